From an optimization exercise on the open Yosys and OpenROAD flow, aimed at small area; shortcuts taken in it are not production practice.
Function was checked by simulation only, so behaviour that the tests miss may differ from the original.
Runs are listed by start time; runs that overlapped did not see each other's results, and the first one shown may already differ from the original design.
Some runs may be left out. An edit can pass the tests and still lose a function that they never use.
Power and IR drop assume default switching activity.

File: flow/design.v
`timescale 10ns/1ns
module Syntacore_simple
#(parameter   MSTR_NUM     = 2,
              SLV_NUM      = 4,
              DATA_WDTH    = 32,
              ADDR_WDTH    = 32,
              IDL_NUM      = 5
)
(
   input                                                  i_clk,
   input                                                  rst,
   input          [(MSTR_NUM - 1)                  : 0]   i_m_s_req,
   input          [(MSTR_NUM * ADDR_WDTH - 1)      : 0]   i_m_s_addr,
   input          [(MSTR_NUM - 1)                  : 0]   i_m_s_cmd,
   input          [(MSTR_NUM * DATA_WDTH - 1)      : 0]   i_m_s_wdata,
   input          [(SLV_NUM - 1)                   : 0]   i_s_m_ack,
   input          [(SLV_NUM * DATA_WDTH - 1)       : 0]   i_s_m_rdata,
   output   reg   [(SLV_NUM - 1)                   : 0]   o_m_s_req,
   output   reg   [(SLV_NUM * ADDR_WDTH - 1)       : 0]   o_m_s_addr,
   output   reg   [(SLV_NUM - 1)                   : 0]   o_m_s_cmd,
   output   reg   [(SLV_NUM * DATA_WDTH - 1)       : 0]   o_m_s_wdata,
   output   reg   [(MSTR_NUM - 1)                  : 0]   o_s_m_ack,
   output   reg   [(MSTR_NUM * DATA_WDTH - 1)      : 0]   o_s_m_rdata
);
reg   [(MSTR_NUM - 1)        : 0]   r_msk_seq          [(SLV_NUM - 1)  : 0];            
reg   [($clog2(MSTR_NUM + 1) - 1) : 0]   rw_slv_mstr_addr   [(SLV_NUM - 1)  : 0];            
reg   [($clog2(MSTR_NUM + 1) - 1) : 0]   r_slv_mstr_addr    [(SLV_NUM - 1)  : 0];            
reg   [(MSTR_NUM - 1)        : 0]   rw_slv_dec_in      [(SLV_NUM - 1)  : 0];            
reg   [($clog2(IDL_NUM) - 1)       : 0]   r_idle_cnt         [(SLV_NUM - 1)  : 0];            
reg   [(ADDR_WDTH - 1)       : 0]   r_m_cb_addr        [(MSTR_NUM - 1) : 0];            
reg   [(DATA_WDTH - 1)       : 0]   r_m_cb_wdata       [(MSTR_NUM - 1) : 0];            
reg   [(DATA_WDTH - 1)       : 0]   r_s_cb_rdata       [(SLV_NUM - 1)  : 0];            
reg   [(ADDR_WDTH - 1)       : 0]   r_cb_s_addr        [(SLV_NUM - 1)  : 0];            
reg   [(DATA_WDTH - 1)       : 0]   r_cb_s_wdata       [(SLV_NUM - 1)  : 0];            
reg   [(DATA_WDTH - 1)       : 0]   r_cb_m_rdata       [(MSTR_NUM - 1) : 0];            
reg   [2                     : 0]   r_s_m_ack_re       [(MSTR_NUM - 1) : 0];            
genvar slv_num;
genvar mstr_num;  
generate
   for(mstr_num = 0; mstr_num < MSTR_NUM; mstr_num = mstr_num + 1)
      begin: mstr_bus_loop
         always @*
            begin
               r_m_cb_addr  [mstr_num]   =   i_m_s_addr  [((mstr_num + 1) * ADDR_WDTH - 1) -: ADDR_WDTH];
               r_m_cb_wdata [mstr_num]   =   i_m_s_wdata [((mstr_num + 1) * DATA_WDTH - 1) -: DATA_WDTH];
               o_s_m_rdata  [((mstr_num + 1) * DATA_WDTH - 1) -: DATA_WDTH] = r_cb_m_rdata[mstr_num];
            end
      end
endgenerate 
generate
   for(slv_num = 0; slv_num < SLV_NUM; slv_num = slv_num + 1)
      begin: slv_bus_loop
         always @*
            begin
               r_s_cb_rdata[slv_num] = i_s_m_rdata[((slv_num + 1) * DATA_WDTH - 1) -: DATA_WDTH];
               o_m_s_addr  [((slv_num + 1) * ADDR_WDTH - 1) -: ADDR_WDTH]   =  r_cb_s_addr  [slv_num];
               o_m_s_wdata [((slv_num + 1) * DATA_WDTH - 1) -: DATA_WDTH]   =  r_cb_s_wdata [slv_num];
            end
      end
endgenerate 
generate
   for(slv_num = 0; slv_num < SLV_NUM; slv_num = slv_num + 1)
      begin: slv_trans_loop
         for(mstr_num = 0; mstr_num < MSTR_NUM; mstr_num = mstr_num + 1)
            begin: mstr_loop
               always @*
                  begin
                     rw_slv_dec_in[slv_num][mstr_num] = (i_m_s_req[mstr_num] & (r_m_cb_addr[mstr_num][(ADDR_WDTH - 1) -: $clog2(SLV_NUM)] == slv_num) 
                                                        & r_msk_seq[slv_num][mstr_num]);
                  end
            end
            always @*
               begin
                  casez(rw_slv_dec_in[slv_num])
                     2'b?1:   rw_slv_mstr_addr[slv_num] = 2'b01;
                     2'b10:   rw_slv_mstr_addr[slv_num] = 2'b10;
                     default: rw_slv_mstr_addr[slv_num] = 2'b00;
                  endcase
               end
            always @(posedge i_clk)
               begin
                  if(rst | (r_idle_cnt[slv_num] == IDL_NUM))
                     r_msk_seq[slv_num] <= 2'b11;
                  else if((r_slv_mstr_addr[slv_num] == 2'b01) & (o_s_m_ack[r_slv_mstr_addr[slv_num] - 1]))
                     r_msk_seq[slv_num] <= 2'b10;
                  else if((r_slv_mstr_addr[slv_num] == 2'b10) & (o_s_m_ack[r_slv_mstr_addr[slv_num] - 1]))
                     r_msk_seq[slv_num] <= 2'b01;
                  else
                     r_msk_seq[slv_num] <= r_msk_seq[slv_num];
               end
				always @(posedge i_clk)
					begin
                  if(rst | (r_idle_cnt[slv_num] == IDL_NUM) | rw_slv_dec_in[slv_num])
                     r_idle_cnt[slv_num] <= 0;
						else
							r_idle_cnt[slv_num] <= r_idle_cnt[slv_num] + 1;
					end
            always @(posedge i_clk)
               begin
                  if(rst | (r_s_m_ack_re[r_slv_mstr_addr[slv_num] - 1][2] & rw_slv_dec_in[slv_num] == 0))
                     r_slv_mstr_addr[slv_num] <= 0;
                  else if(rw_slv_dec_in[slv_num] != 0)	
                     r_slv_mstr_addr[slv_num] <= rw_slv_mstr_addr[slv_num];
                  else
                     r_slv_mstr_addr[slv_num] <= r_slv_mstr_addr[slv_num];
               end
            always @(posedge i_clk)
               begin
                  if(rst | !rw_slv_mstr_addr[slv_num] | !rw_slv_dec_in[slv_num][rw_slv_mstr_addr[slv_num] - 1] | o_s_m_ack[rw_slv_mstr_addr[slv_num] - 1])
                     begin
                        o_m_s_req    [slv_num]   <= 0;
                        r_cb_s_addr  [slv_num]   <= 0;
                        o_m_s_cmd    [slv_num]   <= 0;
                        r_cb_s_wdata [slv_num]   <= 0;
                     end
                  else
                     begin
                        o_m_s_req    [slv_num]   <= rw_slv_dec_in [slv_num][rw_slv_mstr_addr[slv_num] - 1];
                        r_cb_s_addr  [slv_num]   <= r_m_cb_addr   [rw_slv_mstr_addr[slv_num] - 1];
                        o_m_s_cmd    [slv_num]   <= i_m_s_cmd     [rw_slv_mstr_addr[slv_num] - 1];
                        r_cb_s_wdata [slv_num]   <= r_m_cb_wdata  [rw_slv_mstr_addr[slv_num] - 1];
                     end
               end
      end
endgenerate
generate
   for(mstr_num = 0; mstr_num < MSTR_NUM; mstr_num = mstr_num + 1)
      begin: mstr_gen_loop
         always @*
            begin
               if((r_slv_mstr_addr[r_m_cb_addr[mstr_num][(ADDR_WDTH - 1) -: $clog2(SLV_NUM)]] - 1) == mstr_num)
                  o_s_m_ack[mstr_num]  = i_s_m_ack[r_m_cb_addr[mstr_num][(ADDR_WDTH - 1) -: $clog2(SLV_NUM)]];
               else
                  o_s_m_ack[mstr_num]  = 0;
            end
         always @*
            begin
					if(rst | !r_s_m_ack_re[mstr_num][2] | i_m_s_cmd[mstr_num])
						r_cb_m_rdata[mstr_num] = 0;
               else
                  r_cb_m_rdata[mstr_num] = r_s_cb_rdata[r_m_cb_addr[mstr_num][(ADDR_WDTH - 1) -: $clog2(SLV_NUM)]];
            end 
         always @(posedge i_clk)
            begin
               r_s_m_ack_re[mstr_num][0] <= o_s_m_ack[mstr_num];
               r_s_m_ack_re[mstr_num][1] <= r_s_m_ack_re[mstr_num][0];
            end
         always @*
            begin
               r_s_m_ack_re[mstr_num][2] = ~r_s_m_ack_re[mstr_num][1] & r_s_m_ack_re[mstr_num][0];  
            end
      end
endgenerate 
endmodule
File: flow/run.sh
#!/bin/bash
# synth_recipe.tcl (not shown) runs the flow's synth.tcl, then flattens the netlist and writes it again
# the make line also repeats each setting of config.mk as NAME=value (left out here)
make -C /OpenROAD-flow-scripts/flow DESIGN_CONFIG=/design/flow/config.mk WORK_HOME=/design/flow/orfs CLKGATE_MAP_FILE= SYNTH_SCRIPT=/design/flow/synth_recipe.tcl finish
File: flow/config.mk
export PLATFORM = sky130hd
export DESIGN_NAME = Syntacore_simple
export DESIGN_NICKNAME = Syntacore_simple
export VERILOG_FILES = /design/flow/design.v
export SDC_FILE = /design/flow/constraint.sdc
export NUM_CORES = 4
export LEC_CHECK = 0
export CAP_MARGIN = 20
export CORE_AREA = 5 5 215 215
export DIE_AREA = 0 0 220 220
export SLEW_MARGIN = 20
File: flow/constraint.sdc
create_clock -name core_clock -period 5.0 [get_ports {i_clk}]
set_input_delay 1.0000 -clock core_clock [delete_from_list [all_inputs] [get_ports {i_clk}]]
set_output_delay 1.0000 -clock core_clock [all_outputs]
set_load 0.01 [all_outputs]
==> summary.txt, run 1 <==
Status - timing/DRC/antenna clean
Min Hold Slack - 356 ps
Post_cts resized - 0
Initial antenna violation count - 7
Most common cell after layout, fill and taps aside - clkdlybuf4s50_1
Mean Syn Cell Area - 11.2 µm²
Row count - 77
Final Cycle Share - 82.5%
Antenna viol nets, final - 0
Crit. End Element - output pin
Fmax - 0.242 GHz
Number of port buffers - 595
Crit-path cells - buf_2 > buf_12 > mux4_2 > and3_1 > clkdlybuf4s50_1
Max Clock Skew - 17.9 ps
Top-area cell type share of the netlist area - 47.9%
Critical Path AT - 3130 ps
Final hold viol count - 0
Layout area overhead - 61.0%
Total track usage - 20.9%
Average wire per standard cell - 23.6 µm
Flops & latches, synth - 296
Vias in the first global route - 12000
Slowest stage delay, CP - 610 ps
TritonCTS Sinks - 296
Clock Root Buffer - clkbuf_16
Yosys warnings - 13
Nets - 1942
Hold depth - 0
FF-to-FF setup slack - 2390 ps
Hold path start - r_s_m_ack_re[0][0]
Cts hold-fix bufs - 0
Top post-synthesis cells by area - dfxtp_1, mux4_2, o22ai_1
Min Tclk post-route - 4130 ps
Slowest CP cell - buf_2
Vias - 11700
CTS Buffer Depth - 3
Setup TNS - 0 ps
First-pass GRT wire length - 77300 µm
Fill count - 4167
Initial Util - 28.1%
Lkg Pwr - 7.02 nW
Core Region - 43900 µm²
Top Ports - 596
Max Cap Viol - 0
Hold WC Path Type - reg -> reg
CTS tree - done
GPL Wtd Cong - 0.866
Largest net degree at the start of global routing - 110
Maximum VDD drop - 0.184 mV
Power density cells - 298 nW/µm²
Maximum fanout count along the critical path - 25
Hold EP - r_s_m_ack_re[0][1]
Cells after DPL - 2211
1st-iter DRT viols - 796
Post-synthesis sequential area ratio - 47.9%
# DRC - 0
RSZ-0062 raised after global routing - false
Slew headroom - 29.0%
CTS Buf Count - 35
Die area - 48400 µm²
Most frequent cells in the layout - clkdlybuf4s50_1, dfxtp_1, o22ai_1
Die height - 220 µm
Final cell count without fillers - 2278
Layout cells sized above 1 - 13.1%
Synth Instances - 1100
Yosys top cell by area - dfxtp_1
Cell count of the worst reg-to-reg path - 7
CP Class - in -> out
Data required time at the worst endpoint - 4000 ps
Max-slew violations - 0
Pre-antenna DRT Iters - 7
Synth Cell Area - 12400 µm²
Reg2Reg Launch Point - r_slv_mstr_addr[1][1]
Routed wire length - 53700 µm
CTS H-tree lvls - 2
Worst-Skew Late Latency - 530 ps
Via/cell ratio - 5.12
Worst-path clk slew - 60 ps
Reg-to-reg endpoint - r_cb_s_addr[1][13]
Setup crit start kind - input port
Placed wire-length estimate - 38000 µm
Grt ovf - 0
Final Setup Violations - 0
Count of cell types in the netlist - 48
Worst slew pin tran - 1060 ps
Setup Fix Bufs, Post-CTS - 0
Die X - 220 µm
## registers in the layout, summed over array words and instances, names as in the netlist
register	flops
r_cb_s_addr	128
o_m_s_req	4
r_s_m_ack_re	4
r_slv_mstr_addr	8
r_cb_s_wdata	128
r_msk_seq	8
r_idle_cnt	12
o_m_s_cmd	4
## cells in the mapped netlist (all sizes together)
| cell | count |
|---|---|
| xnor2 | 4 |
| a21o | 6 |
| and3b | 1 |
| nand4b | 3 |
| and4b | 2 |
| conb | 1 |
| mux4 | 64 |
| nor2b | 35 |
| clkbuf | 34 |
| ha | 20 |
| o22ai | 246 |
| and3 | 35 |
| inv | 18 |
| and4 | 2 |
| nand2 | 22 |
| nand4 | 10 |
| dfxtp | 296 |
| nor3b | 6 |
| and4bb | 1 |
| nand3 | 11 |
| o21ai | 5 |
| o21bai | 1 |
| a211o | 5 |
| a211oi | 12 |
| nor2 | 30 |
| nor4 | 3 |
| nand2b | 124 |
| nand3b | 2 |
| or3 | 1 |
| a31oi | 6 |
| buf | 66 |
| a41oi | 1 |
| a22oi | 3 |
| o41ai | 1 |
| mux2i | 1 |
| a21oi | 22 |
## area by class of cell
class	instances	area, µm²	share of cell area [%]
antenna	5	12.5	0.0629
clock buffer	50	1010	5.09
clock inverter	12	136	0.685
inverter	18	67.6	0.339
multi-input combinational	689	5840	29.4
sequential	296	5930	29.8
tap	592	741	3.72
timing repair buffer	616	6170	31.0
## kinds of logic after synthesis
family                     count (synthesis)  synth area share, %
AOI/OAI and AO/OA                        308                 18.8
xor gates and xnor gates                   4                0.283
and+or+nand+nor                          288                 14.1
DFF                                      296                 47.9
adders and majority gates                 20                 2.02
muxes                                     65                 11.7
buffers and inverters                    118                 5.05
other                                      1               0.0303
## per-stage QoR
stage	total power, mW	area, µm²	setup slack (ps)	util, %
CTS	6.00	19900	815	45.3
global placement	3.43	18700	810	42.7
floorplan	2.94	12400	1770	-
finish	5.92	19900	873	45.3
detailed placement	3.44	18700	820	42.7
global route	6.17	19900	752	45.3
## worst max path at each step
stage | startpoint | to | cells after the start
final | i_m_s_addr[63] | o_s_m_rdata[46] | 5
after global routing | i_m_s_addr[63] | o_s_m_rdata[46] | 5
after floorplan | i_m_s_addr[63] | o_s_m_rdata[33] | 4
after global placement | i_m_s_addr[63] | o_s_m_rdata[46] | 5
after CTS | i_m_s_addr[63] | o_s_m_rdata[46] | 5
after detailed placement | i_m_s_addr[63] | o_s_m_rdata[46] | 5
## worst max-delay path, delay by kind of cell
family / cells / cell delay, ps
buffers and inverters: 3 / 1430
muxes: 1 / 500
and+or+nand+nor: 1 / 190
## per-layer routing
metal | global-route usage, % | wire length (µm) | vias to the layer above
met5 | 0 | 20 | -
met3 | 5.73 | 4610 | 112
met4 | 8.15 | 2060 | 2
li1 | - | - | 5252
met1 | 25.5 | 21200 | 5744
met2 | 35.0 | 25900 | 557
## power breakdown
group	leakage [nW]	internal (mW)	total, mW	switching [mW]
clock network	0.556	1.52	2.53	1.01
registers	2.41	2.44	2.47	0.0312
logic	4.06	0.500	0.916	0.416
total	7.02	4.46	5.92	1.46
==> inputs of run 2 (changes only) <==
==> flow/design.v (replaced) <==
`timescale 10ns/1ns
module Syntacore_simple
#(parameter   MSTR_NUM     = 2,
              SLV_NUM      = 4,
              DATA_WDTH    = 32,
              ADDR_WDTH    = 32,
              IDL_NUM      = 5
)
(
   input                                                  i_clk,
   input                                                  rst,
   input          [(MSTR_NUM - 1)                  : 0]   i_m_s_req,
   input          [(MSTR_NUM * ADDR_WDTH - 1)      : 0]   i_m_s_addr,
   input          [(MSTR_NUM - 1)                  : 0]   i_m_s_cmd,
   input          [(MSTR_NUM * DATA_WDTH - 1)      : 0]   i_m_s_wdata,
   input          [(SLV_NUM - 1)                   : 0]   i_s_m_ack,
   input          [(SLV_NUM * DATA_WDTH - 1)       : 0]   i_s_m_rdata,
   output   reg   [(SLV_NUM - 1)                   : 0]   o_m_s_req,
   output   reg   [(SLV_NUM * ADDR_WDTH - 1)       : 0]   o_m_s_addr,
   output   reg   [(SLV_NUM - 1)                   : 0]   o_m_s_cmd,
   output   reg   [(SLV_NUM * DATA_WDTH - 1)       : 0]   o_m_s_wdata,
   output   reg   [(MSTR_NUM - 1)                  : 0]   o_s_m_ack,
   output   reg   [(MSTR_NUM * DATA_WDTH - 1)      : 0]   o_s_m_rdata
);
localparam SW = $clog2(SLV_NUM);
localparam IW = $clog2(IDL_NUM);
wire [SW-1:0] sel0 = i_m_s_addr[ADDR_WDTH-1 -: SW];
wire [SW-1:0] sel1 = i_m_s_addr[2*ADDR_WDTH-1 -: SW];
reg  [1:0]    msk   [0:SLV_NUM-1];    
reg  [1:0]    own   [0:SLV_NUM-1];    
reg  [IW-1:0] idle  [0:SLV_NUM-1];    
reg  [1:0]    dec   [0:SLV_NUM-1];    
reg  [1:0]    ack_d1, ack_d2;         
wire [1:0]    ack_post = ack_d1 & ~ack_d2;
always @* begin
   o_s_m_ack[0] = i_s_m_ack[sel0] & own[sel0][0];
   o_s_m_ack[1] = i_s_m_ack[sel1] & own[sel1][1];
   o_s_m_rdata[DATA_WDTH-1:0]           = i_s_m_rdata[sel0*DATA_WDTH +: DATA_WDTH];
   o_s_m_rdata[2*DATA_WDTH-1:DATA_WDTH] = i_s_m_rdata[sel1*DATA_WDTH +: DATA_WDTH];
end
always @(posedge i_clk) begin
   ack_d1 <= o_s_m_ack;
   ack_d2 <= ack_d1;
end
genvar s;
generate
   for (s = 0; s < SLV_NUM; s = s + 1) begin: slv
      always @* begin
         dec[s][0] = i_m_s_req[0] & (sel0 == s) & msk[s][0];
         dec[s][1] = i_m_s_req[1] & (sel1 == s) & msk[s][1];
         o_m_s_addr [s*ADDR_WDTH +: ADDR_WDTH] = ({ADDR_WDTH{own[s][0]}} & i_m_s_addr [0 +: ADDR_WDTH])
                                               | ({ADDR_WDTH{own[s][1]}} & i_m_s_addr [ADDR_WDTH +: ADDR_WDTH]);
         o_m_s_wdata[s*DATA_WDTH +: DATA_WDTH] = ({DATA_WDTH{own[s][0]}} & i_m_s_wdata[0 +: DATA_WDTH])
                                               | ({DATA_WDTH{own[s][1]}} & i_m_s_wdata[DATA_WDTH +: DATA_WDTH]);
         o_m_s_cmd[s] = (own[s][0] & i_m_s_cmd[0]) | (own[s][1] & i_m_s_cmd[1]);
      end
      always @(posedge i_clk) begin
         if (rst | (idle[s] == IDL_NUM))
            msk[s] <= 2'b11;
         else if (own[s][0] & o_s_m_ack[0])
            msk[s] <= 2'b10;
         else if (own[s][1] & o_s_m_ack[1])
            msk[s] <= 2'b01;
         if (rst | (idle[s] == IDL_NUM) | (dec[s] != 0))
            idle[s] <= 0;
         else
            idle[s] <= idle[s] + 1'b1;
         if (rst | (dec[s] == 0 & |(own[s] & ack_post)))
            own[s] <= 2'b00;
         else if (dec[s][0])
            own[s] <= 2'b01;
         else if (dec[s][1])
            own[s] <= 2'b10;
         o_m_s_req[s] <= ~rst & (dec[s][0] ? ~o_s_m_ack[0] : dec[s][1] & ~o_s_m_ack[1]);
      end
   end
endgenerate
endmodule
==> run 2 against run 1 <==
  * First-iteration DRC count decreased by 27%
  * Final cell count decreased by 25%
  * Sequential power decreased by 87%
  * Total power decreased by 70%
  * Largest power group is now combinational logic
  * Die area unchanged
  * Sequential cell count decreased by 260
  * Clock-buffer cell count decreased by 43
  * Critical path depth unchanged
  * Via count decreased by 31%
  * Non-clock buffer count decreased by 3
==> summary.txt, run 2 <==
Status - timing/DRC/antenna clean (unchanged)
Final hold viol count - 0 (unchanged)
Layout cells sized above 1 - 9.86% (was 13.1%)
Metal3 WL - 3120 µm (was 4610 µm)
Layout area overhead - 118% (was 61.0%)
Max-slew violations - 0 (unchanged)
Dpl ws - 1170 ps (was 820 ps)
Largest Register - idle
Die X - 220 µm (unchanged)
Psw - 0.595 mW (was 1.46 mW)
Top-count cell post-synth - a22o_1 (was dfxtp_1)
Slowest stage delay, CP - 560 ps (was 610 ps)
Total track usage - 14.0% (was 20.9%)
Sw frac - 33.6% (was 24.6%)
Number of port buffers - 595 (unchanged)
Antenna viol nets, final - 0 (unchanged)
Routed wire length - 38600 µm (was 53700 µm)
Max FFs per register - 12
M1 WL - 15400 µm (was 21200 µm)
Core Region - 43900 µm² (unchanged)
Hold WC Path Type - reg -> reg (unchanged)
Lkg Pwr - 4.33 nW (was 7.02 nW)
Crit. End Element - output pin (unchanged)
Max Cap Viol - 0 (unchanged)
CTS tree - done (unchanged)
Crit-path cells - clkdlybuf4s50_1 > nand2_1 > mux4_2 > clkinv_4 > clkdlybuf4s50_1 (was buf_2 > buf_12 > mux4_2 > and3_1 > clkdlybuf4s50_1)
Cts hold-fix bufs - 0 (unchanged)
CTS H-tree lvls - 2 (unchanged)
Most common cell after layout, fill and taps aside - clkdlybuf4s50_1 (unchanged)
Synth Instances - 572 (was 1100)
Post_cts resized - 0 (unchanged)
Clk pwr share - 17.7% (was 42.8%)
Average wire per standard cell - 22.7 µm (was 23.6 µm)
Final Cycle Share - 76.9% (was 82.5%)
Initial antenna violation count - 7 (unchanged)
Mean Syn Cell Area - 9.93 µm² (was 11.2 µm²)
Met2 wire length - 19200 µm (was 25900 µm)
CP Class - in -> out (unchanged)
Fin util - 28.1% (was 45.3%)
Vias in the first global route - 7753 (was 12000)
Placed wire-length estimate - 30400 µm (was 38000 µm)
Initial Util - 12.9% (was 28.1%)
Asr flop ratio synth - 0% (unchanged)
Setup Fix Bufs, Post-CTS - 0 (unchanged)
Worst-Skew Late Latency - 270 ps (was 530 ps)
Most frequent cells in the layout - clkdlybuf4s50_1, a22o_1, mux4_2 (was clkdlybuf4s50_1, dfxtp_1, o22ai_1)
Fill count - 4703 (was 4167)
Pre-antenna DRT Iters - 5 (was 7)
Slowest CP cell - mux4_2 (was buf_2)
Row count - 77 (unchanged)
Slew headroom - 35.7% (was 29.0%)
Maximum VDD drop - 0.217 mV (was 0.184 mV)
Combinational share of power - 63.8% (was 15.5%)
Max Clock Skew - 4.47 ps (was 17.9 ps)
Worst-path clk slew - 50 ps (was 60 ps)
Cells after DPL - 1691 (was 2211)
Final cell count without fillers - 1702 (was 2278)
Count of cell types in the netlist - 40 (was 48)
First-pass GRT wire length - 52500 µm (was 77300 µm)
Max Used Layer - met5 (unchanged)
Final worst-path setup slack - 1160 ps (was 873 ps)
Vias - 8009 (was 11700)
Yosys top cell by area - a22o_1 (was dfxtp_1)
Worst slew pin tran - 964 ps (was 1060 ps)
Number of flops mapped to enable cells by yosys - 0 (unchanged)
Setup crit start kind - input port (unchanged)
Most used cell, CP - clkdlybuf4s50_1
Critical Path AT - 2840 ps (was 3130 ps)
1st-iter DRT viols - 584 (was 796)
RSZ-0062 raised after global routing - false (unchanged)
List of most frequent post-synthesis cells - a22o_1, mux4_2, clkbuf_1 (was dfxtp_1, o22ai_1, nand2b_1)
Flops & latches, synth - 36 (was 296)
Fmax - 0.260 GHz (was 0.242 GHz)
TritonCTS Sinks - 36 (was 296)
Yosys warnings - 5 (was 13)
CTS Buffer Depth - 2 (was 3)
Maximum fanout count along the critical path - 8 (was 25)
DP Area - 12200 µm² (was 18700 µm²)
Clock Root Buffer - clkbuf_16 (unchanged)
Top post-synthesis cells by area - a22o_1, mux4_2, dfxtp_1 (was dfxtp_1, mux4_2, o22ai_1)
Setup TNS - 0 ps (unchanged)
Top-area cell type share of the netlist area - 40.1% (was 47.9%)
Largest net degree at the start of global routing - 71 (was 110)
Nets - 1380 (was 1942)
Data required time at the worst endpoint - 4000 ps (about the same)
Die area - 48400 µm² (unchanged)
Post-synthesis sequential area ratio - 12.7% (was 47.9%)
Top Ports - 596 (unchanged)
Power density cells - 143 nW/µm² (was 298 nW/µm²)
Ys flop type - dfxtp_1 (unchanged)
Synth Cell Area - 5680 µm² (was 12400 µm²)
Grt ovf - 0 (unchanged)
Seq pwr share - 18.4% (was 41.8%)
Final Cell Area - 12400 µm² (was 19900 µm²)
Cell Int Power - 1.17 mW (was 4.46 mW)
Largest registers - idle (12), msk (8), own (8) (was r_cb_s_addr (128), r_cb_s_wdata (128), r_idle_cnt (12))
Final Setup Violations - 0 (unchanged)
GPL Wtd Cong - 0.949 (was 0.866)
CTS Buf Count - 5 (was 35)
Min Tclk post-route - 3840 ps (was 4130 ps)
Via/cell ratio - 4.71 (was 5.12)
Die height - 220 µm (unchanged)
# DRC - 0 (unchanged)
run 2: changes by cell type after synthesis, sizes merged, moves of 14 or more:
cell,previous run,this run
a22o,0,260
dfxtp,296,36
o22ai,246,0
nand2b,124,1
and3,35,1
nor2b,35,4
buf,66,37
nor2,30,12
clkbuf,34,49
nand2,22,8
run 2: path summary, 6_finish.rpt:
check	cells past startpoint	startpoint	slack, ps	to
worst min-delay path	0	ack_d1[1]	340	ack_d2[1]
worst min register to register	0	ack_d1[1]	340	ack_d2[1]
worst max register to register	5	own[2][1]	2920	msk[0][1]
worst max-delay path	5	i_s_m_ack[0]	1160	o_s_m_ack[1]
run 2: power groups by stage:
| stage | Sequential [mW] | Combinational (mW) | Clock (mW) |
|---|---|---|---|
| detailed placement | 0.332 | 1.13 | 0 |
| global placement | 0.332 | 1.12 | 0 |
| CTS | 0.326 | 1.13 | 0.324 |
| floorplan | 0.315 | 0.430 | 0 |
| global route | 0.328 | 1.19 | 0.337 |
| finish | 0.326 | 1.13 | 0.314 |
run 2: kinds of logic after synthesis:
kind of cell    count (synthesis)  share of synthesized area (%)
buf+inv                        98                           7.58
flops                          36                           12.7
mux                            67                           26.4
compound gates                297                           45.0
xor+xnor                        4                          0.617
fa+ha+maj                       8                           1.76
simple gates                   62                           5.95
run 2: final cells by class:
class | instances | area (µm²) | area share [%]
tap | 592 | 741 | 5.99
sequential | 36 | 731 | 5.91
antenna | 4 | 10.0 | 0.0810
inverter | 12 | 50.0 | 0.405
clock buffer | 7 | 153 | 1.24
multi-input combinational | 438 | 4530 | 36.6
timing repair buffer | 613 | 6150 | 49.7
run 2: critical path, delay by kind of cell:
family | cells | cell delay (ps)
buffers and inverters | 3 | 1210
muxes | 1 | 560
and+or+nand+nor | 1 | 80
run 2: stage by stage:
step / hold slack [ps] / power, mW
after floorplan: 324 / 0.746
after global placement: 326 / 1.45
after detailed placement: 329 / 1.46
after CTS: 341 / 1.78
after global routing: 351 / 1.85
final: 339 / 1.77
run 2: routing by layer:
layer | global-route usage [%] | vias to the layer above
met4 | 3.08 | 8
li1 | - | 3522
met5 | 0 | -
met2 | 24.4 | 411
met1 | 17.5 | 4014
met3 | 3.19 | 54
==> inputs of run 3 (changes only) <==
==> flow/flow/run.sh (new file) <==
#!/bin/bash
# Standard ORFS layout, except that the port buffers that global placement
# inserts use the smallest buffer (buf_1) instead of the tool's default pick.
set -euo pipefail
cd "$(dirname "$0")/.."
export BUFFER_PORTS_ARGS="-buffer_cell sky130_fd_sc_hd__buf_1"
bash standard.sh > flow_standard.log 2>&1
==> flow/standard.sh (new file) <==
#!/bin/bash
# synth_recipe.tcl (not shown) runs the flow's synth.tcl, then flattens the netlist and writes it again
# the make line also repeats each setting of config.mk as NAME=value (left out here)
make -C /OpenROAD-flow-scripts/flow DESIGN_CONFIG=/design/flow/config.mk WORK_HOME=/design/flow/orfs CLKGATE_MAP_FILE= SYNTH_SCRIPT=/design/flow/synth_recipe.tcl "${@:-finish}"
removed: flow/run.sh
==> run 3 against run 2 <==
  * Synthesized cell count unchanged
  * Register-to-register slack improved by 180 ps
  * Design area decreased by 30%
  * Total power decreased by 18%
  * Largest cell class is now multi-input combinational cells
  * Largest power group unchanged
==> summary.txt, run 3 <==
Fmax - 0.278 GHz (was 0.260 GHz)
Worst-Skew Late Latency - 280 ps (was 270 ps)
Worst-path clk slew - 50 ps (about the same)
Critical Path AT - 2600 ps (was 2840 ps)
Crit. End Element - output pin (unchanged)
Placed wire-length estimate - 28100 µm (was 30400 µm)
TritonCTS Sinks - 36 (unchanged)
Vias - 8347 (was 8009)
Setup Fix Bufs, Post-CTS - 0 (unchanged)
Top-area cell type share of the netlist area - 40.1% (unchanged)
Min Tclk post-route - 3600 ps (was 3840 ps)
DP Area - 8450 µm² (was 12200 µm²)
Largest registers - idle (12), msk (8), own (8) (unchanged)
Flops & latches, synth - 36 (unchanged)
Initial antenna violation count - 5 (was 7)
Max FFs per register - 12 (unchanged)
CTS Buffer Depth - 2 (unchanged)
Lkg Pwr - 2.82 nW (was 4.33 nW)
Pre-antenna DRT Iters - 6 (was 5)
Mean Syn Cell Area - 9.93 µm² (unchanged)
Post_cts resized - 0 (unchanged)
Routed wire length - 36000 µm (was 38600 µm)
Maximum fanout count along the critical path - 18 (was 8)
Top Ports - 596 (unchanged)
Antenna viol nets, final - 0 (unchanged)
Power density cells - 168 nW/µm² (was 143 nW/µm²)
Die X - 220 µm (unchanged)
Top post-synthesis cells by area - a22o_1, mux4_2, dfxtp_1 (unchanged)
Count of cell types in the netlist - 40 (unchanged)
CTS Buf Count - 5 (unchanged)
Die height - 220 µm (unchanged)
Slew headroom - 36.3% (was 35.7%)
Number of port buffers - 595 (unchanged)
Vias in the first global route - 7588 (was 7753)
Setup crit start kind - input port (unchanged)
Nets - 1379 (was 1380)
Total track usage - 12.7% (was 14.0%)
Max-slew violations - 0 (unchanged)
Clock Root Buffer - clkbuf_16 (unchanged)
Crit-path cells - buf_2 > buf_4 > mux4_2 > buf_1 (was clkdlybuf4s50_1 > nand2_1 > mux4_2 > clkinv_4 > clkdlybuf4s50_1)
CTS H-tree lvls - 2 (unchanged)
Initial Util - 12.9% (unchanged)
Yosys top cell by area - a22o_1 (unchanged)
1st-iter DRT viols - 788 (was 584)
Yosys warnings - 5 (unchanged)
Worst slew pin tran - 956 ps (was 964 ps)
Layout area overhead - 52.1% (was 118%)
Synth Cell Area - 5680 µm² (unchanged)
Maximum VDD drop - 0.242 mV (was 0.217 mV)
RSZ-0062 raised after global routing - false (unchanged)
CP Class - in -> out (unchanged)
Most frequent cells in the layout - buf_1, a22o_1, mux4_2 (was clkdlybuf4s50_1, a22o_1, mux4_2)
Status - timing/DRC/antenna clean (unchanged)
Max Cap Viol - 0 (unchanged)
Synth Instances - 572 (unchanged)
Post-synthesis sequential area ratio - 12.7% (unchanged)
Data required time at the worst endpoint - 4000 ps (about the same)
Slowest CP cell - mux4_2 (unchanged)
Ys flop type - dfxtp_1 (unchanged)
Slowest stage delay, CP - 550 ps (was 560 ps)
Number of flops mapped to enable cells by yosys - 0 (unchanged)
Setup TNS - 0 ps (unchanged)
Die area - 48400 µm² (unchanged)
Final Setup Violations - 0 (unchanged)
Final hold viol count - 0 (unchanged)
Average wire per standard cell - 21.1 µm (was 22.7 µm)
Top-count cell post-synth - a22o_1 (unchanged)
Core Region - 43900 µm² (unchanged)
Grt ovf - 0 (unchanged)
First-pass GRT wire length - 47800 µm (was 52500 µm)
GPL Wtd Cong - 0.994 (was 0.949)
Min Hold Slack - 345 ps (was 339 ps)
Fin util - 19.7% (was 28.1%)
Asr flop ratio synth - 0% (unchanged)
Max Clock Skew - 3.47 ps (was 4.47 ps)
Layout cells sized above 1 - 9.86% (unchanged)
Final Cell Area - 8630 µm² (was 12400 µm²)
Cts hold-fix bufs - 0 (unchanged)
List of most frequent post-synthesis cells - a22o_1, mux4_2, clkbuf_1 (unchanged)
Hold WC Path Type - reg -> reg (unchanged)
Final Cycle Share - 72.0% (was 76.9%)
Largest Register - idle (unchanged)
# DRC - 0 (unchanged)
CTS tree - done (unchanged)
Largest net degree at the start of global routing - 71 (unchanged)
Most common cell after layout, fill and taps aside - buf_1 (was clkdlybuf4s50_1)
Row count - 77 (unchanged)
Via/cell ratio - 4.90 (was 4.71)
[run 3: changes by cell type in the layout (fill, tap and decap cells not counted), sizes merged]
cell           previous run  this run
diode                     4         6
bufinv                    0         1
buf                      22       609
clkbuf                    7         8
clkinvlp                  0         1
clkinv                    1         2
clkdlybuf4s50           591         0
[run 3: worst paths after layout]
| kind | start | to | slack [ps] | cells after the start |
|---|---|---|---|---|
| worst max register to register | own[3][1] | msk[0][1] | 3100 | 5 |
| worst min-delay path | ack_d1[1] | ack_d2[1] | 350 | 0 |
| worst max-delay path | i_m_s_addr[62] | o_s_m_rdata[57] | 1400 | 4 |
| worst min register to register | ack_d1[1] | ack_d2[1] | 350 | 0 |
[run 3: final cells by class]
| class | count | area (µm²) |
|---|---|---|
| inverters | 12 | 50.0 |
| flip-flops and latches | 36 | 731 |
| diodes | 6 | 15.0 |
| clock inverters | 3 | 42.5 |
| clock buffers | 5 | 125 |
| multi-input cells | 438 | 4530 |
| repair buffers | 612 | 2400 |
| well taps | 592 | 741 |
| fillers | 4964 | 35300 |
[run 3: layer usage]
metal / part of all wire [%] / up-vias / global-route usage [%]
met1: 41 / 4165 / 16.5
met5: 0 / - / 1.46
met3: 8.3 / 69 / 2.28
met2: 49 / 577 / 21.7
met4: 2.0 / 0 / 3.00
li1: - / 3536 / -
[run 3: through the flow]
stage | worst slack (ps) | power, mW | std cells
3_5_place_dp | 1360 | 1.09 | 1690
4_1_cts | 1370 | 1.44 | 1698
2_1_floorplan | 1950 | 0.746 | 572
6_report | 1400 | 1.45 | 1704
3_3_place_gp | 1380 | 1.08 | 1690
5_1_grt | 1300 | 1.52 | 1703
[run 3: critical path: cells and delay by family]
family	cells	cell delay, ps
buffers and inverters	3	1030
multiplexers	1	550
[run 3: kinds of logic after synthesis]
family / count (synthesis) / share of synthesized area [%]
fa+ha+maj: 8 / 1.76
compound gates: 297 / 45.0
mux: 67 / 26.4
flops: 36 / 12.7
buf+inv: 98 / 7.58
xor+xnor: 4 / 0.617
simple gates: 62 / 5.95
[run 3: power breakdown]
group          switching, mW  internal [mW]
sequential            0.0197          0.303
clock                  0.116          0.234
combinational          0.462          0.311
total                  0.598          0.848
==> inputs of run 4 (changes only) <==
--- a/flow/design.v
+++ b/flow/design.v
@@ -31,12 +31,20 @@
 reg  [IW-1:0] idle  [0:SLV_NUM-1];    
 reg  [1:0]    dec   [0:SLV_NUM-1];    
 reg  [1:0]    ack_d1, ack_d2;         
+function [DATA_WDTH-1:0] rmux(input [4*DATA_WDTH-1:0] d, input [1:0] sel);
+   reg [3:0] n;
+   begin
+      n = ~(4'b0001 << sel);
+      rmux = ~(~((d[0 +: DATA_WDTH] | {DATA_WDTH{n[0]}}) & (d[DATA_WDTH +: DATA_WDTH] | {DATA_WDTH{n[1]}}))
+             | ~((d[2*DATA_WDTH +: DATA_WDTH] | {DATA_WDTH{n[2]}}) & (d[3*DATA_WDTH +: DATA_WDTH] | {DATA_WDTH{n[3]}})));
+   end
+endfunction
 wire [1:0]    ack_post = ack_d1 & ~ack_d2;
 always @* begin
    o_s_m_ack[0] = i_s_m_ack[sel0] & own[sel0][0];
    o_s_m_ack[1] = i_s_m_ack[sel1] & own[sel1][1];
-   o_s_m_rdata[DATA_WDTH-1:0]           = i_s_m_rdata[sel0*DATA_WDTH +: DATA_WDTH];
-   o_s_m_rdata[2*DATA_WDTH-1:DATA_WDTH] = i_s_m_rdata[sel1*DATA_WDTH +: DATA_WDTH];
+   o_s_m_rdata[DATA_WDTH-1:0]           = rmux(i_s_m_rdata, sel0);
+   o_s_m_rdata[2*DATA_WDTH-1:DATA_WDTH] = rmux(i_s_m_rdata, sel1);
 end
 always @(posedge i_clk) begin
    ack_d1 <= o_s_m_ack;
--- a/flow/config.mk
+++ b/flow/config.mk
@@ -5,7 +5,9 @@
 export SDC_FILE = /design/flow/constraint.sdc
 export NUM_CORES = 4
 export LEC_CHECK = 0
+export ABC_AREA = 1
 export CAP_MARGIN = 20
 export CORE_AREA = 5 5 215 215
+export CTS_BUF_LIST = sky130_fd_sc_hd__clkbuf_2 sky130_fd_sc_hd__clkbuf_4
 export DIE_AREA = 0 0 220 220
 export SLEW_MARGIN = 20
==> run 4 against run 3 <==
  * Worst setup slack worse by 470 ps
  * Clock power down 57%
  * Total power down 8.3%
  * Global-route usage up 3.5 points
  * Design area down 4.7%
  * Via count up 17%
  * Critical endpoint is now o_s_m_rdata[58]
==> summary.txt, run 4 <==
Crit. End Element - output pin (unchanged)
Layout area overhead - 51.7% (was 52.1%)
Sw frac - 52.7% (was 41.4%)
Largest Register - idle (unchanged)
Nets - 1703 (was 1379)
Top Ports - 596 (unchanged)
Die height - 220 µm (unchanged)
Ys flop type - dfxtp_1 (unchanged)
# DRC - 0 (unchanged)
1st-iter DRT viols - 892 (was 788)
RSZ-0062 raised after global routing - false (unchanged)
Min Tclk post-route - 4070 ps (was 3600 ps)
Final cell count without fillers - 2022 (was 1704)
Lkg Pwr - 3.31 nW (was 2.82 nW)
Fill count - 5171 (was 4964)
Grt ovf - 0 (unchanged)
Top post-synthesis cells by area - o22ai_1, inv_1, dfxtp_1 (was a22o_1, mux4_2, dfxtp_1)
Top-count cell post-synth - o22ai_1 (was a22o_1)
Initial Util - 12.3% (was 12.9%)
Initial antenna violation count - 6 (was 5)
Cts hold-fix bufs - 0 (unchanged)
CP Class - in -> out (unchanged)
Setup crit start kind - input port (unchanged)
Vias - 9798 (was 8347)
ANT cells - 0 (was 6)
Cells after DPL - 2014 (was 1690)
Data required time at the worst endpoint - 4000 ps (about the same)
Total track usage - 16.2% (was 12.7%)
Worst-Skew Late Latency - 330 ps (was 280 ps)
DP Area - 8170 µm² (was 8450 µm²)
Synth Instances - 890 (was 572)
Max Clock Skew - 13.7 ps (was 3.47 ps)
CTS Buf Count - 5 (unchanged)
Final Setup Violations - 0 (unchanged)
Post_cts resized - 0 (unchanged)
CTS tree - done (unchanged)
Average wire per standard cell - 22.2 µm (was 21.1 µm)
Cell Int Power - 0.628 mW (was 0.848 mW)
Setup TNS - 0 ps (unchanged)
CTS Buffer Depth - 2 (unchanged)
Via/cell ratio - 4.85 (was 4.90)
Min Hold Slack - 423 ps (was 345 ps)
Maximum VDD drop - 0.0758 mV (was 0.242 mV)
Mean Syn Cell Area - 6.09 µm² (was 9.93 µm²)
Clock Root Buffer - clkbuf_4 (was clkbuf_16)
Worst slew pin tran - 937 ps (was 956 ps)
Placed wire-length estimate - 35900 µm (was 28100 µm)
Core Region - 43900 µm² (unchanged)
Largest registers - idle (12), msk (8), own (8) (unchanged)
Routed wire length - 44800 µm (was 36000 µm)
Asr flop ratio synth - 0% (unchanged)
Seq pwr share - 23.8% (was 22.3%)
Layout cells sized above 1 - 4.06% (was 9.86%)
Fin util - 18.7% (was 19.7%)
Synth Cell Area - 5420 µm² (was 5680 µm²)
Combinational share of power - 64.8% (was 53.5%)
Number of port buffers - 595 (unchanged)
CTS H-tree lvls - 2 (unchanged)
Final Cell Area - 8230 µm² (was 8630 µm²)
Clk pwr share - 11.4% (was 24.2%)
Status - timing/DRC/antenna clean (unchanged)
Yosys top cell by area - o22ai_1 (was a22o_1)
Yosys warnings - 5 (unchanged)
Psw - 0.699 mW (was 0.598 mW)
Pre-antenna DRT Iters - 5 (was 6)
Row count - 77 (unchanged)
Flops & latches, synth - 36 (unchanged)
Vias in the first global route - 8704 (was 7588)
Final hold viol count - 0 (unchanged)
Top-area cell type share of the netlist area - 38.8% (was 40.1%)
Slew headroom - 37.6% (was 36.3%)
Max-slew violations - 0 (unchanged)
Die area - 48400 µm² (unchanged)
First-pass GRT wire length - 59200 µm (was 47800 µm)
Largest net degree at the start of global routing - 63 (was 71)
Hold WC Path Type - reg -> reg (unchanged)
Final Cycle Share - 81.5% (was 72.0%)
Max Cap Viol - 0 (unchanged)
Critical Path AT - 3070 ps (was 2600 ps)
Area of the multi-input gates - 3550 µm² (was 4530 µm²)
Antenna viol nets, final - 0 (unchanged)
Number of flops mapped to enable cells by yosys - 0 (unchanged)
Worst-path clk slew - 110 ps (was 50 ps)
List of most frequent post-synthesis cells - o22ai_1, inv_1, nand2_1 (was a22o_1, mux4_2, clkbuf_1)
Most common cell after layout, fill and taps aside - buf_1 (unchanged)
Most frequent cells in the layout - buf_1, o22ai_1, inv_1 (was buf_1, a22o_1, mux4_2)
Register area - 721 µm² (was 731 µm²)
Die X - 220 µm (unchanged)
Setup Fix Bufs, Post-CTS - 0 (unchanged)
Power density cells - 161 nW/µm² (was 168 nW/µm²)
Fmax - 0.245 GHz (was 0.278 GHz)
Count of cell types in the netlist - 31 (was 40)
Max FFs per register - 12 (unchanged)
Post-synthesis sequential area ratio - 13.3% (was 12.7%)
Maximum fanout count along the critical path - 34 (was 18)
TritonCTS Sinks - 36 (unchanged)
GPL Wtd Cong - 0.876 (was 0.994)
==> run 4: power by group through the flow <==
stage	registers, mW	logic, mW	clock network, mW
finish	0.315	0.860	0.151
global route	0.317	0.923	0.171
CTS	0.315	0.856	0.157
detailed placement	0.322	0.852	0
global placement	0.322	0.852	0
floorplan	0.319	0.464	0
==> run 4: worst paths after layout <==
kind | startpoint | end | slack [ps] | cells past startpoint
setup / recovery | i_m_s_addr[62] | o_s_m_rdata[58] | 930 | 7
hold / removal | ack_d1[0] | ack_d2[0] | 420 | 0
setup reg to reg | own[0][1] | own[0][1] | 3370 | 5
hold reg to reg | ack_d1[0] | ack_d2[0] | 420 | 0
==> run 4: per-layer routing <==
metal	GRT usage [%]	vias up	wire [µm]	part of all wire [%]
li1	-	4383	-	-
met1	20.3	4471	17300	39
met2	28.2	819	21600	48
met3	3.48	115	4570	10
met4	4.16	10	1250	2.8
met5	0	-	66	0.15
==> run 4: area by class of cell <==
class	instances	share of cell area (%)
Timing Repair Buffer	608	28.6
Clock buffer	6	0.548
Tap cell	592	9.00
Inverter	213	9.81
Multi-Input combinational cell	565	43.1
Clock inverter	2	0.137
Sequential cell	36	8.76
==> run 4: through the flow <==
stage / total power [mW] / worst slack (ps)
floorplan: 0.782 / 2050
global placement: 1.17 / 851
detailed placement: 1.17 / 762
CTS: 1.33 / 757
global route: 1.41 / 770
finish: 1.33 / 926
==> run 4: cells by family (layout without fill, tap and decap cells) <==
logic type	count (synthesis)	after routing	synth area share, %
flip-flops	36	36	13.3
AO/OA/AOI/OAI	405	405	49.7
buffers and inverters	289	829	21.3
adder cells (fa/ha/maj)	8	8	1.85
AND/OR/NAND/NOR	148	148	13.2
XOR/XNOR	4	4	0.646
==> run 4: worst max-delay path, cell delays in order <==
cell	delay (ps)
buf_1	170
buf_4	250
inv_2	90
nand2_2	600
o22ai_1	140
a221oi_1	520
buf_1	250
==> inputs of run 5 (changes only) <==
==> flow/design.v (replaced) <==
`timescale 10ns/1ns
module Syntacore_simple
#(parameter   MSTR_NUM     = 2,
              SLV_NUM      = 4,
              DATA_WDTH    = 32,
              ADDR_WDTH    = 32,
              IDL_NUM      = 5
)
(
   input                                                  i_clk,
   input                                                  rst,
   input          [(MSTR_NUM - 1)                  : 0]   i_m_s_req,
   input          [(MSTR_NUM * ADDR_WDTH - 1)      : 0]   i_m_s_addr,
   input          [(MSTR_NUM - 1)                  : 0]   i_m_s_cmd,
   input          [(MSTR_NUM * DATA_WDTH - 1)      : 0]   i_m_s_wdata,
   input          [(SLV_NUM - 1)                   : 0]   i_s_m_ack,
   input          [(SLV_NUM * DATA_WDTH - 1)       : 0]   i_s_m_rdata,
   output   reg   [(SLV_NUM - 1)                   : 0]   o_m_s_req,
   output   reg   [(SLV_NUM * ADDR_WDTH - 1)       : 0]   o_m_s_addr,
   output   reg   [(SLV_NUM - 1)                   : 0]   o_m_s_cmd,
   output   reg   [(SLV_NUM * DATA_WDTH - 1)       : 0]   o_m_s_wdata,
   output   reg   [(MSTR_NUM - 1)                  : 0]   o_s_m_ack,
   output   reg   [(MSTR_NUM * DATA_WDTH - 1)      : 0]   o_s_m_rdata
);
localparam SW = $clog2(SLV_NUM);
localparam IW = $clog2(IDL_NUM);
wire [SW-1:0] sel0 = i_m_s_addr[ADDR_WDTH-1 -: SW];
wire [SW-1:0] sel1 = i_m_s_addr[2*ADDR_WDTH-1 -: SW];
reg  [1:0]         msk   [0:SLV_NUM-1];    
reg  [IW-1:0]      idle  [0:SLV_NUM-1];    
reg  [1:0]         dec   [0:SLV_NUM-1];    
reg  [SLV_NUM-1:0] own1;                   
function [DATA_WDTH-1:0] rmux(input [4*DATA_WDTH-1:0] d, input [1:0] sel);
   reg [3:0] n;
   begin
      n = ~(4'b0001 << sel);
      rmux = ~(~((d[0 +: DATA_WDTH] | {DATA_WDTH{n[0]}}) & (d[DATA_WDTH +: DATA_WDTH] | {DATA_WDTH{n[1]}}))
             | ~((d[2*DATA_WDTH +: DATA_WDTH] | {DATA_WDTH{n[2]}}) & (d[3*DATA_WDTH +: DATA_WDTH] | {DATA_WDTH{n[3]}})));
   end
endfunction
always @* begin
   o_s_m_ack[0] = i_s_m_ack[sel0] & ~own1[sel0];
   o_s_m_ack[1] = i_s_m_ack[sel1] &  own1[sel1];
   o_s_m_rdata[DATA_WDTH-1:0]           = rmux(i_s_m_rdata, sel0);
   o_s_m_rdata[2*DATA_WDTH-1:DATA_WDTH] = rmux(i_s_m_rdata, sel1);
end
genvar s;
generate
   for (s = 0; s < SLV_NUM; s = s + 1) begin: slv
      always @* begin
         dec[s][0] = i_m_s_req[0] & (sel0 == s) & msk[s][0];
         dec[s][1] = i_m_s_req[1] & (sel1 == s) & msk[s][1];
         o_m_s_addr [s*ADDR_WDTH +: ADDR_WDTH] = own1[s] ? i_m_s_addr [ADDR_WDTH +: ADDR_WDTH] : i_m_s_addr [0 +: ADDR_WDTH];
         o_m_s_wdata[s*DATA_WDTH +: DATA_WDTH] = own1[s] ? i_m_s_wdata[DATA_WDTH +: DATA_WDTH] : i_m_s_wdata[0 +: DATA_WDTH];
         o_m_s_cmd[s] = own1[s] ? i_m_s_cmd[1] : i_m_s_cmd[0];
      end
      always @(posedge i_clk) begin
         if (rst | (idle[s] == IDL_NUM))
            msk[s] <= 2'b11;
         else if (i_s_m_ack[s])
            msk[s] <= {~own1[s], own1[s]};
         if (rst | (idle[s] == IDL_NUM) | (dec[s] != 0))
            idle[s] <= 0;
         else
            idle[s] <= idle[s] + 1'b1;
         own1[s] <= ~dec[s][0];
         o_m_s_req[s] <= (dec[s] != 0) & ~(i_s_m_ack[s] & (own1[s] == ~dec[s][0]));
      end
   end
endgenerate
endmodule
--- a/flow/config.mk
+++ b/flow/config.mk
@@ -7,7 +7,7 @@
 export LEC_CHECK = 0
 export ABC_AREA = 1
 export CAP_MARGIN = 20
-export CORE_AREA = 5 5 215 215
-export CTS_BUF_LIST = sky130_fd_sc_hd__clkbuf_2 sky130_fd_sc_hd__clkbuf_4
-export DIE_AREA = 0 0 220 220
+export CORE_AREA = 5 5 135 135
+export CTS_BUF_LIST = sky130_fd_sc_hd__clkbuf_4 sky130_fd_sc_hd__clkbuf_8
+export DIE_AREA = 0 0 140 140
 export SLEW_MARGIN = 20
==> run 5 against run 4 <==
  * The flow now stops in I/O pin placement
  * Synthesized cell count increased by 28%
  * Area after synthesis is 1.6% higher
==> summary.txt, run 5 <==
Top-count cell post-synth - nand2_1 (was o22ai_1)
Post-synthesis simple-gate area fraction - 34.1% (was 13.2%)
Top-area cell type share of the netlist area - 29.4% (was 38.8%)
Row count - 47 (was 77)
Die X - 140 µm (was 220 µm)
Ys flop type - dfxtp_1 (unchanged)
Yosys warnings - 4 (was 5)
Stop err - [ERROR PPL-0024] Number of IO pins (596) exceeds maximum number of available positions (498). Increase the die perimeter from 560.00um to 810.56um.
List of most frequent post-synthesis cells - nand2_1, o21ai_0, inv_1 (was o22ai_1, inv_1, nand2_1)
Asr flop ratio synth - 0% (unchanged)
Initial Util - 33.2% (was 12.3%)
Synthesized-area fraction occupied by adder cells - 1.82% (was 1.85%)
Number of flops mapped to enable cells by yosys - 0 (unchanged)
Largest family of logic cells by synthesized area - compound AO/OA/AOI/OAI gates (unchanged)
Exit stage - I/O pin placement
Post-synthesis xor/xnor area fraction - 0.636% (was 0.646%)
Mean Syn Cell Area - 4.84 µm² (was 6.09 µm²)
Complex-gate fraction of the synthesized area - 37.2% (was 49.7%)
Synth Instances - 1138 (was 890)
Status - aborted with a tool error (was timing/DRC/antenna clean)
Yosys top cell by area - o21ai_0 (was o22ai_1)
Flops & latches, synth - 28 (was 36)
Post-synthesis sequential area ratio - 10.2% (was 13.3%)
Count of cell types in the netlist - 19 (was 31)
Top post-synthesis cells by area - o21ai_0, nand2_1, dfxtp_1 (was o22ai_1, inv_1, dfxtp_1)
Mux share of post-synthesis cell area - 0% (unchanged)
Synth Cell Area - 5510 µm² (was 5420 µm²)
Die height - 140 µm (was 220 µm)
-- run 5: cell types whose count changed after synthesis, sizes merged, moves of 8 or more --
cell / previous run / this run
o21ai: 4 / 324
nand2: 67 / 374
o22ai: 336 / 64
inv: 213 / 133
nor2: 44 / 97
a221oi: 50 / 0
buf: 39 / 57
nand3: 29 / 13
clkbuf: 37 / 25
dfxtp: 36 / 28
-- run 5: cell families after synthesis --
logic type	Yosys count
AND/OR/NAND/NOR	490
AO/OA/AOI/OAI	393
buffers and inverters	215
flip-flops	28
adder cells (fa/ha/maj)	8
XOR/XNOR	4
==> inputs of run 6 (changes only) <==
==> flow/flow/run.sh (replaced) <==
#!/bin/bash
# Standard ORFS layout with two changes:
#  * after the standard synthesis, the combinational logic of the netlist is
#    mapped again by ABC with an area-oriented script (remap.ys); the
#    flip-flops are kept as they are (same instances, names and cells);
#  * the port buffers that global placement inserts use buf_1.
# Each tool's output goes to a log file of its own in this folder.
set -euo pipefail
cd "$(dirname "$0")/.."
W=$PWD
R=$W/orfs/results/$FLOW_PLATFORM/Syntacore_simple/base
LIB=$FLOW_HOME/platforms/$FLOW_PLATFORM/lib/sky130_fd_sc_hd__tt_025C_1v80.lib
export BUFFER_PORTS_ARGS="-buffer_cell sky130_fd_sc_hd__buf_1"

bash standard.sh "$R/1_2_yosys.v" > log_1_synth.log 2>&1
cp "$R/1_2_yosys.v" "$W/synth_standard.v"

# cells ABC must not use: the platform's don't-use cells
DONT=$(grep -o 'cell *( *"\?sky130_fd_sc_hd__\(lpflow\|probe\)[a-z0-9_]*' "$LIB" | sed 's/.*"\?\(sky130[a-z0-9_]*\)/-dont_use \1/' | tr '\n' ' ')
sed -e "s#@LIB@#$LIB#g" -e "s#@IN@#$W/synth_standard.v#" -e "s#@OUT@#$W/synth_remap.v#" \
    -e "s#@SCRIPT@#$W/flow/remap.abc#" -e "s#@DONT@#$DONT#" flow/remap.ys > remap_run.ys
YOSYS=yosys
[[ -x $FLOW_HOME/../tools/install/yosys/bin/yosys ]] && YOSYS=$FLOW_HOME/../tools/install/yosys/bin/yosys
$YOSYS -l log_2_remap.log -q remap_run.ys > /dev/null 2>&1
cp "$W/synth_remap.v" "$R/1_2_yosys.v"

bash standard.sh > log_3_layout.log 2>&1
==> flow/flow/remap.abc (new file) <==
strash
dch
amap
topo
==> flow/flow/remap.ys (new file) <==
# Re-map the combinational cells of the standard synthesis netlist.
read_liberty -ignore_miss_func @LIB@
read_verilog @IN@
hierarchy -top Syntacore_simple
# flip-flops and tie cells stay as they are
blackbox sky130_fd_sc_hd__dfxtp_1 sky130_fd_sc_hd__dfxtp_2 sky130_fd_sc_hd__dfxtp_4 sky130_fd_sc_hd__conb_1
flatten
opt_clean -purge
abc -liberty @LIB@ -script @SCRIPT@ @DONT@
opt_clean -purge
stat -liberty @LIB@
write_verilog -noattr -noexpr -nohex -nodec @OUT@
==> run 6 against run 5 <==
  * The run again fails in I/O pin placement
  * Synthesized cell count decreased by 34%
  * Area after synthesis shrank 21%
==> summary.txt, run 6 <==
Status - aborted with a tool error (unchanged)
Exit stage - I/O pin placement (unchanged)
Stop err - [ERROR PPL-0024] Number of IO pins (596) exceeds maximum number of available positions (498). Increase the die perimeter from 560.00um to 810.56um. (unchanged)
Yosys warnings - 4 (unchanged)
Synth Instances - 754 (was 1138)
Die X - 140 µm (unchanged)
Row count - 47 (unchanged)
Die height - 140 µm (unchanged)
Initial Util - 26.1% (was 33.2%)
Synth Cell Area - 4330 µm² (was 5510 µm²)
Mean Syn Cell Area - 5.75 µm² (was 4.84 µm²)
==> inputs of run 7 (changes only) <==
==> flow/flow/run.sh (replaced) <==
#!/bin/bash
# Standard ORFS layout, except that the port buffers that global placement
# inserts use the smallest buffer (buf_1) instead of the tool's default pick.
set -euo pipefail
cd "$(dirname "$0")/.."
export BUFFER_PORTS_ARGS="-buffer_cell sky130_fd_sc_hd__buf_1"
bash standard.sh > flow_standard.log 2>&1
--- a/flow/config.mk
+++ b/flow/config.mk
@@ -7,7 +7,7 @@
 export LEC_CHECK = 0
 export ABC_AREA = 1
 export CAP_MARGIN = 20
-export CORE_AREA = 5 5 135 135
-export CTS_BUF_LIST = sky130_fd_sc_hd__clkbuf_4 sky130_fd_sc_hd__clkbuf_8
-export DIE_AREA = 0 0 140 140
+export CORE_AREA = 5 5 215 215
+export CTS_BUF_LIST = sky130_fd_sc_hd__clkbuf_8
+export DIE_AREA = 0 0 220 220
 export SLEW_MARGIN = 20
removed: flow/flow/remap.abc
removed: flow/flow/remap.ys
==> run 7 against run 6 <==
  * Now clean on timing, DRC and antenna
  * Area after synthesis up 27%
  * Synthesized cell count up 51%
==> summary.txt, run 7 <==
Fmax - 0.266 GHz
Buffers & Inverters on Critical Path - 4
FF-to-FF setup slack - 3340 ps
Final Cell Area - 8290 µm²
Synth Instances - 1138 (was 754)
Largest net degree at the start of global routing - 103
Max Cap Viol - 0
Top post-synthesis cells by area - o21ai_0, nand2_1, dfxtp_1
Nets - 1945
CP delay by family, top - buffers and inverters
GRT met2 Usage - 26.0%
Maximum VDD drop - 0.0967 mV
Area of the multi-input gates - 4060 µm²
CP Class - in -> out
GPL Wtd Cong - 1.03
Critical Path AT - 2750 ps
Final Setup Violations - 0
Vias - 9889
Crit-path cells - buf_1 > inv_1 > nand2_1 > buf_4 > o21ai_0 > nor2_1 > buf_1
Most frequent cells in the layout - buf_1, nand2_1, o21ai_0
Min Hold Slack - 460 ps
Status - timing/DRC/antenna clean (was aborted with a tool error)
Average wire per standard cell - 17.9 µm
Row count - 77 (was 47)
Hold WC Path Type - reg -> reg
Top Ports - 596
Total track usage - 14.8%
Setup TNS - 0 ps
RSZ-0062 raised after global routing - false
Ys flop type - dfxtp_1
Maximum fanout count along the critical path - 27
CTS Buf Count - 3
Most common cell after layout, fill and taps aside - buf_1
Layout cells sized above 1 - 1.56%
Most used cell, CP - buf_1
GR Layer Usage met3 - 3.26%
Die X - 220 µm (was 140 µm)
1st-iter DRT viols - 871
Final worst-path setup slack - 1250 ps
Top-area cell type share of the netlist area - 29.4%
Mean Syn Cell Area - 4.84 µm² (was 5.75 µm²)
Asr flop ratio synth - 0%
Number of flops mapped to enable cells by yosys - 0
Max Clock Skew - 4.31 ps
Yosys top cell by area - o21ai_0
Post-synthesis sequential area ratio - 10.2%
TritonCTS Sinks - 28
Hold EP - idle[0][0]
Min Tclk post-route - 3750 ps
Pwr Total - 1.21 mW
Die height - 220 µm (was 140 µm)
Antenna viol nets, final - 0
Count of cell types in the netlist - 19
Worst slew pin tran - 1080 ps
CTS Buffer Depth - 2
Crit. End Element - output pin
GRT Max-Usage Layer - met2
Max-slew violations - 0
First-pass GRT wire length - 54200 µm
Post_cts resized - 0
Max FFs per register - 12
DP Area - 8240 µm²
Register area - 576 µm²
# DRC - 0
Die area - 48400 µm²
Power density cells - 146 nW/µm²
Setup Fix Bufs, Post-CTS - 0
Via/cell ratio - 4.36
Cts hold-fix bufs - 0
Hold path start - idle[0][0]
Grt ovf - 0
Final hold viol count - 0
Hold depth - 1
Reg-to-reg endpoint - o_m_s_req[2]
Largest registers - idle (12), msk (8)
Data required time at the worst endpoint - 4000 ps
CTS H-tree lvls - 1
Slowest CP cell - nand2_1
Number of port buffers - 595
Setup crit start kind - input port
Largest Register - idle
Pre-antenna DRT Iters - 6
Slowest stage delay, CP - 690 ps
Final Cycle Share - 75.1%
Lkg Pwr - 3.69 nW
Placed wire-length estimate - 34300 µm
Core Region - 43900 µm²
Cell count of the worst reg-to-reg path - 4
Worst-Skew Late Latency - 270 ps
Layout area overhead - 50.5%
Met1 Resource Use GR - 17.7%
List of most frequent post-synthesis cells - nand2_1, o21ai_0, inv_1
Top-count cell post-synth - nand2_1
Yosys warnings - 4 (unchanged)
Routed wire length - 40600 µm
Flops & latches, synth - 28
Fill count - 5200
Initial antenna violation count - 7
CTS tree - done
Worst-path clk slew - 90 ps
Clock Root Buffer - clkbuf_8
Synth Cell Area - 5510 µm² (was 4330 µm²)
Reg2Reg Launch Point - own1[2]
Dpl ws - 1270 ps
Vias in the first global route - 8362
Slew headroom - 27.7%
Initial Util - 12.5% (was 26.1%)
==> run 7: cell families (layout without fill, tap and decap cells) <==
group | count (synthesis) | after routing | synth area share (%)
AND/OR/NAND/NOR | 490 | 490 | 34.1
buffers and inverters | 215 | 747 | 16.1
XOR/XNOR | 4 | 4 | 0.636
other | 0 | 4 | 0
AO/OA/AOI/OAI | 393 | 393 | 37.2
flip-flops | 28 | 28 | 10.2
adder cells (fa/ha/maj) | 8 | 8 | 1.82
==> run 7: area by class of cell <==
cell class | instances | area share [%]
flip-flops and latches | 28 | 6.94
inverters | 133 | 6.02
clock inverters | 1 | 0.0453
diodes | 4 | 0.121
multi-input cells | 895 | 49.0
well taps | 592 | 8.93
repair buffers | 610 | 28.4
clock buffers | 3 | 0.498
==> run 7: through the flow <==
step | std cells | util (%)
6_report | 2266 | 18.9
3_5_place_dp | 2258 | 18.8
4_1_cts | 2262 | 18.9
5_1_grt | 2265 | 18.9
3_3_place_gp | 2258 | 18.8
2_1_floorplan | 1138 | -
==> run 7: report_power, final <==
group	switching [mW]	total (mW)	leakage, nW	internal (mW)
sequential	0.0372	0.275	0.231	0.238
clock	0.0677	0.123	0.0269	0.0550
combinational	0.558	0.815	3.43	0.257
==> run 7: worst reg2reg max path: stages, from the launching register on <==
cell and delay [ps]:
dfxtp_4 1010, nor2_1 210, nand3_1 140, nand2_1 60
nor2_1 170
==> run 7: metal layers <==
layer | vias up | share of wire, %
met3 | 89 | 11
met2 | 660 | 48
met5 | - | 0.084
li1 | 4772 | -
met4 | 6 | 3.8
met1 | 4362 | 37
==> run 7: worst max path at each step <==
stage | cells after the start | start | to | slack (ps)
3_5_place_dp | 7 | i_m_s_addr[31] | o_s_m_rdata[8] | 1270
3_3_place_gp | 7 | i_m_s_addr[63] | o_s_m_rdata[63] | 1300
6_report | 7 | i_m_s_addr[31] | o_s_m_rdata[8] | 1250
4_1_cts | 7 | i_m_s_addr[31] | o_s_m_rdata[8] | 1270
2_1_floorplan | 6 | i_m_s_addr[31] | o_s_m_rdata[10] | 2220
5_1_grt | 7 | i_m_s_addr[31] | o_s_m_rdata[8] | 1130
==> inputs of run 8 (changes only) <==
==> flow/flow/run.sh (replaced) <==
#!/bin/bash
# Standard ORFS layout with two changes:
#  * after the standard synthesis, the combinational logic of the netlist is
#    mapped again by ABC with an area-oriented script (remap.ys); the
#    flip-flops are kept as they are (same instances, names and cells);
#  * the port buffers that global placement inserts use buf_1.
# Each tool's output goes to a log file of its own in this folder.
set -euo pipefail
cd "$(dirname "$0")/.."
W=$PWD
R=$W/orfs/results/$FLOW_PLATFORM/Syntacore_simple/base
LIB=$FLOW_HOME/platforms/$FLOW_PLATFORM/lib/sky130_fd_sc_hd__tt_025C_1v80.lib
export BUFFER_PORTS_ARGS="-buffer_cell sky130_fd_sc_hd__buf_1"

bash standard.sh "$R/1_2_yosys.v" > log_1_synth.log 2>&1
cp "$R/1_2_yosys.v" "$W/synth_standard.v"

# cells ABC must not use: the platform's don't-use cells
DONT=$(grep -o 'cell *( *"\?sky130_fd_sc_hd__\(lpflow\|probe\)[a-z0-9_]*' "$LIB" | sed 's/.*"\?\(sky130[a-z0-9_]*\)/-dont_use \1/' | tr '\n' ' ')
sed -e "s#@LIB@#$LIB#g" -e "s#@IN@#$W/synth_standard.v#" -e "s#@OUT@#$W/synth_remap.v#" \
    -e "s#@SCRIPT@#$W/flow/remap.abc#" -e "s#@DONT@#$DONT#" flow/remap.ys > remap_run.ys
YOSYS=yosys
[[ -x $FLOW_HOME/../tools/install/yosys/bin/yosys ]] && YOSYS=$FLOW_HOME/../tools/install/yosys/bin/yosys
$YOSYS -l log_2_remap.log -q remap_run.ys > /dev/null 2>&1
cp "$W/synth_remap.v" "$R/1_2_yosys.v"

bash standard.sh > log_3_layout.log 2>&1
==> flow/flow/remap.abc (new file) <==
strash
dch
amap
topo
==> flow/flow/remap.ys (new file) <==
# Re-map the combinational cells of the standard synthesis netlist.
read_liberty -ignore_miss_func @LIB@
read_verilog @IN@
hierarchy -top Syntacore_simple
# flip-flops and tie cells stay as they are
blackbox sky130_fd_sc_hd__dfxtp_1 sky130_fd_sc_hd__dfxtp_2 sky130_fd_sc_hd__dfxtp_4 sky130_fd_sc_hd__conb_1
flatten
opt_clean -purge
abc -liberty @LIB@ -script @SCRIPT@ @DONT@
opt_clean -purge
stat -liberty @LIB@
write_verilog -noattr -noexpr -nohex -nodec @OUT@
==> run 8 against run 7 <==
  * Still clean on timing, DRC and antenna
  * Total power grew 8.4%
  * Clock power up 45%
  * Register-to-register slack got worse by 280 ps
  * Area after synthesis down 21%
  * Global-route usage increased by 1.8 points
  * Sequential power is 8.4% lower
  * Clock skew is 1.7 ps higher
  * Die area unchanged
  * Sequential cell count unchanged
  * Clock-buffer cell count unchanged
  * Critical endpoint is now o_s_m_rdata[36]
==> summary.txt, run 8 <==
Slew headroom - 31.9% (was 27.7%)
Data required time at the worst endpoint - 4000 ps (about the same)
CTS Buf Count - 3 (unchanged)
Hold EP - msk[1][0] (was idle[0][0])
Row count - 77 (unchanged)
Psw - 0.687 mW (was 0.663 mW)
Synth Instances - 754 (was 1138)
Nets - 1639 (was 1945)
Hold depth - 2 (was 1)
Most common cell after layout, fill and taps aside - buf_1 (unchanged)
Final Setup Violations - 0 (unchanged)
Crit-path cells - buf_1 > clkinv_1 > nor2_1 > clkinv_1 > buf_4 > o22ai_1 > nor2_1 > buf_1 (was buf_1 > inv_1 > nand2_1 > buf_4 > o21ai_0 > nor2_1 > buf_1)
Pwr Total - 1.31 mW (was 1.21 mW)
Worst-path clk slew - 90 ps (about the same)
Power density cells - 174 nW/µm² (was 146 nW/µm²)
M1 WL - 16700 µm (was 15200 µm)
Routed wire length - 45400 µm (was 40600 µm)
Grt ovf - 0 (unchanged)
FF-to-FF setup slack - 3060 ps (was 3340 ps)
Setup crit start kind - input port (unchanged)
Max Used Layer - met5 (unchanged)
Initial Util - 9.87% (was 12.5%)
Largest net degree at the start of global routing - 67 (was 103)
Largest registers - idle (12), msk (8) (unchanged)
Cell count of the worst reg-to-reg path - 3 (was 4)
Antenna viol nets, final - 0 (unchanged)
Placed wire-length estimate - 37600 µm (was 34300 µm)
TritonCTS Sinks - 28 (unchanged)
First-pass GRT wire length - 59300 µm (was 54200 µm)
Reg-to-reg endpoint - o_m_s_req[1] (was o_m_s_req[2])
Area of the multi-input gates - 3180 µm² (was 4060 µm²)
Vias - 9448 (was 9889)
Post_cts resized - 0 (unchanged)
Slowest stage delay, CP - 620 ps (was 690 ps)
Most frequent cells in the layout - buf_1, o22ai_1, clkinv_1 (was buf_1, nand2_1, o21ai_0)
CTS tree - done (unchanged)
Lkg Pwr - 2.18 nW (was 3.69 nW)
Worst slew pin tran - 1020 ps (was 1080 ps)
Final Cycle Share - 81.4% (was 75.1%)
Reg2Reg Launch Point - own1[1] (was own1[2])
Max-slew violations - 0 (unchanged)
Initial antenna violation count - 20 (was 7)
Maximum VDD drop - 0.131 mV (was 0.0967 mV)
Hold WC Path Type - reg -> reg (unchanged)
Layout area overhead - 74.3% (was 50.5%)
Min Tclk post-route - 4070 ps (was 3750 ps)
Via/cell ratio - 4.79 (was 4.36)
CTS H-tree lvls - 1 (unchanged)
Average wire per standard cell - 23.0 µm (was 17.9 µm)
Metal3 WL - 5060 µm (was 4370 µm)
Clock Root Buffer - clkbuf_8 (unchanged)
Buffers & Inverters on Critical Path - 5 (was 4)
Number of port buffers - 595 (unchanged)
Core Region - 43900 µm² (unchanged)
Setup Fix Bufs, Post-CTS - 0 (unchanged)
Dpl ws - 993 ps (was 1270 ps)
Pre-antenna DRT Iters - 5 (was 6)
Final worst-path setup slack - 932 ps (was 1250 ps)
Cell Int Power - 0.628 mW (was 0.550 mW)
RSZ-0062 raised after global routing - false (unchanged)
Worst-Skew Late Latency - 270 ps (about the same)
Cts hold-fix bufs - 0 (unchanged)
# DRC - 0 (unchanged)
Clk pwr share - 13.6% (was 10.1%)
Top Ports - 596 (unchanged)
Maximum fanout count along the critical path - 21 (was 27)
Vias in the first global route - 8205 (was 8362)
Synth Cell Area - 4330 µm² (was 5510 µm²)
CP delay by family, top - buffers and inverters (unchanged)
Crit. End Element - output pin (unchanged)
Die area - 48400 µm² (unchanged)
Total track usage - 16.6% (was 14.8%)
Status - timing/DRC/antenna clean (unchanged)
Yosys warnings - 4 (unchanged)
Max Clock Skew - 6.01 ps (was 4.31 ps)
Mean Syn Cell Area - 5.75 µm² (was 4.84 µm²)
Fill count - 5239 (was 5200)
1st-iter DRT viols - 909 (was 871)
Hold path start - msk[1][0] (was idle[0][0])
Layout cells sized above 1 - 2.26% (was 1.56%)
Final hold viol count - 0 (unchanged)
Fmax - 0.246 GHz (was 0.266 GHz)
Max Cap Viol - 0 (unchanged)
Largest Register - idle (unchanged)
CTS Buffer Depth - 2 (unchanged)
Max FFs per register - 12 (unchanged)
Setup TNS - 0 ps (unchanged)
CP Class - in -> out (unchanged)
Seq pwr share - 19.2% (was 22.7%)
Met2 wire length - 22200 µm (was 19400 µm)
Critical Path AT - 3070 ps (was 2750 ps)
Die X - 220 µm (unchanged)
Combinational share of power - 67.3% (was 67.2%)
GPL Wtd Cong - 0.955 (was 1.03)
Die height - 220 µm (unchanged)
Slowest CP cell - clkinv_1 (was nand2_1)
Sw frac - 52.2% (was 54.7%)
Register area - 576 µm² (unchanged)
[run 8: changes by cell type in the layout (fill, tap and decap cells not counted), sizes merged, moves of 8 or more]
cell	previous run	this run
nand2	374	9
o21ai	324	7
o22ai	64	355
clkinv	0	153
inv	134	4
nor3	0	44
nor2	97	126
nand3	13	0
ha	8	0
[run 8: area by class of cell]
class	instances	share of cell area (%)
Tap cell	592	9.80
Sequential cell	28	7.62
Clock buffer	3	0.547
Antenna cell	7	0.232
Timing Repair Buffer	614	31.5
Clock inverter	1	0.397
Inverter	157	7.80
Multi-Input combinational cell	569	42.1
[run 8: worst reg2reg max path: stages (launching register included)]
cell	delay (ps)
dfxtp_4	510
inv_2	640
nor2_1	250
o32ai_1	430
[run 8: power by group through the flow]
stage                     combinational, mW  sequential, mW  clock (mW)
final                                 0.885           0.252       0.178
after global routing                  0.945           0.254       0.194
after CTS                             0.884           0.252       0.183
after detailed placement              0.881           0.257           0
after global placement                0.883           0.257           0
after floorplan                       0.426           0.267           0
[run 8: routing by layer]
metal | up-vias | global-route usage (%)
li1 | 4205 | -
met1 | 4390 | 19.5
met2 | 737 | 30.0
met3 | 94 | 4.41
met4 | 22 | 3.85
met5 | - | 0
[run 8: worst max path at each step]
| stage | end | slack (ps) | start | cells past startpoint |
|---|---|---|---|---|
| 6_report | o_s_m_rdata[36] | 930 | i_m_s_addr[63] | 8 |
| 5_1_grt | o_s_m_rdata[63] | 790 | i_m_s_addr[63] | 8 |
| 4_1_cts | o_s_m_rdata[2] | 990 | i_m_s_addr[30] | 7 |
| 3_5_place_dp | o_s_m_rdata[2] | 990 | i_m_s_addr[30] | 7 |
| 3_3_place_gp | o_s_m_rdata[2] | 1040 | i_m_s_addr[30] | 7 |
| 2_1_floorplan | o_s_m_ack[1] | 350 | own1[0] | 4 |
[run 8: stage by stage]
stage / utilization [%] / cell area, µm² / instances / hold slack (ps)
3_5_place_dp: 17.0 / 7470 / 1960 / 442
3_3_place_gp: 17.0 / 7470 / 1960 / 438
4_1_cts: 17.2 / 7540 / 1964 / 461
6_report: 17.2 / 7550 / 1971 / 457
2_1_floorplan: - / 4330 / 754 / 422
5_1_grt: 17.2 / 7550 / 1968 / 482
==> inputs of run 9 (changes only) <==
--- a/flow/design.v
+++ b/flow/design.v
@@ -23,11 +23,11 @@
    output   reg   [(MSTR_NUM * DATA_WDTH - 1)      : 0]   o_s_m_rdata
 );
 localparam SW = $clog2(SLV_NUM);
-localparam IW = $clog2(IDL_NUM);
 wire [SW-1:0] sel0 = i_m_s_addr[ADDR_WDTH-1 -: SW];
 wire [SW-1:0] sel1 = i_m_s_addr[2*ADDR_WDTH-1 -: SW];
 reg  [1:0]         msk   [0:SLV_NUM-1];    
-reg  [IW-1:0]      idle  [0:SLV_NUM-1];    
+reg  [2:0]         idle  [0:SLV_NUM-1];    
+reg  [SLV_NUM-1:0] idle5;                  
 reg  [1:0]         dec   [0:SLV_NUM-1];    
 reg  [SLV_NUM-1:0] own1;                   
 function [DATA_WDTH-1:0] rmux(input [4*DATA_WDTH-1:0] d, input [1:0] sel);
@@ -48,6 +48,7 @@
 generate
    for (s = 0; s < SLV_NUM; s = s + 1) begin: slv
       always @* begin
+         idle5[s]  = idle[s][2] & ~idle[s][1];
          dec[s][0] = i_m_s_req[0] & (sel0 == s) & msk[s][0];
          dec[s][1] = i_m_s_req[1] & (sel1 == s) & msk[s][1];
          o_m_s_addr [s*ADDR_WDTH +: ADDR_WDTH] = own1[s] ? i_m_s_addr [ADDR_WDTH +: ADDR_WDTH] : i_m_s_addr [0 +: ADDR_WDTH];
@@ -55,14 +56,14 @@
          o_m_s_cmd[s] = own1[s] ? i_m_s_cmd[1] : i_m_s_cmd[0];
       end
       always @(posedge i_clk) begin
-         if (rst | (idle[s] == IDL_NUM))
+         if (rst | idle5[s])
             msk[s] <= 2'b11;
          else if (i_s_m_ack[s])
             msk[s] <= {~own1[s], own1[s]};
-         if (rst | (idle[s] == IDL_NUM) | (dec[s] != 0))
-            idle[s] <= 0;
+         if (rst | idle5[s] | (dec[s] != 0))
+            idle[s] <= 3'b000;
          else
-            idle[s] <= idle[s] + 1'b1;
+            idle[s] <= {idle[s][1:0], ~idle[s][2]};
          own1[s] <= ~dec[s][0];
          o_m_s_req[s] <= (dec[s] != 0) & ~(i_s_m_ack[s] & (own1[s] == ~dec[s][0]));
       end
--- a/flow/config.mk
+++ b/flow/config.mk
@@ -6,8 +6,8 @@
 export NUM_CORES = 4
 export LEC_CHECK = 0
 export ABC_AREA = 1
-export CAP_MARGIN = 20
+export CAP_MARGIN = 5
 export CORE_AREA = 5 5 215 215
 export CTS_BUF_LIST = sky130_fd_sc_hd__clkbuf_8
 export DIE_AREA = 0 0 220 220
-export SLEW_MARGIN = 20
+export SLEW_MARGIN = 5
==> run 9 against run 8 <==
  * Largest power group unchanged
  * First-iteration DRC count is 2.2% lower
  * Non-clock buffer count is 4 higher
  * Critical path type unchanged
  * Final cell count hardly changed
  * Highest routed layer unchanged
  * Design area hardly changed
  * Die area stayed put
  * Sequential power hardly changed
==> summary.txt, run 9 <==
Status - timing/DRC/antenna clean (unchanged)
Largest registers - idle (12), msk (8) (unchanged)
Routed wire length - 45600 µm (was 45400 µm)
Final Cycle Share - 79.2% (was 81.4%)
Nets - 1640 (was 1639)
GPL Wtd Cong - 0.914 (was 0.955)
RSZ-0062 raised after global routing - false (unchanged)
Most frequent cells in the layout - buf_1, o22ai_1, clkinv_1 (unchanged)
Cell count of the worst reg-to-reg path - 5 (was 3)
Top Ports - 596 (unchanged)
Mean Syn Cell Area - 5.72 µm² (was 5.75 µm²)
Critical Path AT - 2960 ps (was 3070 ps)
CTS Buffer Depth - 2 (unchanged)
CTS tree - done (unchanged)
Hold path start - idle[0][1] (was msk[1][0])
Final Setup Violations - 0 (unchanged)
1st-iter DRT viols - 889 (was 909)
Fill count - 5254 (was 5239)
Most common cell after layout, fill and taps aside - buf_1 (unchanged)
Cell Int Power - 0.630 mW (was 0.628 mW)
Grt ovf - 0 (unchanged)
Clk pwr share - 13.6% (about the same)
Fmax - 0.252 GHz (was 0.246 GHz)
Max Cap Viol - 0 (unchanged)
Lkg Pwr - 2.24 nW (was 2.18 nW)
Max FFs per register - 12 (unchanged)
Combinational share of power - 67.3% (about the same)
Die X - 220 µm (unchanged)
GR Layer Usage met3 - 5.92% (was 4.41%)
Die height - 220 µm (unchanged)
Setup crit start kind - input port (unchanged)
Met1 Resource Use GR - 18.8% (was 19.5%)
Psw - 0.679 mW (was 0.687 mW)
GRT Max-Usage Layer - met2 (unchanged)
Core Region - 43900 µm² (unchanged)
Via/cell ratio - 4.81 (was 4.79)
GRT met2 Usage - 28.5% (was 30.0%)
# DRC - 0 (unchanged)
Crit. End Element - output pin (unchanged)
Placed wire-length estimate - 37600 µm (about the same)
CTS H-tree lvls - 1 (unchanged)
Initial Util - 9.78% (was 9.87%)
Initial antenna violation count - 16 (was 20)
Min Tclk post-route - 3960 ps (was 4070 ps)
Seq pwr share - 19.1% (was 19.2%)
Hold WC Path Type - reg -> reg (unchanged)
Reg-to-reg endpoint - o_m_s_req[0] (was o_m_s_req[1])
Hold depth - 2 (unchanged)
Synth Cell Area - 4300 µm² (was 4330 µm²)
TritonCTS Sinks - 28 (unchanged)
Power density cells - 173 nW/µm² (was 174 nW/µm²)
Setup TNS - 0 ps (unchanged)
Fin util - 17.2% (about the same)
First-pass GRT wire length - 59000 µm (was 59300 µm)
Cts hold-fix bufs - 0 (unchanged)
Crit path launch - i_m_s_addr[63] (unchanged)
Largest Register - idle (unchanged)
Post_cts resized - 0 (unchanged)
Largest net degree at the start of global routing - 63 (was 67)
Pre-antenna DRT Iters - 5 (unchanged)
Worst-Skew Late Latency - 280 ps (was 270 ps)
Maximum VDD drop - 0.160 mV (was 0.131 mV)
Data required time at the worst endpoint - 4000 ps (about the same)
Setup Fix Bufs, Post-CTS - 0 (unchanged)
Yosys warnings - 4 (unchanged)
FF-to-FF setup slack - 3150 ps (was 3060 ps)
Synth Instances - 751 (was 754)
Worst slew pin tran - 894 ps (was 1020 ps)
Maximum fanout count along the critical path - 18 (was 21)
Number of port buffers - 595 (unchanged)
Die area - 48400 µm² (unchanged)
Vias in the first global route - 8377 (was 8205)
CTS Buf Count - 3 (unchanged)
Min Hold Slack - 422 ps (was 457 ps)
Reg2Reg Launch Point - own1[0] (was own1[1])
Average wire per standard cell - 23.1 µm (was 23.0 µm)
Hold EP - idle[0][2] (was msk[1][0])
Final hold viol count - 0 (unchanged)
Max-slew violations - 0 (unchanged)
Layout area overhead - 75.7% (was 74.3%)
Clock Root Buffer - clkbuf_8 (unchanged)
Antenna viol nets, final - 0 (unchanged)
Row count - 77 (unchanged)
Layout cells sized above 1 - 2.55% (was 2.26%)
Sw frac - 51.9% (was 52.2%)
Vias - 9494 (was 9448)
Worst-path clk slew - 100 ps (was 90 ps)
CP Class - in -> out (unchanged)
Slew headroom - 40.3% (was 31.9%)
Max Clock Skew - 5.24 ps (was 6.01 ps)
Total track usage - 16.6% (about the same)
==> run 9: metrics by stage <==
stage	total power, mW	cells	worst slack, ps	area (µm²)
2_1_floorplan	0.693	751	378	4300
3_3_place_gp	1.13	1961	1170	7460
3_5_place_dp	1.13	1961	1120	7460
4_1_cts	1.31	1965	1120	7540
5_1_grt	1.38	1970	895	7550
6_report	1.31	1972	1040	7550
==> run 9: critical path, stage by stage <==
cell	delay, ps
buf_1	140
clkinv_1	190
nand2_1	620
buf_4	360
o22ai_1	100
nor3_1	320
buf_1	210
==> run 9: worst max-delay path by stage <==
stage	end	cells after the start
after floorplan	o_s_m_ack[1]	4
after global placement	o_s_m_rdata[53]	7
after detailed placement	o_s_m_rdata[53]	7
after CTS	o_s_m_rdata[53]	7
after global routing	o_s_m_rdata[53]	7
final	o_s_m_rdata[43]	7
==> run 9: area by class of cell <==
type / count / area, µm² / area share (%)
repair buffers: 618 / 2410 / 31.9
multi-input cells: 562 / 3130 / 41.5
clock buffers: 3 / 41.3 / 0.547
flip-flops and latches: 28 / 576 / 7.62
diodes: 7 / 17.5 / 0.232
inverters: 161 / 609 / 8.07
clock inverters: 1 / 30.0 / 0.398
well taps: 592 / 741 / 9.81
==> run 9: power groups by stage <==
stage / clock, mW / combinational, mW / sequential, mW
after floorplan: 0 / 0.429 / 0.264
after global placement: 0 / 0.875 / 0.254
after detailed placement: 0 / 0.872 / 0.255
after CTS: 0.183 / 0.876 / 0.250
after global routing: 0.189 / 0.943 / 0.251
final: 0.178 / 0.881 / 0.250
==> run 9: metal layers <==
layer  routed length, µm  up-vias
met1               16400     4411
met3                5770      116
li1                    -     4178
met4                1970       12
met2               21400      777
met5                  77        -
==> inputs of run 10 (changes only) <==
--- a/flow/flow/run.sh
+++ b/flow/flow/run.sh
@@ -4,6 +4,7 @@
 #    mapped again by ABC with an area-oriented script (remap.ys); the
 #    flip-flops are kept as they are (same instances, names and cells);
 #  * the port buffers that global placement inserts use buf_1.
+#  * IO pins may sit one routing track apart (PLACE_PINS_ARGS).
 # Each tool's output goes to a log file of its own in this folder.
 set -euo pipefail
 cd "$(dirname "$0")/.."
@@ -11,6 +12,8 @@
 R=$W/orfs/results/$FLOW_PLATFORM/Syntacore_simple/base
 LIB=$FLOW_HOME/platforms/$FLOW_PLATFORM/lib/sky130_fd_sc_hd__tt_025C_1v80.lib
 export BUFFER_PORTS_ARGS="-buffer_cell sky130_fd_sc_hd__buf_1"
+# pins one routing track apart, so that they fit on a smaller die
+export PLACE_PINS_ARGS="-min_distance 1 -min_distance_in_tracks"
 
 bash standard.sh "$R/1_2_yosys.v" > log_1_synth.log 2>&1
 cp "$R/1_2_yosys.v" "$W/synth_standard.v"
--- a/flow/config.mk
+++ b/flow/config.mk
@@ -7,7 +7,7 @@
 export LEC_CHECK = 0
 export ABC_AREA = 1
 export CAP_MARGIN = 5
-export CORE_AREA = 5 5 215 215
+export CORE_AREA = 5 5 145 145
 export CTS_BUF_LIST = sky130_fd_sc_hd__clkbuf_8
-export DIE_AREA = 0 0 220 220
+export DIE_AREA = 0 0 150 150
 export SLEW_MARGIN = 5
==> run 10 against run 9 <==
  * Register-to-register slack better by 240 ps
  * Global-route usage up 7.5 points
  * Worst setup slack better by 300 ps
  * First-iteration DRC count down 20%
  * Non-clock buffer count down 6
  * Critical path depth unchanged
  * Via count down 2.9%
  * Clock-buffer cell count unchanged
  * Largest power group unchanged
  * Highest routed layer unchanged
==> summary.txt, run 10 <==
Clock Root Buffer - clkbuf_8 (unchanged)
Cell count of the worst reg-to-reg path - 5 (unchanged)
Final Setup Violations - 0 (unchanged)
Maximum fanout count along the critical path - 27 (was 18)
# DRC - 0 (unchanged)
Most frequent cells in the layout - buf_1, o22ai_1, clkinv_1 (unchanged)
Crit. End Element - output pin (unchanged)
Cts hold-fix bufs - 0 (unchanged)
Final Cell Area - 7080 µm² (was 7550 µm²)
Final Cycle Share - 73.2% (was 79.2%)
Initial Util - 22.2% (was 9.78%)
Sw frac - 49.6% (was 51.9%)
Metal3 WL - 4920 µm (was 5770 µm)
Pwr Total - 1.25 mW (was 1.31 mW)
Max-slew violations - 0 (unchanged)
Maximum VDD drop - 0.104 mV (was 0.160 mV)
Total track usage - 24.1% (was 16.6%)
Nets - 1634 (was 1640)
Top Ports - 596 (unchanged)
Hold depth - 2 (unchanged)
Number of port buffers - 595 (unchanged)
Core Region - 19400 µm² (was 43900 µm²)
Final worst-path setup slack - 1340 ps (was 1040 ps)
TritonCTS Sinks - 28 (unchanged)
CP Class - in -> out (unchanged)
Max FFs per register - 12 (unchanged)
Largest Register - idle (unchanged)
Die area - 22500 µm² (was 48400 µm²)
M1 WL - 11100 µm (was 16400 µm)
Post_cts resized - 0 (unchanged)
Most common cell after layout, fill and taps aside - buf_1 (unchanged)
Via/cell ratio - 5.65 (was 4.81)
Min Tclk post-route - 3660 ps (was 3960 ps)
Max Used Layer - met5 (unchanged)
Seq pwr share - 19.4% (was 19.1%)
Slew headroom - 35.2% (was 40.3%)
Worst-Skew Late Latency - 270 ps (was 280 ps)
Lkg Pwr - 2.21 nW (was 2.24 nW)
Setup crit start kind - input port (unchanged)
Row count - 51 (was 77)
ANT cells - 0 (was 7)
Vias - 9223 (was 9494)
1st-iter DRT viols - 714 (was 889)
Status - timing/DRC/antenna clean (unchanged)
Setup Fix Bufs, Post-CTS - 0 (unchanged)
Initial antenna violation count - 1 (was 16)
DP Area - 7010 µm² (was 7460 µm²)
Antenna viol nets, final - 0 (unchanged)
Worst-path clk slew - 100 ps (about the same)
CTS Buf Count - 3 (unchanged)
Critical Path AT - 2660 ps (was 2960 ps)
Fin util - 36.5% (was 17.2%)
Placed wire-length estimate - 23700 µm (was 37600 µm)
Combinational share of power - 66.6% (was 67.3%)
Largest registers - idle (12), msk (8) (unchanged)
Max Clock Skew - 9.48 ps (was 5.24 ps)
CTS tree - done (unchanged)
RSZ-0062 raised after global routing - false (unchanged)
Min Hold Slack - 423 ps (was 422 ps)
CTS Buffer Depth - 2 (unchanged)
Die height - 150 µm (was 220 µm)
Cells after DPL - 1628 (was 1961)
Worst slew pin tran - 973 ps (was 894 ps)
Synth Instances - 751 (unchanged)
Max Cap Viol - 0 (unchanged)
Dpl ws - 1410 ps (was 1120 ps)
Pre-antenna DRT Iters - 26 (was 5)
Vias in the first global route - 8357 (was 8377)
Layout cells sized above 1 - 2.12% (was 2.55%)
Cell Int Power - 0.630 mW (about the same)
Setup TNS - 0 ps (unchanged)
Die X - 150 µm (was 220 µm)
Average wire per standard cell - 19.1 µm (was 23.1 µm)
Met2 wire length - 13600 µm (was 21400 µm)
Psw - 0.620 mW (was 0.679 mW)
Final cell count without fillers - 1632 (was 1972)
Final hold viol count - 0 (unchanged)
Synth Cell Area - 4300 µm² (unchanged)
Clk pwr share - 14.0% (was 13.6%)
Power density cells - 177 nW/µm² (was 173 nW/µm²)
CTS H-tree lvls - 1 (unchanged)
Hold WC Path Type - reg -> reg (unchanged)
Data required time at the worst endpoint - 4000 ps (about the same)
First-pass GRT wire length - 44400 µm (was 59000 µm)
Grt ovf - 0 (unchanged)
Yosys warnings - 4 (unchanged)
Mean Syn Cell Area - 5.72 µm² (unchanged)
Routed wire length - 31200 µm (was 45600 µm)
Largest net degree at the start of global routing - 68 (was 63)
Fmax - 0.273 GHz (was 0.252 GHz)
Layout area overhead - 64.7% (was 75.7%)
GPL Wtd Cong - 1.06 (was 0.914)
[run 10: per-layer routing]
layer,vias up,GRT usage (%)
met5,-,0
met4,2,10.6
met3,137,8.75
met2,843,40.3
met1,4078,27.5
li1,4163,-
[run 10: area by class of cell]
| class | count | area, µm² |
|---|---|---|
| Clock buffer | 3 | 41.3 |
| Multi-Input combinational cell | 562 | 3130 |
| Timing Repair Buffer | 612 | 2370 |
| Tap cell | 265 | 332 |
| Fill cell | 2174 | 12300 |
| Sequential cell | 28 | 566 |
| Inverter | 161 | 604 |
| Clock inverter | 1 | 30.0 |
[run 10: power by group through the flow]
| stage | registers, mW | logic [mW] | clock network [mW] |
|---|---|---|---|
| CTS | 0.243 | 0.811 | 0.176 |
| detailed placement | 0.248 | 0.807 | 0 |
| global placement | 0.247 | 0.811 | 0 |
| global route | 0.244 | 0.886 | 0.190 |
| floorplan | 0.264 | 0.429 | 0 |
| finish | 0.243 | 0.833 | 0.175 |
[run 10: final timing paths]
check / slack, ps / from / end
setup / recovery: 1340 / i_m_s_addr[63] / o_s_m_rdata[50]
hold / removal: 420 / idle[1][1] / idle[1][2]
setup reg to reg: 3390 / own1[0] / o_m_s_req[0]
hold reg to reg: 420 / idle[1][1] / idle[1][2]
[run 10: worst max-delay path, cell delays in order]
cell,delay (ps)
buf_1,160
clkinv_1,200
nand2_1,330
buf_4,390
o22ai_1,120
nor3_1,240
buf_1,200
==> inputs of run 11 (changes only) <==
--- a/flow/design.v
+++ b/flow/design.v
@@ -25,9 +25,11 @@
 localparam SW = $clog2(SLV_NUM);
 wire [SW-1:0] sel0 = i_m_s_addr[ADDR_WDTH-1 -: SW];
 wire [SW-1:0] sel1 = i_m_s_addr[2*ADDR_WDTH-1 -: SW];
+reg  [2:0]         cnt   [0:SLV_NUM-1];
+reg  [SLV_NUM-1:0] one0;                   
+reg  [SLV_NUM-1:0] open;                   
+reg  [SLV_NUM-1:0] idle5;                  
 reg  [1:0]         msk   [0:SLV_NUM-1];    
-reg  [2:0]         idle  [0:SLV_NUM-1];    
-reg  [SLV_NUM-1:0] idle5;                  
 reg  [1:0]         dec   [0:SLV_NUM-1];    
 reg  [SLV_NUM-1:0] own1;                   
 function [DATA_WDTH-1:0] rmux(input [4*DATA_WDTH-1:0] d, input [1:0] sel);
@@ -48,7 +50,9 @@
 generate
    for (s = 0; s < SLV_NUM; s = s + 1) begin: slv
       always @* begin
-         idle5[s]  = idle[s][2] & ~idle[s][1];
+         open[s]   = ~cnt[s][2] & cnt[s][1] & ~cnt[s][0];
+         idle5[s]  = cnt[s][2] & ~cnt[s][1];
+         msk[s]    = {open[s] | ~one0[s], open[s] | one0[s]};
          dec[s][0] = i_m_s_req[0] & (sel0 == s) & msk[s][0];
          dec[s][1] = i_m_s_req[1] & (sel1 == s) & msk[s][1];
          o_m_s_addr [s*ADDR_WDTH +: ADDR_WDTH] = own1[s] ? i_m_s_addr [ADDR_WDTH +: ADDR_WDTH] : i_m_s_addr [0 +: ADDR_WDTH];
@@ -57,13 +61,11 @@
       end
       always @(posedge i_clk) begin
          if (rst | idle5[s])
-            msk[s] <= 2'b11;
-         else if (i_s_m_ack[s])
-            msk[s] <= {~own1[s], own1[s]};
-         if (rst | idle5[s] | (dec[s] != 0))
-            idle[s] <= 3'b000;
-         else
-            idle[s] <= {idle[s][1:0], ~idle[s][2]};
+            cnt[s] <= 3'b010;
+         else if (i_s_m_ack[s] | ~open[s])
+            cnt[s] <= (dec[s] != 0) ? 3'b000 : (open[s] ? 3'b001 : {cnt[s][1:0], ~cnt[s][2]});
+         if (i_s_m_ack[s])
+            one0[s] <= own1[s];
          own1[s] <= ~dec[s][0];
          o_m_s_req[s] <= (dec[s] != 0) & ~(i_s_m_ack[s] & (own1[s] == ~dec[s][0]));
       end
--- a/flow/flow/run.sh
+++ b/flow/flow/run.sh
@@ -3,8 +3,9 @@
 #  * after the standard synthesis, the combinational logic of the netlist is
 #    mapped again by ABC with an area-oriented script (remap.ys); the
 #    flip-flops are kept as they are (same instances, names and cells);
-#  * the port buffers that global placement inserts use buf_1.
-#  * IO pins may sit one routing track apart (PLACE_PINS_ARGS).
+#  * the port buffers that global placement inserts use buf_1;
+#  * clock tree synthesis adds no dummy loads (CTS_ARGS, otherwise ORFS's
+#    own arguments).
 # Each tool's output goes to a log file of its own in this folder.
 set -euo pipefail
 cd "$(dirname "$0")/.."
@@ -12,8 +13,7 @@
 R=$W/orfs/results/$FLOW_PLATFORM/Syntacore_simple/base
 LIB=$FLOW_HOME/platforms/$FLOW_PLATFORM/lib/sky130_fd_sc_hd__tt_025C_1v80.lib
 export BUFFER_PORTS_ARGS="-buffer_cell sky130_fd_sc_hd__buf_1"
-# pins one routing track apart, so that they fit on a smaller die
-export PLACE_PINS_ARGS="-min_distance 1 -min_distance_in_tracks"
+export CTS_ARGS="-sink_clustering_enable -repair_clock_nets -buf_list sky130_fd_sc_hd__clkbuf_8 -dont_use_dummy_load"
 
 bash standard.sh "$R/1_2_yosys.v" > log_1_synth.log 2>&1
 cp "$R/1_2_yosys.v" "$W/synth_standard.v"
--- a/flow/config.mk
+++ b/flow/config.mk
@@ -7,7 +7,7 @@
 export LEC_CHECK = 0
 export ABC_AREA = 1
 export CAP_MARGIN = 5
-export CORE_AREA = 5 5 145 145
+export CORE_AREA = 5 5 215 215
 export CTS_BUF_LIST = sky130_fd_sc_hd__clkbuf_8
-export DIE_AREA = 0 0 150 150
+export DIE_AREA = 0 0 220 220
 export SLEW_MARGIN = 5
==> run 11 against run 10 <==
  * The run now fails in netlist read-in after synthesis
==> summary.txt, run 11 <==
Exit stage - netlist read-in after synthesis
Status - aborted with a tool error (was timing/DRC/antenna clean)
Yosys warnings - 4 (unchanged)
Stop err - [ERROR ORD-2013] instance _0854_.A_reg LEF master $_DFF_P_ not found.
==> inputs of run 12 (changes only) <==
--- a/flow/flow/run.sh
+++ b/flow/flow/run.sh
@@ -24,7 +24,15 @@
     -e "s#@SCRIPT@#$W/flow/remap.abc#" -e "s#@DONT@#$DONT#" flow/remap.ys > remap_run.ys
 YOSYS=yosys
 [[ -x $FLOW_HOME/../tools/install/yosys/bin/yosys ]] && YOSYS=$FLOW_HOME/../tools/install/yosys/bin/yosys
-$YOSYS -l log_2_remap.log -q remap_run.ys > /dev/null 2>&1
-cp "$W/synth_remap.v" "$R/1_2_yosys.v"
+$YOSYS -l log_2_remap.log -q remap_run.ys > /dev/null 2>&1 || true
+# use the re-mapped netlist only if it keeps every register of the standard
+# synthesis: the same instance names in the same cells
+regs() { grep -o 'sky130_fd_sc_hd__[a-z0-9]*d[fl][a-z0-9_]* *[^ (]*' "$1" | tr -s ' ' | sort; }
+if [[ -s $W/synth_remap.v ]] && cmp -s <(regs "$W/synth_standard.v") <(regs "$W/synth_remap.v"); then
+  cp "$W/synth_remap.v" "$R/1_2_yosys.v"
+  echo "using the re-mapped netlist" > log_2_remap_choice.log
+else
+  echo "registers differ; using the standard netlist" > log_2_remap_choice.log
+fi
 
 bash standard.sh > log_3_layout.log 2>&1
--- a/flow/flow/remap.ys
+++ b/flow/flow/remap.ys
@@ -3,7 +3,7 @@
 read_verilog @IN@
 hierarchy -top Syntacore_simple
 # flip-flops and tie cells stay as they are
-blackbox sky130_fd_sc_hd__dfxtp_1 sky130_fd_sc_hd__dfxtp_2 sky130_fd_sc_hd__dfxtp_4 sky130_fd_sc_hd__conb_1
+blackbox sky130_fd_sc_hd__*df* sky130_fd_sc_hd__*dl* sky130_fd_sc_hd__conb_1
 flatten
 opt_clean -purge
 abc -liberty @LIB@ -script @SCRIPT@ @DONT@
==> run 12 against run 11 <==
  * The run now finishes clean
==> summary.txt, run 12 <==
Core Region - 43900 µm²
Final Cycle Share - 81.4%
Min Tclk post-route - 4070 ps
Top Ports - 596
Crit-path cells - buf_1 > clkinv_1 > nor2_1 > clkinv_1 > buf_4 > o22ai_1 > nor2_1 > buf_1
Reg-to-reg endpoint - o_m_s_req[2]
Die area - 48400 µm²
Pre-antenna DRT Iters - 9
1st-iter DRT viols - 870
Slew headroom - 30.4%
Setup crit start kind - input port
Layout cells sized above 1 - 2.64%
Die height - 220 µm
Max Clock Skew - 10.1 ps
Hold path start - cnt[3][1]
DP Area - 7440 µm²
Cell count of the worst reg-to-reg path - 4
Via/cell ratio - 4.80
CTS Buf Count - 3
Final worst-path setup slack - 931 ps
Lkg Pwr - 2.13 nW
Largest Register - cnt
Cts hold-fix bufs - 0
Clock Root Buffer - clkbuf_8
Yosys warnings - 4 (unchanged)
Power density cells - 171 nW/µm²
Data required time at the worst endpoint - 4000 ps
Final Cell Area - 7500 µm²
Worst-path clk slew - 70 ps
FF-to-FF setup slack - 2750 ps
Average wire per standard cell - 23.7 µm
CTS Buffer Depth - 2
Mean Syn Cell Area - 5.72 µm²
Vias in the first global route - 8641
Min Hold Slack - 442 ps
Synth Instances - 742
Setup Fix Bufs, Post-CTS - 0
Critical Path AT - 3070 ps
Max FFs per register - 12
Hold depth - 2
Worst slew pin tran - 1040 ps
RSZ-0062 raised after global routing - false
Layout area overhead - 76.7%
Slowest CP cell - o22ai_1
Fmax - 0.246 GHz
Row count - 77
Hold WC Path Type - reg -> reg
First-pass GRT wire length - 61100 µm
Largest net degree at the start of global routing - 57
Maximum fanout count along the critical path - 32
CTS H-tree lvls - 1
Final hold viol count - 0
Final Setup Violations - 0
GPL Wtd Cong - 0.939
Reg2Reg Launch Point - own1[2]
Total track usage - 17.2%
Vias - 9451
Synth Cell Area - 4250 µm²
Max Cap Viol - 0
Nets - 1633
Max-slew violations - 0
CTS tree - done
Routed wire length - 46600 µm
Hold EP - cnt[3][2]
Maximum VDD drop - 0.0809 mV
Crit. End Element - output pin
Dpl ws - 923 ps
Placed wire-length estimate - 38600 µm
Number of port buffers - 595
Post_cts resized - 0
Setup TNS - 0 ps
Antenna viol nets, final - 0
CP delay by family, top - buffers and inverters
Die X - 220 µm
Buffers & Inverters on Critical Path - 5
Slowest stage delay, CP - 550 ps
Initial antenna violation count - 13
Pwr Total - 1.29 mW
Grt ovf - 0
Worst-Skew Late Latency - 260 ps
# DRC - 0
Initial Util - 9.67%
CP Class - in -> out
Most frequent cells in the layout - buf_1, o22ai_1, clkinv_1
TritonCTS Sinks - 24
Most common cell after layout, fill and taps aside - buf_1
Status - timing/DRC/antenna clean (was aborted with a tool error)
-- run 12: tightest hold or removal path: cells and delay by family, from the launching register on --
kind                   cells  cell delay, ps
DFF                        1             300
buffers and inverters      1              60
and+or+nand+nor            1              50
-- run 12: how the worst max path moves through the flow --
stage / start / end / slack, ps / depth (start not counted)
after floorplan: own1[0] / o_m_s_addr[31] / 450 / 2
after global placement: i_m_s_addr[62] / o_s_m_rdata[45] / 910 / 8
after detailed placement: i_m_s_addr[62] / o_s_m_rdata[45] / 920 / 8
after CTS: i_m_s_addr[62] / o_s_m_rdata[45] / 920 / 8
after global routing: i_m_s_addr[62] / o_s_m_rdata[45] / 840 / 8
final: i_m_s_addr[62] / o_s_m_rdata[45] / 930 / 8
-- run 12: layout make-up --
type / instances / area [µm²]
sequential: 24 / 536
clock buffer: 3 / 41.3
timing repair buffer: 620 / 2430
multi-input combinational: 560 / 3130
tap: 592 / 741
antenna: 10 / 25.0
inverter: 158 / 594
fill: 5242 / 36400
-- run 12: report_power, final --
| group | internal, mW | total (mW) | leakage (nW) | switching [mW] |
|---|---|---|---|---|
| registers | 0.218 | 0.244 | 0.197 | 0.0259 |
| logic | 0.300 | 0.930 | 1.91 | 0.630 |
| clock network | 0.0538 | 0.111 | 0.0216 | 0.0572 |
-- run 12: routing by layer --
metal	up-vias	part of all wire [%]	global-route usage, %
li1	4179	-	-
met1	4399	37	19.9
met2	764	47	30.1
met3	109	10	4.14
met4	0	5.3	7.18
met5	-	0	0
-- run 12: stage by stage --
step,util (%),std cells
CTS,17.0,1957
detailed placement,16.9,1954
global placement,16.9,1954
finish,17.1,1967
floorplan,-,742
global route,17.1,1965
==> inputs of run 13 (changes only) <==
==> flow/flow/remap.abc (replaced) <==
strash
dch
amap -F 3 -A 5
topo
--- a/flow/flow/remap.ys
+++ b/flow/flow/remap.ys
@@ -4,9 +4,17 @@
 hierarchy -top Syntacore_simple
 # flip-flops and tie cells stay as they are
 blackbox sky130_fd_sc_hd__*df* sky130_fd_sc_hd__*dl* sky130_fd_sc_hd__conb_1
+# so do the read-data selects where the standard synthesis already made them
+# as two OR-AND-inverts and a NOR per bit
+cd Syntacore_simple
+select -set rdn w:o_s_m_rdata %ci1 t:sky130_fd_sc_hd__nor2_1 %i
+select -set rdo @rdn %ci2 t:sky130_fd_sc_hd__o22ai_1 %i
+setattr -set keep_hierarchy 1 @rdn @rdo
+cd
 flatten
 opt_clean -purge
 abc -liberty @LIB@ -script @SCRIPT@ @DONT@
 opt_clean -purge
 stat -liberty @LIB@
+blackbox sky130_fd_sc_hd__*
 write_verilog -noattr -noexpr -nohex -nodec @OUT@
==> run 13 against run 12 <==
  * Critical path type unchanged
  * Sequential cell count is the same
  * Area after synthesis shrank 3.2%
  * Critical endpoint unchanged
  * Non-clock buffer count shrank 4
  * Global-route usage shrank 4.0 points
  * Design area shrank 2.5%
  * Total power shrank 4.9%
==> summary.txt, run 13 <==
Final Setup Violations - 0 (unchanged)
Initial Util - 9.36% (was 9.67%)
Max Cap Viol - 0 (unchanged)
Cell count of the worst reg-to-reg path - 8 (was 4)
Final Cycle Share - 81.3% (was 81.4%)
FF-to-FF setup slack - 3280 ps (was 2750 ps)
Cell Int Power - 0.569 mW (was 0.572 mW)
Seq pwr share - 19.1% (was 19.0%)
Slowest CP cell - nand2_1 (was o22ai_1)
Die height - 220 µm (unchanged)
Grt ovf - 0 (unchanged)
Slowest stage delay, CP - 740 ps (was 550 ps)
Setup TNS - 0 ps (unchanged)
Lkg Pwr - 1.99 nW (was 2.13 nW)
Status - timing/DRC/antenna clean (unchanged)
Hold path start - cnt[1][2] (was cnt[3][1])
RSZ-0062 raised after global routing - false (unchanged)
CTS H-tree lvls - 1 (unchanged)
Cts hold-fix bufs - 0 (unchanged)
Vias in the first global route - 7517 (was 8641)
Sw frac - 53.5% (was 55.5%)
Combinational share of power - 71.7% (was 72.4%)
Max-slew violations - 0 (unchanged)
CTS Buf Count - 3 (unchanged)
Data required time at the worst endpoint - 4000 ps (about the same)
Final hold viol count - 0 (unchanged)
Psw - 0.653 mW (was 0.713 mW)
Reg-to-reg endpoint - cnt[3][1] (was o_m_s_req[2])
1st-iter DRT viols - 1075 (was 870)
Worst-path clk slew - 80 ps (was 70 ps)
Top Ports - 596 (unchanged)
Crit-path cells - buf_1 > buf_4 > clkinv_1 > nand2_1 > buf_4 > o22ai_1 > nor2_1 > buf_1 (was buf_1 > clkinv_1 > nor2_1 > clkinv_1 > buf_4 > o22ai_1 > nor2_1 > buf_1)
Synth Cell Area - 4110 µm² (was 4250 µm²)
Power density cells - 167 nW/µm² (was 171 nW/µm²)
Min Tclk post-route - 4060 ps (was 4070 ps)
Slew headroom - 30.9% (was 30.4%)
Largest Register - cnt (unchanged)
Maximum VDD drop - 0.131 mV (was 0.0809 mV)
Number of port buffers - 595 (unchanged)
# DRC - 0 (unchanged)
CTS Buffer Depth - 2 (unchanged)
GPL Wtd Cong - 0.972 (was 0.939)
Crit. End Element - output pin (unchanged)
Most common cell after layout, fill and taps aside - buf_1 (unchanged)
Layout cells sized above 1 - 2.45% (was 2.64%)
CTS tree - done (unchanged)
Layout area overhead - 78.1% (was 76.7%)
Average wire per standard cell - 19.9 µm (was 23.7 µm)
Pre-antenna DRT Iters - 5 (was 9)
Synth Instances - 689 (was 742)
Setup Fix Bufs, Post-CTS - 0 (unchanged)
Core Region - 43900 µm² (unchanged)
Area of the multi-input gates - 3020 µm² (was 3130 µm²)
Maximum fanout count along the critical path - 21 (was 32)
Placed wire-length estimate - 30700 µm (was 38600 µm)
Hold EP - cnt[1][0] (was cnt[3][2])
Die X - 220 µm (unchanged)
Nets - 1576 (was 1633)
Max Clock Skew - 1.01 ps (was 10.1 ps)
Routed wire length - 38000 µm (was 46600 µm)
Register area - 526 µm² (was 536 µm²)
Fmax - 0.246 GHz (about the same)
Antenna viol nets, final - 0 (unchanged)
Hold depth - 1 (was 2)
Initial antenna violation count - 20 (was 13)
Fin util - 16.7% (was 17.1%)
Most frequent cells in the layout - buf_1, o22ai_1, clkinv_1 (unchanged)
Post_cts resized - 0 (unchanged)
Vias - 9203 (was 9451)
Total track usage - 13.2% (was 17.2%)
TritonCTS Sinks - 24 (unchanged)
Setup crit start kind - input port (unchanged)
First-pass GRT wire length - 48800 µm (was 61100 µm)
Worst-Skew Late Latency - 260 ps (about the same)
Largest net degree at the start of global routing - 68 (was 57)
Hold WC Path Type - reg -> reg (unchanged)
Max FFs per register - 12 (unchanged)
CP Class - in -> out (unchanged)
Worst slew pin tran - 1040 ps (about the same)
Fill count - 5158 (was 5242)
Via/cell ratio - 4.83 (was 4.80)
Clk pwr share - 9.2% (was 8.6%)
Row count - 77 (unchanged)
Yosys warnings - 4 (unchanged)
Die area - 48400 µm² (unchanged)
Mean Syn Cell Area - 5.97 µm² (was 5.72 µm²)
Reg2Reg Launch Point - cnt[3][1] (was own1[2])
Clock Root Buffer - clkbuf_8 (unchanged)
Critical Path AT - 3060 ps (was 3070 ps)
## run 13: worst max path at each step
stage	start	to	slack, ps
2_1_floorplan	own1[3]	o_s_m_ack[1]	400
3_3_place_gp	i_m_s_addr[62]	o_s_m_rdata[45]	1050
3_5_place_dp	i_m_s_addr[62]	o_s_m_rdata[45]	960
4_1_cts	i_m_s_addr[62]	o_s_m_rdata[45]	950
5_1_grt	i_m_s_addr[62]	o_s_m_rdata[45]	820
6_report	i_m_s_addr[62]	o_s_m_rdata[45]	940
## run 13: cell type report
cell class,instances,share of cell area (%)
clock buffers,3,0.564
repair buffers,616,32.8
well taps,592,10.1
diodes,7,0.239
multi-input cells,512,41.2
inverters,153,7.85
flip-flops and latches,24,7.18
## run 13: power by group through the flow
stage / registers (mW) / logic, mW / clock network (mW)
after floorplan: 0.252 / 0.448 / 0
after global placement: 0.238 / 0.862 / 0
after detailed placement: 0.238 / 0.861 / 0
after CTS: 0.234 / 0.865 / 0.114
after global routing: 0.237 / 0.940 / 0.124
final: 0.234 / 0.876 / 0.112
## run 13: routing by layer
metal  wire, µm  GRT usage, %  vias to the layer above
met2      18200          22.7                      829
li1           -             -                     4074
met3       5320          5.54                       93
met4        676          2.39                        6
met5         41             0                        -
met1      13800          15.5                     4201
## run 13: critical path, delay by kind of cell
| kind | cells | cell delay, ps |
|---|---|---|
| AOI/OAI and AO/OA | 1 | 90 |
| buffers and inverters | 5 | 1040 |
| and+or+nand+nor | 2 | 920 |
## run 13: metrics by stage
step	instance area [µm²]	worst slack (ps)	power, mW	instances	hold slack (ps)
detailed placement	7260	956	1.10	1897	445
global placement	7260	1050	1.10	1897	437
global route	7310	821	1.30	1902	480
finish	7320	937	1.22	1907	454
floorplan	4110	400	0.700	689	422
CTS	7300	946	1.21	1900	454
==> inputs of run 14 (changes only) <==
--- a/flow/flow/run.sh
+++ b/flow/flow/run.sh
@@ -1,10 +1,11 @@
 #!/bin/bash
-# Standard ORFS layout with two changes:
+# Standard ORFS layout with these changes:
 #  * after the standard synthesis, the combinational logic of the netlist is
 #    mapped again by ABC with an area-oriented script (remap.ys); the
 #    flip-flops are kept as they are (same instances, names and cells);
 #  * the port buffers that global placement inserts use buf_1;
-#  * clock tree synthesis adds no dummy loads (CTS_ARGS, otherwise ORFS's
+#  * clock tree synthesis adds no dummy loads and puts all registers in one
+#    sink cluster (CTS_ARGS, otherwise ORFS's
 #    own arguments).
 # Each tool's output goes to a log file of its own in this folder.
 set -euo pipefail
@@ -13,7 +14,7 @@
 R=$W/orfs/results/$FLOW_PLATFORM/Syntacore_simple/base
 LIB=$FLOW_HOME/platforms/$FLOW_PLATFORM/lib/sky130_fd_sc_hd__tt_025C_1v80.lib
 export BUFFER_PORTS_ARGS="-buffer_cell sky130_fd_sc_hd__buf_1"
-export CTS_ARGS="-sink_clustering_enable -repair_clock_nets -buf_list sky130_fd_sc_hd__clkbuf_8 -dont_use_dummy_load"
+export CTS_ARGS="-sink_clustering_enable -sink_clustering_size 30 -sink_clustering_max_diameter 400 -repair_clock_nets -buf_list sky130_fd_sc_hd__clkbuf_8 -dont_use_dummy_load"
 
 bash standard.sh "$R/1_2_yosys.v" > log_1_synth.log 2>&1
 cp "$R/1_2_yosys.v" "$W/synth_standard.v"
==> run 14 against run 13 <==
  * Combinational power barely moved
  * Largest power group unchanged
  * Critical path depth is the same
  * Sequential share of layout area unchanged
  * Critical endpoint unchanged
  * Register-to-register slack is essentially flat
  * Wire length stayed put
  * First-iteration DRC count stayed put
  * Global-route usage stayed put
  * Design area unchanged
  * Via count unchanged
  * Total power unchanged
  * Non-clock buffer count unchanged
  * Die area unchanged
==> summary.txt, run 14 <==
FF-to-FF setup slack - 3280 ps (about the same)
Reg2Reg Launch Point - cnt[3][1] (unchanged)
Row count - 77 (unchanged)
1st-iter DRT viols - 1075 (unchanged)
Status - timing/DRC/antenna clean (unchanged)
Die height - 220 µm (unchanged)
Hold EP - cnt[1][0] (unchanged)
Initial Util - 9.36% (unchanged)
Final Cell Area - 7320 µm² (unchanged)
Yosys warnings - 4 (unchanged)
Number of port buffers - 595 (unchanged)
Hold WC Path Type - reg -> reg (unchanged)
Routed wire length - 38000 µm (unchanged)
Final cell count without fillers - 1907 (unchanged)
Average wire per standard cell - 19.9 µm (unchanged)
Crit-path cells - buf_1 > buf_4 > clkinv_1 > nand2_1 > buf_4 > o22ai_1 > nor2_1 > buf_1 (unchanged)
DP Area - 7260 µm² (unchanged)
Initial antenna violation count - 20 (unchanged)
Antenna viol nets, final - 0 (unchanged)
Cells after DPL - 1897 (unchanged)
Layout cells sized above 1 - 2.45% (unchanged)
Grt ovf - 0 (unchanged)
Largest net degree at the start of global routing - 68 (unchanged)
Max Cap Viol - 0 (unchanged)
CP Class - in -> out (unchanged)
Clock Root Buffer - clkbuf_8 (unchanged)
Layout area overhead - 78.1% (unchanged)
Core Region - 43900 µm² (unchanged)
Hold path start - cnt[1][2] (unchanged)
Die area - 48400 µm² (unchanged)
Final Setup Violations - 0 (unchanged)
Top Ports - 596 (unchanged)
Die X - 220 µm (unchanged)
Fin util - 16.7% (unchanged)
Max FFs per register - 12 (unchanged)
Largest Register - cnt (unchanged)
Nets - 1576 (unchanged)
Post_cts resized - 0 (unchanged)
Worst-path clk slew - 80 ps (about the same)
GPL Wtd Cong - 0.972 (unchanged)
Vias in the first global route - 7517 (unchanged)
Power density cells - 167 nW/µm² (unchanged)
Hold depth - 1 (unchanged)
Maximum VDD drop - 0.131 mV (unchanged)
CTS Buf Count - 3 (unchanged)
Cell count of the worst reg-to-reg path - 8 (unchanged)
Maximum fanout count along the critical path - 21 (unchanged)
CP delay by family, top - buffers and inverters (unchanged)
Crit. End Element - output pin (unchanged)
Setup crit start kind - input port (unchanged)
Synth Instances - 689 (unchanged)
Slowest stage delay, CP - 740 ps (about the same)
Setup Fix Bufs, Post-CTS - 0 (unchanged)
Most common cell after layout, fill and taps aside - buf_1 (unchanged)
Worst-Skew Late Latency - 260 ps (about the same)
Slew headroom - 30.9% (unchanged)
Max Clock Skew - 1.01 ps (unchanged)
Most frequent cells in the layout - buf_1, o22ai_1, clkinv_1 (unchanged)
Via/cell ratio - 4.83 (unchanged)
First-pass GRT wire length - 48800 µm (unchanged)
Worst slew pin tran - 1040 ps (unchanged)
Max-slew violations - 0 (unchanged)
Reg-to-reg endpoint - cnt[3][1] (unchanged)
Cts hold-fix bufs - 0 (unchanged)
Pre-antenna DRT Iters - 5 (unchanged)
RSZ-0062 raised after global routing - false (unchanged)
Critical Path AT - 3060 ps (about the same)
Lkg Pwr - 1.99 nW (unchanged)
Vias - 9203 (unchanged)
# DRC - 0 (unchanged)
Synth Cell Area - 4110 µm² (unchanged)
Final worst-path setup slack - 937 ps (unchanged)
Final hold viol count - 0 (unchanged)
Final Cycle Share - 81.3% (unchanged)
Total track usage - 13.2% (unchanged)
Dpl ws - 956 ps (unchanged)
Min Tclk post-route - 4060 ps (unchanged)
Critical path depth in cells - 8 (unchanged)
TritonCTS Sinks - 24 (unchanged)
CTS H-tree lvls - 1 (unchanged)
Mean Syn Cell Area - 5.97 µm² (unchanged)
Buffers & Inverters on Critical Path - 5 (unchanged)
Setup TNS - 0 ps (unchanged)
Data required time at the worst endpoint - 4000 ps (about the same)
Placed wire-length estimate - 30700 µm (unchanged)
CTS Buffer Depth - 2 (unchanged)
Slowest CP cell - nand2_1 (unchanged)
CTS tree - done (unchanged)
Fmax - 0.246 GHz (unchanged)
run 14: how the worst max path moves through the flow:
stage / from / endpoint / slack, ps
after floorplan: own1[3] / o_s_m_ack[1] / 400
after detailed placement: i_m_s_addr[62] / o_s_m_rdata[45] / 960
final: i_m_s_addr[62] / o_s_m_rdata[45] / 940
after global placement: i_m_s_addr[62] / o_s_m_rdata[45] / 1050
after CTS: i_m_s_addr[62] / o_s_m_rdata[45] / 950
after global routing: i_m_s_addr[62] / o_s_m_rdata[45] / 820
run 14: final cells by class:
type / count / area, µm²
antenna: 7 / 17.5
clock buffer: 3 / 41.3
fill: 5158 / 36600
inverter: 153 / 574
multi-input combinational: 512 / 3020
sequential: 24 / 526
tap: 592 / 741
timing repair buffer: 616 / 2400
run 14: routing by layer:
| metal | vias to the layer above | routed length (µm) | global-route usage, % |
|---|---|---|---|
| met5 | - | 41 | 0 |
| met4 | 6 | 676 | 2.39 |
| met3 | 93 | 5320 | 5.54 |
| met2 | 829 | 18200 | 22.7 |
| met1 | 4201 | 13800 | 15.5 |
| li1 | 4074 | - | - |
run 14: power breakdown:
part | switching, mW | internal, mW
clock network | 0.0584 | 0.0538
logic | 0.581 | 0.295
registers | 0.0134 | 0.220
total | 0.653 | 0.569
run 14: through the flow:
step / hold slack, ps / total power, mW
finish: 454 / 1.22
global route: 480 / 1.30
CTS: 454 / 1.21
detailed placement: 445 / 1.10
global placement: 437 / 1.10
floorplan: 422 / 0.700
==> inputs of run 15 (changes only) <==
--- a/flow/design.v
+++ b/flow/design.v
@@ -56,6 +56,7 @@
          dec[s][0] = i_m_s_req[0] & (sel0 == s) & msk[s][0];
          dec[s][1] = i_m_s_req[1] & (sel1 == s) & msk[s][1];
          o_m_s_addr [s*ADDR_WDTH +: ADDR_WDTH] = own1[s] ? i_m_s_addr [ADDR_WDTH +: ADDR_WDTH] : i_m_s_addr [0 +: ADDR_WDTH];
+         o_m_s_addr [s*ADDR_WDTH + ADDR_WDTH-1 -: SW] = s;
          o_m_s_wdata[s*DATA_WDTH +: DATA_WDTH] = own1[s] ? i_m_s_wdata[DATA_WDTH +: DATA_WDTH] : i_m_s_wdata[0 +: DATA_WDTH];
          o_m_s_cmd[s] = own1[s] ? i_m_s_cmd[1] : i_m_s_cmd[0];
       end
--- a/flow/flow/run.sh
+++ b/flow/flow/run.sh
@@ -4,8 +4,7 @@
 #    mapped again by ABC with an area-oriented script (remap.ys); the
 #    flip-flops are kept as they are (same instances, names and cells);
 #  * the port buffers that global placement inserts use buf_1;
-#  * clock tree synthesis adds no dummy loads and puts all registers in one
-#    sink cluster (CTS_ARGS, otherwise ORFS's
+#  * clock tree synthesis adds no dummy loads (CTS_ARGS, otherwise ORFS's
 #    own arguments).
 # Each tool's output goes to a log file of its own in this folder.
 set -euo pipefail
@@ -14,7 +13,7 @@
 R=$W/orfs/results/$FLOW_PLATFORM/Syntacore_simple/base
 LIB=$FLOW_HOME/platforms/$FLOW_PLATFORM/lib/sky130_fd_sc_hd__tt_025C_1v80.lib
 export BUFFER_PORTS_ARGS="-buffer_cell sky130_fd_sc_hd__buf_1"
-export CTS_ARGS="-sink_clustering_enable -sink_clustering_size 30 -sink_clustering_max_diameter 400 -repair_clock_nets -buf_list sky130_fd_sc_hd__clkbuf_8 -dont_use_dummy_load"
+export CTS_ARGS="-sink_clustering_enable -repair_clock_nets -buf_list sky130_fd_sc_hd__clkbuf_8 -dont_use_dummy_load"
 
 bash standard.sh "$R/1_2_yosys.v" > log_1_synth.log 2>&1
 cp "$R/1_2_yosys.v" "$W/synth_standard.v"
==> run 15 against run 14 <==
  * Die area is the same
  * Combinational power shrank 0.5%
  * Sequential share of layout area grew 0.057 points
  * Core utilization shrank 0.13 points
  * Sequential power is essentially flat
  * Area after synthesis shrank 0.73%
  * Clock-buffer cell count is the same
  * Design area shrank 0.79%
  * Largest power group unchanged
==> summary.txt, run 15 <==
Layout cells sized above 1 - 2.39% (was 2.45%)
Die X - 220 µm (unchanged)
Top Ports - 596 (unchanged)
Most common cell after layout, fill and taps aside - buf_1 (unchanged)
GRT met2 Usage - 24.6% (was 22.7%)
Fin util - 16.5% (was 16.7%)
Die area - 48400 µm² (unchanged)
Initial Util - 9.29% (was 9.36%)
Clock Root Buffer - clkbuf_8 (unchanged)
Nets - 1567 (was 1576)
1st-iter DRT viols - 724 (was 1075)
Slowest CP cell - clkinv_1 (was nand2_1)
Power density cells - 168 nW/µm² (was 167 nW/µm²)
Average wire per standard cell - 20.7 µm (was 19.9 µm)
Fmax - 0.274 GHz (was 0.246 GHz)
TritonCTS Sinks - 24 (unchanged)
Yosys warnings - 4 (unchanged)
Pre-antenna DRT Iters - 5 (unchanged)
Worst slew pin tran - 893 ps (was 1040 ps)
Buffers & Inverters on Critical Path - 5 (unchanged)
Pwr Total - 1.22 mW (about the same)
DP Area - 7200 µm² (was 7260 µm²)
Die height - 220 µm (unchanged)
Cells after DPL - 1888 (was 1897)
Max FFs per register - 12 (unchanged)
CTS Buffer Depth - 2 (unchanged)
Grt ovf - 0 (unchanged)
Critical Path AT - 2650 ps (was 3060 ps)
Largest net degree at the start of global routing - 67 (was 68)
Synth Cell Area - 4080 µm² (was 4110 µm²)
FF-to-FF setup slack - 3330 ps (was 3280 ps)
Worst-Skew Late Latency - 270 ps (was 260 ps)
GR Layer Usage met3 - 2.16% (was 5.54%)
Max Clock Skew - 8.58 ps (was 1.01 ps)
Synth Instances - 683 (was 689)
Layout area overhead - 78.0% (was 78.1%)
Fill count - 5176 (was 5158)
RSZ-0062 raised after global routing - false (unchanged)
Most frequent cells in the layout - buf_1, o22ai_1, clkinv_1 (unchanged)
Core Region - 43900 µm² (unchanged)
Slew headroom - 40.5% (was 30.9%)
Vias in the first global route - 7575 (was 7517)
CP delay by family, top - buffers and inverters (unchanged)
Crit. End Element - output pin (unchanged)
Slowest stage delay, CP - 460 ps (was 740 ps)
Maximum VDD drop - 0.0930 mV (was 0.131 mV)
CTS tree - done (unchanged)
Lkg Pwr - 1.98 nW (was 1.99 nW)
Setup crit start kind - input port (unchanged)
GRT Max-Usage Layer - met2 (unchanged)
Antenna viol nets, final - 0 (unchanged)
Max Cap Viol - 0 (unchanged)
Total track usage - 13.8% (was 13.2%)
Hold WC Path Type - reg -> reg (unchanged)
Row count - 77 (unchanged)
Max-slew violations - 0 (unchanged)
GPL Wtd Cong - 0.919 (was 0.972)
Data required time at the worst endpoint - 4000 ps (about the same)
Routed wire length - 39300 µm (was 38000 µm)
Maximum fanout count along the critical path - 19 (was 21)
Min Tclk post-route - 3650 ps (was 4060 ps)
Number of port buffers - 587 (was 595)
Initial antenna violation count - 16 (was 20)
Worst-path clk slew - 90 ps (was 80 ps)
CTS H-tree lvls - 1 (unchanged)
Cts hold-fix bufs - 0 (unchanged)
CP Class - in -> out (unchanged)
Mean Syn Cell Area - 5.97 µm² (about the same)
Crit-path cells - buf_1 > clkinv_1 > nor2_1 > clkinv_1 > buf_4 > o22ai_1 > nor2_1 > buf_1 (was buf_1 > buf_4 > clkinv_1 > nand2_1 > buf_4 > o22ai_1 > nor2_1 > buf_1)
Final Setup Violations - 0 (unchanged)
Post_cts resized - 0 (unchanged)
Final Cycle Share - 73.0% (was 81.3%)
Placed wire-length estimate - 32900 µm (was 30700 µm)
# DRC - 0 (unchanged)
Setup Fix Bufs, Post-CTS - 0 (unchanged)
CTS Buf Count - 3 (unchanged)
Vias - 9120 (was 9203)
Status - timing/DRC/antenna clean (unchanged)
Final hold viol count - 0 (unchanged)
Via/cell ratio - 4.81 (was 4.83)
Largest Register - cnt (unchanged)
First-pass GRT wire length - 51100 µm (was 48800 µm)
Final Cell Area - 7260 µm² (was 7320 µm²)
Met1 Resource Use GR - 16.4% (was 15.5%)
Final cell count without fillers - 1898 (was 1907)
Setup TNS - 0 ps (unchanged)
run 15: worst paths after layout:
check,cells past startpoint,from,endpoint
worst max-delay path,8,i_m_s_addr[31],o_s_m_rdata[28]
worst min-delay path,1,cnt[3][2],cnt[3][0]
worst max register to register,6,cnt[0][1],cnt[0][1]
worst min register to register,1,cnt[3][2],cnt[3][0]
run 15: power by group:
part	total [mW]	internal (mW)	switching, mW	leakage (nW)
clock	0.114	0.0539	0.0600	0.0216
combinational	0.872	0.291	0.581	1.77
sequential	0.234	0.220	0.0138	0.196
total	1.22	0.565	0.655	1.98
run 15: final cells by class:
cell class	count	area (µm²)	share of cell area, %
diodes	7	17.5	0.241
clock buffers	3	41.3	0.569
inverters	156	586	8.06
multi-input cells	509	3000	41.3
flip-flops and latches	24	526	7.24
well taps	592	741	10.2
repair buffers	607	2350	32.4
run 15: routing by layer:
metal	share of wire, %	vias to the layer above	wire, µm
met4	4.7	0	1860
met2	49	814	19300
met1	36	4148	14300
li1	-	4025	-
met5	0	-	0
met3	10	133	3920
run 15: per-stage QoR:
step	setup slack (ps)	hold WS, ps
floorplan	525	422
global placement	1350	434
detailed placement	1350	436
CTS	1350	449
global route	1210	472
finish	1350	447
==> inputs of run 16 (changes only) <==
--- a/flow/flow/run.sh
+++ b/flow/flow/run.sh
@@ -4,6 +4,8 @@
 #    mapped again by ABC with an area-oriented script (remap.ys); the
 #    flip-flops are kept as they are (same instances, names and cells);
 #  * the port buffers that global placement inserts use buf_1;
+#  * IO pins may sit one routing track apart (PLACE_PINS_ARGS), so that they
+#    fit on a smaller die;
 #  * clock tree synthesis adds no dummy loads (CTS_ARGS, otherwise ORFS's
 #    own arguments).
 # Each tool's output goes to a log file of its own in this folder.
@@ -13,6 +15,7 @@
 R=$W/orfs/results/$FLOW_PLATFORM/Syntacore_simple/base
 LIB=$FLOW_HOME/platforms/$FLOW_PLATFORM/lib/sky130_fd_sc_hd__tt_025C_1v80.lib
 export BUFFER_PORTS_ARGS="-buffer_cell sky130_fd_sc_hd__buf_1"
+export PLACE_PINS_ARGS="-min_distance 1 -min_distance_in_tracks"
 export CTS_ARGS="-sink_clustering_enable -repair_clock_nets -buf_list sky130_fd_sc_hd__clkbuf_8 -dont_use_dummy_load"
 
 bash standard.sh "$R/1_2_yosys.v" > log_1_synth.log 2>&1
--- a/flow/config.mk
+++ b/flow/config.mk
@@ -7,7 +7,7 @@
 export LEC_CHECK = 0
 export ABC_AREA = 1
 export CAP_MARGIN = 5
-export CORE_AREA = 5 5 215 215
+export CORE_AREA = 5 5 145 145
 export CTS_BUF_LIST = sky130_fd_sc_hd__clkbuf_8
-export DIE_AREA = 0 0 220 220
+export DIE_AREA = 0 0 150 150
 export SLEW_MARGIN = 5
==> run 16 against run 15 <==
  * Still clean on timing, DRC and antenna
  * Area after synthesis unchanged
  * Critical path depth is 1 lower
  * Worst setup slack lost 82 ps
  * Via count decreased by 2.6%
  * Register-to-register slack gained 20 ps
  * Wire length down 26%
  * Sequential share of layout area is 0.47 points higher
  * First-iteration DRC count shrank 6.2%
  * Sequential cell count unchanged
  * Hold slack improved by 3.8 ps
  * Sequential power barely moved
  * Die area is 54% lower
  * Critical path type unchanged
==> summary.txt, run 16 <==
Maximum VDD drop - 0.104 mV (was 0.0930 mV)
CP Class - in -> out (unchanged)
Layout cells sized above 1 - 2.16% (was 2.39%)
Clock Root Buffer - clkbuf_8 (unchanged)
Average wire per standard cell - 18.5 µm (was 20.7 µm)
Top Ports - 596 (unchanged)
Worst-path clk slew - 70 ps (was 90 ps)
Synth Instances - 683 (unchanged)
Die X - 150 µm (was 220 µm)
Min Tclk post-route - 3730 ps (was 3650 ps)
Setup crit start kind - input port (unchanged)
Final hold viol count - 0 (unchanged)
First-pass GRT wire length - 42000 µm (was 51100 µm)
Max FFs per register - 12 (unchanged)
Slowest CP cell - clkinv_1 (unchanged)
Core Region - 19400 µm² (was 43900 µm²)
Power density cells - 173 nW/µm² (was 168 nW/µm²)
Cells after DPL - 1558 (was 1888)
Final Setup Violations - 0 (unchanged)
Placed wire-length estimate - 21900 µm (was 32900 µm)
Max Clock Skew - 17.1 ps (was 8.58 ps)
CTS Buffer Depth - 2 (unchanged)
Grt ovf - 0 (unchanged)
Worst slew pin tran - 1180 ps (was 893 ps)
TritonCTS Sinks - 24 (unchanged)
Most frequent cells in the layout - buf_1, o22ai_1, clkinv_1 (unchanged)
Row count - 51 (was 77)
Max Cap Viol - 0 (unchanged)
Vias - 8886 (was 9120)
Routed wire length - 28900 µm (was 39300 µm)
Setup TNS - 0 ps (unchanged)
Post_cts resized - 0 (unchanged)
Max-slew violations - 0 (unchanged)
Critical Path AT - 2730 ps (was 2650 ps)
Total track usage - 22.5% (was 13.8%)
Antenna viol nets, final - 0 (unchanged)
Yosys warnings - 4 (unchanged)
Pre-antenna DRT Iters - 23 (was 5)
Met2 wire length - 12800 µm (was 19300 µm)
Metal3 WL - 4500 µm (was 3920 µm)
Data required time at the worst endpoint - 4000 ps (about the same)
Largest Register - cnt (unchanged)
Slew headroom - 21.3% (was 40.5%)
Crit-path cells - buf_1 > nor2_1 > clkinv_1 > buf_4 > o22ai_1 > nor2_1 > buf_1 (was buf_1 > clkinv_1 > nor2_1 > clkinv_1 > buf_4 > o22ai_1 > nor2_1 > buf_1)
Crit. End Element - output pin (unchanged)
Lkg Pwr - 1.97 nW (was 1.98 nW)
Vias in the first global route - 8048 (was 7575)
Fmax - 0.268 GHz (was 0.274 GHz)
Most common cell after layout, fill and taps aside - buf_1 (unchanged)
Largest net degree at the start of global routing - 66 (was 67)
Synth Cell Area - 4080 µm² (unchanged)
Die height - 150 µm (was 220 µm)
Slowest stage delay, CP - 650 ps (was 460 ps)
Number of port buffers - 587 (unchanged)
Initial Util - 21.0% (was 9.29%)
Via/cell ratio - 5.69 (was 4.81)
Cts hold-fix bufs - 0 (unchanged)
Die area - 22500 µm² (was 48400 µm²)
1st-iter DRT viols - 679 (was 724)
Hold WC Path Type - reg -> reg (unchanged)
Final cell count without fillers - 1562 (was 1898)
Layout area overhead - 67.0% (was 78.0%)
Fill count - 2142 (was 5176)
Setup Fix Bufs, Post-CTS - 0 (unchanged)
Worst-Skew Late Latency - 260 ps (was 270 ps)
CTS H-tree lvls - 1 (unchanged)
Final Cycle Share - 74.7% (was 73.0%)
Nets - 1564 (was 1567)
CTS tree - done (unchanged)
GPL Wtd Cong - 1.03 (was 0.919)
Status - timing/DRC/antenna clean (unchanged)
Mean Syn Cell Area - 5.97 µm² (unchanged)
RSZ-0062 raised after global routing - false (unchanged)
# DRC - 0 (unchanged)
M1 WL - 10200 µm (was 14300 µm)
Max Used Layer - met4 (unchanged)
CTS Buf Count - 3 (unchanged)
Maximum fanout count along the critical path - 24 (was 19)
Initial antenna violation count - 1 (was 16)
-- run 16: changes by cell type in the layout (fill, tap and decap cells not counted) --
cell | previous run | this run
buf_4 | 20 | 17
diode_2 | 7 | 1
-- run 16: critical path, delay by kind of cell --
family          cells  cell delay, ps
compound gates      1             120
buf+inv             4            1340
simple gates        2             270
-- run 16: cell type report --
class	count	area (µm²)	area share, %
Inverter	156	586	8.59
Multi-Input combinational cell	509	3000	44.0
Tap cell	265	332	4.87
Antenna cell	1	2.50	0.0367
Sequential cell	24	526	7.71
Clock buffer	3	41.3	0.606
Timing Repair Buffer	604	2330	34.2
-- run 16: worst paths after layout --
kind / start / end / slack [ps] / depth (start not counted)
worst max-delay path: i_m_s_addr[31] / o_s_m_rdata[26] / 1270 / 7
worst min-delay path: cnt[1][2] / cnt[1][0] / 450 / 1
worst max register to register: cnt[1][1] / o_m_s_req[1] / 3350 / 6
worst min register to register: cnt[1][2] / cnt[1][0] / 450 / 1
-- run 16: routing by layer --
layer,GRT usage (%),vias up
li1,-,3999
met1,24.8,3972
met2,38.3,776
met3,8.24,139
met4,10.5,0
met5,0.455,-
-- run 16: power by group --
part           switching [mW]  internal, mW
sequential             0.0109         0.220
clock                  0.0564        0.0537
combinational           0.550         0.290
total                   0.617         0.564
-- run 16: per-stage QoR --
step | hold WS (ps) | area (µm²) | utilization [%] | power [mW] | worst slack (ps)
after floorplan | 422 | 4100 | - | 0.697 | 525
after global placement | 434 | 6770 | 34.9 | 1.06 | 1350
after detailed placement | 440 | 6770 | 34.9 | 1.05 | 1310
after CTS | 453 | 6810 | 35.1 | 1.17 | 1300
after global routing | 479 | 6810 | 35.1 | 1.26 | 1150
final | 451 | 6810 | 35.1 | 1.18 | 1270
==> inputs of run 17 (changes only) <==
--- a/flow/flow/run.sh
+++ b/flow/flow/run.sh
@@ -4,8 +4,6 @@
 #    mapped again by ABC with an area-oriented script (remap.ys); the
 #    flip-flops are kept as they are (same instances, names and cells);
 #  * the port buffers that global placement inserts use buf_1;
-#  * IO pins may sit one routing track apart (PLACE_PINS_ARGS), so that they
-#    fit on a smaller die;
 #  * clock tree synthesis adds no dummy loads (CTS_ARGS, otherwise ORFS's
 #    own arguments).
 # Each tool's output goes to a log file of its own in this folder.
@@ -15,7 +13,6 @@
 R=$W/orfs/results/$FLOW_PLATFORM/Syntacore_simple/base
 LIB=$FLOW_HOME/platforms/$FLOW_PLATFORM/lib/sky130_fd_sc_hd__tt_025C_1v80.lib
 export BUFFER_PORTS_ARGS="-buffer_cell sky130_fd_sc_hd__buf_1"
-export PLACE_PINS_ARGS="-min_distance 1 -min_distance_in_tracks"
 export CTS_ARGS="-sink_clustering_enable -repair_clock_nets -buf_list sky130_fd_sc_hd__clkbuf_8 -dont_use_dummy_load"
 
 bash standard.sh "$R/1_2_yosys.v" > log_1_synth.log 2>&1
--- a/flow/config.mk
+++ b/flow/config.mk
@@ -7,7 +7,8 @@
 export LEC_CHECK = 0
 export ABC_AREA = 1
 export CAP_MARGIN = 5
-export CORE_AREA = 5 5 145 145
+export CORE_AREA = 5 5 215 215
 export CTS_BUF_LIST = sky130_fd_sc_hd__clkbuf_8
-export DIE_AREA = 0 0 150 150
+export DIE_AREA = 0 0 220 220
+export GPL_TIMING_DRIVEN = 0
 export SLEW_MARGIN = 5
==> run 17 against run 16 <==
  * Fmax decreased by 12%
  * Worst setup slack got worse by 490 ps
  * Hold slack got worse by 0.71 ps
  * Register-to-register slack got worse by 840 ps
  * Non-clock buffer count decreased by 11
  * Sequential cell count unchanged
  * First-iteration DRC count increased by 24%
  * Critical endpoint is now o_s_m_ack[0]
==> summary.txt, run 17 <==
Vias - 9023 (was 8886)
Worst-path clk slew - 70 ps (about the same)
Maximum fanout count along the critical path - 34 (was 24)
Mean Syn Cell Area - 5.97 µm² (unchanged)
Setup TNS - 0 ps (unchanged)
Crit. End Element - output pin (unchanged)
Number of port buffers - 587 (unchanged)
Min Tclk post-route - 4220 ps (was 3730 ps)
Cells after DPL - 1874 (was 1558)
Grt ovf - 0 (unchanged)
Psw - 0.657 mW (was 0.617 mW)
Slew headroom - 24.1% (was 21.3%)
Final cell count without fillers - 1886 (was 1562)
Vias in the first global route - 7459 (was 8048)
CTS Buf Count - 3 (unchanged)
Slowest stage delay, CP - 880 ps (was 650 ps)
Die X - 220 µm (was 150 µm)
Worst slew pin tran - 1130 ps (was 1180 ps)
Slowest CP cell - clkinv_1 (unchanged)
Seq pwr share - 21.0% (was 19.6%)
Top Ports - 596 (unchanged)
Buffers & Inverters on Critical Path - 4 (unchanged)
Initial antenna violation count - 20 (was 1)
Min Hold Slack - 450 ps (was 451 ps)
Max Cap Viol - 0 (unchanged)
CTS tree - done (unchanged)
Setup Fix Bufs, Post-CTS - 0 (unchanged)
Die area - 48400 µm² (was 22500 µm²)
Sw frac - 53.8% (was 52.3%)
Layout area overhead - 77.9% (was 67.0%)
Yosys warnings - 4 (unchanged)
Antenna viol nets, final - 0 (unchanged)
Max-slew violations - 0 (unchanged)
CP delay by family, top - buffers and inverters (unchanged)
Via/cell ratio - 4.78 (was 5.69)
Synth Cell Area - 4080 µm² (unchanged)
Average wire per standard cell - 20.2 µm (was 18.5 µm)
Layout cells sized above 1 - 1.56% (was 2.16%)
Final Setup Violations - 0 (unchanged)
CTS Buffer Depth - 2 (unchanged)
Maximum VDD drop - 0.0844 mV (was 0.104 mV)
# DRC - 0 (unchanged)
Placed wire-length estimate - 31900 µm (was 21900 µm)
Final hold viol count - 0 (unchanged)
Cts hold-fix bufs - 0 (unchanged)
RSZ-0062 raised after global routing - false (unchanged)
Clk pwr share - 9.1% (was 9.3%)
Initial Util - 9.29% (was 21.0%)
Synth Instances - 683 (unchanged)
Nets - 1553 (was 1564)
Lkg Pwr - 1.94 nW (was 1.97 nW)
Crit-path cells - buf_1 > clkinv_1 > nor2_1 > clkinv_1 > o22ai_1 > o221a_1 > buf_1 (was buf_1 > nor2_1 > clkinv_1 > buf_4 > o22ai_1 > nor2_1 > buf_1)
Routed wire length - 38100 µm (was 28900 µm)
Combinational share of power - 70.0% (was 71.1%)
Status - timing/DRC/antenna clean (unchanged)
FF-to-FF setup slack - 2510 ps (was 3350 ps)
CP Class - in -> out (unchanged)
CTS H-tree lvls - 1 (unchanged)
Post_cts resized - 0 (unchanged)
Most frequent cells in the layout - buf_1, o22ai_1, clkinv_1 (unchanged)
Total track usage - 13.4% (was 22.5%)
Fmax - 0.237 GHz (was 0.268 GHz)
TritonCTS Sinks - 24 (unchanged)
First-pass GRT wire length - 49300 µm (was 42000 µm)
Max FFs per register - 12 (unchanged)
Most common cell after layout, fill and taps aside - buf_1 (unchanged)
Fin util - 16.5% (was 35.1%)
GPL Wtd Cong - 0.820 (was 1.03)
Largest net degree at the start of global routing - 67 (was 66)
1st-iter DRT viols - 840 (was 679)
Max Clock Skew - 3.85 ps (was 17.1 ps)
Setup crit start kind - input port (unchanged)
Critical Path AT - 3220 ps (was 2730 ps)
Row count - 77 (was 51)
Pwr Total - 1.22 mW (was 1.18 mW)
Largest Register - cnt (unchanged)
Final Cycle Share - 84.4% (was 74.7%)
Die height - 220 µm (was 150 µm)
Power density cells - 168 nW/µm² (was 173 nW/µm²)
Cell Int Power - 0.563 mW (was 0.564 mW)
Clock Root Buffer - clkbuf_8 (unchanged)
Core Region - 43900 µm² (was 19400 µm²)
Pre-antenna DRT Iters - 6 (was 23)
Data required time at the worst endpoint - 4000 ps (about the same)
Worst-Skew Late Latency - 260 ps (about the same)
Hold WC Path Type - reg -> reg (unchanged)
[run 17: layer usage]
layer | track usage (%) | wire, µm | vias up
met1 | 16.0 | 14100 | 4170
li1 | - | - | 3994
met3 | 1.72 | 3520 | 102
met4 | 5.55 | 1520 | 2
met2 | 24.0 | 18900 | 755
met5 | 0 | 20 | -
[run 17: area by class of cell]
type                            count  area (µm²)
Antenna cell                        9        22.5
Clock buffer                        3        41.3
Fill cell                        5231       36700
Inverter                          156         591
Multi-Input combinational cell    509        3000
Sequential cell                    24         536
Tap cell                          592         741
Timing Repair Buffer              593        2330
[run 17: worst paths after layout]
| path | startpoint | endpoint | cells past startpoint |
|---|---|---|---|
| max | i_m_s_addr[30] | o_s_m_ack[0] | 7 |
| min | cnt[3][2] | cnt[3][0] | 1 |
| max reg2reg | own1[3] | o_m_s_req[3] | 4 |
| min reg2reg | cnt[3][2] | cnt[3][0] | 1 |
[run 17: power groups by stage]
stage                     clock, mW  combinational, mW  sequential (mW)
after detailed placement          0              0.842            0.260
after CTS                     0.114              0.844            0.256
after floorplan                   0              0.445            0.252
final                         0.110              0.854            0.256
after global placement            0              0.829            0.266
after global routing          0.123              0.917            0.261
[run 17: metrics by stage]
stage	setup slack (ps)	cell area [µm²]
floorplan	525	4100
global placement	-2280	7050
detailed placement	824	7190
CTS	818	7230
global route	561	7260
finish	780	7260
[run 17: worst reg2reg max path, cell delays in order, from the launching register on]
cell	delay, ps
dfxtp_4	840
clkinv_2	870
buf_12	400
a21oi_1	180
o22ai_1	80
==> inputs of run 18 (changes only) <==
--- a/flow/flow/run.sh
+++ b/flow/flow/run.sh
@@ -4,6 +4,8 @@
 #    mapped again by ABC with an area-oriented script (remap.ys); the
 #    flip-flops are kept as they are (same instances, names and cells);
 #  * the port buffers that global placement inserts use buf_1;
+#  * IO pins may sit one routing track apart (PLACE_PINS_ARGS), so that they
+#    fit on a smaller die;
 #  * clock tree synthesis adds no dummy loads (CTS_ARGS, otherwise ORFS's
 #    own arguments).
 # Each tool's output goes to a log file of its own in this folder.
@@ -13,6 +15,7 @@
 R=$W/orfs/results/$FLOW_PLATFORM/Syntacore_simple/base
 LIB=$FLOW_HOME/platforms/$FLOW_PLATFORM/lib/sky130_fd_sc_hd__tt_025C_1v80.lib
 export BUFFER_PORTS_ARGS="-buffer_cell sky130_fd_sc_hd__buf_1"
+export PLACE_PINS_ARGS="-min_distance 1 -min_distance_in_tracks"
 export CTS_ARGS="-sink_clustering_enable -repair_clock_nets -buf_list sky130_fd_sc_hd__clkbuf_8 -dont_use_dummy_load"
 
 bash standard.sh "$R/1_2_yosys.v" > log_1_synth.log 2>&1
--- a/flow/config.mk
+++ b/flow/config.mk
@@ -7,8 +7,8 @@
 export LEC_CHECK = 0
 export ABC_AREA = 1
 export CAP_MARGIN = 5
-export CORE_AREA = 5 5 215 215
+export CORE_AREA = 5 5 145 145
 export CTS_BUF_LIST = sky130_fd_sc_hd__clkbuf_8
-export DIE_AREA = 0 0 220 220
+export DIE_AREA = 0 0 150 150
 export GPL_TIMING_DRIVEN = 0
 export SLEW_MARGIN = 5
==> run 18 against run 17 <==
  * Still clean on timing, DRC and antenna
  * Fmax down 2.3%
  * Die area down 54%
  * Final cell count down 18%
  * Combinational power down 4.1%
  * Largest cell class unchanged
  * Largest power group unchanged
==> summary.txt, run 18 <==
Slew headroom - 11.2% (was 24.1%)
Largest Register - cnt (unchanged)
Worst-path clk slew - 70 ps (about the same)
Maximum VDD drop - 0.106 mV (was 0.0844 mV)
CTS Buf Count - 3 (unchanged)
Placed wire-length estimate - 21600 µm (was 31900 µm)
Synth Instances - 683 (unchanged)
Grt ovf - 0 (unchanged)
Core Region - 19400 µm² (was 43900 µm²)
Min Tclk post-route - 4320 ps (was 4220 ps)
Hold WC Path Type - reg -> reg (unchanged)
Power density cells - 173 nW/µm² (was 168 nW/µm²)
Die height - 150 µm (was 220 µm)
Antenna viol nets, final - 0 (unchanged)
Top Ports - 596 (unchanged)
Crit. End Element - output pin (unchanged)
CP Class - in -> out (unchanged)
Setup crit start kind - input port (unchanged)
Total track usage - 21.9% (was 13.4%)
Die X - 150 µm (was 220 µm)
Initial antenna violation count - 0 (was 20)
RSZ-0062 raised after global routing - false (unchanged)
CTS tree - done (unchanged)
Max Cap Viol - 0 (unchanged)
Final Setup Violations - 0 (unchanged)
Row count - 51 (was 77)
Worst-Skew Late Latency - 270 ps (was 260 ps)
DP Area - 6830 µm² (was 7190 µm²)
Pre-antenna DRT Iters - 24 (was 6)
Vias - 8822 (was 9023)
Initial Util - 21.0% (was 9.29%)
Largest net degree at the start of global routing - 67 (unchanged)
Final hold viol count - 0 (unchanged)
Slowest stage delay, CP - 890 ps (was 880 ps)
GPL Wtd Cong - 0.947 (was 0.820)
Vias in the first global route - 8032 (was 7459)
First-pass GRT wire length - 41100 µm (was 49300 µm)
Routed wire length - 28600 µm (was 38100 µm)
Max Clock Skew - 15.5 ps (was 3.85 ps)
Layout area overhead - 68.7% (was 77.9%)
ANT cells - 0 (was 9)
Final Cycle Share - 86.4% (was 84.4%)
Layout cells sized above 1 - 1.48% (was 1.56%)
Status - timing/DRC/antenna clean (unchanged)
Mean Syn Cell Area - 5.97 µm² (unchanged)
CTS Buffer Depth - 2 (unchanged)
Crit-path cells - buf_1 > clkinv_1 > nor2_1 > clkinv_1 > o22ai_1 > o221a_1 > buf_1 (unchanged)
Most frequent cells in the layout - buf_1, o22ai_1, clkinv_1 (unchanged)
Most common cell after layout, fill and taps aside - buf_1 (unchanged)
Fmax - 0.231 GHz (was 0.237 GHz)
Met2 wire length - 12900 µm (was 18900 µm)
Final Cell Area - 6880 µm² (was 7260 µm²)
TritonCTS Sinks - 24 (unchanged)
Setup Fix Bufs, Post-CTS - 0 (unchanged)
Number of port buffers - 587 (unchanged)
Maximum fanout count along the critical path - 33 (was 34)
Nets - 1555 (was 1553)
Cts hold-fix bufs - 0 (unchanged)
Data required time at the worst endpoint - 4000 ps (about the same)
Max-slew violations - 0 (unchanged)
Max Used Layer - met4 (was met5)
Worst slew pin tran - 1330 ps (was 1130 ps)
Pwr Total - 1.19 mW (was 1.22 mW)
Synth Cell Area - 4080 µm² (unchanged)
M1 WL - 10100 µm (was 14100 µm)
1st-iter DRT viols - 548 (was 840)
Average wire per standard cell - 18.5 µm (was 20.2 µm)
# DRC - 0 (unchanged)
Die area - 22500 µm² (was 48400 µm²)
Max FFs per register - 12 (unchanged)
Min Hold Slack - 446 ps (was 450 ps)
Slowest CP cell - clkinv_1 (unchanged)
Via/cell ratio - 5.68 (was 4.78)
Clock Root Buffer - clkbuf_8 (unchanged)
Yosys warnings - 4 (unchanged)
Post_cts resized - 0 (unchanged)
Metal3 WL - 4340 µm (was 3520 µm)
Critical Path AT - 3320 ps (was 3220 ps)
Lkg Pwr - 1.97 nW (was 1.94 nW)
CTS H-tree lvls - 1 (unchanged)
## run 18: per-stage QoR
stage	util (%)	worst slack, ps	instances	setup TNS [ps]
global route	35.5	558	1552	0
CTS	35.4	750	1551	0
detailed placement	35.2	758	1548	0
global placement	34.2	-1960	1541	-453810
floorplan	-	525	689	0
finish	35.5	679	1552	0
## run 18: power breakdown
part,leakage [nW],switching (mW),internal (mW)
clock,0.0216,0.0585,0.0540
sequential,0.197,0.0372,0.219
combinational,1.75,0.523,0.296
## run 18: worst max-delay path: cells and delay by family
family	cells	cell delay, ps
compound gates	2	730
buf+inv	4	1360
simple gates	1	230
## run 18: cell type report
class / count / area, µm²
well taps: 265 / 332
inverters: 156 / 591
multi-input cells: 509 / 3000
clock buffers: 3 / 41.3
flip-flops and latches: 24 / 533
repair buffers: 595 / 2390
fillers: 2163 / 12500
## run 18: path summary, 6_finish.rpt
path | startpoint | endpoint | slack [ps] | depth (start not counted)
max | i_m_s_addr[31] | o_s_m_ack[0] | 680 | 7
min | cnt[2][2] | cnt[2][0] | 450 | 1
max reg2reg | own1[2] | o_m_s_req[2] | 3230 | 3
min reg2reg | cnt[2][2] | cnt[2][0] | 450 | 1
## run 18: routing by layer
metal	vias to the layer above	track usage [%]
met1	3939	23.4
met2	750	37.9
li1	4003	-
met5	-	0
met3	130	8.00
met4	0	11.0

[re-timing with driven ports]
No port has a modelled driver above. Below, the same layouts with a new extraction and two added sets of constraints.
Step 1 assumes that a clkbuf_16 drives the clock port and a buf_2 every other input.
Step 2 adds t to the input delays and takes it off the output delays; t is the mean of the earliest and latest rising clock arrival at the registers after step 1. Input paths then give back, and output paths get back, about the clock's delay inside the block.
Slacks: ideal ports / drivers / drivers and shift; pairs: ideal ports / drivers.
| run | t (ns) | slack for setup (ns) | clock arrival spread, ns |
|---|---|---|---|
| run 1 | 0.567 | 0.873 / 0.848 / 0.848 | 0.021 / 0.022 |
| run 2 | 0.300 | 1.156 / 1.128 / 1.128 | 0.005 / 0.004 |
| run 3 | 0.304 | 1.398 / 1.365 / 1.365 | 0.004 / 0.003 |
| run 4 | 0.354 | 0.926 / 0.894 / 0.894 | 0.014 / 0.014 |
| run 7 | 0.295 | 1.246 / 1.217 / 1.217 | 0.004 / 0.005 |
| run 8 | 0.297 | 0.932 / 0.908 / 0.908 | 0.006 / 0.007 |
| run 9 | 0.300 | 1.040 / 1.011 / 1.011 | 0.005 / 0.005 |
| run 10 | 0.286 | 1.339 / 1.290 / 1.290 | 0.010 / 0.009 |
| run 12 | 0.280 | 0.931 / 0.905 / 0.905 | 0.012 / 0.013 |
| run 13 | 0.290 | 0.937 / 0.910 / 0.910 | 0.002 / 0.002 |
| run 14 | 0.290 | 0.937 / 0.910 / 0.910 | 0.002 / 0.002 |
| run 15 | 0.288 | 1.348 / 1.320 / 1.320 | 0.008 / 0.009 |
| run 16 | 0.279 | 1.266 / 1.229 / 1.229 | 0.017 / 0.017 |
| run 17 | 0.286 | 0.780 / 0.756 / 0.756 | 0.004 / 0.004 |
| run 18 | 0.291 | 0.679 / 0.614 / 0.614 | 0.016 / 0.016 |
After both steps setup and hold are still met in every run listed. The setup slack of run 18, which loses most, moves by -0.065 ns with the drivers and by -0.065 ns with both steps.
